From an optimization exercise on the open Yosys and OpenROAD flow, aimed at small area and a short achievable clock period; shortcuts taken in it are not production practice. In this exercise RTL edits were held to simulation tests only and were not proved equivalent to the original. Runs are listed by start time; runs that overlapped did not see each other's results, and the first one shown may already differ from the original design. Some runs may be left out. An edit can pass the tests and still lose a function that they never use.

**run.sh**
```bash
#!/bin/bash
# synth_recipe.tcl (not shown) runs the flow's synth.tcl, then flattens the netlist and writes it again
# the make line also repeats each setting of config.mk as NAME=value (left out here)
make -C /OpenROAD-flow-scripts/flow DESIGN_CONFIG=/design/flow/config.mk WORK_HOME=/design/flow/orfs CLKGATE_MAP_FILE= SYNTH_SCRIPT=/design/flow/synth_recipe.tcl finish
```
**config.mk**
```make
export PLATFORM = sky130hd
export DESIGN_NAME = core_top
export DESIGN_NICKNAME = core_top
export VERILOG_FILES = /design/flow/design.v
export SDC_FILE = /design/flow/constraint.sdc
export NUM_CORES = 8
export LEC_CHECK = 0
export CAP_MARGIN = 20
export CORE_MARGIN = 2
export CORE_UTILIZATION = 40
export SLEW_MARGIN = 20
```
**constraint.sdc**
```tcl
create_clock -name core_clock -period 16.0 [get_ports {clk_i}]
set_input_delay 3.2000 -clock core_clock [delete_from_list [all_inputs] [get_ports {clk_i}]]
set_output_delay 3.2000 -clock core_clock [all_outputs]
set_load 0.01 [all_outputs]
```
**design.v**
```verilog
`timescale 1ns / 1ps 
module csr_file #(parameter HART_ID = 0, XLEN = 32 )
(
    input               clk_i,
    input               rst_i,
    input               stall_i,
    input [11: 0]       csr_raddr_i,
    output [XLEN-1 : 0] csr_data_o,
    input               csr_we_i,
    input  [11: 0]      csr_waddr_i,
    input  [XLEN-1 : 0] csr_wdata_i,
    input               fetch_valid_i,
    input               ext_irq_i,  
    input               tmr_irq_i,  
    input               sft_irq_i,  
    output              irq_taken_o,
    output [XLEN-1 : 0] pc_handler_o,
    input  [XLEN-1 : 0] nxt_unwb_PC_i,
    input  [XLEN-1 : 0] pc_i,       
    input               sys_jump_i,
    input  [ 1 : 0]     sys_jump_csr_addr_i,
    output              sys_jump_o,
    output [XLEN-1 : 0] sys_jump_csr_data_o,
    output [ 1 : 0]     privilege_level_o,
    input               xcpt_valid_i,
    input  [ 3 : 0]     xcpt_cause_i,
    input  [XLEN-1 : 0] xcpt_tval_i
);
reg  [XLEN-1 : 0] mstatus_r;
reg  [XLEN-1 : 0] mie_r;
reg  [XLEN-1 : 0] mip_r;
reg  [XLEN-1 : 0] mtvec_r;
reg  [XLEN-1 : 0] mscratch_r;
reg  [XLEN-1 : 0] mepc_r;
reg  [XLEN-1 : 0] mcause_r, mcause_d;
reg  [XLEN-1 : 0] mtval_r;   
reg  [XLEN-1 : 0] medeleg_r;   
reg  [XLEN-1 : 0] mideleg_r;   
reg  [63           : 0] mcycle_r;
reg  [63 : 0] minstret_r;
wire [XLEN-1 : 0] mvendorid = 0;   
wire [XLEN-1 : 0] marchid   = 0;
wire [XLEN-1 : 0] mimpid    = 0;
wire [XLEN-1 : 0] mhartid   = HART_ID;
wire [XLEN-1 : 0] sstatus;
wire [XLEN-1 : 0] sip;
wire [XLEN-1 : 0] sie;
reg  [XLEN-1 : 0] satp_r;
reg  [XLEN-1 : 0] stvec_r;
reg  [XLEN-1 : 0] sscratch_r;
reg  [XLEN-1 : 0] sepc_r;
reg  [XLEN-1 : 0] scause_r, scause_d;
reg  [XLEN-1 : 0] stval_r;   
reg  [63           : 0] cycle_r;
reg  [1            : 0] privilege_level_r;
wire [XLEN-1 : 0] mtvec_base;
wire [XLEN-1 : 0] stvec_base;
wire is_mret = (sys_jump_csr_addr_i == 2'b11);
wire is_sret = (sys_jump_csr_addr_i == 2'b01);
wire is_uret = (sys_jump_csr_addr_i == 2'b00);  
reg  [XLEN-1 : 0] csr_data;
reg          trap_to_M;
reg  [ 3: 0] interrupt_cause;
reg          irq_taken;
reg  [31: 0] pc_handler;
always @(posedge clk_i)
begin
    if (rst_i)
    begin
        mstatus_r <= {19'b0, 2'b11, 7'b0, 1'b1, 3'b0}; 
    end
    else if (irq_taken)
        if(trap_to_M)
        begin
            mstatus_r <= {mstatus_r[31:13], privilege_level_r, mstatus_r[10:8], mstatus_r[3], mstatus_r[6:4], 1'b0, mstatus_r[2:0]}; 
        end
        else
        begin
            mstatus_r <= {mstatus_r[31:9], privilege_level_r, mstatus_r[7:6], mstatus_r[1], mstatus_r[4:2], 1'b0, mstatus_r[0]}; 
        end
    else if (sys_jump_i)
    begin
        if(is_mret)
        begin
            mstatus_r <= {mstatus_r[31:8], 1'b1, mstatus_r[6:4], mstatus_r[7], mstatus_r[2:0]}; 
        end
        else if(is_sret)
        begin
            mstatus_r <= {mstatus_r[31:6], 1'b1,mstatus_r[4:2], mstatus_r[5],mstatus_r[0]}; 
        end
    end
    else if (csr_we_i)
    begin
        if(csr_waddr_i == 12'h300)
        begin
            mstatus_r <= csr_wdata_i;
        end
        else if(csr_waddr_i == 12'h100)
        begin
            mstatus_r <= {csr_wdata_i[31], mstatus_r[30:20], csr_wdata_i[19:18], mstatus_r[17], csr_wdata_i[16:13], mstatus_r[12:9], csr_wdata_i[8], mstatus_r[7:6], csr_wdata_i[5:4], mstatus_r[3:2], csr_wdata_i[1:0]};
        end
    end
end
always @(posedge clk_i)
begin
    if (rst_i)
    begin
        mie_r <= 32'b0;
    end
    else if (csr_we_i && csr_waddr_i == 12'h304)
    begin
        mie_r <= csr_wdata_i;
    end
end
always @(posedge clk_i)
begin
    if (rst_i)
    begin
        mip_r <= 32'b0;
    end
    else if (csr_we_i && csr_waddr_i == 12'h304)
    begin
        mip_r <= {22'b0, csr_wdata_i[9:8], 2'b0, csr_wdata_i[5:4], 2'b0, csr_wdata_i[1:0]};
    end
    else
    begin
        mip_r <= {20'b0, ext_irq_i, 3'b0, tmr_irq_i, 3'b0, sft_irq_i, 3'b0} & mie_r;
    end
end
assign mtvec_base = {mtvec_r[XLEN-1 : 2], 2'b00};
always @(posedge clk_i)
begin
    if (rst_i)
    begin
        mtvec_r <= 32'h0;  
    end
    else if (csr_we_i && csr_waddr_i == 12'h305)
    begin
        mtvec_r <= csr_wdata_i;
    end
end
always @(posedge clk_i)
begin
    if (rst_i)
    begin
        mscratch_r <= 32'b0;
    end
    else if (csr_we_i && csr_waddr_i == 12'h340)
    begin
        mscratch_r <= csr_wdata_i;
    end
end
always @(posedge clk_i)
begin
    if (rst_i)
    begin
        mepc_r <= 32'b0;
    end
    else if (irq_taken && trap_to_M)
    begin
        mepc_r <= nxt_unwb_PC_i;
    end
    else if (csr_we_i && csr_waddr_i == 12'h341)
    begin
        mepc_r <= csr_wdata_i;
    end
end
always @(posedge clk_i)
begin
    if (rst_i)
    begin
        mcause_r <= 32'b0;
    end
    else if (irq_taken)
    begin
        mcause_r <= mcause_d;
    end
    else if (csr_we_i && csr_waddr_i == 12'h342)
    begin
        mcause_r <= csr_wdata_i;
    end
end
always @(*)
begin
    mcause_d = mcause_r;
    if(irq_taken && trap_to_M)
    begin
        if(!xcpt_valid_i) mcause_d = {1'b1, 27'b0, interrupt_cause};
        else           mcause_d = {1'b0, 27'b0, xcpt_cause_i};     
    end
end
always @(posedge clk_i)
begin
    if (rst_i)
    begin
        mtval_r <= 32'b0;
    end
    else if(xcpt_valid_i && trap_to_M)
    begin
        if( (xcpt_cause_i >= 'd0  && xcpt_cause_i <= 'd1)  ||
            (xcpt_cause_i >= 'd4  && xcpt_cause_i <= 'd7)  ||
            (xcpt_cause_i >= 'd12 && xcpt_cause_i <= 'd13) ||
            (xcpt_cause_i == 'd15))
        begin
            mtval_r <= xcpt_tval_i;
        end
    end
    else if (csr_we_i && csr_waddr_i == 12'h343)
    begin
        mtval_r <= csr_wdata_i;
    end
end
always @(posedge clk_i)
begin
    if (rst_i)
    begin
        medeleg_r <= 32'b0;
    end
    else if (csr_we_i && csr_waddr_i == 12'h302)
    begin
        medeleg_r <= csr_wdata_i;
    end
end
always @(posedge clk_i)
begin
    if (rst_i)
    begin
        mideleg_r <= 32'b0;
    end
    else if (csr_we_i && csr_waddr_i == 12'h302)
    begin
        mideleg_r <= csr_wdata_i;
    end
end
always @(posedge clk_i)
begin
    if (rst_i)
    begin
        mcycle_r    <= 64'b0;
    end
    else if (csr_we_i &&
                (csr_waddr_i == 12'hB00 ||
                 csr_waddr_i == 12'hC00 ||
                 csr_waddr_i == 12'hC00 ||
                 csr_waddr_i == 12'hB80))
    begin
        case (csr_waddr_i)
            12'hB00 :
                mcycle_r[31 : 0] <= csr_wdata_i;
            12'hB80 :
                mcycle_r[63: 32] <= csr_wdata_i;
            12'hC00 :
                mcycle_r[31 : 0] <= csr_wdata_i;
            12'hC00 :
                mcycle_r[63: 32] <= csr_wdata_i;
        endcase
    end
    else
    begin
        mcycle_r <= mcycle_r + 1;
    end
end
always @(posedge clk_i)
begin
    if (rst_i) begin
        minstret_r <= 64'b0;
    end else if (csr_we_i &&
            (csr_waddr_i == 12'hC02 ||
             csr_waddr_i == 12'hC02 ||
             csr_waddr_i == 12'hB02 ||
             csr_waddr_i == 12'hB82)) begin
        case(csr_waddr_i)
            12'hC02:
                minstret_r <= {minstret_r[63:32], csr_wdata_i};
            12'hB02:
                minstret_r <= {minstret_r[63:32], csr_wdata_i};
            12'hB82:
                minstret_r <= {csr_waddr_i, minstret_r[31:0]};
            12'hC02:
                minstret_r <= {csr_waddr_i, minstret_r[31:0]};
        endcase
    end else if (stall_i) begin
        minstret_r <= minstret_r;
    end else begin
        minstret_r <= minstret_r + fetch_valid_i;
    end
end
assign sstatus = {mstatus_r[31], 11'b0, mstatus_r[19:18], 1'b0, mstatus_r[16:13], 4'b0, mstatus_r[ 8], 2'b0, mstatus_r[ 5: 4], 2'b0, mstatus_r[ 1: 0]};
assign sip = {20'b0, mip_r[9:8], 2'b0, mip_r[5:4], 2'b0, mip_r[1:0]};
assign sie = {20'b0, mie_r[9:8], 2'b0, mie_r[5:4], 2'b0, mie_r[1:0]};
always @(posedge clk_i)
begin
    if (rst_i)
    begin
        satp_r <= 32'b0;
    end
    else if (csr_we_i && csr_waddr_i == 12'h180)
    begin
        satp_r <= csr_wdata_i;
    end
end
assign stvec_base = {stvec_r[XLEN-1 : 2], 2'b00};
always @(posedge clk_i)
begin
    if (rst_i)
    begin
        stvec_r <= 32'h0;  
    end
    else if (csr_we_i && csr_waddr_i == 12'h105)
    begin
        stvec_r <= csr_wdata_i;
    end
end
always @(posedge clk_i)
begin
    if (rst_i)
    begin
        sscratch_r <= 32'b0;
    end
    else if (csr_we_i && csr_waddr_i == 12'h140)
    begin
        sscratch_r <= csr_wdata_i;
    end
end
always @(posedge clk_i)
begin
    if (rst_i)
    begin
        sepc_r <= 32'b0;
    end
    else if (irq_taken && !trap_to_M)
    begin
        sepc_r <= nxt_unwb_PC_i;
    end
    else if (csr_we_i && csr_waddr_i == 12'h141)
    begin
        sepc_r <= csr_wdata_i;
    end
end
always @(posedge clk_i)
begin
    if (rst_i)
    begin
        scause_r <= 32'b0;
    end
    else if (irq_taken)
    begin
        scause_r <= scause_d;
    end
    else if (csr_we_i && csr_waddr_i == 12'h142)
    begin
        scause_r <= csr_wdata_i;
    end
end
always @(*)
begin
    scause_d = scause_r;
    if(irq_taken && !trap_to_M)
    begin
        scause_d = {1'b0, 27'b0, xcpt_cause_i};
    end
end
always @(posedge clk_i)
begin
    if (rst_i)
    begin
        stval_r <= 32'b0;
    end
    else if(xcpt_valid_i && !trap_to_M)
    begin
        if( (xcpt_cause_i >= 'd0  && xcpt_cause_i <= 'd1)  ||
            (xcpt_cause_i >= 'd4  && xcpt_cause_i <= 'd7)  ||
            (xcpt_cause_i >= 'd12 && xcpt_cause_i <= 'd13) ||
            (xcpt_cause_i == 'd15))
        begin
            stval_r <= xcpt_tval_i;
        end
    end
    else if (csr_we_i && csr_waddr_i == 12'h143)
    begin
        stval_r <= csr_wdata_i;
    end
end
always @(posedge clk_i)
begin
    if (rst_i)
    begin
        cycle_r <= 64'b0;
    end
    else
    begin
        cycle_r <= cycle_r + 1;
    end
end
always @( * )
begin
    case (csr_raddr_i)
        12'h300:
            csr_data = mstatus_r;
        12'h304:
            csr_data = mie_r;
        12'h344:
            csr_data = mip_r;
        12'h305:
            csr_data = mtvec_r;
        12'h340:
            csr_data = mscratch_r;
        12'h341:
            csr_data = mepc_r;
        12'h342:
            csr_data = mcause_r;
        12'h343:       
            csr_data = mtval_r;
        12'hB00:
            csr_data = mcycle_r[31 : 0];
        12'hB80:
            csr_data = mcycle_r[63: 32];
        12'hB02:  csr_data = minstret_r[XLEN-1 :0];
        12'hB82: csr_data = minstret_r[63:32];
        12'hC02:  csr_data = minstret_r[XLEN-1 :0];
        12'hC02: csr_data = minstret_r[63:32];
        12'hF11:
            csr_data = mvendorid;
        12'hF12:
            csr_data = marchid;
        12'hF13:
            csr_data = mimpid;
        12'hF14:
            csr_data = mhartid;
        12'h302:
            csr_data = medeleg_r;
        12'h303:
            csr_data = mideleg_r;
        12'h100:
            csr_data = sstatus;
        12'h304:
            csr_data = sie;
        12'h144:
            csr_data = sip;
        12'h180:
            csr_data = satp_r;
        12'h105:
            csr_data = stvec_r;
        12'h140:
            csr_data = sscratch_r;
        12'h141:
            csr_data = sepc_r;
        12'h142:
            csr_data = scause_r;
        12'h143:
            csr_data = stval_r;
        12'hC00:                        
            csr_data = mcycle_r[31 : 0];   
        12'hC00:                       
            csr_data = mcycle_r[63: 32];   
        default :
            csr_data = 0;
    endcase
end
always@(*) begin
    irq_taken         = 0;
    interrupt_cause   = 0; 
    trap_to_M         = 1;
    if(!xcpt_valid_i)
    begin
        case(privilege_level_r)
            2'b11: if(mstatus_r[3])
                    begin
                        if(ext_irq_i & mie_r[11])     
                        begin
                            irq_taken       = 1;
                            trap_to_M       = 1;
                            interrupt_cause = 'd11;
                        end
                        else if(tmr_irq_i & mie_r[7])
                        begin
                            irq_taken      = 1;
                            trap_to_M      = 1;
                            interrupt_cause = 'd7;
                        end
                        else if(sft_irq_i & mie_r[3])
                        begin
                            irq_taken       = 1;
                            trap_to_M       = 1;
                            interrupt_cause = 'd3;
                        end
                        else
                        begin
                            irq_taken = 0;
                            trap_to_M = 1;
                        end
                    end
            2'b01: irq_taken = 0;
            2'b00: irq_taken = 0;
            default: irq_taken = 0;
        endcase
    end
    else
    begin
        irq_taken = 1;
        trap_to_M = (privilege_level_r == 2'b11)?1:~medeleg_r[xcpt_cause_i];
    end
end
always@(*)
begin
    if(trap_to_M)
    begin
        if(mtvec_r[1: 0] == 2'b00 || !mcause_d[31])
        begin
            pc_handler = mtvec_base;
        end
        else
        begin
            pc_handler = mtvec_base + (mcause_d[30: 0] << 2);
        end
    end
    else
    begin
        if(mtvec_r[1: 0] == 2'b00)
        begin
            pc_handler = stvec_base;
        end
        else
        begin
            pc_handler = stvec_base + (scause_d[30: 0] << 2);
        end
    end
end
always @(posedge clk_i)
begin
    if (rst_i)
    begin 
        privilege_level_r <= 2'b11; 
    end
    else
    begin
        if(is_mret)
        begin
            privilege_level_r <= mstatus_r[12:11];  
        end
        else if(is_sret)
        begin
            privilege_level_r <= {1'b0, mstatus_r[8]};  
        end
        else if(irq_taken)
        begin
            privilege_level_r <= (trap_to_M)?2'b11:2'b01;
        end
    end
end
assign csr_data_o = csr_data;
assign sys_jump_o = sys_jump_i;
assign sys_jump_csr_data_o = is_mret ? mepc_r :
                             is_sret ? sepc_r :
                             32'b0;
assign irq_taken_o  = irq_taken;
assign pc_handler_o = pc_handler;
assign privilege_level_o       = privilege_level_r;
endmodule
`timescale 1ns / 1ps
module alu #(parameter XLEN = 32)
(
    input  [XLEN-1 : 0] a_i,
    input  [XLEN-1 : 0] b_i,              
    input  [ 2 : 0]     operation_sel_i,
    input               shift_sel_i,      
    output [XLEN-1 : 0] alu_result_o
);
wire [XLEN-1 : 0] ones;
wire [XLEN-1 : 0] result_add, result_sll, result_slt, result_sltu;
wire [XLEN-1 : 0] result_xor, result_sr, result_or, result_and;
wire operation_add, operation_sll, operation_slt, operation_sltu;
wire operation_xor, operation_sr, operation_or, operation_and;
assign result_add = a_i + b_i;                                     
assign result_sll = a_i << b_i[4:0];                               
assign result_slt = ($signed(a_i) < $signed(b_i)) ? 1 : 0;         
assign result_sltu = (a_i < b_i) ? 1 : 0;                          
assign result_xor = a_i ^ b_i;                                     
assign result_sr = shift_sel_i? ($signed(a_i) >>> b_i[4:0]) : ($signed(a_i) >> b_i[4:0]);  
assign result_or = a_i | b_i;                                      
assign result_and = a_i & b_i;                                     
assign operation_add  = (operation_sel_i == 3'b000);
assign operation_sll  = (operation_sel_i == 3'b001);
assign operation_slt  = (operation_sel_i == 3'b010);
assign operation_sltu = (operation_sel_i == 3'b011);
assign operation_xor  = (operation_sel_i == 3'b100);
assign operation_sr   = (operation_sel_i == 3'b101);
assign operation_or   = (operation_sel_i == 3'b110);
assign operation_and  = (operation_sel_i == 3'b111);
assign alu_result_o =
       (    {XLEN{operation_add }} & result_add  )
       | (  {XLEN{operation_sll }} & result_sll  )
       | (  {XLEN{operation_slt }} & result_slt  )
       | (  {XLEN{operation_sltu}} & result_sltu )
       | (  {XLEN{operation_xor }} & result_xor  )
       | (  {XLEN{operation_sr  }} & result_sr   )
       | (  {XLEN{operation_or  }} & result_or   )
       | (  {XLEN{operation_and }} & result_and  );
endmodule  
`timescale 1ns / 1ps
module bcu#(parameter XLEN = 32)
(
    input  [XLEN-1 : 0] a_i,
    input  [XLEN-1 : 0] b_i,
    input  [ 2 : 0]     operation_sel_i,
    output              compare_result_o
);
wire signed [XLEN-1 : 0] signed_a = a_i;
wire signed [XLEN-1 : 0] signed_b = b_i;
wire result_beq  = (a_i == b_i) ? 1 : 0;
wire result_bne  = (a_i != b_i) ? 1 : 0;
wire result_blt  = (signed_a < signed_b) ? 1 : 0;
wire result_bge  = (signed_a >= signed_b) ? 1 : 0;
wire result_bltu = (a_i < b_i) ? 1 : 0;
wire result_bgeu = (a_i >= b_i) ? 1 : 0;
wire operation_beq = (operation_sel_i == 3'b000);
wire operation_bne = (operation_sel_i == 3'b001);
wire operation_blt = (operation_sel_i == 3'b100);
wire operation_bge = (operation_sel_i == 3'b101);
wire operation_bltu = (operation_sel_i == 3'b110);
wire operation_bgeu = (operation_sel_i == 3'b111);
assign compare_result_o =
       (operation_beq & result_beq )
       | (operation_bne & result_bne )
       | (operation_blt & result_blt )
       | (operation_bge & result_bge )
       | (operation_bltu & result_bltu)
       | (operation_bgeu & result_bgeu);
endmodule  
`timescale 1ns / 1ps 
module bpu #( parameter ENTRY_NUM = 32, parameter XLEN = 32 )
(
    input               clk_i,
    input               rst_i,
    input               stall_i,
    input  [XLEN-1 : 0] pc_i,
    input               is_jal_i,
    input               is_cond_branch_i,
    input  [XLEN-1 : 0] dec_pc_i,
    input               branch_taken_i,
    input               branch_misprediction_i,
    input  [XLEN-1 : 0] branch_target_addr_i,
    output              branch_hit_o,
    output              branch_decision_o,
    output [XLEN-1 : 0] branch_target_addr_o
);
localparam TBL_WIDTH = $clog2(ENTRY_NUM);
reg  [XLEN-1 : 0]      branch_pc_table[ENTRY_NUM-1 : 0];
wire                   we;
wire [XLEN-1 : 0]      predicted_pc;
wire [ENTRY_NUM-1 : 0] addr_hit_PCU;
wire [ENTRY_NUM-1 : 0] addr_hit_DEC;
reg  [TBL_WIDTH-1 : 0] read_addr;
reg  [TBL_WIDTH-1 : 0] write_addr;
reg  [TBL_WIDTH-1 : 0] update_addr;
reg  [1: 0]            branch_likelihood[ENTRY_NUM-1 : 0];
assign we = ~stall_i & (is_cond_branch_i | is_jal_i) & ~(|addr_hit_DEC);
genvar i;
generate
    for (i = 0; i < ENTRY_NUM; i = i + 1)
    begin
        assign addr_hit_PCU[i] = (branch_pc_table[i] == pc_i);
        assign addr_hit_DEC[i] = (branch_pc_table[i] == dec_pc_i);
    end
endgenerate
always @(posedge clk_i)
begin
    if (rst_i)
    begin
        write_addr <= 0;
    end
    else if (stall_i)
    begin
        write_addr <= write_addr;
    end
    else if (we)
    begin
        write_addr <= (write_addr == (ENTRY_NUM - 1)) ? 0 : write_addr + 1;
    end
end
always @(*)
begin
    case (addr_hit_PCU)
        32'h0000_0002: read_addr <= 1 ;
        32'h0000_0004: read_addr <= 2 ;
        32'h0000_0008: read_addr <= 3 ;
        32'h0000_0010: read_addr <= 4 ;
        32'h0000_0020: read_addr <= 5 ;
        32'h0000_0040: read_addr <= 6 ;
        32'h0000_0080: read_addr <= 7 ;
        32'h0000_0100: read_addr <= 8 ;
        32'h0000_0200: read_addr <= 9 ;
        32'h0000_0400: read_addr <= 10;
        32'h0000_0800: read_addr <= 11;
        32'h0000_1000: read_addr <= 12;
        32'h0000_2000: read_addr <= 13;
        32'h0000_4000: read_addr <= 14;
        32'h0000_8000: read_addr <= 15;
        32'h0001_0000: read_addr <= 16;
        32'h0002_0000: read_addr <= 17;
        32'h0004_0000: read_addr <= 18;
        32'h0008_0000: read_addr <= 19;
        32'h0010_0000: read_addr <= 20;
        32'h0020_0000: read_addr <= 21;
        32'h0040_0000: read_addr <= 22;
        32'h0080_0000: read_addr <= 23;
        32'h0100_0000: read_addr <= 24;
        32'h0200_0000: read_addr <= 25;
        32'h0400_0000: read_addr <= 26;
        32'h0800_0000: read_addr <= 27;
        32'h1000_0000: read_addr <= 28;
        32'h2000_0000: read_addr <= 29;
        32'h4000_0000: read_addr <= 30;
        32'h8000_0000: read_addr <= 31;
        default:       read_addr <= 0;   
    endcase
end
always @(*)
begin
    case (addr_hit_DEC)
        32'h0000_0002: update_addr <= 1 ;
        32'h0000_0004: update_addr <= 2 ;
        32'h0000_0008: update_addr <= 3 ;
        32'h0000_0010: update_addr <= 4 ;
        32'h0000_0020: update_addr <= 5 ;
        32'h0000_0040: update_addr <= 6 ;
        32'h0000_0080: update_addr <= 7 ;
        32'h0000_0100: update_addr <= 8 ;
        32'h0000_0200: update_addr <= 9 ;
        32'h0000_0400: update_addr <= 10;
        32'h0000_0800: update_addr <= 11;
        32'h0000_1000: update_addr <= 12;
        32'h0000_2000: update_addr <= 13;
        32'h0000_4000: update_addr <= 14;
        32'h0000_8000: update_addr <= 15;
        32'h0001_0000: update_addr <= 16;
        32'h0002_0000: update_addr <= 17;
        32'h0004_0000: update_addr <= 18;
        32'h0008_0000: update_addr <= 19;
        32'h0010_0000: update_addr <= 20;
        32'h0020_0000: update_addr <= 21;
        32'h0040_0000: update_addr <= 22;
        32'h0080_0000: update_addr <= 23;
        32'h0100_0000: update_addr <= 24;
        32'h0200_0000: update_addr <= 25;
        32'h0400_0000: update_addr <= 26;
        32'h0800_0000: update_addr <= 27;
        32'h1000_0000: update_addr <= 28;
        32'h2000_0000: update_addr <= 29;
        32'h4000_0000: update_addr <= 30;
        32'h8000_0000: update_addr <= 31;
        default:       update_addr <= 0;   
    endcase
end
integer idx;
always @(posedge clk_i)
begin
    if (rst_i)
    begin
        for (idx = 0; idx < ENTRY_NUM; idx = idx + 1)
            branch_pc_table[idx] <= 0;
    end
    else if (stall_i)
    begin
        for (idx = 0; idx < ENTRY_NUM; idx = idx + 1)
            branch_pc_table[idx] <= branch_pc_table[idx];
    end
    else if (we)
    begin
        branch_pc_table[write_addr] <= dec_pc_i;
    end
end
always @(posedge clk_i)
begin
    if (rst_i)
    begin
        for (idx = 0; idx < ENTRY_NUM; idx = idx + 1)
            branch_likelihood[idx] <= 2'b0;
    end
    else if (stall_i)
    begin
        for (idx = 0; idx < ENTRY_NUM; idx = idx + 1)
            branch_likelihood[idx] <= branch_likelihood[idx];
    end
    else
    begin
        if (we)
        begin
            branch_likelihood[write_addr] <= {branch_taken_i, branch_taken_i};
        end
        else if (branch_misprediction_i)
        begin
            case (branch_likelihood[update_addr])
                2'b00:   
                    if (branch_taken_i)
                        branch_likelihood[update_addr] <= 2'b01;
                    else
                        branch_likelihood[update_addr] <= 2'b00;
                2'b01:   
                    if (branch_taken_i)
                        branch_likelihood[update_addr] <= 2'b11;
                    else
                        branch_likelihood[update_addr] <= 2'b00;
                2'b10:   
                    if (branch_taken_i)
                        branch_likelihood[update_addr] <= 2'b11;
                    else
                        branch_likelihood[update_addr] <= 2'b00;
                2'b11:   
                    if (branch_taken_i)
                        branch_likelihood[update_addr] <= 2'b11;
                    else
                        branch_likelihood[update_addr] <= 2'b10;
            endcase
        end
    end
end
distri_ram #(.ENTRY_NUM(ENTRY_NUM), .XLEN(XLEN))
bpu_pc_history(
    .clk_i(clk_i),
    .we_i(we),
    .write_addr_i(write_addr),
    .read_addr_i(read_addr),
    .data_i(branch_target_addr_i),
    .data_o(predicted_pc)
);
assign branch_hit_o = ( | addr_hit_PCU) & ( | pc_i);
assign branch_target_addr_o = {32{( | addr_hit_PCU)}} & predicted_pc;
assign branch_decision_o = ( | branch_likelihood[read_addr][1]) | is_jal_i;
endmodule
`timescale 1ns / 1ps
module distri_ram
#(parameter ENTRY_NUM = 32,
  parameter XLEN = 32,
  parameter AWDTH = $clog2(ENTRY_NUM))
(
    input                clk_i,
    input                we_i,
    input  [AWDTH-1 : 0] read_addr_i,
    input  [AWDTH-1 : 0] write_addr_i,
    input  [XLEN-1 : 0]  data_i,
    output [XLEN-1 : 0]  data_o
);
reg [XLEN-1 : 0] RAM[ENTRY_NUM-1 : 0];
integer i;
assign data_o = RAM[read_addr_i];
always @(posedge clk_i)
begin
    if (we_i)
    begin
        RAM[write_addr_i] <= data_i;
    end
end
endmodule
`timescale 1ns / 1ps
module decode #(parameter XLEN = 32)
(
    input                   clk_i,
    input                   rst_i,
    input                   stall_i,
    input                   flush_i,
    input  [XLEN-1 : 0]     pc_i,
    input  [XLEN-1 : 0]     instruction_i,
    input                   branch_hit_i,
    input                   branch_decision_i,
    input  [XLEN-1 : 0]     csr_data_i,
    input  [ 1 : 0]         privilege_lvl_i,
    input  [XLEN-1 : 0]     rs1_data_i,
    input  [XLEN-1 : 0]     rs2_data_i,
    output [ 4 : 0]         rs1_addr_o,
    output [ 4 : 0]         rs2_addr_o,
    output                  illegal_instr_o,
    output reg [XLEN-1 : 0] imm_o,
    output reg [ 1 : 0]     inputA_sel_o,
    output reg [ 1 : 0]     inputB_sel_o,
    output reg [ 2 : 0]     operation_sel_o,
    output reg              alu_muldiv_sel_o,
    output reg              shift_sel_o,
    output reg              branch_hit_o,
    output reg              branch_decision_o,
    output reg              is_jalr_o,
    output reg              is_fencei_o,
    output reg [XLEN-1 : 0] pc_o,  
    output reg              is_branch_o,
    output reg              is_jal_o,
    output reg              is_csr_instr_o,
    output     [11 : 0]     csr_addr_o,
    output reg [ 4 : 0]     csr_imm_o,
    output reg              regfile_we_o,
    output reg [ 2 : 0]     regfile_input_sel_o,
    output reg              we_o,
    output reg              re_o,
    output reg [ 1 : 0]     dsize_sel_o,   
    output reg              signex_sel_o,  
    output reg              is_amo_o,
    output reg [ 4 : 0]     amo_type_o,
    output reg [ 4 : 0]     rd_addr_o,
    output reg [4 : 0]      rs1_addr2fwd_o,
    output reg [4 : 0]      rs2_addr2fwd_o,
    output reg [XLEN-1 : 0] rs1_data2fwd_o,
    output reg [XLEN-1 : 0] rs2_data2fwd_o,
    output reg [11 : 0]     csr_addr2fwd_o,
    output reg [XLEN-1 : 0] csr_data2fwd_o,
    output reg              sys_jump_o,
    output reg [ 1 : 0]     sys_jump_csr_addr_o,
    input                   fetch_valid_i,
    output reg              fetch_valid_o,
    input                   xcpt_valid_i,
    input  [ 3 : 0]         xcpt_cause_i,
    input  [XLEN-1 : 0]     xcpt_tval_i,
    output reg              xcpt_valid_o,
    output reg [ 3 : 0]     xcpt_cause_o,
    output reg [XLEN-1 : 0] xcpt_tval_o
);
wire [XLEN-1 : 0] imm;
wire [ 4 : 0]     rd_addr;
wire              we;
wire              re;
wire              regfile_we;
reg  [ 1 : 0]     inputA_sel;
reg  [ 1 : 0]     inputB_sel;
reg  [ 2 : 0]     regfile_input_sel;
wire [ 2 : 0]     operation_sel;
wire [ 1 : 0]     dsize_sel;
wire              signex_sel;      
wire              alu_muldiv_sel;  
wire              shift_sel;       
wire [ 4 : 0]     csr_imm;
wire [XLEN-1 : 0] rv32_instr = instruction_i;
wire [ 6 : 0]     opcode = rv32_instr[6: 0];
wire [ 4 : 0]     rv32_shamt = rv32_instr[24: 20];
wire [ 2 : 0]     rv32_funct3 = rv32_instr[14: 12];
wire [ 6 : 0]     rv32_funct7 = rv32_instr[XLEN-1 : 25];
wire [ 4 : 0]     amo_type = rv32_instr[XLEN-1 : 27];
wire [XLEN-1 : 0] immI, immS, immB, immU, immJ;
assign immI = { {21{rv32_instr[31]}}, rv32_instr[30: 25],
                 rv32_instr[24: 21], rv32_instr[20] };
assign immS = { {21{rv32_instr[31]}}, rv32_instr[30: 25], rv32_instr[11: 7] };
assign immB = { {20{rv32_instr[31]}}, rv32_instr[7],
                 rv32_instr[30: 25], rv32_instr[11: 8], 1'b0 };
assign immU = { rv32_instr[31: 12], 12'b0 };
assign immJ = { {12{rv32_instr[31]}}, rv32_instr[19: 12],
                rv32_instr[20], rv32_instr[30: 25], rv32_instr[24: 21], 1'b0 };
wire opcode_4_2_000 = (opcode[4: 2] == 3'b000);
wire opcode_4_2_001 = (opcode[4: 2] == 3'b001);
wire opcode_4_2_010 = (opcode[4: 2] == 3'b010);
wire opcode_4_2_011 = (opcode[4: 2] == 3'b011);
wire opcode_4_2_100 = (opcode[4: 2] == 3'b100);
wire opcode_4_2_101 = (opcode[4: 2] == 3'b101);
wire opcode_4_2_110 = (opcode[4: 2] == 3'b110);
wire opcode_4_2_111 = (opcode[4: 2] == 3'b111);
wire opcode_6_5_00 = (opcode[6: 5] == 2'b00);
wire opcode_6_5_01 = (opcode[6: 5] == 2'b01);
wire opcode_6_5_10 = (opcode[6: 5] == 2'b10);
wire opcode_6_5_11 = (opcode[6: 5] == 2'b11);
wire rv32_funct3_000 = (rv32_funct3 == 3'b000);
wire rv32_funct3_001 = (rv32_funct3 == 3'b001);
wire rv32_funct3_010 = (rv32_funct3 == 3'b010);
wire rv32_funct3_011 = (rv32_funct3 == 3'b011);
wire rv32_funct3_100 = (rv32_funct3 == 3'b100);
wire rv32_funct3_101 = (rv32_funct3 == 3'b101);
wire rv32_funct3_110 = (rv32_funct3 == 3'b110);
wire rv32_funct3_111 = (rv32_funct3 == 3'b111);
wire rv32_funct7_0000000 = (rv32_funct7 == 7'b0000000);
wire rv32_funct7_0100000 = (rv32_funct7 == 7'b0100000);
wire rv32_funct7_0000001 = (rv32_funct7 == 7'b0000001);
wire rv32_funct7_0000101 = (rv32_funct7 == 7'b0000101);
wire rv32_funct7_0001001 = (rv32_funct7 == 7'b0001001);
wire rv32_funct7_0001101 = (rv32_funct7 == 7'b0001101);
wire rv32_funct7_0010101 = (rv32_funct7 == 7'b0010101);
wire rv32_funct7_0100001 = (rv32_funct7 == 7'b0100001);
wire rv32_funct7_0010001 = (rv32_funct7 == 7'b0010001);
wire rv32_funct7_0101101 = (rv32_funct7 == 7'b0101101);
wire rv32_funct7_1111111 = (rv32_funct7 == 7'b1111111);
wire rv32_funct7_0000100 = (rv32_funct7 == 7'b0000100);
wire rv32_funct7_0001000 = (rv32_funct7 == 7'b0001000);
wire rv32_funct7_0001100 = (rv32_funct7 == 7'b0001100);
wire rv32_funct7_0101100 = (rv32_funct7 == 7'b0101100);
wire rv32_funct7_0010000 = (rv32_funct7 == 7'b0010000);
wire rv32_funct7_0010100 = (rv32_funct7 == 7'b0010100);
wire rv32_funct7_1100000 = (rv32_funct7 == 7'b1100000);
wire rv32_funct7_1110000 = (rv32_funct7 == 7'b1110000);
wire rv32_funct7_1010000 = (rv32_funct7 == 7'b1010000);
wire rv32_funct7_1101000 = (rv32_funct7 == 7'b1101000);
wire rv32_funct7_1111000 = (rv32_funct7 == 7'b1111000);
wire rv32_funct7_1010001 = (rv32_funct7 == 7'b1010001);
wire rv32_funct7_1110001 = (rv32_funct7 == 7'b1110001);
wire rv32_funct7_1100001 = (rv32_funct7 == 7'b1100001);
wire rv32_funct7_1101001 = (rv32_funct7 == 7'b1101001);
wire rv32_op = opcode_6_5_01 & opcode_4_2_100;       
wire rv32_op_imm = opcode_6_5_00 & opcode_4_2_100;   
wire rv32_jal = opcode_6_5_11 & opcode_4_2_011;      
wire rv32_jalr = opcode_6_5_11 & opcode_4_2_001;     
wire rv32_load = opcode_6_5_00 & opcode_4_2_000;     
wire rv32_store = opcode_6_5_01 & opcode_4_2_000;    
wire rv32_branch = opcode_6_5_11 & opcode_4_2_000;   
wire rv32_lui = opcode_6_5_01 & opcode_4_2_101;      
wire rv32_auipc = opcode_6_5_00 & opcode_4_2_101;    
wire rv32_miscmem = opcode_6_5_00 & opcode_4_2_011;  
wire rv32_system = opcode_6_5_11 & opcode_4_2_100;   
wire rv32_amo = opcode_6_5_01 & opcode_4_2_011;      
wire rv32m = rv32_op & rv32_funct7_0000001;   
wire rv32_imm_seli = rv32_op_imm | rv32_jalr | rv32_load;
wire rv32_imm_sels = rv32_store;
wire rv32_imm_selb = rv32_branch;
wire rv32_imm_selu = rv32_lui | rv32_auipc;
wire rv32_imm_selj = rv32_jal;
wire rv32_sub = rv32_op & rv32_funct3_000 & rv32_funct7_0100000;
wire rv32_beq = rv32_branch & rv32_funct3_000;
wire rv32_bne = rv32_branch & rv32_funct3_001;
wire rv32_blt = rv32_branch & rv32_funct3_100;
wire rv32_bgt = rv32_branch & rv32_funct3_101;
wire rv32_bltu = rv32_branch & rv32_funct3_110;
wire rv32_bgtu = rv32_branch & rv32_funct3_111;
wire rv32_fence  = rv32_miscmem & rv32_funct3_000;
wire rv32_fencei = rv32_miscmem & rv32_funct3_001;
wire rv32_csrrw = rv32_system & rv32_funct3_001;
wire rv32_csrrs = rv32_system & rv32_funct3_010;
wire rv32_csrrc = rv32_system & rv32_funct3_011;
wire rv32_csrrwi = rv32_system & rv32_funct3_101;
wire rv32_csrrsi = rv32_system & rv32_funct3_110;
wire rv32_csrrci = rv32_system & rv32_funct3_111;
wire rv32_csr = rv32_system & (~rv32_funct3_000);
wire rv32_sys_op = rv32_system & rv32_funct3_000;
wire rv32_ecall = rv32_sys_op & (rv32_instr[31: 20] == 12'b0000_0000_0000);
wire rv32_ebreak = rv32_sys_op & (rv32_instr[31: 20] == 12'b0000_0000_0001);
wire rv32_mret = rv32_sys_op & (rv32_instr[31: 20] == 12'b0011_0000_0010);
wire rv32_sret = rv32_sys_op & (rv32_instr[31: 20] == 12'b0001_0000_0010);
wire rv32_lb = rv32_load & rv32_funct3_000;
wire rv32_lh = rv32_load & rv32_funct3_001;
wire rv32_lw = rv32_load & rv32_funct3_010;
wire rv32_lbu = rv32_load & rv32_funct3_100;
wire rv32_lhu = rv32_load & rv32_funct3_101;
wire rv32_sb = rv32_store & rv32_funct3_000;
wire rv32_sh = rv32_store & rv32_funct3_001;
wire rv32_sw = rv32_store & rv32_funct3_010;
wire         xcpt_valid   = rv32_ecall;
wire [ 3: 0] xcpt_cause = (privilege_lvl_i == 2'b11)?'d11:
                         (privilege_lvl_i == 2'b01)?'d9 :'d8;
wire [31: 0] xcpt_tval  = 0;
assign imm =
       ({32{rv32_imm_seli}} & immI)
       | ({32{rv32_imm_sels}} & immS)
       | ({32{rv32_imm_selb}} & immB)
       | ({32{rv32_imm_selu}} & immU)
       | ({32{rv32_imm_selj}} & immJ)
       ;
assign regfile_we = rv32_lui | rv32_auipc | rv32_load | rv32_op_imm |
                    rv32_op | rv32_csr | rv32_amo | rv32_jal | rv32_jalr;
assign re = rv32_load | rv32_amo;  
assign we = rv32_store | rv32_fencei;
assign rd_addr = rv32_instr[11: 7];
assign rs1_addr_o = rv32_instr[19: 15];
assign rs2_addr_o = rv32_instr[24: 20];
assign dsize_sel = rv32_funct3[1: 0];              
assign signex_sel = rv32_funct3[2];                
assign alu_muldiv_sel = rv32m;                     
assign operation_sel = (rv32_lui | rv32_auipc) ?   
       3'b000 : rv32_funct3;                       
assign shift_sel = rv32_funct7_0100000;            
assign csr_addr_o = rv32_instr[31: 20];
assign csr_imm = rv32_instr[19: 15];
always @(*)
begin
    if (rv32_auipc | rv32_jal | rv32_branch)
        inputA_sel = 1;  
    else if (rv32_lui | rv32_store)
        inputA_sel = 0;  
    else
        inputA_sel = 2;  
end
always @(*)
begin
    if (rv32_sub)
        inputB_sel = 2;  
    else if (rv32_store | rv32_op | rv32_amo)
        inputB_sel = 1;  
    else
        inputB_sel = 0;  
end
always @(*)
begin
    if (rv32_lb | rv32_lbu)
        regfile_input_sel = 0;  
    else if (rv32_lh | rv32_lhu)
        regfile_input_sel = 1;  
    else if (rv32_lw | rv32_amo)
        regfile_input_sel = 2;  
    else if (rv32_jal | rv32_jalr)
        regfile_input_sel = 3;  
    else if (rv32_csr)
        regfile_input_sel = 5;  
    else
        regfile_input_sel = 4;  
end
assign illegal_instr_o =      
         rv32_fence
       | rv32_ebreak;
always @(posedge clk_i)
begin
    if (rst_i || (flush_i && !stall_i))  
    begin
        pc_o <= (flush_i)? pc_i : 0;
        fetch_valid_o <= 0;
        rs1_data2fwd_o <= 0;
        rs2_data2fwd_o <= 0;
        imm_o <= 0;
        inputA_sel_o <= 2;
        inputB_sel_o <= 0;
        operation_sel_o <= 0;
        signex_sel_o <= 0;
        dsize_sel_o <= 0;
        alu_muldiv_sel_o <= 0;
        shift_sel_o <= 0;
        is_branch_o <= 0;
        is_jal_o <= 0;
        is_jalr_o <= 0;
        regfile_we_o <= 1;
        regfile_input_sel_o <= 4;
        we_o <= 0;
        re_o <= 0;
        dsize_sel_o <= 0;
        rd_addr_o <= 0;
        rs1_addr2fwd_o <= 0;
        rs2_addr2fwd_o <= 0;
        is_csr_instr_o <= 0;
        csr_imm_o <= 0;
        branch_hit_o <= 0;
        branch_decision_o <= 0;
        is_fencei_o <= 0;
        amo_type_o <= 0;
        is_amo_o <= 0;
        sys_jump_o <= 0;
        sys_jump_csr_addr_o <= 0;
        xcpt_valid_o <= 0;
        xcpt_cause_o <= 0;
        xcpt_tval_o <= 0;
        csr_data2fwd_o <= 0;
        csr_addr2fwd_o <= 0;
    end
    else if (stall_i)
    begin
        pc_o <= pc_o;
        fetch_valid_o <= fetch_valid_o;
        rs1_data2fwd_o <= rs1_data2fwd_o;
        rs2_data2fwd_o <= rs2_data2fwd_o;
        imm_o <= imm_o;
        inputA_sel_o <= inputA_sel_o;
        inputB_sel_o <= inputB_sel_o;
        operation_sel_o <= operation_sel_o;
        signex_sel_o <= signex_sel_o;
        alu_muldiv_sel_o <= alu_muldiv_sel_o;
        shift_sel_o <= shift_sel_o;
        is_branch_o <= is_branch_o;
        is_jal_o <= is_jal_o;
        is_jalr_o <= is_jalr_o;
        regfile_we_o <= regfile_we_o;
        regfile_input_sel_o <= regfile_input_sel_o;
        we_o <= we_o;
        re_o <= re_o;
        dsize_sel_o <= dsize_sel_o;
        rd_addr_o <= rd_addr_o;
        rs1_addr2fwd_o <= rs1_addr2fwd_o;
        rs2_addr2fwd_o <= rs2_addr2fwd_o;
        is_csr_instr_o <= is_csr_instr_o;
        csr_imm_o <= csr_imm_o;
        branch_hit_o <= branch_hit_o;
        branch_decision_o <= branch_decision_o;
        is_fencei_o <= is_fencei_o;
        amo_type_o <= amo_type_o;
        is_amo_o <= is_amo_o;
        sys_jump_o <= sys_jump_o;
        sys_jump_csr_addr_o <= sys_jump_csr_addr_o;
        xcpt_valid_o <= xcpt_valid_o;
        xcpt_cause_o <= xcpt_cause_o;
        xcpt_tval_o <= xcpt_tval_o;
        csr_data2fwd_o <= csr_data2fwd_o;
        csr_addr2fwd_o <= csr_addr2fwd_o;
    end
    else if (xcpt_valid)
    begin
        pc_o <= pc_i;
        fetch_valid_o <= 1;
        rs1_data2fwd_o <= 0;
        rs2_data2fwd_o <= 0;
        imm_o <= 0;
        inputA_sel_o <= 2;
        inputB_sel_o <= 0;
        operation_sel_o <= 0;
        signex_sel_o <= 0;
        dsize_sel_o <= 0;
        alu_muldiv_sel_o <= 0;
        shift_sel_o <= 0;
        is_branch_o <= 0;
        is_jal_o <= 0;
        is_jalr_o <= 0;
        regfile_we_o <= 1;
        regfile_input_sel_o <= 4;
        we_o <= 0;
        re_o <= 0;
        dsize_sel_o <= 0;
        rd_addr_o <= 0;
        rs1_addr2fwd_o <= 0;
        rs2_addr2fwd_o <= 0;
        is_csr_instr_o <= 0;
        csr_imm_o <= 0;
        branch_hit_o <= 0;
        branch_decision_o <= 0;
        is_fencei_o <= 0;
        amo_type_o <= 0;
        is_amo_o <= 0;
        sys_jump_o <= 0;
        sys_jump_csr_addr_o <= 0;
        xcpt_valid_o <= xcpt_valid;
        xcpt_cause_o <= xcpt_cause;
        xcpt_tval_o <= xcpt_tval;
        csr_data2fwd_o <= 0;
        csr_addr2fwd_o <= 0;
    end
    else
    begin
        pc_o <= pc_i;
        fetch_valid_o <= fetch_valid_i;
        rs1_data2fwd_o <= rs1_data_i;
        rs2_data2fwd_o <= rs2_data_i;
        imm_o <= imm;
        inputA_sel_o <= inputA_sel;
        inputB_sel_o <= inputB_sel;
        operation_sel_o <= operation_sel;
        signex_sel_o <= signex_sel;
        alu_muldiv_sel_o <= alu_muldiv_sel;
        shift_sel_o <= shift_sel;
        is_branch_o <= rv32_branch;
        is_jal_o <= rv32_jal;
        is_jalr_o <= rv32_jalr;
        regfile_we_o <= regfile_we;
        regfile_input_sel_o <= regfile_input_sel;
        we_o <= we;
        re_o <= re;
        dsize_sel_o <= dsize_sel;
        rd_addr_o <= rd_addr;
        rs1_addr2fwd_o <= rs1_addr_o;
        rs2_addr2fwd_o <= rs2_addr_o;
        is_csr_instr_o <= rv32_csr;
        csr_imm_o <= csr_imm;
        branch_hit_o <= branch_hit_i;
        branch_decision_o <= branch_decision_i;
        is_fencei_o <= rv32_fencei;
        amo_type_o <= amo_type;
        is_amo_o <= rv32_amo;
        sys_jump_o <= rv32_mret | rv32_sret;
        sys_jump_csr_addr_o <= ({2{rv32_mret}} & 2'b11) | ({2{rv32_sret}} & 2'b01);
        xcpt_valid_o <= xcpt_valid_i;
        xcpt_cause_o <= xcpt_cause_i;
        xcpt_tval_o <= xcpt_tval_i;
        csr_data2fwd_o <= csr_data_i;
        csr_addr2fwd_o <= csr_addr_o;
    end
end
endmodule
`timescale 1ns / 1ps
module execute #( parameter XLEN = 32 )
(
    input                   clk_i,
    input                   rst_i,
    input                   stall_i,
    input                   flush_i,
    input  [XLEN-1 : 0]     imm_i,
    input  [ 1 : 0]         inputA_sel_i,
    input  [ 1 : 0]         inputB_sel_i,
    input  [ 2 : 0]         operation_sel_i,
    input                   alu_muldiv_sel_i,
    input                   shift_sel_i,
    input                   is_branch_i,
    input                   is_jal_i,
    input                   is_jalr_i,
    input                   branch_hit_i,
    input                   branch_decision_i,
    input                   regfile_we_i,
    input  [ 2 : 0]         regfile_input_sel_i,
    input                   we_i,
    input                   re_i,
    input  [ 1 : 0]         dsize_sel_i,
    input                   signex_sel_i,
    input  [ 4 : 0]         rd_addr_i,
    input                   is_fencei_i,
    input                   is_amo_i,
    input  [4 : 0]          amo_type_i,
    input  [ 4 : 0]         csr_imm_i,
    input                   csr_we_i,
    input  [11 : 0]         csr_we_addr_i,
    input  [XLEN-1 : 0]     rs1_data_i,
    input  [XLEN-1 : 0]     rs2_data_i,
    input  [XLEN-1 : 0]     csr_data_i,
    output [XLEN-1 : 0]     branch_restore_pc_o,     
    output [XLEN-1 : 0]     branch_target_addr_o,    
    output                  branch_taken_o,
    output                  branch_misprediction_o,
    output                  stall_from_exe_o,
    output reg              we_o,
    output reg              re_o,
    output reg              is_fencei_o,
    output reg              is_amo_o,
    output reg [ 4 : 0]     amo_type_o,
    output reg [XLEN-1 : 0] rs2_data_o,
    output reg [XLEN-1 : 0] addr_o,
    output reg [ 1 : 0]     dsize_sel_o,
    output reg [ 2 : 0]     regfile_input_sel_o,
    output reg              regfile_we_o,
    output reg [ 4 : 0]     rd_addr_o,
    output reg [XLEN-1 : 0] p_data_o,
    output reg              csr_we_o,
    output reg [11 : 0]     csr_we_addr_o,
    output reg [XLEN-1 : 0] csr_we_data_o,
    output reg              signex_sel_o,
    input  [XLEN-1 : 0]     pc_i,
    output reg [XLEN-1 : 0] pc_o,
    input                   sys_jump_i,
    input  [ 1 : 0]         sys_jump_csr_addr_i,
    output reg              sys_jump_o,
    output reg [ 1 : 0]     sys_jump_csr_addr_o,
    input                   fetch_valid_i,
    output reg              fetch_valid_o,
    input                   xcpt_valid_i,
    input  [ 3 : 0]         xcpt_cause_i,
    input  [XLEN-1 : 0]     xcpt_tval_i,
    output reg              xcpt_valid_o,
    output reg [ 3 : 0]     xcpt_cause_o,
    output reg [XLEN-1 : 0] xcpt_tval_o
);
reg  [XLEN-1 : 0] inputA, inputB;
wire [XLEN-1 : 0] alu_result;
wire [XLEN-1 : 0] muldiv_result;
wire              compare_result, stall_from_muldiv, muldiv_ready;
wire [XLEN-1 : 0] result;
wire [XLEN-1 : 0] mem_addr;
always @(*)
begin
    case (inputA_sel_i)
        3'd0: inputA = 0;
        3'd1: inputA = pc_i;
        3'd2: inputA = rs1_data_i;
        default: inputA = 0;
    endcase
end
always @(*)
begin
    case (inputB_sel_i)
        3'd0: inputB = imm_i;
        3'd1: inputB = rs2_data_i;
        3'd2: inputB = ~rs2_data_i + 1'b1;
        default: inputB = 0;
    endcase
end
wire [2: 0] alu_operation = (is_branch_i | is_jal_i | is_jalr_i)? 3'b000 : operation_sel_i;
wire [2: 0] muldiv_operation = operation_sel_i;
wire muldiv_req = alu_muldiv_sel_i & !muldiv_ready;
wire [2: 0] branch_operation = operation_sel_i;
alu ALU(
    .a_i(inputA),
    .b_i(inputB),
    .operation_sel_i(alu_operation),
    .shift_sel_i(shift_sel_i),
    .alu_result_o(alu_result)
);
muldiv MulDiv(
    .clk_i(clk_i),
    .rst_i(rst_i),
    .stall_i(stall_i),
    .a_i(inputA),
    .b_i(inputB),
    .req_i(muldiv_req),
    .operation_sel_i(muldiv_operation),
    .muldiv_result_o(muldiv_result),
    .ready_o(muldiv_ready)
);
bcu BCU(
    .a_i(rs1_data_i),
    .b_i(rs2_data_i),
    .operation_sel_i(branch_operation),
    .compare_result_o(compare_result)
);
assign mem_addr = rs1_data_i + imm_i;      
assign branch_target_addr_o = alu_result;  
assign branch_restore_pc_o = pc_i + 'd4;   
assign branch_taken_o = (is_branch_i & compare_result) | is_jal_i | is_jalr_i;
assign branch_misprediction_o = branch_hit_i &
                                    (branch_decision_i ^ branch_taken_o);
assign result = alu_muldiv_sel_i ? muldiv_result : alu_result;
assign stall_from_exe_o = alu_muldiv_sel_i & !muldiv_ready;
wire [XLEN-1 : 0] csr_inputA = csr_data_i;
wire [XLEN-1 : 0] csr_inputB = operation_sel_i[2] ? {27'b0, csr_imm_i} : rs1_data_i;
reg  [XLEN-1 : 0] csr_update_data;
always @(*)
begin
    case (operation_sel_i[1: 0])
        2'b01:
            csr_update_data = csr_inputB;
        2'b10:
            csr_update_data = csr_inputA | csr_inputB;
        2'b11:
            csr_update_data = csr_inputA & ~csr_inputB;
        default:
            csr_update_data = csr_inputA;
    endcase
end
always @(posedge clk_i)
begin
    if (rst_i || (flush_i && !stall_i))  
    begin
        we_o <= 0;
        re_o <= 0;
        rs2_data_o <= 0;
        addr_o <= 0;
        dsize_sel_o <= 0;
        signex_sel_o <= 0;
        regfile_input_sel_o <= 0;
        regfile_we_o <= 0;
        rd_addr_o <= 0;
        is_fencei_o <= 0;
        is_amo_o <= 0;
        amo_type_o <= 0;
        sys_jump_o <= 0;
        sys_jump_csr_addr_o <= 0;
        xcpt_valid_o <= 0;
        xcpt_cause_o <= 0;
        xcpt_tval_o <= 0;
        pc_o <= 0;
        fetch_valid_o <= 0;
        csr_we_o <= 0;
        csr_we_addr_o <= 0;
        csr_we_data_o <= 0;
    end
    else if (stall_i || stall_from_exe_o)
    begin
        we_o <= we_o;
        re_o <= re_o;
        rs2_data_o <= rs2_data_o;
        addr_o <= addr_o;
        dsize_sel_o <= dsize_sel_o;
        signex_sel_o <= signex_sel_o;
        regfile_input_sel_o <= regfile_input_sel_o;
        regfile_we_o <= regfile_we_o;
        rd_addr_o <= rd_addr_o;
        is_fencei_o <= is_fencei_o;
        is_amo_o <= is_amo_o;
        amo_type_o <= amo_type_o;
        sys_jump_o <= sys_jump_o;
        sys_jump_csr_addr_o <= sys_jump_csr_addr_o;
        xcpt_valid_o <= xcpt_valid_o;
        xcpt_cause_o <= xcpt_cause_o;
        xcpt_tval_o <= xcpt_tval_o;
        pc_o <= pc_o;
        fetch_valid_o <= fetch_valid_o;
        csr_we_o <= csr_we_o;
        csr_we_addr_o <= csr_we_addr_o;
        csr_we_data_o <= csr_we_data_o;
    end
    else
    begin
        we_o <= we_i ;
        re_o <= re_i;
        rs2_data_o <= rs2_data_i;
        addr_o  <= mem_addr;
        dsize_sel_o <= dsize_sel_i;
        signex_sel_o <= signex_sel_i;
        regfile_input_sel_o <= regfile_input_sel_i;
        regfile_we_o <= regfile_we_i;
        rd_addr_o <= rd_addr_i;
        is_fencei_o <= is_fencei_i;
        is_amo_o <= is_amo_i;
        amo_type_o <= amo_type_i;
        sys_jump_o <= sys_jump_i;
        sys_jump_csr_addr_o <= sys_jump_csr_addr_i;
        xcpt_valid_o <= xcpt_valid_i;
        xcpt_cause_o <= xcpt_cause_i;
        xcpt_tval_o <= xcpt_tval_i;
        pc_o <= pc_i;
        fetch_valid_o <= fetch_valid_i;
        csr_we_o <= csr_we_i;
        csr_we_addr_o <= csr_we_addr_i;
        csr_we_data_o <= csr_update_data;
    end
end
always @(posedge clk_i)
begin
    if (rst_i || (flush_i && !stall_i))  
    begin
        p_data_o <= 0;   
    end
    else if (stall_i || stall_from_exe_o)
    begin
        p_data_o <= p_data_o;
    end
    else
    begin
        case (regfile_input_sel_i)
            3'b011: p_data_o <= branch_restore_pc_o;
            3'b100: p_data_o <= result;
            3'b101: p_data_o <= csr_data_i;
            default: p_data_o <= 0;
        endcase
    end
end
endmodule
`timescale 1ns / 1ps
module fetch #( parameter XLEN = 32 )
(
    input                   clk_i,
    input                   rst_i,
    input                   stall_i,
    input                   flush_i,
    input  [XLEN-1 : 0]     instruction_i,
    input  [XLEN-1 : 0]     pc_i,
    input                   branch_hit_i,
    input                   branch_decision_i,
    output reg [XLEN-1 : 0] pc_o,
    output reg [XLEN-1 : 0] instruction_o,
    output reg              branch_hit_o,
    output reg              branch_decision_o,
    output reg              fetch_valid_o,  
    output reg              xcpt_valid_o,   
    output reg [ 3 : 0]     xcpt_cause_o,   
    output reg [XLEN-1 : 0] xcpt_tval_o     
);
reg stall_delay;
reg flush_delay;
reg [31: 0] instruction_delay;
always @(posedge clk_i)
begin
    stall_delay <= stall_i;
    flush_delay <= flush_i;
    instruction_delay <= stall_delay ? instruction_delay : instruction_i;
end
always @(*)
begin
    if (rst_i)
        instruction_o = 32'h00000013;
    else if (~fetch_valid_o)
        instruction_o = 32'h00000013;
    else if (stall_delay)
        instruction_o = instruction_delay;
    else if (flush_delay)
        instruction_o = 32'h00000013;
    else
        instruction_o = instruction_i;
end
always @(posedge clk_i)
begin
    if (rst_i)
    begin
        pc_o <= 32'h00000000;
        fetch_valid_o <= 0;
        branch_hit_o <= 0;
        branch_decision_o <= 0;
    end
    else if (stall_i)
    begin
        pc_o <= pc_o;
        fetch_valid_o <= fetch_valid_o;
        branch_hit_o <= branch_hit_o;
        branch_decision_o <= branch_decision_o;
    end
    else if (flush_i)
    begin
        pc_o <= pc_i;
        fetch_valid_o <= 0;
        branch_hit_o <= 0;
        branch_decision_o <= 0;
    end
    else
    begin
        pc_o <= pc_i;
        fetch_valid_o <= 1;  
        branch_hit_o <= branch_hit_i;
        branch_decision_o <= branch_decision_i;
    end
end
always @(posedge clk_i)
begin
    xcpt_valid_o <= 0;
    xcpt_cause_o <= 0;
    xcpt_tval_o <= 0;
end
endmodule
`timescale 1ns / 1ps
module forwarding_unit #( parameter XLEN = 32 )
(
    input  [4: 0]       rs1_addr_i,
    input  [4: 0]       rs2_addr_i,
    input  [11: 0]      csr_addr_i,
    input  [XLEN-1 : 0] rs1_data_i,
    input  [XLEN-1 : 0] rs2_data_i,
    input  [XLEN-1 : 0] csr_data_i,
    input  [4: 0]       exe_rd_addr_i,
    input               exe_regfile_we_i,
    input  [2: 0]       exe_regfile_input_sel_i,
    input  [XLEN-1 : 0] exe_p_data_i,
    input               exe_csr_we_i,
    input  [11: 0]      exe_csr_addr_i,
    input  [XLEN-1 : 0] exe_csr_data_i,
    input  [4: 0]       wbk_rd_addr_i,
    input               wbk_regfile_we_i,
    input  [XLEN-1 : 0] wbk_rd_data_i,
    input               wbk_csr_we_i,
    input  [11: 0]      wbk_csr_addr_i,
    input  [XLEN-1 : 0] wbk_csr_data_i,
    output [XLEN-1 : 0] rs1_o,
    output [XLEN-1 : 0] rs2_o,
    output [XLEN-1 : 0] csr_data_o
);
wire is_rs1_rd_EXE_MEM_same, is_rs2_rd_EXE_MEM_same, is_csr_addr_EXE_MEM_same;
wire is_rs1_rd_MEM_WB_same, is_rs2_rd_MEM_WB_same, is_csr_addr_MEM_WB_same;
wire is_rd_EXE_MEM_not_zero, is_rd_MEM_WB_not_zero;
wire rs1_EXE_MEM_fwd, rs2_EXE_MEM_fwd;
wire rs1_MEM_WB_fwd, rs2_MEM_WB_fwd;
wire [XLEN-1 : 0] correct_rs1_data, correct_rs2_data, correct_csr_data;
wire [XLEN-1 : 0] correct_fwd_src2, csr_EXE_MEM_fwd;
wire [XLEN-1 : 0] correct_fwd_src1, csr_MEM_WB_fwd;
assign is_rs1_rd_EXE_MEM_same = (rs1_addr_i == exe_rd_addr_i);
assign is_rs2_rd_EXE_MEM_same = (rs2_addr_i == exe_rd_addr_i);
assign is_csr_addr_EXE_MEM_same = (csr_addr_i == exe_csr_addr_i);
assign is_rs1_rd_MEM_WB_same = (rs1_addr_i == wbk_rd_addr_i);
assign is_rs2_rd_MEM_WB_same = (rs2_addr_i == wbk_rd_addr_i);
assign is_csr_addr_MEM_WB_same = (csr_addr_i == wbk_csr_addr_i);
assign is_rd_EXE_MEM_not_zero = ( | exe_rd_addr_i);
assign is_rd_MEM_WB_not_zero = ( | wbk_rd_addr_i);
assign rs1_EXE_MEM_fwd = exe_regfile_we_i & is_rs1_rd_EXE_MEM_same & is_rd_EXE_MEM_not_zero;
assign rs2_EXE_MEM_fwd = exe_regfile_we_i & is_rs2_rd_EXE_MEM_same & is_rd_EXE_MEM_not_zero;
assign csr_EXE_MEM_fwd = exe_csr_we_i & is_csr_addr_EXE_MEM_same;
assign rs1_MEM_WB_fwd = wbk_regfile_we_i & is_rs1_rd_MEM_WB_same & is_rd_MEM_WB_not_zero;
assign rs2_MEM_WB_fwd = wbk_regfile_we_i & is_rs2_rd_MEM_WB_same & is_rd_MEM_WB_not_zero;
assign csr_MEM_WB_fwd = wbk_csr_we_i & is_csr_addr_MEM_WB_same;
assign correct_fwd_src2 = wbk_rd_data_i;
assign correct_fwd_src1 = exe_p_data_i;     
assign correct_rs1_data =
       rs1_EXE_MEM_fwd ? correct_fwd_src1
       : rs1_MEM_WB_fwd ? correct_fwd_src2
       : rs1_data_i;
assign correct_rs2_data =
       rs2_EXE_MEM_fwd ? correct_fwd_src1
       : rs2_MEM_WB_fwd ? correct_fwd_src2
       : rs2_data_i;
assign correct_csr_data =
       csr_EXE_MEM_fwd ? exe_csr_data_i
       : csr_MEM_WB_fwd ? wbk_csr_data_i
       : csr_data_i;
assign rs1_o = correct_rs1_data;
assign rs2_o = correct_rs2_data;
assign csr_data_o = correct_csr_data;
endmodule    
`timescale 1ns / 1ps
module memory #( parameter XLEN = 32 )
(
    input  [XLEN-1 : 0]     mem_addr_i,
    input  [1 : 0]          dsize_sel_i,       
    input  [XLEN-1 : 0]     unaligned_data_i,  
    input                   we_i,
    input                   re_i,
    output reg [XLEN-1 : 0] data_o,            
    output reg [ 3 : 0]     byte_sel_o,
    output reg              mem_align_exception_o,
    input  [XLEN-1 : 0]     pc_i,
    output [XLEN-1 : 0]     pc_o,
    input                   sys_jump_i,
    input  [ 1 : 0]         sys_jump_csr_addr_i,
    output                  sys_jump_o,
    output [ 1 : 0]         sys_jump_csr_addr_o,
    input                   fetch_valid_i,
    output                  fetch_valid_o,
    input                   xcpt_valid_i,
    input  [ 3 : 0]         xcpt_cause_i,
    input  [XLEN-1 : 0]     xcpt_tval_i,
    output reg              xcpt_valid_o,
    output reg [ 3 : 0]     xcpt_cause_o,
    output reg [XLEN-1 : 0] xcpt_tval_o
);
assign sys_jump_o = sys_jump_i;
assign sys_jump_csr_addr_o = sys_jump_csr_addr_i;
assign pc_o = pc_i;
assign fetch_valid_o = fetch_valid_i;
always@(*)
begin
    if (mem_align_exception_o && (we_i || re_i))
    begin
        xcpt_valid_o   = 1'b1;
        xcpt_cause_o = (we_i)?'d6:'d4;
        xcpt_tval_o  = mem_addr_i;
    end
    else
    begin
        xcpt_valid_o   = xcpt_valid_i;
        xcpt_cause_o = xcpt_cause_i;
        xcpt_tval_o  = xcpt_tval_i;
    end
end
always @(*)
begin
    case (mem_addr_i[1:0])
        2'b00:
        begin
            case (dsize_sel_i)
                2'b00:
                begin    
                    data_o = {24'b0, unaligned_data_i[7: 0]};
                    byte_sel_o = 4'b0001;
                    mem_align_exception_o = 0;
                end
                2'b01:
                begin    
                    data_o = {16'b0, unaligned_data_i[15: 0]};
                    byte_sel_o = 4'b0011;
                    mem_align_exception_o = 0;
                end
                2'b10:
                begin    
                    data_o = unaligned_data_i;
                    byte_sel_o = 4'b1111;
                    mem_align_exception_o = 0;
                end
                default:
                begin
                    data_o = 0;
                    byte_sel_o = 4'b0000;
                    mem_align_exception_o = 1;
                end
            endcase
        end
        2'b01:
        begin
            case (dsize_sel_i)
                2'b00:
                begin    
                    data_o = {16'b0, unaligned_data_i[7: 0], 8'b0};
                    byte_sel_o = 4'b0010;
                    mem_align_exception_o = 0;
                end
                default:
                begin
                    data_o = 0;
                    byte_sel_o = 4'b0000;
                    mem_align_exception_o = 1;
                end
            endcase
        end
        2'b10:
        begin
            case (dsize_sel_i)
                2'b00:
                begin
                    data_o = {8'b0, unaligned_data_i[7: 0], 16'b0};
                    byte_sel_o = 4'b0100;
                    mem_align_exception_o = 0;
                end
                2'b01:
                begin
                    data_o = {unaligned_data_i[15: 0], 16'b0};
                    byte_sel_o = 4'b1100;
                    mem_align_exception_o = 0;
                end
                default:
                begin
                    data_o = 0;
                    byte_sel_o = 4'b0000;
                    mem_align_exception_o = 1;
                end
            endcase
        end
        2'b11:
        begin
            case (dsize_sel_i)
                2'b00:
                begin
                    data_o = {unaligned_data_i[7: 0], 24'b0};
                    byte_sel_o = 4'b1000;
                    mem_align_exception_o = 0;
                end
                default:
                begin
                    data_o = 0;
                    byte_sel_o = 4'b0000;
                    mem_align_exception_o = 1;
                end
            endcase
        end
        default:
        begin
            data_o = 0;
            byte_sel_o = 4'b0000;
            mem_align_exception_o = 0;
        end
    endcase
end
endmodule
`timescale 1ns / 1ps
module muldiv#(parameter XLEN = 32)
(
    input                   clk_i,
    input                   rst_i,
    input                   stall_i,
    input  [XLEN-1 : 0]     a_i,
    input  [XLEN-1 : 0]     b_i,
    input                   req_i,
    input  [ 2 : 0]         operation_sel_i,
    output reg [XLEN-1 : 0] muldiv_result_o,
    output reg              ready_o
);
function [XLEN-1 : 0] abs;
    input [XLEN-1 : 0] num;
    abs = num[XLEN-1] ? -num : num;
endfunction
wire operation_mul, operation_mulh, operation_mulhsu, operation_mulhu,
     operation_div, operation_divu, operation_rem, operation_remu;
assign operation_mul = (operation_sel_i == 3'b000);
assign operation_mulh = (operation_sel_i == 3'b001);
assign operation_mulhsu = (operation_sel_i == 3'b010);
assign operation_mulhu = (operation_sel_i == 3'b011);
assign operation_div = (operation_sel_i == 3'b100);
assign operation_divu = (operation_sel_i == 3'b101);
assign operation_rem = (operation_sel_i == 3'b110);
assign operation_remu = (operation_sel_i == 3'b111);
wire is_divider, is_a_zero, is_b_zero,
     is_a_neg, is_b_neg, signed_adjust, mul_overflow;
assign is_divider = operation_sel_i[2];
assign is_a_zero = (a_i == 32'b0);
assign is_b_zero = (b_i == 32'b0);
assign is_a_neg  = a_i[31] & (operation_mulh | operation_mulhsu | operation_div | operation_rem);
assign is_b_neg  = b_i[31] & (operation_mulh | operation_div | operation_rem);
assign signed_adjust = is_a_neg ^ is_b_neg;
assign mul_overflow   = (is_a_neg & (a_i[30: 0] == 31'b0));
wire [XLEN-1 : 0] op_a, op_b;
assign op_a = ( | is_a_neg)? abs(a_i) : a_i;
assign op_b = ( | is_b_neg)? abs(b_i) : b_i;
wire              is_calc_done;
reg  [XLEN-1 : 0] reg32;
reg  [XLEN*2 : 0] result;        
reg  [ 5 : 0]     cnt;
reg  [XLEN*2-1 : 0] fast_result, mul0, mul1;
reg  [ 1 : 0]       fast_mul_counter;
assign is_calc_done = !(operation_mul | operation_mulh | operation_mulhsu |
                        operation_mulhu)? ~|cnt : & fast_mul_counter;
wire [XLEN-1 : 0] mull, mulh, quotient, remainder;
assign mull = result[31 : 0];
assign mulh = result[63 : 32];
assign quotient = result[31 : 0];
assign remainder = result[64 : 33];
localparam S_IDLE        = 3'b000,
           S_CALC        = 3'b001,
           S_SIGN_ADJUST = 3'b010,
           S_DONE        = 3'b011,
           S_STALL       = 3'b100;
reg [2 : 0] S, S_nxt;
always @(posedge clk_i)
begin
    if (rst_i)
        S <= S_IDLE;
    else
        S <= S_nxt;
end
always @(*)
begin
    case (S)
        S_IDLE:
            S_nxt = (req_i)? (is_a_zero | is_b_zero)? S_DONE : S_CALC : S_IDLE;
        S_CALC:
            S_nxt = (is_calc_done)? S_SIGN_ADJUST : S_CALC;
        S_SIGN_ADJUST:
            S_nxt = S_DONE;
        S_DONE:
            S_nxt = (stall_i)? S_STALL : S_IDLE;
        S_STALL:
            S_nxt = (stall_i)? S_STALL : S_IDLE;
        default:
            S_nxt = S_IDLE;
    endcase
end
wire mul_add = result[0];
wire div_sub = (result[63: 32] >= reg32);
wire [32 : 0] adder_opa, adder_opb;
assign adder_opa = is_divider ? -reg32 : reg32;
assign adder_opb = result[63: 32];
wire [32 : 0] adder_tmp = adder_opa + adder_opb;
wire [64 : 0] result_tmp = {adder_tmp, result[31: 0]};
always @(posedge clk_i)
begin
    if (rst_i || ((S == S_IDLE) & req_i)) begin
        fast_result <= 32'b0;
        fast_mul_counter <= 2'b0; 
    end
    else begin
        mul0 <= op_a * op_b;
        mul1 <= mul0;
        fast_result <= mul1;
        fast_mul_counter <= (& fast_mul_counter)? fast_mul_counter : fast_mul_counter + 1;
    end
end
always @(posedge clk_i)
begin
    if ( (S == S_IDLE) & req_i)
    begin
        if (is_divider)
        begin                        
            if (is_b_zero)
            begin                    
                result[64: 33] <= a_i;
                result[32]  <= 1'b0;
                result[31: 0] <= {32{1'b1}};
            end
            else
            begin
                cnt <= 'd32;
                reg32 <= op_b;
                result <= {1'b0, 32'b0, op_a};   
            end
        end
        else
        begin                        
            if (is_a_zero | is_b_zero)
            begin
                result <= 65'b0;
            end
            else
            begin
                cnt <= 'd31;
                reg32 <= op_a;
                result <= {1'b0, 32'b0, op_b};   
            end
        end
    end
    else if (S == S_CALC)
    begin
        cnt <= cnt - 'd1;
        if (is_divider)
        begin
            result <= (div_sub)? {result_tmp[63 : 0], 1'b1} : {result[63 : 0], 1'b0};
        end
        else
        begin
            result <= (mul_add)? {1'b0, result_tmp[64 : 1]} : {1'b0, result[64 : 1]};
        end
    end
    else if (S == S_SIGN_ADJUST)
    begin
        if (is_divider)
        begin
            result[64: 33] <= (is_a_neg)? -remainder : remainder;
            result[31: 0] <= (signed_adjust)? -quotient : quotient;
        end
        else
        begin
            result <= (operation_mulh | operation_mulhu)? (signed_adjust)? -fast_result : fast_result
                    : (operation_mulhsu)? (is_a_neg)? -fast_result : fast_result : fast_result;
        end
    end
end
always @(posedge clk_i)
begin
    if (S == S_DONE || S == S_STALL)
        ready_o <= 1;
    else
        ready_o <= 0;
end
always @(posedge clk_i)
begin
    if (S == S_DONE)
        muldiv_result_o <= ( {32{operation_mul}} & mull)
                      | ( {32{operation_mulh | operation_mulhsu | operation_mulhu}} & mulh)
                      | ( {32{operation_div | operation_divu}} & quotient)
                      | ( {32{operation_rem | operation_remu}} & remainder)
                      ;
    else
        muldiv_result_o <= muldiv_result_o;
end
endmodule
`timescale 1ns / 1ps
module pipeline_control(
    input [4: 0] rs1_addr_i,
    input [4: 0] rs2_addr_i,
    input [4: 0] rd_addr_i,
    input        illegal_instr_i,
    input        is_load_instr_i,
    input        branch_hit_i,
    input        branch_taken_i,
    input        branch_misprediction_i,
    input        is_fencei_i,
    input        sys_jump_i,
    output       flush2fet_o,
    output       flush2dec_o,
    output       flush2exe_o,
    output       flush2wbk_o,
    output       stall_from_hazard_o
);
wire is_rs1_rd_same;
wire is_rs2_rd_same;
wire is_load_use;
wire branch_flush;
assign is_rs1_rd_same = (rs1_addr_i == rd_addr_i);
assign is_rs2_rd_same = (rs2_addr_i == rd_addr_i);
assign is_load_use = (is_rs1_rd_same | is_rs2_rd_same) & is_load_instr_i;
    assign branch_flush = (branch_taken_i & !branch_hit_i) |
                           branch_misprediction_i;
assign flush2fet_o = branch_flush | sys_jump_i | is_fencei_i;
assign flush2dec_o = branch_flush | is_load_use | illegal_instr_i | is_fencei_i;
assign flush2exe_o = is_fencei_i | sys_jump_i;
assign flush2wbk_o = sys_jump_i;
assign stall_from_hazard_o = is_load_use;
endmodule
`timescale 1ns / 1ps 
module program_counter #( parameter XLEN = 32 )
(
    input               clk_i,
    input               rst_i,
    input  [XLEN-1 : 0] init_pc_addr_i,
    input               irq_taken_i,
    input  [XLEN-1 : 0] PC_handler_i,
    input               stall_i,
    input               bpu_branch_hit_i,
    input               bpu_branch_decision_i,
    input  [XLEN-1 : 0] bpu_branch_target_addr_i,
    input               sys_jump_i,
    input  [XLEN-1 : 0] sys_jump_data_i,
    input               dec_branch_hit_i,
    input               dec_branch_decision_i,
    input  [XLEN-1 : 0] dec_pc_i,
    input               exe_branch_misprediction_i,
    input               exe_branch_taken_i,
    input  [XLEN-1 : 0] exe_branch_target_addr_i,
    input  [XLEN-1 : 0] exe_branch_restore_addr_i,   
    input               is_fencei_i,
    output [XLEN-1 : 0] pc_o
);
reg  [XLEN-1 : 0] pc_r;
wire              rv32 = 1;
wire [ 2 : 0]     pc_offset = rv32 ? 4 : 2;
wire [XLEN-1 : 0] pc_increment;
assign pc_increment = pc_r + pc_offset;
always @(posedge clk_i)
begin
    if (rst_i)
        pc_r <= init_pc_addr_i;
    else if (irq_taken_i)
        pc_r <= PC_handler_i;
    else if (stall_i)
        pc_r <= pc_r;
    else
    if (is_fencei_i)
        pc_r <= dec_pc_i;
    else
    if (exe_branch_taken_i & !dec_branch_hit_i)
        pc_r <= exe_branch_target_addr_i;
    else if (exe_branch_misprediction_i)
        pc_r <= dec_branch_decision_i ? exe_branch_restore_addr_i : exe_branch_target_addr_i;
    else if (sys_jump_i)
        pc_r <= sys_jump_data_i;
    else if (bpu_branch_hit_i & bpu_branch_decision_i)
        pc_r <= bpu_branch_target_addr_i;
    else
        pc_r <= pc_increment;
end
assign pc_o = pc_r;
endmodule    
`timescale 1ns / 1ps
module reg_file #(
    parameter NUM_REGS = 32,
    parameter XLEN = 32,
    parameter NRLEN = $clog2(NUM_REGS) )
(
    input                clk_i,
    input                rst_i,
    input  [NRLEN-1 : 0] rs1_addr_i,
    input  [NRLEN-1 : 0] rs2_addr_i,
    input                regfile_we_i,
    input  [NRLEN-1 : 0] rd_addr_i,
    input  [XLEN-1 : 0]  rd_data_i,
    output [XLEN-1 : 0]  rs1_data_o,
    output [XLEN-1 : 0]  rs2_data_o
);
wire we = regfile_we_i & ( | rd_addr_i);  
reg [XLEN-1 : 0] rf [0 : NUM_REGS-1];
assign rs1_data_o = (we & (rs1_addr_i == rd_addr_i)) ? rd_data_i : rf[rs1_addr_i];
assign rs2_data_o = (we & (rs2_addr_i == rd_addr_i)) ? rd_data_i : rf[rs2_addr_i];
integer i;
always @(posedge clk_i)
begin
    if (rst_i)
    begin
        rf[0 ] <= 32'b0;
        rf[1 ] <= 32'b0;  
        rf[2 ] <= 32'b0;  
        rf[3 ] <= 32'b0;  
        rf[4 ] <= 32'b0;  
        rf[5 ] <= 32'b0;  
        rf[6 ] <= 32'b0;  
        rf[7 ] <= 32'b0;  
        rf[8 ] <= 32'b0;  
        rf[9 ] <= 32'b0;  
        rf[10] <= 32'b0;  
        rf[11] <= 32'b0;  
        rf[12] <= 32'b0;  
        rf[13] <= 32'b0;  
        rf[14] <= 32'b0;  
        rf[15] <= 32'b0;  
        rf[16] <= 32'b0;  
        rf[17] <= 32'b0;  
        rf[18] <= 32'b0;  
        rf[19] <= 32'b0;  
        rf[20] <= 32'b0;  
        rf[21] <= 32'b0;  
        rf[22] <= 32'b0;  
        rf[23] <= 32'b0;  
        rf[24] <= 32'b0;  
        rf[25] <= 32'b0;  
        rf[26] <= 32'b0;  
        rf[27] <= 32'b0;  
        rf[28] <= 32'b0;  
        rf[29] <= 32'b0;  
        rf[30] <= 32'b0;  
        rf[31] <= 32'b0;  
    end
    else
    begin
        if (we)
        begin
            rf[rd_addr_i] <= rd_data_i;
        end
    end
end
endmodule
`timescale 1ns / 1ps
module writeback #( parameter XLEN = 32 )
(
    input               clk_i,
    input               rst_i,
    input               stall_i,
    input               flush_i,
    input               regfile_we_i,
    input  [ 4 : 0]     rd_addr_i,
    input  [ 2 : 0]     regfile_input_sel_i,
    input               signex_sel_i,
    input  [ 1 : 0]     addr_alignment_i,
    input  [XLEN-1 : 0] p_data_i,
    input               csr_we_i,
    input  [11: 0]      csr_we_addr_i,
    input  [XLEN-1 : 0] csr_we_data_i,
    input  [XLEN-1 : 0] m_data_i,
    output              rd_we_o,
    output [ 4 : 0]     rd_addr_o,
    output [XLEN-1 : 0] rd_data_o,
    input  [XLEN-1 : 0] pc_i,
    output [XLEN-1 : 0] pc_o,
    input               sys_jump_i,
    input  [ 1 : 0]     sys_jump_csr_addr_i,
    output              sys_jump_o,
    output [ 1 : 0]     sys_jump_csr_addr_o,
    input               fetch_valid_i,
    output              fetch_valid_o,
    output              csr_we_o,
    output [11 : 0]     csr_we_addr_o,
    output [XLEN-1 : 0] csr_we_data_o,
    input               xcpt_valid_i,
    input  [ 3 : 0]     xcpt_cause_i,
    input  [XLEN-1 : 0] xcpt_tval_i,
    output              xcpt_valid_o,
    output [ 3 : 0]     xcpt_cause_o,
    output [XLEN-1 : 0] xcpt_tval_o
);
reg [ 2 : 0]            regfile_input_sel_r;
reg                     regfile_we_r;
reg [ 4 : 0]            rd_addr_r;
reg                     signex_sel_r;
reg [ 1 : 0]            addr_alignment_r;
reg [XLEN-1 : 0]        p_data_r, data_r;
reg [XLEN-1 : 0]        aligned_data, rd_data;
reg                     xcpt_valid_r;
reg [ 3 : 0]            xcpt_cause_r;
reg [XLEN-1 : 0]        xcpt_tval_r;
reg                     sys_jump_r;
reg [ 1 : 0]            sys_jump_csr_addr_r;
reg [XLEN-1 : 0]        pc_r;
reg                     fetch_valid_r;
reg                     csr_we_r;
reg [XLEN-1 : 0]        csr_we_addr_r;
reg [XLEN-1 : 0]        csr_we_data_r;
always @(posedge clk_i)
begin
    if (rst_i || (flush_i && !stall_i))  
    begin
        regfile_we_r <= 0;
        rd_addr_r <= 0;
        regfile_input_sel_r <= 4;
        signex_sel_r <= 0;
        addr_alignment_r <= 0;
        p_data_r <= 0;
        csr_we_r <= 0;
        csr_we_addr_r <= 0;
        csr_we_data_r <= 0;
        sys_jump_r <= 0;
        sys_jump_csr_addr_r <= 0;
        xcpt_valid_r <= 0;
        xcpt_cause_r <= 0;
        xcpt_tval_r <= 0;
        pc_r <= 0;
        fetch_valid_r <= 0;
    end
    else if (stall_i)
    begin
        regfile_we_r <= regfile_we_r;
        rd_addr_r <= rd_addr_r;
        regfile_input_sel_r <= regfile_input_sel_r;
        signex_sel_r <= signex_sel_r;
        addr_alignment_r <= addr_alignment_r;
        p_data_r <= p_data_r;
        csr_we_r <= csr_we_r;
        csr_we_addr_r <= csr_we_addr_r;
        csr_we_data_r <= csr_we_data_r;
        sys_jump_r <= sys_jump_r;
        sys_jump_csr_addr_r <= sys_jump_csr_addr_r;
        xcpt_valid_r <= xcpt_valid_r;
        xcpt_cause_r <= xcpt_cause_r;
        xcpt_tval_r <= xcpt_tval_r;
        pc_r <= pc_r;
        fetch_valid_r <= fetch_valid_r;
    end
    else if (xcpt_valid_i)
    begin
        regfile_we_r <= 0;
        rd_addr_r <= 0;
        regfile_input_sel_r <= 4;
        signex_sel_r <= 0;
        addr_alignment_r <= 0;
        p_data_r <= 0;
        csr_we_r <= 0;
        csr_we_addr_r <= 0;
        csr_we_data_r <= 0;
        sys_jump_r <= 0;
        sys_jump_csr_addr_r <= 0;
        xcpt_valid_r <= xcpt_valid_i;
        xcpt_cause_r <= xcpt_cause_i;
        xcpt_tval_r <= xcpt_tval_i;
        pc_r <= pc_i;
        fetch_valid_r <= 1;
    end
    else
    begin
        regfile_we_r <= regfile_we_i;
        rd_addr_r <= rd_addr_i;
        regfile_input_sel_r <= regfile_input_sel_i;
        signex_sel_r <= signex_sel_i;
        addr_alignment_r <= addr_alignment_i;
        p_data_r <= p_data_i;
        csr_we_r <= csr_we_i;
        csr_we_addr_r <= csr_we_addr_i;
        csr_we_data_r <= csr_we_data_i;
        sys_jump_r <= sys_jump_i;
        sys_jump_csr_addr_r <= sys_jump_csr_addr_i;
        xcpt_valid_r <= xcpt_valid_i;
        xcpt_cause_r <= xcpt_cause_i;
        xcpt_tval_r <= xcpt_tval_i;
        pc_r <= pc_i;
        fetch_valid_r <= fetch_valid_i;
    end
end
always @(posedge clk_i)
begin
    if (rst_i)
        data_r <= 32'b0;
    else if (stall_i)
        data_r <= data_r;
    else if (xcpt_valid_i)
        data_r <= 32'b0;
    else
        data_r <= m_data_i;
end
always @(*)
begin
    case (addr_alignment_r)
        2'b00: aligned_data = data_r;
        2'b01: aligned_data = {data_r[ 7: 0], data_r[31: 8]};
        2'b10: aligned_data = {data_r[15: 0], data_r[31: 16]};
        2'b11: aligned_data = {data_r[23: 0], data_r[31: 24]};
        default: aligned_data = data_r;
    endcase
end
always @(*)
begin
    case (regfile_input_sel_r)
        3'b000: rd_data = signex_sel_r ?
                          {24'b0, aligned_data[7 : 0]} :
                          {{24{aligned_data[7]}}, aligned_data[7 : 0]};    
        3'b001: rd_data = signex_sel_r ?
                          {16'b0, aligned_data[15 : 0]} :
                          {{16{aligned_data[15]}}, aligned_data[15 : 0]};  
        3'b010: rd_data = aligned_data;                                    
        default: rd_data = p_data_r;                                       
    endcase
end
assign rd_we_o = regfile_we_r;
assign rd_addr_o = rd_addr_r;
assign rd_data_o = rd_data;
assign sys_jump_o = sys_jump_r;
assign sys_jump_csr_addr_o = sys_jump_csr_addr_r;
assign csr_we_o = csr_we_r;
assign csr_we_addr_o = csr_we_addr_r;
assign csr_we_data_o = csr_we_data_r;
assign xcpt_valid_o = xcpt_valid_r;
assign xcpt_cause_o = xcpt_cause_r;
assign xcpt_tval_o = xcpt_tval_r;
assign pc_o = pc_r;
assign fetch_valid_o = fetch_valid_r;
endmodule
`timescale 1ns / 1ps
module core_top #(
    parameter HART_ID       = 0,
    parameter XLEN          = 32,
    parameter BPU_ENTRY_NUM = 32
)
(
    input                 clk_i,
    input                 rst_i,
    input                 stall_i,
    input  [XLEN-1 : 0]   init_pc_addr_i,
    input  [XLEN-1 : 0]   code_i,
    input                 code_ready_i,
    output [XLEN-1 : 0]   code_addr_o,
    output                code_req_o,
    input  [XLEN-1 : 0]   data_i,
    input                 data_ready_i,
    output [XLEN-1 : 0]   data_o,
    output [XLEN-1 : 0]   data_addr_o,
    output                data_rw_o,       
    output [XLEN/8-1 : 0] data_byte_enable_o,
    output                data_req_o,
    output                data_is_amo_o,
    output [ 4: 0]        data_amo_type_o,
    output                cache_flush_o,
    input                 ext_irq_i,
    input                 tmr_irq_i,
    input                 sft_irq_i
);
wire [XLEN-1 : 0] fet_instr2dec, fet_pc2dec;
wire              fet_branch_hit, fet_branch_decision;
wire              fet_valid2dec;
wire              fet_xcpt_valid2dec;
wire [ 3 : 0]     fet_xcpt_cause2dec;
wire [XLEN-1 : 0] fet_xcpt_tval2dec;
wire [XLEN-1 : 0] dec_pc;
wire [ 4 : 0]     dec_rs1_addr, dec_rs2_addr, dec_rd_addr, dec_csr_imm;
wire              dec_we, dec_re;
wire              dec_is_branch, dec_is_jal, dec_is_jalr;
wire              dec_branch_hit, dec_branch_decision;
wire              dec_illegal_instr;
wire [ 4 : 0]     dec_rs1_addr2fwd, dec_rs2_addr2fwd;
wire [XLEN-1 : 0] dec_rs1_data2fwd, dec_rs2_data2fwd;
wire [11: 0]      dec_csr_addr2fwd;
wire [XLEN-1 : 0] dec_csr_data2fwd;
wire [11 : 0]     dec_csr_addr2csr;
wire              dec_is_csr_instr;
wire [XLEN-1 : 0] dec_imm2exe;
wire [ 1 : 0]     dec_inA_sel2exe, dec_inB_sel2exe, dec_dsize_sel2exe;
wire [ 2 : 0]     dec_regfile_sel2exe, dec_operation_sel2exe;
wire              dec_regfile_we2exe, dec_signex_sel2exe;
wire              dec_alu_muldiv_sel2exe, dec_shift_sel2exe;
wire              dec_is_fencei2exe;
wire              dec_is_amo2exe;
wire [ 4 : 0]     dec_amo_type2exe;
wire              dec_fetch_valid2exe;
wire              dec_sys_jump2exe;
wire [ 1 : 0]     dec_sys_jump_csr_addr2exe;
wire              dec_xcpt_valid2exe;
wire [ 3 : 0]     dec_xcpt_cause2exe;
wire [XLEN-1 : 0] dec_xcpt_tval2exe;
wire              exe_branch_taken;
wire [XLEN-1 : 0] exe_branch_restore_pc, exe_branch_target_addr;
wire              exe_we, exe_re;
wire              exe_regfile_we2wbk;
wire [ 1 : 0]     exe_dsize_sel2mem;
wire              exe_signex_sel2wbk;
wire [XLEN-1 : 0] exe_rs2_data2mem, exe_addr2mem, exe_p_data;
wire [ 4 : 0]     exe_rd_addr2wbk;
wire [ 2 : 0]     exe_regfile_input_sel2wbk;
wire              exe_branch_misprediction;
wire              exe_is_fencei;
wire              exe_is_amo2mem;
wire [ 4 : 0]     exe_amo_type2mem;
wire              exe_csr_we;
wire [11 : 0]     exe_csr_addr;
wire [31 : 0]     exe_csr_data;
wire              exe_fetch_valid2mem;
wire              exe_sys_jump2mem;
wire [ 1 : 0]     exe_sys_jump_csr_addr2mem;
wire              exe_xcpt_valid2mem;
wire [ 3 : 0]     exe_xcpt_cause2mem;
wire [XLEN-1 : 0] exe_xcpt_tval2mem;
wire [XLEN-1 : 0] exe_pc2mem;
wire [XLEN-1 : 0] mem_dataout;
wire [ 3 : 0]     mem_byte_sel;
wire              mem_align_exception;
wire              mem_fetch_valid2wbk;
wire              mem_sys_jump2wbk;
wire [ 1 : 0]     mem_sys_jump_csr_addr2wbk;
wire              mem_xcpt_valid2wbk;
wire [ 3 : 0]     mem_xcpt_cause2wbk;
wire [XLEN-1 : 0] mem_xcpt_tval2wbk;
wire [XLEN-1 : 0] mem_pc2wbk;
wire [XLEN-1 : 0] wbk_rd_data;
wire              wbk_rd_we;
wire [ 4 : 0]     wbk_rd_addr;
wire              wbk_csr_we;
wire [11 : 0]     wbk_csr_addr;
wire [XLEN-1 : 0] wbk_csr_data;
wire              wbk_fetch_valid2csr;
wire              wbk_sys_jump2csr;
wire [ 1 : 0]     wbk_sys_jump_csr_addr2csr;
wire              wbk_xcpt_valid2csr;
wire [ 3 : 0]     wbk_xcpt_cause2csr;
wire [XLEN-1 : 0] wbk_xcpt_tval2csr;
wire [XLEN-1 : 0] wbk_pc2csr;
wire plc_flush2fet, plc_flush2dec, plc_flush2exe, plc_flush2wbk;
wire [XLEN-1 : 0] pcu_pc;
wire [XLEN-1 : 0] fwd_rs1, fwd_rs2;
wire [XLEN-1 : 0] fwd_csr_data2exe;
wire [XLEN-1 : 0] rfu_rs1_data2dec, rfu_rs2_data2dec;
wire              csr_irq_taken;
reg               csr_irq_taken_r;
wire [XLEN-1 : 0] csr_pc_handler;
wire [XLEN-1 : 0] csr_data2dec;
wire              csr_sys_jump;
wire [XLEN-1 : 0] csr_sys_jump_data;
wire              bpu_branch_hit, bpu_branch_decision;
wire [XLEN-1 : 0] bpu_branch_target_addr;
wire              irq_taken;
reg  [XLEN-1 : 0] nxt_unwb_PC;
wire [ 1 : 0]     privilege_level;
assign code_addr_o = pcu_pc;
assign data_addr_o = exe_addr2mem;
assign data_rw_o = exe_we;
assign data_o = mem_dataout;
assign data_byte_enable_o = mem_byte_sel;
assign cache_flush_o = exe_is_fencei;
assign data_is_amo_o = exe_is_amo2mem;
assign data_amo_type_o = exe_amo_type2mem;
localparam i_NEXT = 0, i_WAIT = 1;
localparam d_IDLE = 0, d_WAIT = 1, d_STALL = 2;
reg iS, iS_nxt;
reg [1:0] dS, dS_nxt;
wire stall_from_hazard;  
wire stall_from_exe;     
wire stall_for_instr_fetch, stall_for_data_fetch;
wire stall_pipeline;
assign stall_for_instr_fetch = (!code_ready_i);
assign stall_for_data_fetch = (dS_nxt == d_WAIT) && (! exe_is_fencei);
assign stall_pipeline = stall_for_instr_fetch | stall_for_data_fetch | stall_from_exe;
assign irq_taken = csr_irq_taken | csr_irq_taken_r;
always @(posedge clk_i)
begin
    if (rst_i)
        csr_irq_taken_r <= 0;
    else if (stall_for_instr_fetch | stall_for_data_fetch | stall_from_exe)
        csr_irq_taken_r <= csr_irq_taken_r | csr_irq_taken;
    else
        csr_irq_taken_r <= 0;
end
always@(*) begin
    if (!wbk_xcpt_valid2csr) begin
        if (mem_fetch_valid2wbk)
            nxt_unwb_PC = mem_pc2wbk;
        else if (exe_fetch_valid2mem)
            nxt_unwb_PC = exe_pc2mem;
        else if (dec_fetch_valid2exe)
            nxt_unwb_PC = dec_pc;
        else if(fet_valid2dec)
            nxt_unwb_PC = fet_pc2dec;
        else
            nxt_unwb_PC = pcu_pc;
    end else begin
        nxt_unwb_PC = wbk_pc2csr;
    end
end
always @(posedge clk_i)
begin
    if (rst_i)
        iS <= i_NEXT;
    else
        iS <= iS_nxt;
end
always @(*)
begin
    case (iS)
        i_NEXT:  
            if (code_ready_i)
                iS_nxt = i_NEXT;
            else
                iS_nxt = i_WAIT;
        i_WAIT:
            if (code_ready_i)
                iS_nxt = i_NEXT;  
            else
                iS_nxt = i_WAIT;
    endcase
end
always @(posedge clk_i)
begin
    if (rst_i)
        dS <= d_IDLE;
    else
        dS <= dS_nxt;
end
always @(*)
begin
    case (dS)
        d_IDLE:
            if ((exe_re || exe_we) && !mem_align_exception)
                dS_nxt = d_WAIT;
            else
                dS_nxt = d_IDLE;
        d_WAIT:
            if (data_ready_i)
                if (stall_for_instr_fetch || stall_from_exe)
                    dS_nxt = d_STALL;
                else
                    dS_nxt = d_IDLE;
            else
                dS_nxt = d_WAIT;
        d_STALL:
            if (stall_for_instr_fetch || stall_from_exe)
                dS_nxt = d_STALL;
            else
                dS_nxt = d_IDLE;
        default:
            dS_nxt = d_IDLE;
    endcase
end
assign code_req_o = (iS == i_NEXT);
assign data_req_o = (dS == d_IDLE) && (exe_re || exe_we);
reg  [XLEN-1 : 0] data_read_reg;
wire [XLEN-1 : 0] data_read2wbk;
always @(posedge clk_i) begin
    if (rst_i)
        data_read_reg <= 0;
    else if (data_ready_i)
        data_read_reg <= data_i;
end
assign data_read2wbk = (dS == d_STALL) ? data_read_reg : data_i;
pipeline_control Pipeline_Control(
    .rs1_addr_i(dec_rs1_addr),
    .rs2_addr_i(dec_rs2_addr),
    .rd_addr_i(dec_rd_addr),
    .illegal_instr_i(dec_illegal_instr),
    .is_load_instr_i(dec_re),
    .branch_hit_i(dec_branch_hit),
    .branch_taken_i(exe_branch_taken),
    .branch_misprediction_i(exe_branch_misprediction),
    .is_fencei_i(exe_is_fencei),
    .sys_jump_i(csr_sys_jump),
    .flush2fet_o(plc_flush2fet),
    .flush2dec_o(plc_flush2dec),
    .flush2exe_o(plc_flush2exe),
    .flush2wbk_o(plc_flush2wbk),
    .stall_from_hazard_o(stall_from_hazard)
);
forwarding_unit Forwarding_Unit(
    .rs1_addr_i(dec_rs1_addr2fwd),
    .rs2_addr_i(dec_rs2_addr2fwd),
    .csr_addr_i(dec_csr_addr2fwd),
    .rs1_data_i(dec_rs1_data2fwd),
    .rs2_data_i(dec_rs2_data2fwd),
    .csr_data_i(dec_csr_data2fwd),
    .exe_regfile_we_i(exe_regfile_we2wbk),
    .exe_rd_addr_i(exe_rd_addr2wbk),
    .exe_regfile_input_sel_i(exe_regfile_input_sel2wbk),
    .exe_p_data_i(exe_p_data),
    .exe_csr_we_i(exe_csr_we),
    .exe_csr_addr_i(exe_csr_addr),
    .exe_csr_data_i(exe_csr_data),
    .wbk_regfile_we_i(wbk_rd_we),
    .wbk_rd_addr_i(wbk_rd_addr),
    .wbk_rd_data_i(wbk_rd_data),
    .wbk_csr_we_i(wbk_csr_we),
    .wbk_csr_addr_i(wbk_csr_addr),
    .wbk_csr_data_i(wbk_csr_data),
    .rs1_o(fwd_rs1),
    .rs2_o(fwd_rs2),
    .csr_data_o(fwd_csr_data2exe)
);
bpu #(.ENTRY_NUM(BPU_ENTRY_NUM), .XLEN(XLEN))
Branch_Prediction_Unit(
    .clk_i(clk_i),
    .rst_i(rst_i),
    .stall_i(stall_pipeline),
    .pc_i(pcu_pc),
    .is_jal_i(dec_is_jal),
    .is_cond_branch_i(dec_is_branch),
    .dec_pc_i(dec_pc),
    .branch_taken_i(exe_branch_taken),
    .branch_misprediction_i(exe_branch_misprediction),
    .branch_target_addr_i(exe_branch_target_addr),
    .branch_hit_o(bpu_branch_hit),
    .branch_decision_o(bpu_branch_decision),
    .branch_target_addr_o(bpu_branch_target_addr)
);
reg_file Register_File(
    .clk_i(clk_i),
    .rst_i(rst_i),
    .rs1_addr_i(dec_rs1_addr),
    .rs2_addr_i(dec_rs2_addr),
    .regfile_we_i(wbk_rd_we),
    .rd_addr_i(wbk_rd_addr),
    .rd_data_i(wbk_rd_data),
    .rs1_data_o(rfu_rs1_data2dec),
    .rs2_data_o(rfu_rs2_data2dec)
);
program_counter Program_Counter(
    .clk_i(clk_i),
    .rst_i(rst_i),
    .init_pc_addr_i(init_pc_addr_i),
    .irq_taken_i(csr_irq_taken),
    .PC_handler_i(csr_pc_handler),
    .stall_i(stall_pipeline || (stall_from_hazard && !irq_taken)),
    .bpu_branch_hit_i(bpu_branch_hit),
    .bpu_branch_decision_i(bpu_branch_decision),
    .bpu_branch_target_addr_i(bpu_branch_target_addr),
    .sys_jump_i(csr_sys_jump),
    .sys_jump_data_i(csr_sys_jump_data),
    .dec_branch_hit_i(dec_branch_hit),
    .dec_branch_decision_i(dec_branch_decision),
    .dec_pc_i(dec_pc),
    .exe_branch_misprediction_i(exe_branch_misprediction),
    .exe_branch_taken_i(exe_branch_taken),
    .exe_branch_target_addr_i(exe_branch_target_addr),
    .exe_branch_restore_addr_i(exe_branch_restore_pc),
    .is_fencei_i(exe_is_fencei),
    .pc_o(pcu_pc)
);
fetch Fetch(
    .clk_i(clk_i),
    .rst_i(rst_i),
    .stall_i(stall_pipeline || (stall_from_hazard && !irq_taken)),
    .flush_i(plc_flush2fet || csr_irq_taken),
    .branch_hit_i(bpu_branch_hit),
    .branch_decision_i(bpu_branch_decision),
    .instruction_i(code_i),
    .pc_i(pcu_pc),
    .pc_o(fet_pc2dec),
    .instruction_o(fet_instr2dec),
    .branch_hit_o(fet_branch_hit),
    .branch_decision_o(fet_branch_decision),
    .fetch_valid_o(fet_valid2dec),    
    .xcpt_valid_o(fet_xcpt_valid2dec),  
    .xcpt_cause_o(fet_xcpt_cause2dec),  
    .xcpt_tval_o(fet_xcpt_tval2dec)     
);
decode Decode(
    .clk_i(clk_i),
    .rst_i(rst_i),
    .stall_i(stall_pipeline),
    .flush_i(plc_flush2dec || csr_irq_taken),
    .instruction_i(fet_instr2dec),
    .branch_hit_i(fet_branch_hit),
    .branch_decision_i(fet_branch_decision),
    .csr_data_i(csr_data2dec),
    .privilege_lvl_i(privilege_level),
    .rs1_data_i(rfu_rs1_data2dec),
    .rs2_data_i(rfu_rs2_data2dec),
    .rs1_addr_o(dec_rs1_addr),
    .rs2_addr_o(dec_rs2_addr),
    .illegal_instr_o(dec_illegal_instr),
    .imm_o(dec_imm2exe),
    .inputA_sel_o(dec_inA_sel2exe),
    .inputB_sel_o(dec_inB_sel2exe),
    .operation_sel_o(dec_operation_sel2exe),
    .alu_muldiv_sel_o(dec_alu_muldiv_sel2exe),
    .shift_sel_o(dec_shift_sel2exe),
    .branch_hit_o(dec_branch_hit),  
    .branch_decision_o(dec_branch_decision),
    .is_jalr_o(dec_is_jalr),
    .is_fencei_o(dec_is_fencei2exe),
    .is_branch_o(dec_is_branch),
    .is_jal_o(dec_is_jal),
    .is_csr_instr_o(dec_is_csr_instr),
    .csr_addr_o(dec_csr_addr2csr),
    .csr_imm_o(dec_csr_imm),   
    .regfile_we_o(dec_regfile_we2exe),
    .regfile_input_sel_o(dec_regfile_sel2exe),
    .we_o(dec_we),
    .re_o(dec_re),    
    .dsize_sel_o(dec_dsize_sel2exe),
    .signex_sel_o(dec_signex_sel2exe),
    .is_amo_o(dec_is_amo2exe),
    .amo_type_o(dec_amo_type2exe),
    .rd_addr_o(dec_rd_addr),
    .rs1_addr2fwd_o(dec_rs1_addr2fwd),
    .rs2_addr2fwd_o(dec_rs2_addr2fwd),
    .rs1_data2fwd_o(dec_rs1_data2fwd),
    .rs2_data2fwd_o(dec_rs2_data2fwd),
    .csr_addr2fwd_o(dec_csr_addr2fwd),  
    .csr_data2fwd_o(dec_csr_data2fwd),
    .pc_i(fet_pc2dec),
    .pc_o(dec_pc),
    .sys_jump_o(dec_sys_jump2exe),
    .sys_jump_csr_addr_o(dec_sys_jump_csr_addr2exe),
    .fetch_valid_i(fet_valid2dec),
    .fetch_valid_o(dec_fetch_valid2exe),
    .xcpt_valid_i(fet_xcpt_valid2dec),
    .xcpt_cause_i(fet_xcpt_cause2dec),
    .xcpt_tval_i(fet_xcpt_tval2dec),
    .xcpt_valid_o(dec_xcpt_valid2exe),
    .xcpt_cause_o(dec_xcpt_cause2exe),
    .xcpt_tval_o(dec_xcpt_tval2exe)
);
execute Execute(
    .clk_i(clk_i),
    .rst_i(rst_i),
    .stall_i(stall_for_instr_fetch | stall_for_data_fetch),
    .flush_i(plc_flush2exe || irq_taken),
    .imm_i(dec_imm2exe),
    .inputA_sel_i(dec_inA_sel2exe),
    .inputB_sel_i(dec_inB_sel2exe),
    .operation_sel_i(dec_operation_sel2exe),
    .alu_muldiv_sel_i(dec_alu_muldiv_sel2exe),
    .shift_sel_i(dec_shift_sel2exe),
    .is_branch_i(dec_is_branch),
    .is_jal_i(dec_is_jal),
    .is_jalr_i(dec_is_jalr),
    .is_fencei_i(dec_is_fencei2exe),
    .branch_hit_i(dec_branch_hit),
    .branch_decision_i(dec_branch_decision),
    .regfile_we_i(dec_regfile_we2exe),
    .regfile_input_sel_i(dec_regfile_sel2exe),
    .we_i(dec_we),
    .re_i(dec_re),
    .dsize_sel_i(dec_dsize_sel2exe),
    .signex_sel_i(dec_signex_sel2exe),
    .rd_addr_i(dec_rd_addr),
    .is_amo_i(dec_is_amo2exe),
    .amo_type_i(dec_amo_type2exe),
    .csr_imm_i(dec_csr_imm),
    .csr_we_i(dec_is_csr_instr),
    .csr_we_addr_i(dec_csr_addr2fwd),
    .rs1_data_i(fwd_rs1),
    .rs2_data_i(fwd_rs2),
    .csr_data_i(fwd_csr_data2exe),
    .branch_taken_o(exe_branch_taken),
    .branch_misprediction_o(exe_branch_misprediction),
    .branch_target_addr_o(exe_branch_target_addr),      
    .branch_restore_pc_o(exe_branch_restore_pc),        
    .stall_from_exe_o(stall_from_exe),
    .we_o(exe_we),
    .re_o(exe_re),
    .is_fencei_o(exe_is_fencei),
    .is_amo_o(exe_is_amo2mem),
    .amo_type_o(exe_amo_type2mem),
    .rs2_data_o(exe_rs2_data2mem),
    .addr_o(exe_addr2mem),
    .dsize_sel_o(exe_dsize_sel2mem),
    .regfile_we_o(exe_regfile_we2wbk),
    .regfile_input_sel_o(exe_regfile_input_sel2wbk),
    .rd_addr_o(exe_rd_addr2wbk),
    .p_data_o(exe_p_data),
    .csr_we_o(exe_csr_we),
    .csr_we_addr_o(exe_csr_addr),
    .csr_we_data_o(exe_csr_data),
    .signex_sel_o(exe_signex_sel2wbk),
    .pc_i(dec_pc),
    .pc_o(exe_pc2mem),
    .sys_jump_i(dec_sys_jump2exe),
    .sys_jump_csr_addr_i(dec_sys_jump_csr_addr2exe),
    .sys_jump_o(exe_sys_jump2mem),
    .sys_jump_csr_addr_o(exe_sys_jump_csr_addr2mem),
    .fetch_valid_i(dec_fetch_valid2exe),
    .fetch_valid_o(exe_fetch_valid2mem),
    .xcpt_valid_i(dec_xcpt_valid2exe),
    .xcpt_cause_i(dec_xcpt_cause2exe),
    .xcpt_tval_i(dec_xcpt_tval2exe),
    .xcpt_valid_o(exe_xcpt_valid2mem),
    .xcpt_cause_o(exe_xcpt_cause2mem),
    .xcpt_tval_o(exe_xcpt_tval2mem)
);
memory Memory(
    .mem_addr_i(exe_addr2mem),
    .unaligned_data_i(exe_rs2_data2mem),       
    .dsize_sel_i(exe_dsize_sel2mem),
    .we_i(exe_we),
    .re_i(exe_re),
    .data_o(mem_dataout),                      
    .byte_sel_o(mem_byte_sel),
    .mem_align_exception_o(mem_align_exception),
    .pc_i(exe_pc2mem),
    .pc_o(mem_pc2wbk),
    .sys_jump_i(exe_sys_jump2mem),
    .sys_jump_csr_addr_i(exe_sys_jump_csr_addr2mem),
    .sys_jump_o(mem_sys_jump2wbk),
    .sys_jump_csr_addr_o(mem_sys_jump_csr_addr2wbk),
    .fetch_valid_i(exe_fetch_valid2mem),
    .fetch_valid_o(mem_fetch_valid2wbk),
    .xcpt_valid_i(exe_xcpt_valid2mem),
    .xcpt_cause_i(exe_xcpt_cause2mem),
    .xcpt_tval_i(exe_xcpt_tval2mem),
    .xcpt_valid_o(mem_xcpt_valid2wbk),
    .xcpt_cause_o(mem_xcpt_cause2wbk),
    .xcpt_tval_o(mem_xcpt_tval2wbk)
);
writeback Writeback(
    .clk_i(clk_i),
    .rst_i(rst_i),
    .stall_i(stall_pipeline),
    .flush_i(plc_flush2wbk || irq_taken),
    .regfile_we_i(exe_regfile_we2wbk),
    .rd_addr_i(exe_rd_addr2wbk),
    .regfile_input_sel_i(exe_regfile_input_sel2wbk),
    .signex_sel_i(exe_signex_sel2wbk),
    .addr_alignment_i(exe_addr2mem[1: 0]),
    .p_data_i(exe_p_data),
    .csr_we_i(exe_csr_we),
    .csr_we_addr_i(exe_csr_addr),
    .csr_we_data_i(exe_csr_data),
    .m_data_i(data_read2wbk),
    .rd_we_o(wbk_rd_we),
    .rd_addr_o(wbk_rd_addr),
    .rd_data_o(wbk_rd_data),
    .pc_i(mem_pc2wbk),
    .pc_o(wbk_pc2csr),
    .sys_jump_i(mem_sys_jump2wbk),
    .sys_jump_csr_addr_i(mem_sys_jump_csr_addr2wbk),
    .sys_jump_o(wbk_sys_jump2csr),
    .sys_jump_csr_addr_o(wbk_sys_jump_csr_addr2csr),
    .fetch_valid_i(mem_fetch_valid2wbk),
    .fetch_valid_o(wbk_fetch_valid2csr),
    .csr_we_o(wbk_csr_we),
    .csr_we_addr_o(wbk_csr_addr),
    .csr_we_data_o(wbk_csr_data),
    .xcpt_valid_i(mem_xcpt_valid2wbk),
    .xcpt_cause_i(mem_xcpt_cause2wbk),
    .xcpt_tval_i(mem_xcpt_tval2wbk),
    .xcpt_valid_o(wbk_xcpt_valid2csr),
    .xcpt_cause_o(wbk_xcpt_cause2csr),
    .xcpt_tval_o(wbk_xcpt_tval2csr)
);
csr_file #( .HART_ID(HART_ID) )
CSR(
    .clk_i(clk_i),
    .rst_i(rst_i),
    .stall_i(stall_pipeline),
    .csr_raddr_i(dec_csr_addr2csr),
    .csr_data_o(csr_data2dec),
    .csr_we_i(wbk_csr_we),
    .csr_waddr_i(wbk_csr_addr),
    .csr_wdata_i(wbk_csr_data),
    .fetch_valid_i(wbk_fetch_valid2csr),
    .ext_irq_i(ext_irq_i),
    .tmr_irq_i(tmr_irq_i),
    .sft_irq_i(sft_irq_i),
    .irq_taken_o(csr_irq_taken),
    .pc_handler_o(csr_pc_handler),
    .nxt_unwb_PC_i(nxt_unwb_PC),
    .pc_i(wbk_pc2csr),
    .sys_jump_i(wbk_sys_jump2csr),
    .sys_jump_csr_addr_i(wbk_sys_jump_csr_addr2csr),
    .sys_jump_csr_data_o(csr_sys_jump_data),
    .sys_jump_o(csr_sys_jump),
    .privilege_level_o(privilege_level),
    .xcpt_valid_i(wbk_xcpt_valid2csr),
    .xcpt_cause_i(wbk_xcpt_cause2csr),
    .xcpt_tval_i(wbk_xcpt_tval2csr)
);
endmodule
```
==> results of run 1 <==
-- placed cells by master (no fill, tap or decap), types with 120 or more instances in the layout --
cell type,instances
nor2b_1,197
xor2_1,1749
a311oi_1,250
mux2_2,182
clkbuf_1,145
nor4_1,499
and3_1,299
buf_4,1084
inv_1,1221
a22oi_1,290
mux2i_1,816
nor2_1,2837
o221ai_1,133
clkdlybuf4s50_1,208
dfxtp_1,1285
nor3_1,514
o211ai_1,196
ha_1,575
o21ai_0,829
xnor2_1,867
clkbuf_16,579
a21o_1,120
o22ai_1,391
edfxtp_1,3492
a221oi_1,135
nand2_1,3736
nand3_1,872
a22o_1,124
and2_1,994
fa_1,901
a31oi_1,311
a21oi_1,1569
nand4_1,384
a211oi_1,690
-- per-layer routing --
metal  share of wire  global-route usage
met1            0.37               0.451
met2            0.42               0.527
met3            0.12              0.0895
met4           0.094               0.265
met5         0.00026                   0
-- per-stage QoR --
stage | utilization | hold slack, ps | instances | setup WS [ps]
after floorplan | - | 400 | 30600 | 2100
after global placement | 0.423 | 401 | 39200 | 567
after detailed placement | 0.423 | 405 | 39200 | 748
after CTS | 0.448 | 411 | 40300 | 610
after global routing | 0.448 | 420 | 40300 | 4.39
final | 0.448 | 385 | 40300 | 393
-- final timing paths --
check | end | slack (ps) | cells past startpoint
min | Writeback.csr_we_data_r[16] | 390 | 2
min reg2reg | Writeback.csr_we_data_r[16] | 390 | 2
max reg2reg | Execute.MulDiv.mul0[61] | 390 | 48
max | Execute.MulDiv.mul0[61] | 390 | 48
-- critical path: cells and delay by family, from the launching register on --
family / cells / cell delay, ps
xor+xnor: 2 / 800
buf+inv: 9 / 2030
compound gates: 15 / 3150
simple gates: 11 / 3570
mux: 2 / 830
fa+ha+maj: 9 / 4520
flops: 1 / 350
-- final cells by class --
class / count / area, um2 / area share
multi-input combinational: 22000 / 151000 / 0.459
sequential: 4798 / 131000 / 0.398
clock buffer: 763 / 15500 / 0.0472
tap: 9827 / 12300 / 0.0374
timing repair buffer: 1362 / 11600 / 0.0352
inverter: 1246 / 4690 / 0.0142
clock inverter: 258 / 2760 / 0.00840
antenna: 49 / 123 / 0.000373
-- logic make-up after synthesis --
group                      after synthesis  synth area share
AOI/OAI and AO/OA                     5805             0.130
xor gates and xnor gates              2696            0.0803
adders and majority gates             1477            0.0858
buffers and inverters                 3827            0.0498
DFF                                   4798             0.445
muxes                                 1052            0.0383
other                                    1         0.0000127
and+or+nand+nor                      11000             0.171
-- what timing repair did --
item	CTS	global route
setup endpoints to repair	0	3
gates resized for setup	0	5
buffers inserted	0	3
==> flow_summary.yaml, run 1 <==
sta:
  worst_pin_slew_ps: 1350
  hold_viol_final: 0
  maxSlewHeadroom: 0.0979
  grt_setup_unrepaired: "false"
  fin_skew_ps: 117
  min_period_ps: 15610
  max_freq_mhz: 64.1
  fin_setup_tns_ps: 0
  final-setup-viol-count: 0
  timing.final.crit_share: 0.975
  final_max_slew_viol_count: 0
run_status:
  outcome: "complete, no violations"
die:
  coreArea_um2: 734000
  die_y_um: 862
  start_util: 0.401
  die_w_um: 862
  num_rows: 315
  io_pins: 214
  design.die.area_um2: 742000
worst_setup_path:
  arrival_ps: 16470
  path_class: "flop to flop"
  cp_max_fo: 34
  cp_slowest_stage_delay_ps: 730
  startpoint_type: "flop"
  critPathLaunch: "Writeback.addr_alignment_r[0]"
  reg2reg_from: "Writeback.addr_alignment_r[0]"
  slowest_stage: "xnor2_2"
  end_kind: "flop"
  required_ps: 16860
final_layout:
  final_area_um2: 329000
  drive_gt1_frac: 0.0900
  reg.largest.list: "Branch_Prediction_Unit.bpu_pc_history.RAM x1024, Branch_Prediction_Unit.branch_pc_table x1024, Register_File.rf x1024"
  fin_nets: 31600
  syn_to_final_growth_pct: 11.9
  fillers: 69500
run:
  cap_violations: 0
drt:
  initialDrtViolationCount: 37800
  dr.pass1.iters: 11
  drc: 0
  vias_per_cell: 6.33
  finalWirelength_um: 1370000
  ant_nets: 0
  wl_per_cell_um: 34.0
  num_vias: 255000
global_route:
  antenna_found_initial: 106
  grt_pass1_wl_um: 1890000
  overflow: 0
  grt_pass1_vias: 243000
  grt_max_degree: 179
  grt_util_all_layers: 0.356
logic_synthesis:
  netlist_area_um2: 294000
  yosysMostFrequentCell: "nand2_1"
  synthArstFlopShare: 0
  synthDistinctLibCells: 107
  avgSynthCellArea_um2: 9.61
  yosysWarningCount: 12
  synthTopCellsByCount: "3790 x nand2_1, 3492 x edfxtp_1, 2932 x nor2_1"
  synth_top_area_share: 0.356
  synth_cells: 30600
  synth_top_area_cell: "edfxtp_1"
  ys_seq_elements: 4798
  synth_edf_count: 3492
  ys_seq_area_frac: 0.445
  ys.flop_type: "edfxtp_1"
  synthTopCellsByArea: "edfxtp_1 36%, dfxtp_1 8.9%, fa_1 6.1%, xor2_1 5.2%, nand2_1 4.8%"
placement:
  placed_cell_area_um2: 310000
  dp_hpwl_um: 907000
  finalWeightedCongestion: 1.04
  io_buffers: 210
clock_tree:
  clock_latency_ps: 1210
  clk_pin_slew_ps: 60
  clock-root-buffer: "clkbuf_16"
  cts_sinks: 4798
  ctsLongestPathBuffers: 4
  cts_max_level: 6
  cts_tree: "built"
  numCtsBuffers: 561
  cts_hold_buffers: 0
min_path:
  hold_class: "flop to flop"
  min_from: "Execute.csr_we_data_o[16]"
Power of run 1 is not shown: the default activity estimate is doubtful for this run.
==> inputs of run 2 (changes only) <==
--- a/design.v
+++ b/design.v
@@ -628,5 +628,5 @@
        | (operation_bgeu & result_bgeu);
 endmodule  
-`timescale 1ns / 1ps 
+`timescale 1ns / 1ps
 module bpu #( parameter ENTRY_NUM = 32, parameter XLEN = 32 )
 (
@@ -635,7 +635,11 @@
     input               stall_i,
     input  [XLEN-1 : 0] pc_i,
+    input  [XLEN-1 : 0] fet_pc_i,
+    input               fet_stall_i,
+    input               dec_flush_i,
     input               is_jal_i,
     input               is_cond_branch_i,
     input  [XLEN-1 : 0] dec_pc_i,
+    input               dec_imm_sign_i,
     input               branch_taken_i,
     input               branch_misprediction_i,
@@ -646,186 +650,111 @@
 );
 localparam TBL_WIDTH = $clog2(ENTRY_NUM);
-reg  [XLEN-1 : 0]      branch_pc_table[ENTRY_NUM-1 : 0];
-wire                   we;
-wire [XLEN-1 : 0]      predicted_pc;
-wire [ENTRY_NUM-1 : 0] addr_hit_PCU;
-wire [ENTRY_NUM-1 : 0] addr_hit_DEC;
-reg  [TBL_WIDTH-1 : 0] read_addr;
+reg  [XLEN-1 : 0]      tag[ENTRY_NUM-1 : 0];
+reg  [ENTRY_NUM-1 : 0] valid;
+reg  [21 : 0]          target[ENTRY_NUM-1 : 0];
+reg  [1 : 0]           likelihood[ENTRY_NUM-1 : 0];
 reg  [TBL_WIDTH-1 : 0] write_addr;
-reg  [TBL_WIDTH-1 : 0] update_addr;
-reg  [1: 0]            branch_likelihood[ENTRY_NUM-1 : 0];
-assign we = ~stall_i & (is_cond_branch_i | is_jal_i) & ~(|addr_hit_DEC);
+reg  [ENTRY_NUM-1 : 0] fet_hit;    
+reg  [ENTRY_NUM-1 : 0] dec_hit;    
+wire pc_zero     = ~|pc_i;
+wire fet_pc_zero = ~|fet_pc_i;
+wire dec_eq_pc   = (dec_pc_i == pc_i);
+wire dec_eq_fet  = (dec_pc_i == fet_pc_i);
+wire we = ~stall_i & (is_cond_branch_i | is_jal_i) & ~(|dec_hit);
+wire [ENTRY_NUM-1 : 0] pc_hit;      
+wire [ENTRY_NUM-1 : 0] pc_vhit;     
+wire [ENTRY_NUM-1 : 0] wsel;
 genvar i;
 generate
     for (i = 0; i < ENTRY_NUM; i = i + 1)
-    begin
-        assign addr_hit_PCU[i] = (branch_pc_table[i] == pc_i);
-        assign addr_hit_DEC[i] = (branch_pc_table[i] == dec_pc_i);
+    begin : g_entry
+        wire eq = (tag[i] == pc_i);
+        assign pc_vhit[i] = valid[i] & eq;
+        assign pc_hit[i]  = valid[i] ? eq : pc_zero;
+        assign wsel[i]    = we & (write_addr == i);
     end
 endgenerate
+wire [ENTRY_NUM-1 : 0] fet_hit_held = (fet_hit & ~wsel) | (wsel & {ENTRY_NUM{dec_eq_fet}});
+wire [ENTRY_NUM-1 : 0] fet_hit_new  = (pc_hit  & ~wsel) | (wsel & {ENTRY_NUM{dec_eq_pc}});
 always @(posedge clk_i)
 begin
     if (rst_i)
-    begin
-        write_addr <= 0;
-    end
-    else if (stall_i)
-    begin
-        write_addr <= write_addr;
-    end
-    else if (we)
-    begin
-        write_addr <= (write_addr == (ENTRY_NUM - 1)) ? 0 : write_addr + 1;
-    end
-end
-always @(*)
-begin
-    case (addr_hit_PCU)
-        32'h0000_0002: read_addr <= 1 ;
-        32'h0000_0004: read_addr <= 2 ;
-        32'h0000_0008: read_addr <= 3 ;
-        32'h0000_0010: read_addr <= 4 ;
-        32'h0000_0020: read_addr <= 5 ;
-        32'h0000_0040: read_addr <= 6 ;
-        32'h0000_0080: read_addr <= 7 ;
-        32'h0000_0100: read_addr <= 8 ;
-        32'h0000_0200: read_addr <= 9 ;
-        32'h0000_0400: read_addr <= 10;
-        32'h0000_0800: read_addr <= 11;
-        32'h0000_1000: read_addr <= 12;
-        32'h0000_2000: read_addr <= 13;
-        32'h0000_4000: read_addr <= 14;
-        32'h0000_8000: read_addr <= 15;
-        32'h0001_0000: read_addr <= 16;
-        32'h0002_0000: read_addr <= 17;
-        32'h0004_0000: read_addr <= 18;
-        32'h0008_0000: read_addr <= 19;
-        32'h0010_0000: read_addr <= 20;
-        32'h0020_0000: read_addr <= 21;
-        32'h0040_0000: read_addr <= 22;
-        32'h0080_0000: read_addr <= 23;
-        32'h0100_0000: read_addr <= 24;
-        32'h0200_0000: read_addr <= 25;
-        32'h0400_0000: read_addr <= 26;
-        32'h0800_0000: read_addr <= 27;
-        32'h1000_0000: read_addr <= 28;
-        32'h2000_0000: read_addr <= 29;
-        32'h4000_0000: read_addr <= 30;
-        32'h8000_0000: read_addr <= 31;
-        default:       read_addr <= 0;   
-    endcase
+        fet_hit <= {ENTRY_NUM{1'b1}};
+    else if (fet_stall_i)
+        fet_hit <= fet_hit_held;
+    else
+        fet_hit <= fet_hit_new;
 end
-always @(*)
+always @(posedge clk_i)
 begin
-    case (addr_hit_DEC)
-        32'h0000_0002: update_addr <= 1 ;
-        32'h0000_0004: update_addr <= 2 ;
-        32'h0000_0008: update_addr <= 3 ;
-        32'h0000_0010: update_addr <= 4 ;
-        32'h0000_0020: update_addr <= 5 ;
-        32'h0000_0040: update_addr <= 6 ;
-        32'h0000_0080: update_addr <= 7 ;
-        32'h0000_0100: update_addr <= 8 ;
-        32'h0000_0200: update_addr <= 9 ;
-        32'h0000_0400: update_addr <= 10;
-        32'h0000_0800: update_addr <= 11;
-        32'h0000_1000: update_addr <= 12;
-        32'h0000_2000: update_addr <= 13;
-        32'h0000_4000: update_addr <= 14;
-        32'h0000_8000: update_addr <= 15;
-        32'h0001_0000: update_addr <= 16;
-        32'h0002_0000: update_addr <= 17;
-        32'h0004_0000: update_addr <= 18;
-        32'h0008_0000: update_addr <= 19;
-        32'h0010_0000: update_addr <= 20;
-        32'h0020_0000: update_addr <= 21;
-        32'h0040_0000: update_addr <= 22;
-        32'h0080_0000: update_addr <= 23;
-        32'h0100_0000: update_addr <= 24;
-        32'h0200_0000: update_addr <= 25;
-        32'h0400_0000: update_addr <= 26;
-        32'h0800_0000: update_addr <= 27;
-        32'h1000_0000: update_addr <= 28;
-        32'h2000_0000: update_addr <= 29;
-        32'h4000_0000: update_addr <= 30;
-        32'h8000_0000: update_addr <= 31;
-        default:       update_addr <= 0;   
-    endcase
+    if (rst_i)
+        dec_hit <= {ENTRY_NUM{~dec_flush_i | fet_pc_zero}};
+    else if (dec_flush_i && !stall_i)
+        dec_hit <= fet_hit_held;
+    else if (stall_i)
+        dec_hit <= dec_hit;
+    else
+        dec_hit <= fet_hit_held;
 end
-integer idx;
 always @(posedge clk_i)
 begin
     if (rst_i)
-    begin
-        for (idx = 0; idx < ENTRY_NUM; idx = idx + 1)
-            branch_pc_table[idx] <= 0;
-    end
-    else if (stall_i)
-    begin
-        for (idx = 0; idx < ENTRY_NUM; idx = idx + 1)
-            branch_pc_table[idx] <= branch_pc_table[idx];
-    end
+        write_addr <= 0;
     else if (we)
-    begin
-        branch_pc_table[write_addr] <= dec_pc_i;
-    end
+        write_addr <= write_addr + 1;
 end
+wire [21 : 0] target_entry = {dec_imm_sign_i,
+                              branch_target_addr_i[21] ^ dec_pc_i[21] ^ dec_imm_sign_i,
+                              branch_target_addr_i[20 : 1]};
+wire no_dec_hit = ~|dec_hit;
+wire upd = ~stall_i & ~we & branch_misprediction_i;
+integer idx;
 always @(posedge clk_i)
 begin
     if (rst_i)
-    begin
-        for (idx = 0; idx < ENTRY_NUM; idx = idx + 1)
-            branch_likelihood[idx] <= 2'b0;
-    end
-    else if (stall_i)
-    begin
-        for (idx = 0; idx < ENTRY_NUM; idx = idx + 1)
-            branch_likelihood[idx] <= branch_likelihood[idx];
-    end
+        valid <= 0;
     else
-    begin
-        if (we)
-        begin
-            branch_likelihood[write_addr] <= {branch_taken_i, branch_taken_i};
-        end
-        else if (branch_misprediction_i)
+        valid <= valid | wsel;
+end
+always @(posedge clk_i)
+begin
+    for (idx = 0; idx < ENTRY_NUM; idx = idx + 1)
+        if (wsel[idx])
         begin
-            case (branch_likelihood[update_addr])
-                2'b00:   
-                    if (branch_taken_i)
-                        branch_likelihood[update_addr] <= 2'b01;
-                    else
-                        branch_likelihood[update_addr] <= 2'b00;
-                2'b01:   
-                    if (branch_taken_i)
-                        branch_likelihood[update_addr] <= 2'b11;
-                    else
-                        branch_likelihood[update_addr] <= 2'b00;
-                2'b10:   
-                    if (branch_taken_i)
-                        branch_likelihood[update_addr] <= 2'b11;
-                    else
-                        branch_likelihood[update_addr] <= 2'b00;
-                2'b11:   
-                    if (branch_taken_i)
-                        branch_likelihood[update_addr] <= 2'b11;
-                    else
-                        branch_likelihood[update_addr] <= 2'b10;
-            endcase
+            tag[idx] <= dec_pc_i;
+            target[idx] <= target_entry;
         end
+end
+always @(posedge clk_i)
+begin
+    for (idx = 0; idx < ENTRY_NUM; idx = idx + 1)
+    begin
+        if (rst_i)
+            likelihood[idx] <= 2'b0;
+        else if (wsel[idx])
+            likelihood[idx] <= {branch_taken_i, branch_taken_i};
+        else if (upd & (dec_hit[idx] | ((idx == 0) & no_dec_hit)))
+            likelihood[idx] <= branch_taken_i ? {|likelihood[idx], 1'b1}
+                                              : {&likelihood[idx], 1'b0};
     end
 end
-distri_ram #(.ENTRY_NUM(ENTRY_NUM), .XLEN(XLEN))
-bpu_pc_history(
-    .clk_i(clk_i),
-    .we_i(we),
-    .write_addr_i(write_addr),
-    .read_addr_i(read_addr),
-    .data_i(branch_target_addr_i),
-    .data_o(predicted_pc)
-);
-assign branch_hit_o = ( | addr_hit_PCU) & ( | pc_i);
-assign branch_target_addr_o = {32{( | addr_hit_PCU)}} & predicted_pc;
-assign branch_decision_o = ( | branch_likelihood[read_addr][1]) | is_jal_i;
+reg [21 : 0] rd_target;
+reg          rd_taken;
+always @(*)
+begin
+    rd_target = 0;
+    rd_taken = 0;
+    for (idx = 0; idx < ENTRY_NUM; idx = idx + 1)
+    begin
+        rd_target = rd_target | ({22{pc_vhit[idx]}} & target[idx]);
+        rd_taken  = rd_taken  | (pc_vhit[idx] & likelihood[idx][1]);
+    end
+end
+wire [10 : 0] pc_hi     = pc_i[31 : 21];
+wire [10 : 0] target_hi = (rd_target[20] == rd_target[21]) ? pc_hi :
+                          rd_target[20] ? pc_hi + 11'd1 : pc_hi - 11'd1;
+assign branch_hit_o = (| pc_vhit) & ~pc_zero;
+assign branch_target_addr_o = {target_hi, rd_target[19 : 0], pc_i[0]};
+assign branch_decision_o = rd_taken | is_jal_i;
 endmodule
 `timescale 1ns / 1ps
@@ -1806,43 +1735,24 @@
     output reg              ready_o
 );
-function [XLEN-1 : 0] abs;
-    input [XLEN-1 : 0] num;
-    abs = num[XLEN-1] ? -num : num;
-endfunction
-wire operation_mul, operation_mulh, operation_mulhsu, operation_mulhu,
-     operation_div, operation_divu, operation_rem, operation_remu;
-assign operation_mul = (operation_sel_i == 3'b000);
-assign operation_mulh = (operation_sel_i == 3'b001);
-assign operation_mulhsu = (operation_sel_i == 3'b010);
-assign operation_mulhu = (operation_sel_i == 3'b011);
-assign operation_div = (operation_sel_i == 3'b100);
-assign operation_divu = (operation_sel_i == 3'b101);
-assign operation_rem = (operation_sel_i == 3'b110);
-assign operation_remu = (operation_sel_i == 3'b111);
-wire is_divider, is_a_zero, is_b_zero,
-     is_a_neg, is_b_neg, signed_adjust, mul_overflow;
-assign is_divider = operation_sel_i[2];
-assign is_a_zero = (a_i == 32'b0);
-assign is_b_zero = (b_i == 32'b0);
-assign is_a_neg  = a_i[31] & (operation_mulh | operation_mulhsu | operation_div | operation_rem);
-assign is_b_neg  = b_i[31] & (operation_mulh | operation_div | operation_rem);
-assign signed_adjust = is_a_neg ^ is_b_neg;
-assign mul_overflow   = (is_a_neg & (a_i[30: 0] == 31'b0));
-wire [XLEN-1 : 0] op_a, op_b;
-assign op_a = ( | is_a_neg)? abs(a_i) : a_i;
-assign op_b = ( | is_b_neg)? abs(b_i) : b_i;
-wire              is_calc_done;
+wire operation_mul    = (operation_sel_i == 3'b000);
+wire operation_mulh   = (operation_sel_i == 3'b001);
+wire operation_mulhsu = (operation_sel_i == 3'b010);
+wire operation_mulhu  = (operation_sel_i == 3'b011);
+wire operation_div    = (operation_sel_i == 3'b100);
+wire operation_rem    = (operation_sel_i == 3'b110);
+wire is_divider = operation_sel_i[2];
+wire is_a_zero  = (a_i == 32'b0);
+wire is_b_zero  = (b_i == 32'b0);
+wire is_a_neg   = a_i[31] & (operation_mulh | operation_mulhsu | operation_div | operation_rem);
+wire is_b_neg   = b_i[31] & (operation_mulh | operation_div | operation_rem);
+wire signed_adjust = is_a_neg ^ is_b_neg;
+wire [XLEN-1 : 0] op_a = is_a_neg ? -a_i : a_i;
+wire [XLEN-1 : 0] op_b = is_b_neg ? -b_i : b_i;
 reg  [XLEN-1 : 0] reg32;
 reg  [XLEN*2 : 0] result;        
 reg  [ 5 : 0]     cnt;
-reg  [XLEN*2-1 : 0] fast_result, mul0, mul1;
-reg  [ 1 : 0]       fast_mul_counter;
-assign is_calc_done = !(operation_mul | operation_mulh | operation_mulhsu |
-                        operation_mulhu)? ~|cnt : & fast_mul_counter;
-wire [XLEN-1 : 0] mull, mulh, quotient, remainder;
-assign mull = result[31 : 0];
-assign mulh = result[63 : 32];
-assign quotient = result[31 : 0];
-assign remainder = result[64 : 33];
+reg  [ 1 : 0]     fast_mul_counter;
+reg               neg_r;
+wire is_calc_done = is_divider ? ~|cnt : &fast_mul_counter;
 localparam S_IDLE        = 3'b000,
            S_CALC        = 3'b001,
@@ -1875,81 +1785,48 @@
     endcase
 end
-wire mul_add = result[0];
-wire div_sub = (result[63: 32] >= reg32);
-wire [32 : 0] adder_opa, adder_opb;
-assign adder_opa = is_divider ? -reg32 : reg32;
-assign adder_opb = result[63: 32];
-wire [32 : 0] adder_tmp = adder_opa + adder_opb;
-wire [64 : 0] result_tmp = {adder_tmp, result[31: 0]};
-always @(posedge clk_i)
-begin
-    if (rst_i || ((S == S_IDLE) & req_i)) begin
-        fast_result <= 32'b0;
-        fast_mul_counter <= 2'b0; 
-    end
-    else begin
-        mul0 <= op_a * op_b;
-        mul1 <= mul0;
-        fast_result <= mul1;
+wire start = (S == S_IDLE) & req_i;
+always @(posedge clk_i)
+begin
+    if (rst_i || start)
+        fast_mul_counter <= 2'b0;
+    else
         fast_mul_counter <= (& fast_mul_counter)? fast_mul_counter : fast_mul_counter + 1;
-    end
 end
+wire [32 : 0] div_diff = {1'b0, result[63: 32]} - {1'b0, reg32};
+wire          div_sub  = ~div_diff[32];
+wire [42 : 0] mul_acc = result[64: 33] + reg32 * result[10: 0];
+wire mul_load = (S == S_CALC) & ~is_divider & (fast_mul_counter == 2'b01);
+wire mul_step = ~is_divider & (((S == S_CALC) & fast_mul_counter[1]) | (S == S_SIGN_ADJUST));
 always @(posedge clk_i)
 begin
-    if ( (S == S_IDLE) & req_i)
-    begin
-        if (is_divider)
-        begin                        
-            if (is_b_zero)
-            begin                    
-                result[64: 33] <= a_i;
-                result[32]  <= 1'b0;
-                result[31: 0] <= {32{1'b1}};
-            end
-            else
-            begin
-                cnt <= 'd32;
-                reg32 <= op_b;
-                result <= {1'b0, 32'b0, op_a};   
-            end
-        end
+    if (start)
+    begin
+        cnt <= 'd32;
+        reg32 <= op_b;
+        neg_r <= 1'b0;
+        if (is_b_zero)
+            result <= is_divider ? {a_i, 1'b0, {32{1'b1}}} : 65'b0;
         else
-        begin                        
-            if (is_a_zero | is_b_zero)
-            begin
-                result <= 65'b0;
-            end
-            else
-            begin
-                cnt <= 'd31;
-                reg32 <= op_a;
-                result <= {1'b0, 32'b0, op_b};   
-            end
-        end
+            result <= {33'b0, op_a};
+    end
+    else if (mul_load)
+    begin
+        reg32 <= op_b;
+        result <= {33'b0, op_a};
+    end
+    else if (mul_step)
+    begin
+        result <= {mul_acc, result[32: 11]};
+        if (S == S_SIGN_ADJUST)
+            neg_r <= (operation_mulhsu) ? is_a_neg : signed_adjust & ~operation_mul;
     end
     else if (S == S_CALC)
     begin
         cnt <= cnt - 'd1;
-        if (is_divider)
-        begin
-            result <= (div_sub)? {result_tmp[63 : 0], 1'b1} : {result[63 : 0], 1'b0};
-        end
-        else
-        begin
-            result <= (mul_add)? {1'b0, result_tmp[64 : 1]} : {1'b0, result[64 : 1]};
-        end
+        result <= (div_sub)? {div_diff[31 : 0], result[31 : 0], 1'b1} : {result[63 : 0], 1'b0};
     end
     else if (S == S_SIGN_ADJUST)
     begin
-        if (is_divider)
-        begin
-            result[64: 33] <= (is_a_neg)? -remainder : remainder;
-            result[31: 0] <= (signed_adjust)? -quotient : quotient;
-        end
-        else
-        begin
-            result <= (operation_mulh | operation_mulhu)? (signed_adjust)? -fast_result : fast_result
-                    : (operation_mulhsu)? (is_a_neg)? -fast_result : fast_result : fast_result;
-        end
+        neg_r <= (operation_rem | operation_sel_i == 3'b111) ? is_a_neg : signed_adjust;
     end
 end
@@ -1961,14 +1838,12 @@
         ready_o <= 0;
 end
+wire [XLEN-1 : 0] sel_result =
+       (operation_sel_i[2:1] == 2'b11) ? result[64: 33] :
+       (operation_sel_i[2] | operation_mul) ? result[31: 0] : result[63: 32];
+wire neg_cin = neg_r & (operation_sel_i[2] | (result[31: 0] == 32'b0));
 always @(posedge clk_i)
 begin
     if (S == S_DONE)
-        muldiv_result_o <= ( {32{operation_mul}} & mull)
-                      | ( {32{operation_mulh | operation_mulhsu | operation_mulhu}} & mulh)
-                      | ( {32{operation_div | operation_divu}} & quotient)
-                      | ( {32{operation_rem | operation_remu}} & remainder)
-                      ;
-    else
-        muldiv_result_o <= muldiv_result_o;
+        muldiv_result_o <= (sel_result ^ {XLEN{neg_r}}) + neg_cin;
 end
 endmodule
@@ -2077,53 +1952,32 @@
 );
 wire we = regfile_we_i & ( | rd_addr_i);  
-reg [XLEN-1 : 0] rf [0 : NUM_REGS-1];
-assign rs1_data_o = (we & (rs1_addr_i == rd_addr_i)) ? rd_data_i : rf[rs1_addr_i];
-assign rs2_data_o = (we & (rs2_addr_i == rd_addr_i)) ? rd_data_i : rf[rs2_addr_i];
+reg [XLEN-1 : 0]     rf [1 : NUM_REGS-1];
+reg [NUM_REGS-1 : 1] valid;
 integer i;
 always @(posedge clk_i)
 begin
     if (rst_i)
+        valid <= 0;
+    else if (we)
+        valid[rd_addr_i] <= 1'b1;
+end
+always @(posedge clk_i)
+begin
+    if (we)
+        rf[rd_addr_i] <= rd_data_i;
+end
+reg [XLEN-1 : 0] rs1_rf, rs2_rf;
+always @(*)
+begin
+    rs1_rf = 0;
+    rs2_rf = 0;
+    for (i = 1; i < NUM_REGS; i = i + 1)
     begin
-        rf[0 ] <= 32'b0;
-        rf[1 ] <= 32'b0;  
-        rf[2 ] <= 32'b0;  
-        rf[3 ] <= 32'b0;  
-        rf[4 ] <= 32'b0;  
-        rf[5 ] <= 32'b0;  
-        rf[6 ] <= 32'b0;  
-        rf[7 ] <= 32'b0;  
-        rf[8 ] <= 32'b0;  
-        rf[9 ] <= 32'b0;  
-        rf[10] <= 32'b0;  
-        rf[11] <= 32'b0;  
-        rf[12] <= 32'b0;  
-        rf[13] <= 32'b0;  
-        rf[14] <= 32'b0;  
-        rf[15] <= 32'b0;  
-        rf[16] <= 32'b0;  
-        rf[17] <= 32'b0;  
-        rf[18] <= 32'b0;  
-        rf[19] <= 32'b0;  
-        rf[20] <= 32'b0;  
-        rf[21] <= 32'b0;  
-        rf[22] <= 32'b0;  
-        rf[23] <= 32'b0;  
-        rf[24] <= 32'b0;  
-        rf[25] <= 32'b0;  
-        rf[26] <= 32'b0;  
-        rf[27] <= 32'b0;  
-        rf[28] <= 32'b0;  
-        rf[29] <= 32'b0;  
-        rf[30] <= 32'b0;  
-        rf[31] <= 32'b0;  
-    end
-    else
-    begin
-        if (we)
-        begin
-            rf[rd_addr_i] <= rd_data_i;
-        end
+        rs1_rf = rs1_rf | ({XLEN{valid[i] & (rs1_addr_i == i)}} & rf[i]);
+        rs2_rf = rs2_rf | ({XLEN{valid[i] & (rs2_addr_i == i)}} & rf[i]);
     end
 end
+assign rs1_data_o = (we & (rs1_addr_i == rd_addr_i)) ? rd_data_i : rs1_rf;
+assign rs2_data_o = (we & (rs2_addr_i == rd_addr_i)) ? rd_data_i : rs2_rf;
 endmodule
 `timescale 1ns / 1ps
@@ -2165,10 +2019,7 @@
     output [XLEN-1 : 0] xcpt_tval_o
 );
-reg [ 2 : 0]            regfile_input_sel_r;
 reg                     regfile_we_r;
 reg [ 4 : 0]            rd_addr_r;
-reg                     signex_sel_r;
-reg [ 1 : 0]            addr_alignment_r;
-reg [XLEN-1 : 0]        p_data_r, data_r;
+reg [XLEN-1 : 0]        rd_data_r;
 reg [XLEN-1 : 0]        aligned_data, rd_data;
 reg                     xcpt_valid_r;
@@ -2180,6 +2031,29 @@
 reg                     fetch_valid_r;
 reg                     csr_we_r;
-reg [XLEN-1 : 0]        csr_we_addr_r;
+reg [11 : 0]            csr_we_addr_r;
 reg [XLEN-1 : 0]        csr_we_data_r;
+always @(*)
+begin
+    case (addr_alignment_i)
+        2'b00: aligned_data = m_data_i;
+        2'b01: aligned_data = {m_data_i[ 7: 0], m_data_i[31: 8]};
+        2'b10: aligned_data = {m_data_i[15: 0], m_data_i[31: 16]};
+        2'b11: aligned_data = {m_data_i[23: 0], m_data_i[31: 24]};
+        default: aligned_data = m_data_i;
+    endcase
+end
+always @(*)
+begin
+    case (regfile_input_sel_i)
+        3'b000: rd_data = signex_sel_i ?
+                          {24'b0, aligned_data[7 : 0]} :
+                          {{24{aligned_data[7]}}, aligned_data[7 : 0]};    
+        3'b001: rd_data = signex_sel_i ?
+                          {16'b0, aligned_data[15 : 0]} :
+                          {{16{aligned_data[15]}}, aligned_data[15 : 0]};  
+        3'b010: rd_data = aligned_data;                                    
+        default: rd_data = p_data_i;                                       
+    endcase
+end
 always @(posedge clk_i)
 begin
@@ -2188,8 +2062,5 @@
         regfile_we_r <= 0;
         rd_addr_r <= 0;
-        regfile_input_sel_r <= 4;
-        signex_sel_r <= 0;
-        addr_alignment_r <= 0;
-        p_data_r <= 0;
+        rd_data_r <= 0;
         csr_we_r <= 0;
         csr_we_addr_r <= 0;
@@ -2207,8 +2078,5 @@
         regfile_we_r <= regfile_we_r;
         rd_addr_r <= rd_addr_r;
-        regfile_input_sel_r <= regfile_input_sel_r;
-        signex_sel_r <= signex_sel_r;
-        addr_alignment_r <= addr_alignment_r;
-        p_data_r <= p_data_r;
+        rd_data_r <= rd_data_r;
         csr_we_r <= csr_we_r;
         csr_we_addr_r <= csr_we_addr_r;
@@ -2226,8 +2094,5 @@
         regfile_we_r <= 0;
         rd_addr_r <= 0;
-        regfile_input_sel_r <= 4;
-        signex_sel_r <= 0;
-        addr_alignment_r <= 0;
-        p_data_r <= 0;
+        rd_data_r <= 0;
         csr_we_r <= 0;
         csr_we_addr_r <= 0;
@@ -2245,8 +2110,5 @@
         regfile_we_r <= regfile_we_i;
         rd_addr_r <= rd_addr_i;
-        regfile_input_sel_r <= regfile_input_sel_i;
-        signex_sel_r <= signex_sel_i;
-        addr_alignment_r <= addr_alignment_i;
-        p_data_r <= p_data_i;
+        rd_data_r <= rd_data;
         csr_we_r <= csr_we_i;
         csr_we_addr_r <= csr_we_addr_i;
@@ -2261,41 +2123,7 @@
     end
 end
-always @(posedge clk_i)
-begin
-    if (rst_i)
-        data_r <= 32'b0;
-    else if (stall_i)
-        data_r <= data_r;
-    else if (xcpt_valid_i)
-        data_r <= 32'b0;
-    else
-        data_r <= m_data_i;
-end
-always @(*)
-begin
-    case (addr_alignment_r)
-        2'b00: aligned_data = data_r;
-        2'b01: aligned_data = {data_r[ 7: 0], data_r[31: 8]};
-        2'b10: aligned_data = {data_r[15: 0], data_r[31: 16]};
-        2'b11: aligned_data = {data_r[23: 0], data_r[31: 24]};
-        default: aligned_data = data_r;
-    endcase
-end
-always @(*)
-begin
-    case (regfile_input_sel_r)
-        3'b000: rd_data = signex_sel_r ?
-                          {24'b0, aligned_data[7 : 0]} :
-                          {{24{aligned_data[7]}}, aligned_data[7 : 0]};    
-        3'b001: rd_data = signex_sel_r ?
-                          {16'b0, aligned_data[15 : 0]} :
-                          {{16{aligned_data[15]}}, aligned_data[15 : 0]};  
-        3'b010: rd_data = aligned_data;                                    
-        default: rd_data = p_data_r;                                       
-    endcase
-end
 assign rd_we_o = regfile_we_r;
 assign rd_addr_o = rd_addr_r;
-assign rd_data_o = rd_data;
+assign rd_data_o = rd_data_r;
 assign sys_jump_o = sys_jump_r;
 assign sys_jump_csr_addr_o = sys_jump_csr_addr_r;
@@ -2589,4 +2417,8 @@
     .stall_i(stall_pipeline),
     .pc_i(pcu_pc),
+    .fet_pc_i(fet_pc2dec),
+    .fet_stall_i(stall_pipeline || (stall_from_hazard && !irq_taken)),
+    .dec_flush_i(plc_flush2dec || csr_irq_taken),
+    .dec_imm_sign_i(dec_imm2exe[XLEN-1]),
     .is_jal_i(dec_is_jal),
     .is_cond_branch_i(dec_is_branch),
==> flow_summary.yaml, run 2 <==
run_status:
  outcome: "complete, no violations"
run:
  cap_violations: 0
placement:
  placed_cell_area_um2: 233000
  dp_hpwl_um: 686000
  finalWeightedCongestion: 1.03
  io_buffers: 210
drt:
  finalWirelength_um: 1060000
  wl_per_cell_um: 37.4
  vias_per_cell: 6.72
  wl_met2_um: 446000
  highest_layer: "met5"
  dr.pass1.iters: 10
  initialDrtViolationCount: 33000
  wl_met1_um: 380000
  ant_nets: 0
  wl_met3_um: 134000
  drc: 0
  num_vias: 190000
logic_synthesis:
  synthTopCellsByArea: "edfxtp_1 40%, dfxtp_1 12%, xnor2_1 4.3%, nand2_1 3.8%, a22oi_1 3.2%"
  avgSynthCellArea_um2: 10.6
  ys_seq_area_frac: 0.528
  netlist_area_um2: 221000
  synthDistinctLibCells: 104
  yosysWarningCount: 14
  synth_top_area_cell: "edfxtp_1"
  ys_seq_elements: 4344
  yosysMostFrequentCell: "edfxtp_1"
  ys.flop_type: "edfxtp_1"
  synth_top_area_share: 0.404
  synth_edf_count: 2975
  synthArstFlopShare: 0
  synth_cells: 20900
  synthTopCellsByCount: "2975 x edfxtp_1, 2223 x nand2_1, 1441 x nor2_1"
worst_setup_path:
  r2r_slack_ps: 5540
  arrival_ps: 11340
  cpMostUsedCell: "ha_1"
  required_ps: 16880
  end_kind: "flop"
  cp_max_fo: 15
  startpoint_type: "flop"
  slowest_stage: "a221oi_1"
  reg2regPathDepth: 29
  path_class: "flop to flop"
  cp_slowest_stage_delay_ps: 920
clock_tree:
  cts_sinks: 4344
  clock-root-buffer: "clkbuf_16"
  clk_pin_slew_ps: 60
  ctsLongestPathBuffers: 4
  cts_hold_buffers: 0
  postCtsSetupBuffers: 0
  numCtsBuffers: 443
  cts_resized: 0
  cts_max_level: 5
  clock_latency_ps: 1170
  cts_tree: "built"
sta:
  worst_pin_slew_ps: 1390
  final-setup-viol-count: 0
  final_max_slew_viol_count: 0
  fin_setup_tns_ps: 0
  hold_viol_final: 0
  fin_skew_ps: 110
  timing.final.crit_share: 0.654
  max_freq_mhz: 95.6
  maxSlewHeadroom: 0.0735
  grt_setup_unrepaired: "false"
  min_period_ps: 10460
final_layout:
  seqCellArea_um2: 117000
  final_area_um2: 248000
  fin_nets: 21400
  largest_register_ff_count: 1024
  multi_input_area_um2: 97100
  fillers: 51300
  drive_gt1_frac: 0.0888
  syn_to_final_growth_pct: 12.4
  top_register: "Branch_Prediction_Unit.tag"
  reg.largest.list: "Branch_Prediction_Unit.tag x1024, Register_File.rf x992, Branch_Prediction_Unit.target x704"
  mostFrequentLayoutCell: "edfxtp_1"
  final_cell_mix: "2975 x edfxtp_1, 2215 x nand2_1, 1359 x nor2_1"
global_route:
  grt_max_degree: 205
  grt_pass1_wl_um: 1440000
  antenna_found_initial: 70
  grt_pass1_vias: 176000
  overflow: 0
  grt_util_all_layers: 0.364
die:
  coreArea_um2: 549000
  start_util: 0.402
  die_y_um: 747
  io_pins: 214
  design.die.area_um2: 558000
  num_rows: 272
  die_w_um: 747
min_path:
  holdPathStages: 2
  hold_class: "flop to flop"
==> run 2: cell count changes in the layout (fill, tap and decap cells not counted), moves of 517 or more <==
cell,change
xor2_1,-1299
nand2_1,-1521
a22oi_1,+649
fa_1,-594
edfxtp_1,-517
inv_1,-649
and2_1,-777
nor2_1,-1478
==> run 2: cell families after synthesis <==
group | synth area share
buffers and inverters | 0.0384
xor gates and xnor gates | 0.0607
adders and majority gates | 0.0495
and+or+nand+nor | 0.129
DFF | 0.528
AOI/OAI and AO/OA | 0.169
muxes | 0.0250
==> run 2: path summary, 6_finish.rpt <==
path / startpoint / endpoint
worst min-delay path: Decode.signex_sel_o / Decode.signex_sel_o
worst min register to register: Decode.signex_sel_o / Decode.signex_sel_o
worst max-delay path: Writeback.rd_addr_r[0] / Program_Counter.pc_r[31]
worst max register to register: Writeback.rd_addr_r[0] / Program_Counter.pc_r[31]
==> run 2: cell type report <==
type	instances	area share
inverters	583	0.00884
repair buffers	965	0.0321
well taps	7261	0.0366
diodes	49	0.000494
clock inverters	243	0.0114
multi-input cells	14300	0.391
clock buffers	595	0.0495
flip-flops and latches	4344	0.470
==> run 2: critical path: cells and delay by family (launching register included) <==
kind                     cells  cell delay (ps)
AO/OA/AOI/OAI               12             4800
XOR/XNOR                     2              260
adder cells (fa/ha/maj)      3             1400
buffers and inverters        3              750
flip-flops                   1              310
AND/OR/NAND/NOR              9             2650
==> run 2: metrics by stage <==
step / std cells / hold slack, ps / utilization / worst slack [ps]
after global placement: 27400 / 432 / 0.424 / 6120
after floorplan: 20900 / 419 / - / 7880
after detailed placement: 27400 / 444 / 0.424 / 6070
after CTS: 28300 / 455 / 0.452 / 6070
after global routing: 28300 / 469 / 0.452 / 5470
final: 28300 / 453 / 0.452 / 5540
==> run 2: layer usage <==
metal  vias to the layer above  track usage
met4                        36        0.271
met3                      4028       0.0958
met2                     15000        0.537
met5                         -     0.000595
li1                      77300            -
met1                     94100        0.459
Power of run 2 is not shown: the default activity estimate is doubtful for this run.
==> inputs of run 3 (changes only) <==
==> flow/run.sh (new file) <==
#!/bin/bash
# Standard ORFS layout (standard.sh, standard synthesis unchanged) with
# repair_timing asked to leave a larger setup margin.
set -o pipefail
bash standard.sh SETUP_SLACK_MARGIN=9 finish > standard_finish.log 2>&1
==> standard.sh (new file) <==
#!/bin/bash
# synth_recipe.tcl (not shown) runs the flow's synth.tcl, then flattens the netlist and writes it again
# the make line also repeats each setting of config.mk as NAME=value (left out here)
make -C /OpenROAD-flow-scripts/flow DESIGN_CONFIG=/design/flow/config.mk WORK_HOME=/design/flow/orfs CLKGATE_MAP_FILE= SYNTH_SCRIPT=/design/flow/synth_recipe.tcl "${@:-finish}"
removed: run.sh
==> flow_summary.yaml, run 3 <==
sta:
  grt_setup_unrepaired: "true"
  worst_pin_slew_ps: 1310
  fin_setup_tns_ps: 0
  max_freq_mhz: 140
  maxSlewHeadroom: 0.120
  fin_skew_ps: 69.1
  min_period_ps: 7130
  hold_viol_final: 0
  final_max_slew_viol_count: 0
  final-setup-viol-count: 0
  timing.final.crit_share: 0.446
logic_synthesis:
  synthTopCellsByArea: "edfxtp_1 40%, dfxtp_1 12%, xnor2_1 4.3%, nand2_1 3.8%, a22oi_1 3.2%"
  yosysMostFrequentCell: "edfxtp_1"
  synth_top_area_share: 0.404
  avgSynthCellArea_um2: 10.6
  synth_edf_count: 2975
  synthArstFlopShare: 0
  ys_seq_area_frac: 0.528
  synthDistinctLibCells: 104
  synthTopCellsByCount: "2975 x edfxtp_1, 2223 x nand2_1, 1441 x nor2_1"
  ys_seq_elements: 4344
  ys.flop_type: "edfxtp_1"
  synth_top_area_cell: "edfxtp_1"
  synth_cells: 20900
  netlist_area_um2: 221000
  yosysWarningCount: 14
die:
  num_rows: 272
  io_pins: 214
  die_w_um: 747
  design.die.area_um2: 558000
  die_y_um: 747
  coreArea_um2: 549000
  start_util: 0.402
placement:
  io_buffers: 210
  dp_hpwl_um: 666000
  finalWeightedCongestion: 1.04
clock_tree:
  cts_max_level: 5
  numCtsBuffers: 446
  cts_hold_buffers: 0
  clock-root-buffer: "clkbuf_16"
  ctsLongestPathBuffers: 4
  clock_latency_ps: 1130
  cts_sinks: 4344
  cts_tree: "built"
  clk_pin_slew_ps: 70
final_layout:
  reg.largest.list: "Branch_Prediction_Unit.tag x1024, Register_File.rf x992, Branch_Prediction_Unit.target x704"
  seqCellArea_um2: 117000
  syn_to_final_growth_pct: 13.8
  multi_input_area_um2: 98600
  drive_gt1_frac: 0.103
  fin_nets: 21600
  top_register: "Branch_Prediction_Unit.tag"
  fillers: 50900
  final_cell_mix: "2975 x edfxtp_1, 2212 x nand2_1, 1354 x nor2_1"
  largest_register_ff_count: 1024
  mostFrequentLayoutCell: "edfxtp_1"
global_route:
  grt_max_degree: 116
  grt_pass1_wl_um: 1420000
  overflow: 0
  grt_pass1_vias: 176000
  antenna_found_initial: 64
  grt_util_all_layers: 0.358
run:
  cap_violations: 0
worst_setup_path:
  arrival_ps: 7930
  end_kind: "flop"
  slowest_stage: "or4b_4"
  path_cells: "inv_8, ha_4, nor4b_4, or4b_4, buf_12, or4_4, a221oi_4, a31o_4, a311oi_1, or3_4, inv_1, ha_4, or3_1, o221a_2, o221ai_1, a31oi_1, o211ai_1, a221oi_1, xnor2_1, o21ai_1, a221oi_2, o21ai_0"
  cp_max_fo: 10
  cpMostUsedCell: "ha_4"
  cp_slowest_stage_delay_ps: 520
  required_ps: 16800
  path_class: "flop to flop"
  startpoint_type: "flop"
drt:
  vias_per_cell: 6.74
  ant_nets: 0
  initialDrtViolationCount: 34700
  finalWirelength_um: 1050000
  num_vias: 192000
  drc: 0
  dr.pass1.iters: 12
  wl_per_cell_um: 36.9
run_status:
  outcome: "complete, no violations"
min_path:
  hold_class: "flop to flop"
==> run 3: cell counts after synthesis <==
No cell type changed its count.
==> run 3: critical path: cells and delay by family (launching register included) <==
kind	cells	cell delay (ps)
AOI/OAI and AO/OA	11	3100
and+or+nand+nor	5	2030
adders and majority gates	2	460
buffers and inverters	3	450
DFF	1	400
xor gates and xnor gates	1	390
==> run 3: cell type report <==
cell class                 count  area share
timing repair inverter         2   0.0000597
multi-input combinational  14300       0.392
timing repair buffer        1089      0.0378
clock inverter               230     0.00892
clock buffer                 614      0.0507
inverter                     583     0.00891
antenna                       40    0.000398
sequential                  4344       0.465
tap                         7261      0.0361
==> run 3: through the flow <==
step / cell area (um2) / hold WS, ps / std cells / utilization / worst slack, ps
6_report: 251000 / 453 / 28500 / 0.458 / 8870
5_1_grt: 251000 / 468 / 28400 / 0.457 / 8870
4_1_cts: 250000 / 453 / 28300 / 0.455 / 8990
3_5_place_dp: 233000 / 443 / 27400 / 0.424 / 6230
3_3_place_gp: 233000 / 436 / 27400 / 0.423 / 6310
2_1_floorplan: 221000 / 419 / 20900 / - / 8020
==> run 3: kinds of logic after synthesis <==
group	count (synthesis)	share of synthesized area
muxes	542	0.0250
DFF	4344	0.528
adders and majority gates	689	0.0495
xor gates and xnor gates	1532	0.0607
AOI/OAI and AO/OA	5431	0.169
and+or+nand+nor	6101	0.129
buffers and inverters	2221	0.0384
==> run 3: metal layers <==
metal,GRT usage,share of wire,up-vias
li1,-,-,77600
met1,0.455,0.36,94100
met2,0.523,0.41,15900
met3,0.107,0.14,4135
met5,0.000595,0.00032,-
met4,0.250,0.089,46
==> run 3: repair_timing <==
action                                   CTS  global route
gates resized for setup                  292           147
cloned                                    13             8
pin swaps                                 43            71
setup buffers                             72            87
endpoints found under the setup margin  1102           471
==> run 3: worst paths after layout <==
kind | start | end | slack, ps | depth (start not counted)
setup reg to reg | Writeback.rd_addr_r[0] | Program_Counter.pc_r[0] | 8870 | 22
hold reg to reg | Decode.sys_jump_csr_addr_o[0] | Execute.sys_jump_csr_addr_o[0] | 450 | 2
setup / recovery | Writeback.rd_addr_r[0] | Program_Counter.pc_r[0] | 8870 | 22
hold / removal | Decode.sys_jump_csr_addr_o[0] | Execute.sys_jump_csr_addr_o[0] | 450 | 2
Power of run 3 is not shown: the default activity estimate is doubtful for this run.
==> inputs of run 4 (changes only) <==
--- a/design.v
+++ b/design.v
@@ -563,38 +563,33 @@
     input  [XLEN-1 : 0] a_i,
     input  [XLEN-1 : 0] b_i,              
+    input               sub_i,            
     input  [ 2 : 0]     operation_sel_i,
     input               shift_sel_i,      
     output [XLEN-1 : 0] alu_result_o
 );
-wire [XLEN-1 : 0] ones;
-wire [XLEN-1 : 0] result_add, result_sll, result_slt, result_sltu;
-wire [XLEN-1 : 0] result_xor, result_sr, result_or, result_and;
-wire operation_add, operation_sll, operation_slt, operation_sltu;
-wire operation_xor, operation_sr, operation_or, operation_and;
-assign result_add = a_i + b_i;                                     
-assign result_sll = a_i << b_i[4:0];                               
-assign result_slt = ($signed(a_i) < $signed(b_i)) ? 1 : 0;         
-assign result_sltu = (a_i < b_i) ? 1 : 0;                          
-assign result_xor = a_i ^ b_i;                                     
-assign result_sr = shift_sel_i? ($signed(a_i) >>> b_i[4:0]) : ($signed(a_i) >> b_i[4:0]);  
-assign result_or = a_i | b_i;                                      
-assign result_and = a_i & b_i;                                     
-assign operation_add  = (operation_sel_i == 3'b000);
-assign operation_sll  = (operation_sel_i == 3'b001);
-assign operation_slt  = (operation_sel_i == 3'b010);
-assign operation_sltu = (operation_sel_i == 3'b011);
-assign operation_xor  = (operation_sel_i == 3'b100);
-assign operation_sr   = (operation_sel_i == 3'b101);
-assign operation_or   = (operation_sel_i == 3'b110);
-assign operation_and  = (operation_sel_i == 3'b111);
+wire operation_add  = (operation_sel_i == 3'b000);
+wire operation_sll  = (operation_sel_i == 3'b001);
+wire operation_slt  = (operation_sel_i == 3'b010);
+wire operation_sltu = (operation_sel_i == 3'b011);
+wire operation_xor  = (operation_sel_i == 3'b100);
+wire operation_sr   = (operation_sel_i == 3'b101);
+wire operation_or   = (operation_sel_i == 3'b110);
+wire operation_and  = (operation_sel_i == 3'b111);
+wire              sub_mode = sub_i | operation_slt | operation_sltu;
+wire [XLEN : 0]   sum = {1'b0, a_i} + {1'b0, b_i ^ {XLEN{sub_mode}}} + sub_mode;
+wire              ltu = ~sum[XLEN];
+wire              lt  = (a_i[XLEN-1] ^ b_i[XLEN-1]) ? a_i[XLEN-1] : ltu;
+wire [XLEN-1 : 0] result_add = sum[XLEN-1 : 0];
+wire [XLEN-1 : 0] result_sll = a_i << b_i[4:0];
+wire [XLEN-1 : 0] result_sr  = shift_sel_i? ($signed(a_i) >>> b_i[4:0]) : ($signed(a_i) >> b_i[4:0]);
 assign alu_result_o =
        (    {XLEN{operation_add }} & result_add  )
        | (  {XLEN{operation_sll }} & result_sll  )
-       | (  {XLEN{operation_slt }} & result_slt  )
-       | (  {XLEN{operation_sltu}} & result_sltu )
-       | (  {XLEN{operation_xor }} & result_xor  )
+       | (  {{(XLEN-1){1'b0}}, operation_slt  & lt } )
+       | (  {{(XLEN-1){1'b0}}, operation_sltu & ltu} )
+       | (  {XLEN{operation_xor }} & (a_i ^ b_i) )
        | (  {XLEN{operation_sr  }} & result_sr   )
-       | (  {XLEN{operation_or  }} & result_or   )
-       | (  {XLEN{operation_and }} & result_and  );
+       | (  {XLEN{operation_or  }} & (a_i | b_i) )
+       | (  {XLEN{operation_and }} & (a_i & b_i) );
 endmodule  
 `timescale 1ns / 1ps
@@ -606,25 +601,22 @@
     output              compare_result_o
 );
-wire signed [XLEN-1 : 0] signed_a = a_i;
-wire signed [XLEN-1 : 0] signed_b = b_i;
-wire result_beq  = (a_i == b_i) ? 1 : 0;
-wire result_bne  = (a_i != b_i) ? 1 : 0;
-wire result_blt  = (signed_a < signed_b) ? 1 : 0;
-wire result_bge  = (signed_a >= signed_b) ? 1 : 0;
-wire result_bltu = (a_i < b_i) ? 1 : 0;
-wire result_bgeu = (a_i >= b_i) ? 1 : 0;
-wire operation_beq = (operation_sel_i == 3'b000);
-wire operation_bne = (operation_sel_i == 3'b001);
-wire operation_blt = (operation_sel_i == 3'b100);
-wire operation_bge = (operation_sel_i == 3'b101);
-wire operation_bltu = (operation_sel_i == 3'b110);
-wire operation_bgeu = (operation_sel_i == 3'b111);
-assign compare_result_o =
-       (operation_beq & result_beq )
-       | (operation_bne & result_bne )
-       | (operation_blt & result_blt )
-       | (operation_bge & result_bge )
-       | (operation_bltu & result_bltu)
-       | (operation_bgeu & result_bgeu);
+wire [XLEN : 0] diff = {1'b0, a_i} - {1'b0, b_i};
+wire eq  = (a_i == b_i);
+wire ltu = diff[XLEN];
+wire lt  = (a_i[XLEN-1] ^ b_i[XLEN-1]) ? a_i[XLEN-1] : ltu;
+reg r;
+always @(*)
+begin
+    case (operation_sel_i)
+        3'b000:  r = eq;
+        3'b001:  r = ~eq;
+        3'b100:  r = lt;
+        3'b101:  r = ~lt;
+        3'b110:  r = ltu;
+        3'b111:  r = ~ltu;
+        default: r = 1'b0;
+    endcase
+end
+assign compare_result_o = r;
 endmodule  
 `timescale 1ns / 1ps
@@ -1278,5 +1270,5 @@
         3'd0: inputB = imm_i;
         3'd1: inputB = rs2_data_i;
-        3'd2: inputB = ~rs2_data_i + 1'b1;
+        3'd2: inputB = rs2_data_i;       
         default: inputB = 0;
     endcase
@@ -1289,4 +1281,5 @@
     .a_i(inputA),
     .b_i(inputB),
+    .sub_i(inputB_sel_i == 2'd2),
     .operation_sel_i(alu_operation),
     .shift_sel_i(shift_sel_i),
@@ -1311,5 +1304,6 @@
 );
 assign mem_addr = rs1_data_i + imm_i;      
-assign branch_target_addr_o = alu_result;  
+wire [XLEN-1 : 0] pc_imm = pc_i + imm_i;
+assign branch_target_addr_o = is_jalr_i ? mem_addr : pc_imm;
 assign branch_restore_pc_o = pc_i + 'd4;   
 assign branch_taken_o = (is_branch_i & compare_result) | is_jal_i | is_jalr_i;
==> flow/run.sh (replaced) <==
#!/bin/bash
# Standard ORFS layout (standard.sh, standard synthesis unchanged) with
# repair_timing asked to leave a larger setup margin.
set -o pipefail
bash standard.sh SETUP_SLACK_MARGIN=11 TNS_END_PERCENT=5 finish > standard_finish.log 2>&1
==> flow_summary.yaml, run 4 <==
min_path:
  hold_class: "flop to flop"
global_route:
  grt_max_degree: 189
  grt_pass1_wl_um: 1470000
  grt_util_all_layers: 0.371
  grt_pass1_vias: 179000
  antenna_found_initial: 111
  overflow: 0
final_layout:
  syn_to_final_growth_pct: 17.5
  fillers: 50200
  drive_gt1_frac: 0.144
  final_cell_mix: "2975 x edfxtp_1, 2273 x nand2_1, 1332 x dfxtp_1"
  fin_nets: 22000
  mostFrequentLayoutCell: "edfxtp_1"
  largest_register_ff_count: 1024
  top_register: "Branch_Prediction_Unit.tag"
  reg.largest.list: "Branch_Prediction_Unit.tag x1024, Register_File.rf x992, Branch_Prediction_Unit.target x704"
clock_tree:
  cts_tree: "built"
  ctsLongestPathBuffers: 4
  numCtsBuffers: 459
  clock_latency_ps: 1140
  cts_max_level: 5
  clk_pin_slew_ps: 60
  cts_sinks: 4344
  clock-root-buffer: "clkbuf_16"
drt:
  drc: 0
  num_vias: 196000
  initialDrtViolationCount: 35300
  ant_nets: 0
  vias_per_cell: 6.77
  wl_per_cell_um: 38.1
  finalWirelength_um: 1100000
  dr.pass1.iters: 8
worst_setup_path:
  path_class: "input pin to flop"
  cp_slowest_stage_delay_ps: 390
  startpoint_type: "input pin"
  arrival_ps: 7700
  cp_max_fo: 5
  end_kind: "flop"
  path_cells: "buf_12, nand2_4, and3_4, nor3_4, or2_4, nor2_4, a31oi_4, ha_4, fa_2, a211oi_4, o21ai_2, a31oi_4, o21ai_4, a22o_4, a221o_1, o31a_1, a311oi_4, buf_4, xor2_4, a311oi_4, a21oi_2, o21ai_1"
  slowest_stage: "fa_2"
  required_ps: 16830
logic_synthesis:
  avgSynthCellArea_um2: 10.7
  synth_top_area_share: 0.402
  synthTopCellsByArea: "edfxtp_1 40%, dfxtp_1 12%, xnor2_1 3.9%, nand2_1 3.9%, a21oi_1 3.2%"
  synthArstFlopShare: 0
  yosysWarningCount: 15
  netlist_area_um2: 222000
  synthTopCellsByCount: "2975 x edfxtp_1, 2314 x nand2_1, 1399 x a21oi_1"
  synth_edf_count: 2975
  ys_seq_area_frac: 0.525
  synthDistinctLibCells: 122
  ys_seq_elements: 4344
  synth_cells: 20800
  yosysMostFrequentCell: "edfxtp_1"
  ys.flop_type: "edfxtp_1"
  synth_top_area_cell: "edfxtp_1"
sta:
  timing.final.crit_share: 0.429
  min_period_ps: 6870
  hold_viol_final: 0
  grt_setup_unrepaired: "true"
  worst_pin_slew_ps: 1700
  final_max_slew_viol_count: 6
  final-setup-viol-count: 0
  fin_setup_tns_ps: 0
  fin_skew_ps: 136
  worst_slack_ps: 9130
  max_freq_mhz: 146
  maxSlewHeadroom: -0.141
die:
  design.die.area_um2: 562000
  die_w_um: 749
  io_pins: 214
  num_rows: 273
  die_y_um: 749
  coreArea_um2: 553000
  start_util: 0.402
placement:
  dp_worst_setup_slack_ps: 6190
  dp_hpwl_um: 682000
  io_buffers: 210
  finalWeightedCongestion: 1.05
run_status:
  outcome: "failed layout checks"
  so_faults: "capacitance limit, slew limit"
run:
  cap_violations: 2
==> run 4: changes by cell type in the layout (fill, tap and decap cells not counted), moves of 85 or more <==
| cell | before | now |
|---|---|---|
| buf_4 | 776 | 892 |
| buf_6 | 49 | 164 |
| nand3_1 | 492 | 396 |
| nor2_1 | 1354 | 1205 |
| o21ai_0 | 712 | 470 |
| o21ai_1 | 27 | 112 |
| o21ai_2 | 10 | 97 |
| xnor2_1 | 1078 | 987 |
| xor2_1 | 450 | 583 |
==> run 4: final timing paths <==
check,end,depth (start not counted),startpoint,slack [ps]
worst max-delay path,Program_Counter.pc_r[28],22,ext_irq_i,9130
worst min-delay path,Decode.sys_jump_csr_addr_o[0],2,Decode.sys_jump_csr_addr_o[0],450
worst max register to register,Program_Counter.pc_r[28],24,Writeback.xcpt_cause_r[0],9210
worst min register to register,Decode.sys_jump_csr_addr_o[0],2,Decode.sys_jump_csr_addr_o[0],450
==> run 4: cell families after synthesis <==
group / count (synthesis) / share of synthesized area
muxes: 610 / 0.0280
xor gates and xnor gates: 1597 / 0.0630
DFF: 4344 / 0.525
adders and majority gates: 723 / 0.0511
and+or+nand+nor: 5882 / 0.122
AOI/OAI and AO/OA: 5438 / 0.169
buffers and inverters: 2235 / 0.0408
==> run 4: cell type report <==
class	instances	area, um2	share of cell area
Multi-Input combinational cell	14300	103000	0.393
Clock buffer	607	12700	0.0487
Timing Repair Buffer	1463	14700	0.0562
Inverter	632	2470	0.00946
Tap cell	7287	9120	0.0349
Antenna cell	68	170	0.000652
Sequential cell	4344	117000	0.447
Clock inverter	247	2490	0.00953
Timing Repair inverter	2	20.0	0.0000767
==> run 4: timing repair <==
| action | CTS | global route |
|---|---|---|
| setup endpoints to repair | 3855 | 3286 |
| buffers inserted | 296 | 227 |
| hold buffers | 0 | 0 |
| pin swaps | 204 | 247 |
| resized for setup | 794 | 892 |
| gates cloned | 46 | 25 |
==> run 4: per-stage QoR <==
| stage | std cells | utilization | cell area [um2] | hold WS (ps) |
|---|---|---|---|---|
| final | 28900 | 0.472 | 261000 | 449 |
| after detailed placement | 27400 | 0.422 | 234000 | 436 |
| after floorplan | 20800 | - | 223000 | 415 |
| after global placement | 27400 | 0.422 | 234000 | 434 |
| after CTS | 28600 | 0.462 | 255000 | 446 |
| after global routing | 28900 | 0.472 | 261000 | 471 |
==> run 4: worst max-delay path, delay by kind of cell <==
family                   cells  cell delay, ps
XOR/XNOR                     1             220
buffers and inverters        2             320
AO/OA/AOI/OAI               12            2600
adder cells (fa/ha/maj)      2             600
AND/OR/NAND/NOR              5             750
==> run 4: metal layers <==
| layer | share of wire | GRT usage | vias to the layer above |
|---|---|---|---|
| li1 | - | - | 78300 |
| met1 | 0.35 | 0.461 | 96200 |
| met2 | 0.41 | 0.539 | 16800 |
| met3 | 0.15 | 0.136 | 4535 |
| met4 | 0.088 | 0.251 | 56 |
| met5 | 0.00040 | 0.000595 | - |
Power of run 4 is not shown: the default activity estimate is doubtful for this run.
==> inputs of run 5 (changes only) <==
--- a/design.v
+++ b/design.v
@@ -792,4 +792,5 @@
     output [ 4 : 0]         rs2_addr_o,
     output                  illegal_instr_o,
+    output                  xcpt_valid_dec_o,
     output reg [XLEN-1 : 0] imm_o,
     output reg [ 1 : 0]     inputA_sel_o,
@@ -957,4 +958,5 @@
 wire rv32_sw = rv32_store & rv32_funct3_010;
 wire         xcpt_valid   = rv32_ecall;
+assign xcpt_valid_dec_o = xcpt_valid;
 wire [ 3: 0] xcpt_cause = (privilege_lvl_i == 2'b11)?'d11:
                          (privilege_lvl_i == 2'b01)?'d9 :'d8;
@@ -1510,4 +1512,18 @@
 module forwarding_unit #( parameter XLEN = 32 )
 (
+    input               clk_i,
+    input               rst_i,
+    input               dec_stall_i,       
+    input               dec_flush_i,
+    input               dec_xcpt_i,        
+    input  [4: 0]       dec_rs1_nxt_i,     
+    input  [4: 0]       dec_rs2_nxt_i,
+    input               dec_regfile_we_i,  
+    input  [4: 0]       dec_rd_addr_i,
+    input               exe_stall_i,       
+    input               exe_sfe_i,         
+    input               exe_flush_i,
+    input               wbk_flush_i,
+    input               mem_xcpt_i,        
     input  [4: 0]       rs1_addr_i,
     input  [4: 0]       rs2_addr_i,
@@ -1549,9 +1565,27 @@
 assign is_rd_EXE_MEM_not_zero = ( | exe_rd_addr_i);
 assign is_rd_MEM_WB_not_zero = ( | wbk_rd_addr_i);
-assign rs1_EXE_MEM_fwd = exe_regfile_we_i & is_rs1_rd_EXE_MEM_same & is_rd_EXE_MEM_not_zero;
-assign rs2_EXE_MEM_fwd = exe_regfile_we_i & is_rs2_rd_EXE_MEM_same & is_rd_EXE_MEM_not_zero;
+wire       dec_clr = rst_i | (dec_flush_i & ~dec_stall_i);
+wire [4:0] rs1_n = dec_clr ? 5'd0 : dec_stall_i ? rs1_addr_i : dec_xcpt_i ? 5'd0 : dec_rs1_nxt_i;
+wire [4:0] rs2_n = dec_clr ? 5'd0 : dec_stall_i ? rs2_addr_i : dec_xcpt_i ? 5'd0 : dec_rs2_nxt_i;
+wire       exe_clr = rst_i | (exe_flush_i & ~exe_stall_i);
+wire       exe_hold = exe_stall_i | exe_sfe_i;
+wire [4:0] exe_rd_n = exe_clr ? 5'd0 : exe_hold ? exe_rd_addr_i : dec_rd_addr_i;
+wire       exe_we_n = exe_clr ? 1'b0 : exe_hold ? exe_regfile_we_i : dec_regfile_we_i;
+wire       wbk_clr = rst_i | (wbk_flush_i & ~dec_stall_i);
+wire [4:0] wbk_rd_n = wbk_clr ? 5'd0 : dec_stall_i ? wbk_rd_addr_i : mem_xcpt_i ? 5'd0 : exe_rd_addr_i;
+wire       wbk_we_n = wbk_clr ? 1'b0 : dec_stall_i ? wbk_regfile_we_i : mem_xcpt_i ? 1'b0 : exe_regfile_we_i;
+reg rs1_EXE_MEM_fwd_r, rs2_EXE_MEM_fwd_r, rs1_MEM_WB_fwd_r, rs2_MEM_WB_fwd_r;
+always @(posedge clk_i)
+begin
+    rs1_EXE_MEM_fwd_r <= exe_we_n & (rs1_n == exe_rd_n) & (|exe_rd_n);
+    rs2_EXE_MEM_fwd_r <= exe_we_n & (rs2_n == exe_rd_n) & (|exe_rd_n);
+    rs1_MEM_WB_fwd_r  <= wbk_we_n & (rs1_n == wbk_rd_n) & (|wbk_rd_n);
+    rs2_MEM_WB_fwd_r  <= wbk_we_n & (rs2_n == wbk_rd_n) & (|wbk_rd_n);
+end
+assign rs1_EXE_MEM_fwd = rs1_EXE_MEM_fwd_r;
+assign rs2_EXE_MEM_fwd = rs2_EXE_MEM_fwd_r;
+assign rs1_MEM_WB_fwd  = rs1_MEM_WB_fwd_r;
+assign rs2_MEM_WB_fwd  = rs2_MEM_WB_fwd_r;
 assign csr_EXE_MEM_fwd = exe_csr_we_i & is_csr_addr_EXE_MEM_same;
-assign rs1_MEM_WB_fwd = wbk_regfile_we_i & is_rs1_rd_MEM_WB_same & is_rd_MEM_WB_not_zero;
-assign rs2_MEM_WB_fwd = wbk_regfile_we_i & is_rs2_rd_MEM_WB_same & is_rd_MEM_WB_not_zero;
 assign csr_MEM_WB_fwd = wbk_csr_we_i & is_csr_addr_MEM_WB_same;
 assign correct_fwd_src2 = wbk_rd_data_i;
@@ -1748,4 +1782,6 @@
 reg  [ 1 : 0]     fast_mul_counter;
 reg               neg_r;
+reg  [XLEN-1 : 0] mul_hc;          
+reg               mul_ci;          
 wire is_calc_done = is_divider ? ~|cnt : &fast_mul_counter;
 localparam S_IDLE        = 3'b000,
@@ -1789,5 +1825,34 @@
 wire [32 : 0] div_diff = {1'b0, result[63: 32]} - {1'b0, reg32};
 wire          div_sub  = ~div_diff[32];
-wire [42 : 0] mul_acc = result[64: 33] + reg32 * result[10: 0];
+function [85 : 0] csa;     
+    input [42 : 0] x, y, z;
+    begin
+        csa[42 : 0]  = x ^ y ^ z;
+        csa[85 : 43] = {(x[41 : 0] & y[41 : 0]) | (x[41 : 0] & z[41 : 0]) | (y[41 : 0] & z[41 : 0]), 1'b0};
+    end
+endfunction
+wire [42 : 0] pp [0 : 10];
+genvar gi;
+generate
+    for (gi = 0; gi < 11; gi = gi + 1)
+    begin : g_pp
+        assign pp[gi] = {11'b0, reg32 & {XLEN{result[gi]}}} << gi;
+    end
+endgenerate
+wire [85 : 0] l1a = csa(pp[0], pp[1], pp[2]);
+wire [85 : 0] l1b = csa(pp[3], pp[4], pp[5]);
+wire [85 : 0] l1c = csa(pp[6], pp[7], pp[8]);
+wire [85 : 0] l1d = csa(pp[9], pp[10], {11'b0, result[64: 33]});
+wire [42 : 0] hc  = {11'b0, mul_hc};
+wire [85 : 0] l2a = csa(l1a[42:0], l1a[85:43], l1b[42:0]);
+wire [85 : 0] l2b = csa(l1b[85:43], l1c[42:0], l1c[85:43]);
+wire [85 : 0] l2c = csa(l1d[42:0], l1d[85:43], hc);
+wire [85 : 0] l3a = csa(l2a[42:0], l2a[85:43], l2b[42:0]);
+wire [85 : 0] l3b = csa(l2b[85:43], l2c[42:0], l2c[85:43]);
+wire [85 : 0] l4a = csa(l3a[42:0], l3a[85:43], l3b[42:0]);
+wire [85 : 0] l5a = csa(l4a[42:0], {l4a[85:44], mul_ci}, l3b[85:43]);
+wire [42 : 0] ms  = l5a[42:0];
+wire [42 : 0] mc  = l5a[85:43];
+wire [11 : 0] mlo = {1'b0, ms[10:0]} + {1'b0, mc[10:0]};
 wire mul_load = (S == S_CALC) & ~is_divider & (fast_mul_counter == 2'b01);
 wire mul_step = ~is_divider & (((S == S_CALC) & fast_mul_counter[1]) | (S == S_SIGN_ADJUST));
@@ -1799,4 +1864,6 @@
         reg32 <= op_b;
         neg_r <= 1'b0;
+        mul_hc <= 0;
+        mul_ci <= 1'b0;
         if (is_b_zero)
             result <= is_divider ? {a_i, 1'b0, {32{1'b1}}} : 65'b0;
@@ -1807,9 +1874,13 @@
     begin
         reg32 <= op_b;
+        mul_hc <= 0;
+        mul_ci <= 1'b0;
         result <= {33'b0, op_a};
     end
     else if (mul_step)
     begin
-        result <= {mul_acc, result[32: 11]};
+        result <= {ms[42: 11], mlo[10: 0], result[32: 11]};
+        mul_hc <= mc[42: 11];
+        mul_ci <= mlo[11];
         if (S == S_SIGN_ADJUST)
             neg_r <= (operation_mulhsu) ? is_a_neg : signed_adjust & ~operation_mul;
@@ -1832,7 +1903,8 @@
         ready_o <= 0;
 end
+wire [XLEN-1 : 0] res_hi = result[64: 33] + mul_hc + mul_ci;
 wire [XLEN-1 : 0] sel_result =
-       (operation_sel_i[2:1] == 2'b11) ? result[64: 33] :
-       (operation_sel_i[2] | operation_mul) ? result[31: 0] : result[63: 32];
+       (operation_sel_i[2:1] == 2'b11) ? res_hi :
+       (operation_sel_i[2] | operation_mul) ? result[31: 0] : {res_hi[30: 0], result[32]};
 wire neg_cin = neg_r & (operation_sel_i[2] | (result[31: 0] == 32'b0));
 always @(posedge clk_i)
@@ -2172,4 +2244,5 @@
 wire              dec_branch_hit, dec_branch_decision;
 wire              dec_illegal_instr;
+wire              dec_xcpt_valid;
 wire [ 4 : 0]     dec_rs1_addr2fwd, dec_rs2_addr2fwd;
 wire [XLEN-1 : 0] dec_rs1_data2fwd, dec_rs2_data2fwd;
@@ -2382,4 +2455,18 @@
 );
 forwarding_unit Forwarding_Unit(
+    .clk_i(clk_i),
+    .rst_i(rst_i),
+    .dec_stall_i(stall_pipeline),
+    .dec_flush_i(plc_flush2dec || csr_irq_taken),
+    .dec_xcpt_i(dec_xcpt_valid),
+    .dec_rs1_nxt_i(dec_rs1_addr),
+    .dec_rs2_nxt_i(dec_rs2_addr),
+    .dec_regfile_we_i(dec_regfile_we2exe),
+    .dec_rd_addr_i(dec_rd_addr),
+    .exe_stall_i(stall_for_instr_fetch | stall_for_data_fetch),
+    .exe_sfe_i(stall_from_exe),
+    .exe_flush_i(plc_flush2exe || irq_taken),
+    .wbk_flush_i(plc_flush2wbk || irq_taken),
+    .mem_xcpt_i(mem_xcpt_valid2wbk),
     .rs1_addr_i(dec_rs1_addr2fwd),
     .rs2_addr_i(dec_rs2_addr2fwd),
@@ -2491,4 +2578,5 @@
     .rs2_addr_o(dec_rs2_addr),
     .illegal_instr_o(dec_illegal_instr),
+    .xcpt_valid_dec_o(dec_xcpt_valid),
     .imm_o(dec_imm2exe),
     .inputA_sel_o(dec_inA_sel2exe),
==> flow/run.sh (replaced) <==
#!/bin/bash
# Standard ORFS layout (standard.sh, with the standard synthesis
# unchanged), with repair_timing asked to leave a larger setup margin
# (fixing the worst 5% of endpoints) and smaller clock-tree buffers.
set -o pipefail
bash standard.sh SETUP_SLACK_MARGIN=10 TNS_END_PERCENT=5 CTS_BUF_LIST=sky130_fd_sc_hd__clkbuf_8 finish > standard_finish.log 2>&1
==> flow_summary.yaml, run 5 <==
run_status:
  outcome: "complete, no violations"
placement:
  dp_hpwl_um: 685000
  finalWeightedCongestion: 1.04
  io_buffers: 210
logic_synthesis:
  synthArstFlopShare: 0
  yosysWarningCount: 16
  ys_seq_area_frac: 0.523
  synth_edf_count: 2975
  synth_top_area_share: 0.397
  ys.flop_type: "edfxtp_1"
  avgSynthCellArea_um2: 10.6
  netlist_area_um2: 225000
  synthDistinctLibCells: 112
  synth_cells: 21200
  ys_seq_elements: 4391
  yosysMostFrequentCell: "edfxtp_1"
  synthTopCellsByArea: "edfxtp_1 40%, dfxtp_1 13%, xnor2_1 3.5%, nand2_1 3.4%, a22oi_1 3.4%"
  synth_top_area_cell: "edfxtp_1"
  synthTopCellsByCount: "2975 x edfxtp_1, 2021 x nand2_1, 1464 x nor2_1"
die:
  die_w_um: 754
  num_rows: 275
  io_pins: 214
  coreArea_um2: 561000
  design.die.area_um2: 569000
  die_y_um: 754
  start_util: 0.401
worst_setup_path:
  startpoint_type: "flop"
  arrival_ps: 3110
  path_class: "flop to output pin"
  slowest_stage: "clkdlybuf4s50_1"
  cp_slowest_stage_delay_ps: 570
  required_ps: 12800
  cp_max_fo: 8
  end_kind: "output pin"
  path_cells: "inv_2, ha_2, and2_4, a22o_1, clkdlybuf4s50_1"
final_layout:
  syn_to_final_growth_pct: 13.8
  mostFrequentLayoutCell: "edfxtp_1"
  final_cell_mix: "2975 x edfxtp_1, 1999 x nand2_1, 1407 x a21oi_1"
  drive_gt1_frac: 0.115
  largest_register_ff_count: 1024
  fin_nets: 22300
  top_register: "Branch_Prediction_Unit.tag"
  reg.largest.list: "Branch_Prediction_Unit.tag x1024, Register_File.rf x992, Branch_Prediction_Unit.target x704"
global_route:
  top_usage_layer: "met2"
  overflow: 0
  grt_max_degree: 197
  use_met1: 0.467
  grt_util_all_layers: 0.368
  use_met2: 0.521
  globalRouteMet3Util: 0.134
  grt_pass1_vias: 181000
  grt_pass1_wl_um: 1480000
  antenna_found_initial: 144
clock_tree:
  numCtsBuffers: 735
  clock-root-buffer: "clkbuf_8"
  clock_latency_ps: 1450
  cts_max_level: 6
  cts_sinks: 4391
  ctsLongestPathBuffers: 4
  clk_pin_slew_ps: 70
  cts_tree: "built"
sta:
  fin_setup_tns_ps: 0
  worst_pin_slew_ps: 1310
  maxSlewHeadroom: 0.128
  final_max_slew_viol_count: 0
  timing.final.crit_share: 0.394
  hold_viol_final: 0
  grt_setup_unrepaired: "true"
  min_period_ps: 6310
  fin_skew_ps: 169
  max_freq_mhz: 158
  final-setup-viol-count: 0
drt:
  num_vias: 197000
  dr.pass1.iters: 13
  wl_per_cell_um: 37.4
  drc: 0
  initialDrtViolationCount: 34500
  ant_nets: 0
  vias_per_cell: 6.67
  finalWirelength_um: 1110000
run:
  cap_violations: 0
min_path:
  hold_class: "flop to flop"
==> run 5: changes by cell type after synthesis, sizes merged, moves of 57 or more <==
cell and delta:
nand2 -294, and2 +194, nor2 +120, inv +94
xnor2 -94, a22oi +81, xor2 +70, clkbuf +65
nor3 +62, buf -57
==> run 5: final timing paths <==
check | cells past startpoint | slack [ps] | startpoint | to
worst max register to register | 18 | 9800 | Forwarding_Unit.rs1_MEM_WB_fwd_r | Program_Counter.pc_r[20]
worst max-delay path | 5 | 9690 | Execute.dsize_sel_o[0] | data_o[24]
worst min register to register | 2 | 430 | Decode.dsize_sel_o[1] | Execute.dsize_sel_o[1]
worst min-delay path | 2 | 430 | Decode.dsize_sel_o[1] | Execute.dsize_sel_o[1]
==> run 5: kinds of logic (layout without fill, tap and decap cells) <==
family,count (synthesis),in the layout,synth area share
fa+ha+maj,772,772,0.0545
xor+xnor,1573,1573,0.0612
compound gates,5582,5582,0.170
simple gates,5962,5971,0.125
buf+inv,2342,3159,0.0407
flops,4391,4391,0.523
other cells,0,73,0
mux,577,577,0.0261
==> run 5: per-stage QoR <==
stage	worst slack (ps)	instances	utilization	cell area (um2)	hold slack, ps
after floorplan	9230	21200	-	226000	431
after global placement	6710	28000	0.423	237000	437
after detailed placement	6710	28000	0.423	237000	445
after CTS	9650	29400	0.452	254000	422
after global routing	9700	29500	0.457	256000	468
final	9690	29600	0.457	256000	434
==> run 5: final cells by class <==
type	count	area, um2
Fill cell	52500	305000
Sequential cell	4391	118000
Multi-Input combinational cell	14500	101000
Clock buffer	808	11100
Timing Repair Buffer	1087	10700
Tap cell	7479	9360
Clock inverter	532	3000
Inverter	731	2800
Antenna cell	73	183
Timing Repair inverter	1	5.00
==> run 5: layer usage <==
| metal | share of wire | vias to the layer above |
|---|---|---|
| li1 | - | 79200 |
| met1 | 0.36 | 96800 |
| met2 | 0.40 | 16900 |
| met3 | 0.15 | 4333 |
| met4 | 0.089 | 78 |
| met5 | 0.00057 | - |
==> run 5: critical path, delay by kind of cell, from the launching register on <==
family,cells,cell delay [ps]
AO/OA/AOI/OAI,1,230
adder cells (fa/ha/maj),1,240
buffers and inverters,2,670
flip-flops,1,380
AND/OR/NAND/NOR,1,230
==> run 5: timing repair <==
action                                  4_1_cts  5_1_grt
gates cloned                                 15       21
endpoints found under the setup margin      839      879
setup buffers                                61       84
pin swaps                                    61       68
resized for setup                           468      244
hold buffers                                  0        0
Power of run 5 is not shown: the default activity estimate is doubtful for this run.
==> inputs of run 6 (changes only) <==
==> flow/run.sh (replaced) <==
#!/bin/bash
# Standard ORFS layout (standard.sh, with the standard synthesis
# unchanged), with repair_timing asked to leave a larger setup margin
# (fixing the worst 5% of endpoints, without gate cloning) and larger
# clock-tree sink clusters.
set -o pipefail
bash standard.sh SETUP_SLACK_MARGIN=10 TNS_END_PERCENT=5 SKIP_GATE_CLONING=1 \
    CTS_CLUSTER_SIZE=24 CTS_CLUSTER_DIAMETER=80 finish > standard_finish.log 2>&1
==> flow_summary.yaml, run 6 <==
run_status:
  outcome: "complete, no violations"
drt:
  vias_per_cell: 6.75
  wl_per_cell_um: 38.2
  ant_nets: 0
  dr.pass1.iters: 13
  num_vias: 193000
  initialDrtViolationCount: 34900
  finalWirelength_um: 1090000
  drc: 0
worst_setup_path:
  end_kind: "flop"
  r2r_end: "Program_Counter.pc_r[20]"
  critPathLaunch: "tmr_irq_i"
  reg2regPathDepth: 18
  required_ps: 16780
  cp_max_fo: 4
  path_class: "input pin to flop"
  reg2reg_from: "Forwarding_Unit.rs1_MEM_WB_fwd_r"
  r2r_slack_ps: 9670
  arrival_ps: 7200
  startpoint_type: "input pin"
final_layout:
  top_register: "Branch_Prediction_Unit.tag"
  largest_register_ff_count: 1024
  final_cell_mix: "2975 x edfxtp_1, 1996 x nand2_1, 1404 x a21oi_1"
  fin_nets: 21800
  mostFrequentLayoutCell: "edfxtp_1"
  reg.largest.list: "Branch_Prediction_Unit.tag x1024, Register_File.rf x992, Branch_Prediction_Unit.target x704"
  syn_to_final_growth_pct: 11.6
  drive_gt1_frac: 0.0947
  fillers: 52400
die:
  num_rows: 275
  io_pins: 214
  die_w_um: 754
  design.die.area_um2: 569000
  die_y_um: 754
  coreArea_um2: 561000
  start_util: 0.401
clock_tree:
  cts_tree: "built"
  clk_pin_slew_ps: 110
  ctsLongestPathBuffers: 4
  cts_sinks: 4391
  cts_hold_buffers: 0
  numCtsBuffers: 265
  clock_latency_ps: 1090
  cts_max_level: 5
  clock-root-buffer: "clkbuf_16"
logic_synthesis:
  synth_top_area_cell: "edfxtp_1"
  yosysWarningCount: 16
  synth_edf_count: 2975
  ys_seq_area_frac: 0.523
  ys.flop_type: "edfxtp_1"
  synthArstFlopShare: 0
  synth_top_area_share: 0.397
  synthTopCellsByCount: "2975 x edfxtp_1, 2021 x nand2_1, 1464 x nor2_1"
  synth_cells: 21200
  yosysMostFrequentCell: "edfxtp_1"
  avgSynthCellArea_um2: 10.6
  synthTopCellsByArea: "edfxtp_1 40%, dfxtp_1 13%, xnor2_1 3.5%, nand2_1 3.4%, a22oi_1 3.4%"
  synthDistinctLibCells: 112
  ys_seq_elements: 4391
  netlist_area_um2: 225000
sta:
  worst_pin_slew_ps: 1280
  min_period_ps: 6420
  hold_viol_final: 0
  fin_skew_ps: 146
  final-setup-viol-count: 0
  maxSlewHeadroom: 0.141
  final_max_slew_viol_count: 0
  max_freq_mhz: 156
  fin_setup_tns_ps: 0
  timing.final.crit_share: 0.401
  grt_setup_unrepaired: "true"
global_route:
  overflow: 0
  antenna_found_initial: 129
  grt_pass1_wl_um: 1470000
  grt_pass1_vias: 177000
  grt_util_all_layers: 0.365
  grt_max_degree: 197
run:
  cap_violations: 0
min_path:
  hold_class: "flop to flop"
  holdPathStages: 2
  hold_path_end: "Execute.dsize_sel_o[1]"
  min_from: "Decode.dsize_sel_o[1]"
placement:
  dp_hpwl_um: 685000
  io_buffers: 210
  finalWeightedCongestion: 1.04
run 6: cell counts after synthesis:
Identical to the previous run, type by type.
run 6: how the worst max path moves through the flow:
stage,endpoint,slack [ps],cells after the start
floorplan,Program_Counter.pc_r[30],9230,21
global placement,Program_Counter.pc_r[30],6710,20
detailed placement,Program_Counter.pc_r[30],6710,20
CTS,data_o[5],9740,6
global route,Program_Counter.pc_r[30],9520,21
finish,Program_Counter.pc_r[30],9580,21
run 6: layout make-up:
cell class,count,area [um2],area share
sequential,4391,118000,0.469
multi-input combinational,14500,101000,0.404
timing repair buffer,1106,11100,0.0441
tap,7479,9360,0.0372
clock buffer,324,7070,0.0281
inverter,731,2790,0.0111
clock inverter,119,1590,0.00631
antenna,59,148,0.000588
run 6: metrics by stage:
stage                     instances  cell area, um2  utilization  hold slack (ps)  worst slack (ps)
after floorplan               21200          226000            -              431              9230
after global placement        28000          237000        0.423              437              6710
after detailed placement      28000          237000        0.423              445              6710
after CTS                     28500          249000        0.444              436              9740
after global routing          28600          251000        0.448              474              9520
final                         28700          251000        0.448              419              9580
run 6: kinds of logic after synthesis:
family / count (synthesis) / synth area share
AO/OA/AOI/OAI: 5582 / 0.170
XOR/XNOR: 1573 / 0.0612
adder cells (fa/ha/maj): 772 / 0.0545
buffers and inverters: 2342 / 0.0407
flip-flops: 4391 / 0.523
multiplexers: 577 / 0.0261
AND/OR/NAND/NOR: 5962 / 0.125
run 6: routing by layer:
layer,track usage,share of wire,wire [um],vias to the layer above
met5,0,0.00048,526,-
met4,0.243,0.087,95200,68
met3,0.123,0.15,163000,4036
met2,0.523,0.41,444000,16100
met1,0.468,0.36,391000,95400
li1,-,-,-,77900
run 6: timing repair:
item	in CTS	in global routing
pin swaps	78	82
endpoints found under the setup margin	1530	1282
setup buffers	87	109
resized for setup	532	230
run 6: worst max-delay path, stage by stage:
cell and delay [ps]:
buf_6 110, nand2_4 70, nand3_4 70, and2_4 160, or2_4 260, nor2_4 130
a31oi_4 60, ha_4 300, a21o_1 120, a21o_1 170, nand2_2 100, a211o_1 370
and3b_2 240, o311a_4 340, o211ai_1 170, buf_4 200, nand2_4 80, a311oi_4 400
a21oi_2 120, o31ai_4 360, o22ai_2 140
Power of run 6 is not shown: the default activity estimate is doubtful for this run.
==> inputs of run 7 (changes only) <==
--- a/design.v
+++ b/design.v
@@ -502,28 +502,37 @@
     end
 end
+wire        vec_mode = (mtvec_r[1: 0] != 2'b00);
+wire [25 : 0] m_hi_inc = mtvec_r[31: 6] + 26'd1;
+wire [25 : 0] s_hi_inc = stvec_r[31: 6] + 26'd1;
+wire [ 6 : 0] m_ext_lo = {1'b0, mtvec_r[5: 2], 2'b00} + 7'd44;
+wire [ 6 : 0] m_tmr_lo = {1'b0, mtvec_r[5: 2], 2'b00} + 7'd28;
+wire [ 6 : 0] m_sft_lo = {1'b0, mtvec_r[5: 2], 2'b00} + 7'd12;
+wire [ 6 : 0] s_x_lo   = {1'b0, stvec_r[5: 2], 2'b00} + {1'b0, xcpt_cause_i, 2'b00};
+wire [XLEN-1 : 0] m_ext_tgt  = {m_ext_lo[6] ? m_hi_inc : mtvec_r[31: 6], m_ext_lo[5: 0]};
+wire [XLEN-1 : 0] m_tmr_tgt  = {m_tmr_lo[6] ? m_hi_inc : mtvec_r[31: 6], m_tmr_lo[5: 0]};
+wire [XLEN-1 : 0] m_sft_tgt  = {m_sft_lo[6] ? m_hi_inc : mtvec_r[31: 6], m_sft_lo[5: 0]};
+wire [XLEN-1 : 0] s_xcpt_tgt = {s_x_lo[6] ? s_hi_inc : stvec_r[31: 6], s_x_lo[5: 0]};
 always@(*)
 begin
-    if(trap_to_M)
+    if (xcpt_valid_i)
     begin
-        if(mtvec_r[1: 0] == 2'b00 || !mcause_d[31])
-        begin
+        if (trap_to_M)
             pc_handler = mtvec_base;
-        end
+        else if (vec_mode)
+            pc_handler = s_xcpt_tgt;
         else
-        begin
-            pc_handler = mtvec_base + (mcause_d[30: 0] << 2);
-        end
+            pc_handler = stvec_base;
     end
-    else
+    else if (vec_mode)
     begin
-        if(mtvec_r[1: 0] == 2'b00)
-        begin
-            pc_handler = stvec_base;
-        end
+        if (ext_irq_i & mie_r[11])
+            pc_handler = m_ext_tgt;
+        else if (tmr_irq_i & mie_r[7])
+            pc_handler = m_tmr_tgt;
         else
-        begin
-            pc_handler = stvec_base + (scause_d[30: 0] << 2);
-        end
+            pc_handler = m_sft_tgt;
     end
+    else
+        pc_handler = mtvec_base;
 end
 always @(posedge clk_i)
@@ -808,5 +817,5 @@
     output reg              is_csr_instr_o,
     output     [11 : 0]     csr_addr_o,
-    output reg [ 4 : 0]     csr_imm_o,
+    output     [ 4 : 0]     csr_imm_o,
     output reg              regfile_we_o,
     output reg [ 2 : 0]     regfile_input_sel_o,
@@ -984,4 +993,5 @@
 assign csr_addr_o = rv32_instr[31: 20];
 assign csr_imm = rv32_instr[19: 15];
+assign csr_imm_o = rs1_addr2fwd_o;
 always @(*)
 begin
@@ -1048,5 +1058,4 @@
         rs2_addr2fwd_o <= 0;
         is_csr_instr_o <= 0;
-        csr_imm_o <= 0;
         branch_hit_o <= 0;
         branch_decision_o <= 0;
@@ -1087,5 +1096,4 @@
         rs2_addr2fwd_o <= rs2_addr2fwd_o;
         is_csr_instr_o <= is_csr_instr_o;
-        csr_imm_o <= csr_imm_o;
         branch_hit_o <= branch_hit_o;
         branch_decision_o <= branch_decision_o;
@@ -1127,5 +1135,4 @@
         rs2_addr2fwd_o <= 0;
         is_csr_instr_o <= 0;
-        csr_imm_o <= 0;
         branch_hit_o <= 0;
         branch_decision_o <= 0;
@@ -1166,5 +1173,4 @@
         rs2_addr2fwd_o <= rs2_addr_o;
         is_csr_instr_o <= rv32_csr;
-        csr_imm_o <= csr_imm;
         branch_hit_o <= branch_hit_i;
         branch_decision_o <= branch_decision_i;
@@ -1226,7 +1232,8 @@
     output reg              is_amo_o,
     output reg [ 4 : 0]     amo_type_o,
-    output reg [XLEN-1 : 0] rs2_data_o,
+    output reg [XLEN-1 : 0] st_data_o,
+    output reg [ 3 : 0]     byte_sel_o,
+    output reg              misalign_o,
     output reg [XLEN-1 : 0] addr_o,
-    output reg [ 1 : 0]     dsize_sel_o,
     output reg [ 2 : 0]     regfile_input_sel_o,
     output reg              regfile_we_o,
@@ -1330,4 +1337,36 @@
     endcase
 end
+function [36 : 0] store_align;     
+    input [1 : 0]  a;
+    input [1 : 0]  dsize;
+    input [31 : 0] d;
+    begin
+        case (a)
+            2'b00:
+                case (dsize)
+                    2'b00:   store_align = {1'b0, 4'b0001, 24'b0, d[7: 0]};
+                    2'b01:   store_align = {1'b0, 4'b0011, 16'b0, d[15: 0]};
+                    2'b10:   store_align = {1'b0, 4'b1111, d};
+                    default: store_align = {1'b1, 4'b0000, 32'b0};
+                endcase
+            2'b01:
+                case (dsize)
+                    2'b00:   store_align = {1'b0, 4'b0010, 16'b0, d[7: 0], 8'b0};
+                    default: store_align = {1'b1, 4'b0000, 32'b0};
+                endcase
+            2'b10:
+                case (dsize)
+                    2'b00:   store_align = {1'b0, 4'b0100, 8'b0, d[7: 0], 16'b0};
+                    2'b01:   store_align = {1'b0, 4'b1100, d[15: 0], 16'b0};
+                    default: store_align = {1'b1, 4'b0000, 32'b0};
+                endcase
+            default:
+                case (dsize)
+                    2'b00:   store_align = {1'b0, 4'b1000, d[7: 0], 24'b0};
+                    default: store_align = {1'b1, 4'b0000, 32'b0};
+                endcase
+        endcase
+    end
+endfunction
 always @(posedge clk_i)
 begin
@@ -1336,7 +1375,8 @@
         we_o <= 0;
         re_o <= 0;
-        rs2_data_o <= 0;
+        st_data_o <= 0;
+        byte_sel_o <= 4'b0001;
+        misalign_o <= 0;
         addr_o <= 0;
-        dsize_sel_o <= 0;
         signex_sel_o <= 0;
         regfile_input_sel_o <= 0;
@@ -1361,7 +1401,8 @@
         we_o <= we_o;
         re_o <= re_o;
-        rs2_data_o <= rs2_data_o;
+        st_data_o <= st_data_o;
+        byte_sel_o <= byte_sel_o;
+        misalign_o <= misalign_o;
         addr_o <= addr_o;
-        dsize_sel_o <= dsize_sel_o;
         signex_sel_o <= signex_sel_o;
         regfile_input_sel_o <= regfile_input_sel_o;
@@ -1386,7 +1427,6 @@
         we_o <= we_i ;
         re_o <= re_i;
-        rs2_data_o <= rs2_data_i;
+        {misalign_o, byte_sel_o, st_data_o} <= store_align(mem_addr[1: 0], dsize_sel_i, rs2_data_i);
         addr_o  <= mem_addr;
-        dsize_sel_o <= dsize_sel_i;
         signex_sel_o <= signex_sel_i;
         regfile_input_sel_o <= regfile_input_sel_i;
@@ -1436,4 +1476,6 @@
     input                   stall_i,
     input                   flush_i,
+    input  [ 4 : 0]         dec_rd_i,
+    output                  rs_match_o,     
     input  [XLEN-1 : 0]     instruction_i,
     input  [XLEN-1 : 0]     pc_i,
@@ -1471,4 +1513,10 @@
         instruction_o = instruction_i;
 end
+wire match_nop   = (dec_rd_i == 5'd0);
+wire match_delay = (instruction_delay[19: 15] == dec_rd_i) | (instruction_delay[24: 20] == dec_rd_i);
+wire match_code  = (instruction_i[19: 15] == dec_rd_i) | (instruction_i[24: 20] == dec_rd_i);
+assign rs_match_o = (rst_i | ~fetch_valid_o) ? match_nop :
+                    stall_delay ? match_delay :
+                    flush_delay ? match_nop : match_code;
 always @(posedge clk_i)
 begin
@@ -1611,11 +1659,12 @@
 (
     input  [XLEN-1 : 0]     mem_addr_i,
-    input  [1 : 0]          dsize_sel_i,       
-    input  [XLEN-1 : 0]     unaligned_data_i,  
+    input  [XLEN-1 : 0]     st_data_i,
+    input  [ 3 : 0]         byte_sel_i,
+    input                   misalign_i,
     input                   we_i,
     input                   re_i,
-    output reg [XLEN-1 : 0] data_o,            
-    output reg [ 3 : 0]     byte_sel_o,
-    output reg              mem_align_exception_o,
+    output [XLEN-1 : 0]     data_o,            
+    output [ 3 : 0]         byte_sel_o,
+    output                  mem_align_exception_o,
     input  [XLEN-1 : 0]     pc_i,
     output [XLEN-1 : 0]     pc_o,
@@ -1637,4 +1686,7 @@
 assign pc_o = pc_i;
 assign fetch_valid_o = fetch_valid_i;
+assign data_o = st_data_i;
+assign byte_sel_o = byte_sel_i;
+assign mem_align_exception_o = misalign_i;
 always@(*)
 begin
@@ -1652,101 +1704,4 @@
     end
 end
-always @(*)
-begin
-    case (mem_addr_i[1:0])
-        2'b00:
-        begin
-            case (dsize_sel_i)
-                2'b00:
-                begin    
-                    data_o = {24'b0, unaligned_data_i[7: 0]};
-                    byte_sel_o = 4'b0001;
-                    mem_align_exception_o = 0;
-                end
-                2'b01:
-                begin    
-                    data_o = {16'b0, unaligned_data_i[15: 0]};
-                    byte_sel_o = 4'b0011;
-                    mem_align_exception_o = 0;
-                end
-                2'b10:
-                begin    
-                    data_o = unaligned_data_i;
-                    byte_sel_o = 4'b1111;
-                    mem_align_exception_o = 0;
-                end
-                default:
-                begin
-                    data_o = 0;
-                    byte_sel_o = 4'b0000;
-                    mem_align_exception_o = 1;
-                end
-            endcase
-        end
-        2'b01:
-        begin
-            case (dsize_sel_i)
-                2'b00:
-                begin    
-                    data_o = {16'b0, unaligned_data_i[7: 0], 8'b0};
-                    byte_sel_o = 4'b0010;
-                    mem_align_exception_o = 0;
-                end
-                default:
-                begin
-                    data_o = 0;
-                    byte_sel_o = 4'b0000;
-                    mem_align_exception_o = 1;
-                end
-            endcase
-        end
-        2'b10:
-        begin
-            case (dsize_sel_i)
-                2'b00:
-                begin
-                    data_o = {8'b0, unaligned_data_i[7: 0], 16'b0};
-                    byte_sel_o = 4'b0100;
-                    mem_align_exception_o = 0;
-                end
-                2'b01:
-                begin
-                    data_o = {unaligned_data_i[15: 0], 16'b0};
-                    byte_sel_o = 4'b1100;
-                    mem_align_exception_o = 0;
-                end
-                default:
-                begin
-                    data_o = 0;
-                    byte_sel_o = 4'b0000;
-                    mem_align_exception_o = 1;
-                end
-            endcase
-        end
-        2'b11:
-        begin
-            case (dsize_sel_i)
-                2'b00:
-                begin
-                    data_o = {unaligned_data_i[7: 0], 24'b0};
-                    byte_sel_o = 4'b1000;
-                    mem_align_exception_o = 0;
-                end
-                default:
-                begin
-                    data_o = 0;
-                    byte_sel_o = 4'b0000;
-                    mem_align_exception_o = 1;
-                end
-            endcase
-        end
-        default:
-        begin
-            data_o = 0;
-            byte_sel_o = 4'b0000;
-            mem_align_exception_o = 0;
-        end
-    endcase
-end
 endmodule
 `timescale 1ns / 1ps
@@ -1760,5 +1715,5 @@
     input                   req_i,
     input  [ 2 : 0]         operation_sel_i,
-    output reg [XLEN-1 : 0] muldiv_result_o,
+    output [XLEN-1 : 0]     muldiv_result_o,
     output reg              ready_o
 );
@@ -1766,5 +1721,4 @@
 wire operation_mulh   = (operation_sel_i == 3'b001);
 wire operation_mulhsu = (operation_sel_i == 3'b010);
-wire operation_mulhu  = (operation_sel_i == 3'b011);
 wire operation_div    = (operation_sel_i == 3'b100);
 wire operation_rem    = (operation_sel_i == 3'b110);
@@ -1781,7 +1735,8 @@
 reg  [ 5 : 0]     cnt;
 reg  [ 1 : 0]     fast_mul_counter;
-reg               neg_r;
-reg  [XLEN-1 : 0] mul_hc;          
-reg               mul_ci;          
+reg               neg_r;         
+reg  [XLEN-1 : 0] mul_hc;        
+reg               mul_ci;        
+reg  [ 2 : 0]     op_r;          
 wire is_calc_done = is_divider ? ~|cnt : &fast_mul_counter;
 localparam S_IDLE        = 3'b000,
@@ -1825,36 +1780,33 @@
 wire [32 : 0] div_diff = {1'b0, result[63: 32]} - {1'b0, reg32};
 wire          div_sub  = ~div_diff[32];
-function [85 : 0] csa;     
-    input [42 : 0] x, y, z;
+function [79 : 0] csa;     
+    input [39 : 0] x, y, z;
     begin
-        csa[42 : 0]  = x ^ y ^ z;
-        csa[85 : 43] = {(x[41 : 0] & y[41 : 0]) | (x[41 : 0] & z[41 : 0]) | (y[41 : 0] & z[41 : 0]), 1'b0};
+        csa[39 : 0]  = x ^ y ^ z;
+        csa[79 : 40] = {(x[38 : 0] & y[38 : 0]) | (x[38 : 0] & z[38 : 0]) | (y[38 : 0] & z[38 : 0]), 1'b0};
     end
 endfunction
-wire [42 : 0] pp [0 : 10];
+wire [39 : 0] pp [0 : 7];
 genvar gi;
 generate
-    for (gi = 0; gi < 11; gi = gi + 1)
+    for (gi = 0; gi < 8; gi = gi + 1)
     begin : g_pp
-        assign pp[gi] = {11'b0, reg32 & {XLEN{result[gi]}}} << gi;
+        assign pp[gi] = {8'b0, reg32 & {XLEN{result[gi]}}} << gi;
     end
 endgenerate
-wire [85 : 0] l1a = csa(pp[0], pp[1], pp[2]);
-wire [85 : 0] l1b = csa(pp[3], pp[4], pp[5]);
-wire [85 : 0] l1c = csa(pp[6], pp[7], pp[8]);
-wire [85 : 0] l1d = csa(pp[9], pp[10], {11'b0, result[64: 33]});
-wire [42 : 0] hc  = {11'b0, mul_hc};
-wire [85 : 0] l2a = csa(l1a[42:0], l1a[85:43], l1b[42:0]);
-wire [85 : 0] l2b = csa(l1b[85:43], l1c[42:0], l1c[85:43]);
-wire [85 : 0] l2c = csa(l1d[42:0], l1d[85:43], hc);
-wire [85 : 0] l3a = csa(l2a[42:0], l2a[85:43], l2b[42:0]);
-wire [85 : 0] l3b = csa(l2b[85:43], l2c[42:0], l2c[85:43]);
-wire [85 : 0] l4a = csa(l3a[42:0], l3a[85:43], l3b[42:0]);
-wire [85 : 0] l5a = csa(l4a[42:0], {l4a[85:44], mul_ci}, l3b[85:43]);
-wire [42 : 0] ms  = l5a[42:0];
-wire [42 : 0] mc  = l5a[85:43];
-wire [11 : 0] mlo = {1'b0, ms[10:0]} + {1'b0, mc[10:0]};
+wire [79 : 0] l1a = csa(pp[0], pp[1], pp[2]);
+wire [79 : 0] l1b = csa(pp[3], pp[4], pp[5]);
+wire [79 : 0] l1c = csa(pp[6], pp[7], {8'b0, result[63: 32]});
+wire [79 : 0] l2a = csa(l1a[39:0], l1a[79:40], l1b[39:0]);
+wire [79 : 0] l2b = csa(l1b[79:40], l1c[39:0], l1c[79:40]);
+wire [79 : 0] l3a = csa(l2a[39:0], l2a[79:40], l2b[39:0]);
+wire [79 : 0] l4a = csa(l3a[39:0], {l3a[79:41], mul_ci}, l2b[79:40]);
+wire [79 : 0] l5a = csa(l4a[39:0], l4a[79:40], {8'b0, mul_hc});
+wire [39 : 0] ms  = l5a[39:0];
+wire [39 : 0] mc  = l5a[79:40];
+wire [ 8 : 0] mlo = {1'b0, ms[7:0]} + {1'b0, mc[7:0]};
 wire mul_load = (S == S_CALC) & ~is_divider & (fast_mul_counter == 2'b01);
-wire mul_step = ~is_divider & (((S == S_CALC) & fast_mul_counter[1]) | (S == S_SIGN_ADJUST));
+wire mul_step = ~is_divider & (((S == S_CALC) & fast_mul_counter[1]) |
+                               (S == S_SIGN_ADJUST) | (S == S_DONE));
 always @(posedge clk_i)
 begin
@@ -1880,7 +1832,7 @@
     else if (mul_step)
     begin
-        result <= {ms[42: 11], mlo[10: 0], result[32: 11]};
-        mul_hc <= mc[42: 11];
-        mul_ci <= mlo[11];
+        result[63: 0] <= {ms[39: 8], mlo[7: 0], result[31: 8]};
+        mul_hc <= mc[39: 8];
+        mul_ci <= mlo[8];
         if (S == S_SIGN_ADJUST)
             neg_r <= (operation_mulhsu) ? is_a_neg : signed_adjust & ~operation_mul;
@@ -1903,14 +1855,15 @@
         ready_o <= 0;
 end
-wire [XLEN-1 : 0] res_hi = result[64: 33] + mul_hc + mul_ci;
-wire [XLEN-1 : 0] sel_result =
-       (operation_sel_i[2:1] == 2'b11) ? res_hi :
-       (operation_sel_i[2] | operation_mul) ? result[31: 0] : {res_hi[30: 0], result[32]};
-wire neg_cin = neg_r & (operation_sel_i[2] | (result[31: 0] == 32'b0));
 always @(posedge clk_i)
 begin
     if (S == S_DONE)
-        muldiv_result_o <= (sel_result ^ {XLEN{neg_r}}) + neg_cin;
+        op_r <= operation_sel_i;
 end
+wire [XLEN-1 : 0] prod_hi = result[63: 32] + mul_hc + mul_ci;
+wire [XLEN-1 : 0] sel_result =
+       (op_r[2:1] == 2'b11) ? result[64: 33] :
+       (op_r[2] | (op_r[1:0] == 2'b00)) ? result[31: 0] : prod_hi;
+wire neg_cin = neg_r & (op_r[2] | (result[31: 0] == 32'b0));
+assign muldiv_result_o = (sel_result ^ {XLEN{neg_r}}) + neg_cin;
 endmodule
 `timescale 1ns / 1ps
@@ -1918,4 +1871,5 @@
     input [4: 0] rs1_addr_i,
     input [4: 0] rs2_addr_i,
+    input        rs_match_i,    
     input [4: 0] rd_addr_i,
     input        illegal_instr_i,
@@ -1938,5 +1892,5 @@
 assign is_rs1_rd_same = (rs1_addr_i == rd_addr_i);
 assign is_rs2_rd_same = (rs2_addr_i == rd_addr_i);
-assign is_load_use = (is_rs1_rd_same | is_rs2_rd_same) & is_load_instr_i;
+assign is_load_use = rs_match_i & is_load_instr_i;
     assign branch_flush = (branch_taken_i & !branch_hit_i) |
                            branch_misprediction_i;
@@ -2235,4 +2189,5 @@
 wire              fet_branch_hit, fet_branch_decision;
 wire              fet_valid2dec;
+wire              fet_rs_match;
 wire              fet_xcpt_valid2dec;
 wire [ 3 : 0]     fet_xcpt_cause2dec;
@@ -2269,7 +2224,8 @@
 wire              exe_we, exe_re;
 wire              exe_regfile_we2wbk;
-wire [ 1 : 0]     exe_dsize_sel2mem;
+wire [ 3 : 0]     exe_byte_sel2mem;
+wire              exe_misalign2mem;
 wire              exe_signex_sel2wbk;
-wire [XLEN-1 : 0] exe_rs2_data2mem, exe_addr2mem, exe_p_data;
+wire [XLEN-1 : 0] exe_st_data2mem, exe_addr2mem, exe_p_data;
 wire [ 4 : 0]     exe_rd_addr2wbk;
 wire [ 2 : 0]     exe_regfile_input_sel2wbk;
@@ -2440,4 +2396,5 @@
     .rs1_addr_i(dec_rs1_addr),
     .rs2_addr_i(dec_rs2_addr),
+    .rs_match_i(fet_rs_match),
     .rd_addr_i(dec_rd_addr),
     .illegal_instr_i(dec_illegal_instr),
@@ -2550,4 +2507,6 @@
     .stall_i(stall_pipeline || (stall_from_hazard && !irq_taken)),
     .flush_i(plc_flush2fet || csr_irq_taken),
+    .dec_rd_i(dec_rd_addr),
+    .rs_match_o(fet_rs_match),
     .branch_hit_i(bpu_branch_hit),
     .branch_decision_i(bpu_branch_decision),
@@ -2664,7 +2623,8 @@
     .is_amo_o(exe_is_amo2mem),
     .amo_type_o(exe_amo_type2mem),
-    .rs2_data_o(exe_rs2_data2mem),
+    .st_data_o(exe_st_data2mem),
+    .byte_sel_o(exe_byte_sel2mem),
+    .misalign_o(exe_misalign2mem),
     .addr_o(exe_addr2mem),
-    .dsize_sel_o(exe_dsize_sel2mem),
     .regfile_we_o(exe_regfile_we2wbk),
     .regfile_input_sel_o(exe_regfile_input_sel2wbk),
@@ -2692,6 +2652,7 @@
 memory Memory(
     .mem_addr_i(exe_addr2mem),
-    .unaligned_data_i(exe_rs2_data2mem),       
-    .dsize_sel_i(exe_dsize_sel2mem),
+    .st_data_i(exe_st_data2mem),               
+    .byte_sel_i(exe_byte_sel2mem),
+    .misalign_i(exe_misalign2mem),
     .we_i(exe_we),
     .re_i(exe_re),
==> flow/run.sh (replaced) <==
#!/bin/bash
# Standard ORFS layout (standard.sh, with the standard synthesis
# unchanged), with repair_timing asked to leave a larger setup margin
# (fixing the worst 5% of endpoints, without gate cloning), larger clock-tree
# sink clusters without dummy loads, denser placement, and buf_4 port buffers.
set -o pipefail
bash standard.sh SETUP_SLACK_MARGIN=11 TNS_END_PERCENT=5 SKIP_GATE_CLONING=1 PLACE_DENSITY=0.7 \
    "CTS_ARGS=-sink_clustering_enable -repair_clock_nets -sink_clustering_size 24 -sink_clustering_max_diameter 80 -dont_use_dummy_load" \
    "BUFFER_PORTS_ARGS=-buffer_cell sky130_fd_sc_hd__buf_4" \
    finish > standard_finish.log 2>&1
==> flow_summary.yaml, run 7 <==
final_layout:
  reg.largest.list: "Branch_Prediction_Unit.tag x1024, Register_File.rf x992, Branch_Prediction_Unit.target x704"
  syn_to_final_growth_pct: 14.5
  mostFrequentLayoutCell: "edfxtp_1"
  fin_nets: 21600
  drive_gt1_frac: 0.138
  final_cell_mix: "2946 x edfxtp_1, 1980 x nand2_1, 1368 x a21oi_1"
  largest_register_ff_count: 1024
  top_register: "Branch_Prediction_Unit.tag"
logic_synthesis:
  synthArstFlopShare: 0
  synth_cells: 20700
  synthTopCellsByArea: "edfxtp_1 40%, dfxtp_1 13%, xnor2_1 5.0%, nand2_1 3.4%, a21oi_1 3.4%"
  ys_seq_area_frac: 0.530
  synthTopCellsByCount: "2946 x edfxtp_1, 2003 x nand2_1, 1505 x nor2_1"
  yosysMostFrequentCell: "edfxtp_1"
  avgSynthCellArea_um2: 10.6
  yosysWarningCount: 16
  synth_top_area_cell: "edfxtp_1"
  synthDistinctLibCells: 115
  ys.flop_type: "edfxtp_1"
  synth_top_area_share: 0.402
  ys_seq_elements: 4360
  synth_edf_count: 2946
  netlist_area_um2: 220000
worst_setup_path:
  cp_slowest_stage_delay_ps: 620
  r2r_slack_ps: 10580
  reg2reg_from: "Writeback.xcpt_cause_r[0]"
  cp_num_buf_inv: 5
  path_cells: "buf_16, nand2b_4, buf_4, buf_4, buf_12, nor2_4, nand2_1, nor2_2, and3_4, buf_12, a222oi_1, a21oi_2, a21oi_1, nor2_1"
  cp_max_fo: 17
  slowest_stage: "and3_4"
  end_kind: "flop"
  critPathTopFamily: "simple AND/OR/NAND/NOR gates"
  arrival_ps: 6580
  startpoint_type: "input pin"
  cp.depth: 14
  reg2regPathDepth: 11
  r2r_end: "CSR.mepc_r[15]"
  required_ps: 16960
  critPathLaunch: "rst_i"
  path_class: "input pin to flop"
global_route:
  grt_max_degree: 200
  overflow: 0
  grt_util_all_layers: 0.374
  grt_pass1_wl_um: 1470000
  grt_pass1_vias: 178000
  antenna_found_initial: 117
clock_tree:
  clk_pin_slew_ps: 110
  clock_latency_ps: 1100
  cts_sinks: 4360
  cts_max_level: 4
  clock-root-buffer: "clkbuf_16"
  numCtsBuffers: 245
  cts_tree: "built"
  ctsLongestPathBuffers: 4
sta:
  final-setup-viol-count: 0
  worst_pin_slew_ps: 1280
  max_freq_mhz: 178
  hold_viol_final: 0
  fin_skew_ps: 271
  maxSlewHeadroom: 0.138
  min_period_ps: 5620
  grt_setup_unrepaired: "true"
  timing.final.crit_share: 0.351
  fin_setup_tns_ps: 0
  final_max_slew_viol_count: 0
drt:
  wl_per_cell_um: 39.1
  vias_per_cell: 7.03
  num_vias: 199000
  dr.pass1.iters: 13
  initialDrtViolationCount: 40200
  drc: 0
  ant_nets: 0
  finalWirelength_um: 1110000
die:
  design.die.area_um2: 557000
  start_util: 0.402
  coreArea_um2: 549000
  io_pins: 214
  die_y_um: 746
  num_rows: 272
  die_w_um: 746
min_path:
  holdPathStages: 2
  min_from: "Branch_Prediction_Unit.likelihood[12][0]"
  hold_class: "flop to flop"
  hold_path_end: "Branch_Prediction_Unit.likelihood[12][1]"
run_status:
  outcome: "complete, no violations"
placement:
  finalWeightedCongestion: 1.03
  dp_hpwl_um: 661000
  io_buffers: 210
run:
  cap_violations: 0
-- run 7: changes by cell type after synthesis, sizes merged, moves of 73 or more --
| cell | before | now |
|---|---|---|
| a221oi | 376 | 491 |
| inv | 721 | 631 |
| fa | 347 | 251 |
| xor2 | 664 | 329 |
| xnor2 | 909 | 1264 |
| and2 | 392 | 247 |
| ha | 425 | 352 |
| o21ai | 752 | 633 |
| nand4 | 463 | 537 |
| nand3 | 387 | 497 |
-- run 7: layer usage --
metal / global-route usage / up-vias / routed length [um]
met5: 0.00463 / - / 719
met4: 0.278 / 80 / 113000
met3: 0.157 / 5628 / 184000
met2: 0.523 / 19600 / 438000
met1: 0.458 / 96400 / 371000
li1: - / 77300 / -
-- run 7: final cells by class --
class	instances	area, um2
antenna	107	268
fill	49700	296000
timing repair buffer	1554	17300
inverter	637	2440
tap	7261	9080
sequential	4360	117000
clock buffer	245	6130
multi-input combinational	14100	100000
-- run 7: what timing repair did --
action                                 in CTS  in global routing
setup buffers                             463                236
hold buffers                                0                  0
gates resized for setup                  1005                514
setup endpoints to repair                3135               2122
pin swaps                                 183                155
endpoints found under the hold margin       0                  0
-- run 7: worst max path at each step --
stage / to
floorplan: Branch_Prediction_Unit.dec_hit[0]
global placement: Forwarding_Unit.rs2_EXE_MEM_fwd_r
detailed placement: Forwarding_Unit.rs2_EXE_MEM_fwd_r
CTS: code_addr_o[25]
global route: Decode.csr_data2fwd_o[7]
finish: Decode.rs1_data2fwd_o[11]
-- run 7: cell families after synthesis --
family / Yosys count / share of synthesized area
compound gates: 5316 / 0.166
xor+xnor: 1593 / 0.0633
fa+ha+maj: 605 / 0.0429
buf+inv: 2249 / 0.0399
flops: 4360 / 0.530
mux: 683 / 0.0319
simple gates: 5936 / 0.126
-- run 7: metrics by stage --
step,area (um2),instances,setup WS [ps],hold slack [ps],util
6_report,252000,28300,10380,373,0.460
4_1_cts,247000,28000,10670,366,0.450
3_3_place_gp,231000,27200,7350,437,0.421
5_1_grt,252000,28200,10470,405,0.459
3_5_place_dp,231000,27200,7370,443,0.421
2_1_floorplan,221000,20700,9630,406,-
-- run 7: tightest hold or removal path: cells and delay by family (launching register included) --
family,cells,cell delay [ps]
simple gates,2,140
flops,1,320
Power of run 7 is not shown: the default activity estimate is doubtful for this run.
==> inputs of run 8 (changes only) <==
--- a/flow/run.sh
+++ b/flow/run.sh
@@ -5,5 +5,5 @@
 # sink clusters without dummy loads, denser placement, and buf_4 port buffers.
 set -o pipefail
-bash standard.sh SETUP_SLACK_MARGIN=11 TNS_END_PERCENT=5 SKIP_GATE_CLONING=1 PLACE_DENSITY=0.7 \
+bash standard.sh SETUP_SLACK_MARGIN=11.5 TNS_END_PERCENT=5 SKIP_GATE_CLONING=1 PLACE_DENSITY=0.7 \
     "CTS_ARGS=-sink_clustering_enable -repair_clock_nets -sink_clustering_size 24 -sink_clustering_max_diameter 80 -dont_use_dummy_load" \
     "BUFFER_PORTS_ARGS=-buffer_cell sky130_fd_sc_hd__buf_4" \
==> flow_summary.yaml, run 8 <==
run_status:
  outcome: "complete, no violations"
sta:
  grt_setup_unrepaired: "true"
  timing.final.crit_share: 0.352
  fin_skew_ps: 268
  max_freq_mhz: 178
  hold_viol_final: 0
  final_max_slew_viol_count: 0
  maxSlewHeadroom: 0.135
  min_period_ps: 5630
  fin_setup_tns_ps: 0
  worst_pin_slew_ps: 1290
  final-setup-viol-count: 0
min_path:
  hold_class: "flop to flop"
  holdPathStages: 2
  min_from: "Branch_Prediction_Unit.likelihood[12][0]"
drt:
  initialDrtViolationCount: 40200
  ant_nets: 0
  dr.pass1.iters: 17
  finalWirelength_um: 1120000
  vias_per_cell: 7.03
  drc: 0
  num_vias: 201000
  wl_per_cell_um: 39.3
logic_synthesis:
  synthTopCellsByArea: "edfxtp_1 40%, dfxtp_1 13%, xnor2_1 5.0%, nand2_1 3.4%, a21oi_1 3.4%"
  synth_cells: 20700
  synth_top_area_share: 0.402
  ys_seq_elements: 4360
  yosysMostFrequentCell: "edfxtp_1"
  synth_top_area_cell: "edfxtp_1"
  synth_edf_count: 2946
  synthTopCellsByCount: "2946 x edfxtp_1, 2003 x nand2_1, 1505 x nor2_1"
  synthDistinctLibCells: 115
  avgSynthCellArea_um2: 10.6
  netlist_area_um2: 220000
  yosysWarningCount: 16
  ys.flop_type: "edfxtp_1"
  ys_seq_area_frac: 0.530
  synthArstFlopShare: 0
final_layout:
  drive_gt1_frac: 0.159
  reg.largest.list: "Branch_Prediction_Unit.tag x1024, Register_File.rf x992, Branch_Prediction_Unit.target x704"
  largest_register_ff_count: 1024
  fin_nets: 21900
  mostFrequentLayoutCell: "edfxtp_1"
  top_register: "Branch_Prediction_Unit.tag"
  final_cell_mix: "2946 x edfxtp_1, 1973 x nand2_1, 1364 x dfxtp_1"
  syn_to_final_growth_pct: 16.7
worst_setup_path:
  startpoint_type: "input pin"
  critPathLaunch: "rst_i"
  path_cells: "buf_16, nand2b_4, buf_12, a21oi_4, buf_6, buf_6, and3_4, nand2_4, or4_4, nor2_4, buf_12, a222oi_1, nand4_1, o21ai_2, a21oi_2"
  cp_slowest_stage_delay_ps: 890
  r2r_slack_ps: 10490
  end_kind: "flop"
  reg2regPathDepth: 20
  reg2reg_from: "Forwarding_Unit.rs1_MEM_WB_fwd_r"
  arrival_ps: 6490
  slowest_stage: "a222oi_1"
  required_ps: 16860
  cp_max_fo: 33
  path_class: "input pin to flop"
placement:
  finalWeightedCongestion: 1.03
  io_buffers: 210
  dp_hpwl_um: 661000
global_route:
  grt_max_degree: 200
  overflow: 0
  antenna_found_initial: 109
  grt_pass1_vias: 178000
  grt_util_all_layers: 0.374
  grt_pass1_wl_um: 1470000
die:
  die_y_um: 746
  die_w_um: 746
  start_util: 0.402
  coreArea_um2: 549000
  num_rows: 272
  io_pins: 214
  design.die.area_um2: 557000
clock_tree:
  clock_latency_ps: 1100
  cts_sinks: 4360
  clk_pin_slew_ps: 110
  numCtsBuffers: 245
  cts_max_level: 4
  cts_hold_buffers: 0
  clock-root-buffer: "clkbuf_16"
  cts_tree: "built"
  ctsLongestPathBuffers: 4
run:
  cap_violations: 0
run 8: cell counts after synthesis:
No cell type changed its count.
run 8: kinds of logic after synthesis:
group                    count (synthesis)  synth area share
AND/OR/NAND/NOR                       5936             0.126
AO/OA/AOI/OAI                         5316             0.166
flip-flops                            4360             0.530
buffers and inverters                 2249            0.0399
XOR/XNOR                              1593            0.0633
multiplexers                           683            0.0319
adder cells (fa/ha/maj)                605            0.0429
run 8: layer usage:
layer | part of all wire | up-vias | global-route usage
met5 | 0.0014 | - | 0.00574
met4 | 0.10 | 97 | 0.277
met3 | 0.17 | 5649 | 0.157
met2 | 0.39 | 19800 | 0.524
met1 | 0.33 | 97400 | 0.457
li1 | - | 77900 | -
run 8: path summary, 6_finish.rpt:
check | endpoint
setup / recovery | Decode.csr_data2fwd_o[18]
hold / removal | Branch_Prediction_Unit.likelihood[12][1]
setup reg to reg | Program_Counter.pc_r[10]
hold reg to reg | Branch_Prediction_Unit.likelihood[12][1]
run 8: through the flow:
step,hold WS [ps],worst slack (ps),util,area [um2],cells
floorplan,406,9630,-,221000,20700
global placement,437,7350,0.421,231000,27200
detailed placement,443,7370,0.421,231000,27200
CTS,366,10670,0.451,248000,28000
global route,394,10480,0.468,257000,28500
finish,364,10370,0.468,257000,28600
run 8: final cells by class:
type / instances / area, um2
fill: 49200 / 292000
sequential: 4360 / 117000
multi-input combinational: 14100 / 102000
timing repair buffer: 1826 / 20300
tap: 7261 / 9080
clock buffer: 245 / 6130
inverter: 637 / 2460
antenna: 126 / 315
run 8: critical path, delay by kind of cell:
| family | cells | cell delay [ps] |
|---|---|---|
| buf+inv | 5 | 740 |
| compound gates | 4 | 1350 |
| simple gates | 6 | 1100 |
run 8: what timing repair did:
| item | CTS | global route |
|---|---|---|
| gates resized for setup | 1060 | 896 |
| setup endpoints to repair | 3821 | 3563 |
| pin swaps | 209 | 308 |
| setup buffers | 489 | 483 |
Power of run 8 is not shown: the default activity estimate is doubtful for this run.
==> inputs of run 9 (changes only) <==
--- a/design.v
+++ b/design.v
@@ -1478,4 +1478,6 @@
     input  [ 4 : 0]         dec_rd_i,
     output                  rs_match_o,     
+    output [XLEN-1 : 0]     instr_raw_o,
+    output                  nop_o,
     input  [XLEN-1 : 0]     instruction_i,
     input  [XLEN-1 : 0]     pc_i,
@@ -1513,4 +1515,6 @@
         instruction_o = instruction_i;
 end
+assign instr_raw_o = stall_delay ? instruction_delay : instruction_i;
+assign nop_o = rst_i | ~fetch_valid_o | (~stall_delay & flush_delay);
 wire match_nop   = (dec_rd_i == 5'd0);
 wire match_delay = (instruction_delay[19: 15] == dec_rd_i) | (instruction_delay[24: 20] == dec_rd_i);
@@ -2190,4 +2194,6 @@
 wire              fet_valid2dec;
 wire              fet_rs_match;
+wire [XLEN-1 : 0] fet_instr_raw;    
+wire              fet_nop;
 wire              fet_xcpt_valid2dec;
 wire [ 3 : 0]     fet_xcpt_cause2dec;
@@ -2472,6 +2478,6 @@
     .clk_i(clk_i),
     .rst_i(rst_i),
-    .rs1_addr_i(dec_rs1_addr),
-    .rs2_addr_i(dec_rs2_addr),
+    .rs1_addr_i(fet_instr_raw[19: 15]),
+    .rs2_addr_i(fet_instr_raw[24: 20]),
     .regfile_we_i(wbk_rd_we),
     .rd_addr_i(wbk_rd_addr),
@@ -2509,4 +2515,6 @@
     .dec_rd_i(dec_rd_addr),
     .rs_match_o(fet_rs_match),
+    .instr_raw_o(fet_instr_raw),
+    .nop_o(fet_nop),
     .branch_hit_i(bpu_branch_hit),
     .branch_decision_i(bpu_branch_decision),
@@ -2530,8 +2538,8 @@
     .branch_hit_i(fet_branch_hit),
     .branch_decision_i(fet_branch_decision),
-    .csr_data_i(csr_data2dec),
+    .csr_data_i(fet_nop ? {XLEN{1'b0}} : csr_data2dec),
     .privilege_lvl_i(privilege_level),
-    .rs1_data_i(rfu_rs1_data2dec),
-    .rs2_data_i(rfu_rs2_data2dec),
+    .rs1_data_i(fet_nop ? {XLEN{1'b0}} : rfu_rs1_data2dec),
+    .rs2_data_i(fet_nop ? {XLEN{1'b0}} : rfu_rs2_data2dec),
     .rs1_addr_o(dec_rs1_addr),
     .rs2_addr_o(dec_rs2_addr),
@@ -2716,5 +2724,5 @@
     .rst_i(rst_i),
     .stall_i(stall_pipeline),
-    .csr_raddr_i(dec_csr_addr2csr),
+    .csr_raddr_i(fet_instr_raw[31: 20]),
     .csr_data_o(csr_data2dec),
     .csr_we_i(wbk_csr_we),
--- a/flow/run.sh
+++ b/flow/run.sh
@@ -5,5 +5,5 @@
 # sink clusters without dummy loads, denser placement, and buf_4 port buffers.
 set -o pipefail
-bash standard.sh SETUP_SLACK_MARGIN=11.5 TNS_END_PERCENT=5 SKIP_GATE_CLONING=1 PLACE_DENSITY=0.7 \
+bash standard.sh SETUP_SLACK_MARGIN=11 TNS_END_PERCENT=5 SKIP_GATE_CLONING=1 PLACE_DENSITY=0.7 \
     "CTS_ARGS=-sink_clustering_enable -repair_clock_nets -sink_clustering_size 24 -sink_clustering_max_diameter 80 -dont_use_dummy_load" \
     "BUFFER_PORTS_ARGS=-buffer_cell sky130_fd_sc_hd__buf_4" \
==> flow_summary.yaml, run 9 <==
logic_synthesis:
  ys_seq_elements: 4360
  yosysMostFrequentCell: "edfxtp_1"
  yosysWarningCount: 16
  ys_seq_area_frac: 0.529
  yosys.area_share.adder: 0.0428
  synthDistinctLibCells: 122
  synth_top_area_share: 0.399
  synthXorXnorAreaFrac: 0.0633
  synth-simple-area-share: 0.123
  synth_top_area_cell: "edfxtp_1"
  synthArstFlopShare: 0
  ys.flop_type: "edfxtp_1"
  netlist_area_um2: 220000
  synth_compound_area_frac: 0.168
  avgSynthCellArea_um2: 10.7
  synth_top_family_by_area: "compound AO/OA/AOI/OAI gates"
  synthTopCellsByArea: "edfxtp_1 40%, dfxtp_1 13%, xnor2_1 4.9%, nand2_1 3.2%, a22oi_1 3.0%"
  synth_cells: 20600
  synth_edf_count: 2929
  synthMuxAreaShare: 0.0330
  synthTopCellsByCount: "2929 x edfxtp_1, 1890 x nand2_1, 1582 x nor2_1"
final_layout:
  largest_register_ff_count: 1024
  final_cell_mix: "2929 x edfxtp_1, 1863 x nand2_1, 1462 x nor2_1"
  reg.largest.list: "Branch_Prediction_Unit.tag x1024, Register_File.rf x992, Branch_Prediction_Unit.target x704"
  mostFrequentLayoutCell: "edfxtp_1"
  final_cell_count_no_fill: 28100
  fillers: 49900
  fin_nets: 21500
  syn_to_final_growth_pct: 13.8
  top_register: "Branch_Prediction_Unit.tag"
  drive_gt1_frac: 0.134
placement:
  dp.cells: 27100
  finalWeightedCongestion: 1.05
  io_buffers: 210
  dp_hpwl_um: 645000
min_path:
  holdPathStages: 2
  hold_class: "flop to flop"
clock_tree:
  clock_latency_ps: 1080
  numCtsBuffers: 262
  cts_max_level: 5
  cts_hold_buffers: 0
  ctsLongestPathBuffers: 4
  cts_sinks: 4360
  clk_pin_slew_ps: 100
  cts_tree: "built"
  clock-root-buffer: "clkbuf_16"
sta:
  final-setup-viol-count: 0
  max_freq_mhz: 171
  worst_pin_slew_ps: 1360
  timing.final.crit_share: 0.365
  whs_ps: 440
  grt_setup_unrepaired: "true"
  hold_viol_final: 0
  min_period_ps: 5830
  fin_skew_ps: 165
  maxSlewHeadroom: 0.0858
  fin_setup_tns_ps: 0
  final_max_slew_viol_count: 0
worst_setup_path:
  end_kind: "flop"
  cp_slowest_stage_delay_ps: 1080
  critPathTopFamily: "simple AND/OR/NAND/NOR gates"
  cp_max_fo: 9
  required_ps: 16820
  reg2regPathDepth: 11
  path_cells: "nand3_1, nor2_1, nand2_1, nor3_1, nand2_1, xor2_1, o221ai_2, nor4_4, o211ai_1, a211oi_1, a2111oi_0"
  path_class: "flop to flop"
  cpMostUsedCell: "nand2_1"
  startpoint_type: "flop"
  arrival_ps: 6650
  r2r_slack_ps: 10170
  cp.depth: 11
  cp_num_buf_inv: 0
  slowest_stage: "edfxtp_1"
die:
  coreArea_um2: 549000
  design.die.area_um2: 557000
  start_util: 0.402
  die_w_um: 746
  io_pins: 214
  num_rows: 272
  die_y_um: 746
global_route:
  grt_pass1_wl_um: 1430000
  grt_max_degree: 150
  grt_util_all_layers: 0.362
  overflow: 0
  grt_pass1_vias: 177000
  antenna_found_initial: 92
drt:
  drc: 0
  num_vias: 196000
  dr.pass1.iters: 13
  finalWirelength_um: 1070000
  wl_per_cell_um: 38.3
  vias_per_cell: 6.97
  ant_nets: 0
  initialDrtViolationCount: 38200
run_status:
  outcome: "complete, no violations"
run:
  cap_violations: 0
[run 9: cell count changes after synthesis, sizes merged, moves of 74 or more]
| cell | delta |
|---|---|
| clkbuf | -101 |
| nor2 | +78 |
| a221oi | +74 |
| nand2 | -112 |
| a22o | +88 |
| a21oi | -143 |
[run 9: worst register-to-register path, delay by kind of cell, from the launching register on]
| family | cells | cell delay (ps) |
|---|---|---|
| AO/OA/AOI/OAI | 4 | 1670 |
| XOR/XNOR | 1 | 840 |
| flip-flops | 1 | 1080 |
| AND/OR/NAND/NOR | 6 | 2040 |
[run 9: cell type report]
cell class,instances,area [um2],share of cell area
Sequential cell,4360,117000,0.465
Tap cell,7261,9080,0.0362
Antenna cell,63,158,0.000629
Timing Repair Buffer,1498,16100,0.0642
Multi-Input combinational cell,14000,99600,0.397
Clock buffer,262,6560,0.0261
Inverter,672,2630,0.0105
[run 9: logic make-up (layout without fill, tap and decap cells)]
| family | count (synthesis) | count (layout) |
|---|---|---|
| AND/OR/NAND/NOR | 5781 | 5781 |
| adder cells (fa/ha/maj) | 604 | 604 |
| other | 0 | 63 |
| AO/OA/AOI/OAI | 5286 | 5286 |
| buffers and inverters | 2243 | 2432 |
| multiplexers | 705 | 705 |
| flip-flops | 4360 | 4360 |
| XOR/XNOR | 1593 | 1593 |
[run 9: final timing paths]
| check | end | from |
|---|---|---|
| max | Execute.p_data_o[17] | Decode.pc_o[5] |
| min | Writeback.csr_we_data_r[29] | Execute.csr_we_data_o[29] |
| max reg2reg | Execute.p_data_o[17] | Decode.pc_o[5] |
| min reg2reg | Writeback.csr_we_data_r[29] | Execute.csr_we_data_o[29] |
[run 9: stage by stage]
| step | util | worst slack, ps | instance area, um2 |
|---|---|---|---|
| 6_report | 0.457 | 10170 | 251000 |
| 4_1_cts | 0.448 | 10420 | 246000 |
| 3_5_place_dp | 0.421 | 7280 | 231000 |
| 5_1_grt | 0.457 | 10280 | 251000 |
| 3_3_place_gp | 0.421 | 7220 | 231000 |
| 2_1_floorplan | - | 9990 | 221000 |
[run 9: metal layers]
layer	track usage	vias to the layer above	part of all wire
li1	-	76800	-
met1	0.461	95000	0.34
met2	0.495	18900	0.39
met3	0.155	4758	0.18
met4	0.243	80	0.090
met5	0.00171	-	0.00086
[run 9: what timing repair did]
action / in CTS / in global routing
gates cloned: 0 / 0
resized for setup: 990 / 479
pin swaps: 119 / 137
setup endpoints to repair: 2925 / 1058
setup buffers: 324 / 303
Power of run 9 is not shown: the default activity estimate is doubtful for this run.
==> inputs of run 10 (changes only) <==
==> flow/run.sh (replaced) <==
#!/bin/bash
# Standard ORFS layout (standard.sh, with the standard synthesis
# unchanged), with repair_timing asked to leave a larger setup margin
# (fixing the worst 5% of endpoints, without gate cloning), larger clock-tree
# sink clusters without dummy loads, and buf_4 port buffers.
set -o pipefail
bash standard.sh SETUP_SLACK_MARGIN=11 TNS_END_PERCENT=5 SKIP_GATE_CLONING=1 \
    "CTS_ARGS=-sink_clustering_enable -repair_clock_nets -sink_clustering_size 24 -sink_clustering_max_diameter 80 -dont_use_dummy_load" \
    "BUFFER_PORTS_ARGS=-buffer_cell sky130_fd_sc_hd__buf_4" \
    finish > standard_finish.log 2>&1
==> flow_summary.yaml, run 10 <==
run_status:
  outcome: "complete, no violations"
global_route:
  grt_pass1_vias: 174000
  grt_pass1_wl_um: 1480000
  overflow: 0
  antenna_found_initial: 98
  grt_util_all_layers: 0.378
  grt_max_degree: 117
final_layout:
  syn_to_final_growth_pct: 14.6
  final_cell_count_no_fill: 28100
  largest_register_ff_count: 1024
  drive_gt1_frac: 0.138
  final_area_um2: 252000
  mostFrequentLayoutCell: "edfxtp_1"
  final_util: 0.460
  reg.largest.list: "Branch_Prediction_Unit.tag x1024, Register_File.rf x992, Branch_Prediction_Unit.target x704"
  fin_nets: 21500
  final_cell_mix: "2929 x edfxtp_1, 1856 x nand2_1, 1452 x nor2_1"
  top_register: "Branch_Prediction_Unit.tag"
logic_synthesis:
  synthMuxAreaShare: 0.0330
  netlist_area_um2: 220000
  synth-simple-area-share: 0.123
  avgSynthCellArea_um2: 10.7
  yosys.area_share.adder: 0.0428
  synthXorXnorAreaFrac: 0.0633
  synth_top_area_share: 0.399
  synthArstFlopShare: 0
  synth_top_family_by_area: "compound AO/OA/AOI/OAI gates"
  synthTopCellsByArea: "edfxtp_1 40%, dfxtp_1 13%, xnor2_1 4.9%, nand2_1 3.2%, a22oi_1 3.0%"
  ys.flop_type: "edfxtp_1"
  synthDistinctLibCells: 122
  ys_seq_elements: 4360
  synth_edf_count: 2929
  synth_compound_area_frac: 0.168
  ys_seq_area_frac: 0.529
  yosysMostFrequentCell: "edfxtp_1"
  synth_top_area_cell: "edfxtp_1"
  synth_cells: 20600
  synthTopCellsByCount: "2929 x edfxtp_1, 1890 x nand2_1, 1582 x nor2_1"
  yosysWarningCount: 16
clock_tree:
  cts_tree: "built"
  cts_sinks: 4360
  cts_hold_buffers: 0
  cts_max_level: 5
  clock_latency_ps: 1070
  clk_pin_slew_ps: 100
  numCtsBuffers: 265
  ctsLongestPathBuffers: 4
  clock-root-buffer: "clkbuf_16"
sta:
  final-setup-viol-count: 0
  final_max_slew_viol_count: 0
  timing.final.crit_share: 0.357
  fin_skew_ps: 163
  max_freq_mhz: 175
  maxSlewHeadroom: 0.123
  worst_pin_slew_ps: 1290
  fin_setup_tns_ps: 0
  min_period_ps: 5710
  grt_setup_unrepaired: "true"
  hold_viol_final: 0
die:
  start_util: 0.402
  coreArea_um2: 549000
  io_pins: 214
  design.die.area_um2: 557000
  num_rows: 272
  die_y_um: 746
  die_w_um: 746
placement:
  dp.cells: 27100
  placed_cell_area_um2: 231000
  dp_hpwl_um: 660000
  finalWeightedCongestion: 1.02
  io_buffers: 210
drt:
  drc: 0
  vias_per_cell: 6.97
  initialDrtViolationCount: 38400
  dr.pass1.iters: 11
  wl_per_cell_um: 39.8
  num_vias: 196000
  finalWirelength_um: 1120000
  ant_nets: 0
run:
  cap_violations: 0
min_path:
  hold_path_end: "Writeback.pc_r[11]"
  min_from: "Execute.pc_o[11]"
  hold_class: "flop to flop"
  holdPathStages: 2
worst_setup_path:
  cp_slowest_stage_delay_ps: 710
  cp_max_fo: 2
  reg2reg_from: "Program_Counter.pc_r[5]"
  cp_num_buf_inv: 2
  r2r_end: "Program_Counter.pc_r[30]"
  end_kind: "output pin"
  required_ps: 12800
  arrival_ps: 2510
  path_cells: "nor2_4, buf_8, nor3_4, buf_6"
  reg2regPathDepth: 26
  critPathTopFamily: "simple AND/OR/NAND/NOR gates"
  r2r_slack_ps: 10370
  slowest_stage: "nor3_4"
  startpoint_type: "flop"
  path_class: "flop to output pin"
[run 10: worst register-to-register path, cell delays in order (launching register included)]
cell and delay [ps]:
edfxtp_1 510, buf_12 240, buf_16 200, buf_6 180
inv_1 70, o21ai_0 440, nor4_2 150, and3_1 290
a221oi_2 310, nand4_1 110, buf_4 200, nor2_4 210
buf_4 160, buf_6 90, ha_4 180, a21o_1 180
a21oi_2 160, o21bai_1 100, a21oi_2 160, o21bai_1 100
a21oi_2 160, o21bai_1 80, a21oi_1 150, xnor2_1 130
o211ai_1 350, a21oi_2 100, o31a_1 290
[run 10: final cells by class]
type	count	area [um2]
flip-flops and latches	4360	117000
repair buffers	1545	17000
clock buffers	265	6630
fillers	50600	296000
well taps	7261	9080
diodes	75	188
multi-input cells	14000	100000
inverters	672	2640
[run 10: cells by family after synthesis]
group | after synthesis
fa+ha+maj | 604
compound gates | 5286
mux | 705
buf+inv | 2243
simple gates | 5781
flops | 4360
xor+xnor | 1593
[run 10: worst max-delay path by stage]
stage	startpoint	end	slack, ps	depth (start not counted)
floorplan	data_ready_i	Decode.rs2_addr2fwd_o[4]	9990	12
global placement	rst_i	Decode.csr_data2fwd_o[14]	7890	13
detailed placement	rst_i	Decode.csr_data2fwd_o[14]	7890	13
CTS	Execute.re_o	data_req_o	10420	4
global route	Execute.we_o	data_req_o	10330	4
finish	Execute.re_o	data_req_o	10290	4
[run 10: what timing repair did]
action	4_1_cts	5_1_grt
pin swaps	158	137
gates resized for setup	900	507
setup buffers	426	268
endpoints found under the setup margin	2782	1193
[run 10: per-layer routing]
metal | routed length (um) | GRT usage | vias up
met4 | 89500 | 0.221 | 72
met1 | 408000 | 0.504 | 97300
met5 | 1220 | 0.00720 | -
met3 | 180000 | 0.137 | 4042
li1 | - | - | 77000
met2 | 441000 | 0.523 | 17700
[run 10: metrics by stage]
step	setup WS [ps]	hold slack [ps]
global route	10330	437
floorplan	9990	406
detailed placement	7890	443
finish	10290	419
CTS	10420	425
global placement	7890	437
Power of run 10 is not shown: the default activity estimate is doubtful for this run.
==> inputs of run 11 (changes only) <==
==> flow/run.sh (replaced) <==
#!/bin/bash
# Standard ORFS layout (standard.sh, with the standard synthesis
# unchanged), with repair_timing asked to leave a larger setup margin
# (fixing the worst 15% of endpoints, without gate cloning), larger clock-tree
# sink clusters without dummy loads, denser placement, and buf_4 port buffers.
set -o pipefail
bash standard.sh SETUP_SLACK_MARGIN=11 TNS_END_PERCENT=15 SKIP_GATE_CLONING=1 PLACE_DENSITY=0.7 \
    "CTS_ARGS=-sink_clustering_enable -repair_clock_nets -sink_clustering_size 24 -sink_clustering_max_diameter 80 -dont_use_dummy_load" \
    "BUFFER_PORTS_ARGS=-buffer_cell sky130_fd_sc_hd__buf_4" \
    finish > standard_finish.log 2>&1
==> flow_summary.yaml, run 11 <==
final_layout:
  fin_nets: 21600
  top_register: "Branch_Prediction_Unit.tag"
  largest_register_ff_count: 1024
  reg.largest.list: "Branch_Prediction_Unit.tag x1024, Register_File.rf x992, Branch_Prediction_Unit.target x704"
  syn_to_final_growth_pct: 14.9
  final_cell_mix: "2929 x edfxtp_1, 1859 x nand2_1, 1451 x nor2_1"
  mostFrequentLayoutCell: "edfxtp_1"
  drive_gt1_frac: 0.144
placement:
  dp_hpwl_um: 645000
  finalWeightedCongestion: 1.05
  io_buffers: 210
  dp_worst_setup_slack_ps: 7280
global_route:
  grt_max_degree: 150
  antenna_found_initial: 115
  overflow: 0
  grt_pass1_wl_um: 1450000
  grt_util_all_layers: 0.368
  grt_pass1_vias: 179000
logic_synthesis:
  ys_seq_area_frac: 0.529
  synthTopCellsByCount: "2929 x edfxtp_1, 1890 x nand2_1, 1582 x nor2_1"
  synthDistinctLibCells: 122
  avgSynthCellArea_um2: 10.7
  synth_edf_count: 2929
  synthTopCellsByArea: "edfxtp_1 40%, dfxtp_1 13%, xnor2_1 4.9%, nand2_1 3.2%, a22oi_1 3.0%"
  ys.flop_type: "edfxtp_1"
  yosysWarningCount: 16
  synth_top_area_cell: "edfxtp_1"
  ys_seq_elements: 4360
  synth_cells: 20600
  yosysMostFrequentCell: "edfxtp_1"
  netlist_area_um2: 220000
  synthArstFlopShare: 0
  synth_top_area_share: 0.399
drt:
  dr.pass1.iters: 13
  ant_nets: 0
  finalWirelength_um: 1090000
  wl_per_cell_um: 38.6
  vias_per_cell: 7.00
  initialDrtViolationCount: 40200
  num_vias: 198000
  drc: 0
clock_tree:
  cts_hold_buffers: 0
  clock-root-buffer: "clkbuf_16"
  numCtsBuffers: 262
  clk_pin_slew_ps: 100
  cts_max_level: 5
  ctsLongestPathBuffers: 4
  clock_latency_ps: 1080
  cts_sinks: 4360
  cts_tree: "built"
die:
  num_rows: 272
  start_util: 0.402
  io_pins: 214
  design.die.area_um2: 557000
  die_w_um: 746
  die_y_um: 746
  coreArea_um2: 549000
run_status:
  so_faults: "capacitance limit, slew limit"
  outcome: "failed layout checks"
min_path:
  min_from: "Execute.csr_we_data_o[29]"
  hold_path_end: "Writeback.csr_we_data_r[29]"
  holdPathStages: 2
  hold_class: "flop to flop"
worst_setup_path:
  r2r_end: "Program_Counter.pc_r[31]"
  reg2regPathDepth: 26
  r2r_slack_ps: 10410
  cpMostUsedCell: "a21oi_2"
  path_class: "flop to flop"
  reg2reg_from: "Program_Counter.pc_r[21]"
  end_kind: "flop"
  arrival_ps: 6320
  required_ps: 16730
  cp_max_fo: 9
  cp_slowest_stage_delay_ps: 450
  slowest_stage: "edfxtp_1"
  startpoint_type: "flop"
sta:
  final_max_slew_viol_count: 3
  min_period_ps: 5590
  fin_skew_ps: 182
  final-setup-viol-count: 0
  worst_pin_slew_ps: 1560
  maxSlewHeadroom: -0.0491
  fin_setup_tns_ps: 0
  timing.final.crit_share: 0.349
  hold_viol_final: 0
  max_freq_mhz: 179
  grt_setup_unrepaired: "true"
  worst_slack_ps: 10410
run:
  cap_violations: 1
[run 11: cell counts after synthesis]
No cell type changed its count.
[run 11: cell type report]
type / instances / area [um2]
diodes: 58 / 145
multi-input cells: 14000 / 100000
inverters: 672 / 2630
fillers: 49600 / 295000
well taps: 7261 / 9080
clock buffers: 262 / 6560
flip-flops and latches: 4360 / 117000
repair buffers: 1632 / 18000
[run 11: through the flow]
step | util | instance area, um2 | cells | hold slack (ps)
after floorplan | - | 221000 | 20600 | 406
after global placement | 0.421 | 231000 | 27100 | 437
after detailed placement | 0.421 | 231000 | 27100 | 443
after CTS | 0.454 | 249000 | 27900 | 431
after global routing | 0.461 | 253000 | 28200 | 467
final | 0.462 | 253000 | 28200 | 447
[run 11: kinds of logic after synthesis]
family | Yosys count | share of synthesized area
fa+ha+maj | 604 | 0.0428
buf+inv | 2243 | 0.0407
flops | 4360 | 0.529
compound gates | 5286 | 0.168
mux | 705 | 0.0330
xor+xnor | 1593 | 0.0633
simple gates | 5781 | 0.123
[run 11: what timing repair did]
action / in CTS / in global routing
buffers inserted: 510 / 252
endpoints found under the hold margin: 0 / 0
pin swaps: 216 / 173
gates resized for setup: 1332 / 360
setup endpoints to repair: 2925 / 860
[run 11: critical path, delay by kind of cell, from the launching register on]
family	cells	cell delay [ps]
simple gates	6	1100
compound gates	11	2090
buf+inv	6	1090
xor+xnor	2	300
flops	1	450
fa+ha+maj	1	250
[run 11: worst max path at each step]
stage / start / to / slack (ps) / depth (start not counted)
floorplan: data_ready_i / Decode.rs2_addr2fwd_o[4] / 9990 / 12
finish: Program_Counter.pc_r[21] / Program_Counter.pc_r[31] / 10410 / 26
CTS: Execute.re_o / data_req_o / 10420 / 4
detailed placement: rst_i / Forwarding_Unit.rs1_EXE_MEM_fwd_r / 7280 / 11
global route: Execute.re_o / data_req_o / 10370 / 4
global placement: rst_i / Forwarding_Unit.rs1_EXE_MEM_fwd_r / 7220 / 11
[run 11: layer usage]
layer | global-route usage | wire [um] | share of wire
met3 | 0.167 | 197000 | 0.18
met5 | 0.00506 | 1110 | 0.0010
met1 | 0.461 | 368000 | 0.34
met4 | 0.248 | 99000 | 0.091
met2 | 0.503 | 423000 | 0.39
Power of run 11 is not shown: the default activity estimate is doubtful for this run.
==> inputs of run 12 (changes only) <==
--- a/design.v
+++ b/design.v
@@ -1478,6 +1478,4 @@
     input  [ 4 : 0]         dec_rd_i,
     output                  rs_match_o,     
-    output [XLEN-1 : 0]     instr_raw_o,
-    output                  nop_o,
     input  [XLEN-1 : 0]     instruction_i,
     input  [XLEN-1 : 0]     pc_i,
@@ -1515,6 +1513,4 @@
         instruction_o = instruction_i;
 end
-assign instr_raw_o = stall_delay ? instruction_delay : instruction_i;
-assign nop_o = rst_i | ~fetch_valid_o | (~stall_delay & flush_delay);
 wire match_nop   = (dec_rd_i == 5'd0);
 wire match_delay = (instruction_delay[19: 15] == dec_rd_i) | (instruction_delay[24: 20] == dec_rd_i);
@@ -2194,6 +2190,4 @@
 wire              fet_valid2dec;
 wire              fet_rs_match;
-wire [XLEN-1 : 0] fet_instr_raw;    
-wire              fet_nop;
 wire              fet_xcpt_valid2dec;
 wire [ 3 : 0]     fet_xcpt_cause2dec;
@@ -2478,6 +2472,6 @@
     .clk_i(clk_i),
     .rst_i(rst_i),
-    .rs1_addr_i(fet_instr_raw[19: 15]),
-    .rs2_addr_i(fet_instr_raw[24: 20]),
+    .rs1_addr_i(dec_rs1_addr),
+    .rs2_addr_i(dec_rs2_addr),
     .regfile_we_i(wbk_rd_we),
     .rd_addr_i(wbk_rd_addr),
@@ -2515,6 +2509,4 @@
     .dec_rd_i(dec_rd_addr),
     .rs_match_o(fet_rs_match),
-    .instr_raw_o(fet_instr_raw),
-    .nop_o(fet_nop),
     .branch_hit_i(bpu_branch_hit),
     .branch_decision_i(bpu_branch_decision),
@@ -2538,8 +2530,8 @@
     .branch_hit_i(fet_branch_hit),
     .branch_decision_i(fet_branch_decision),
-    .csr_data_i(fet_nop ? {XLEN{1'b0}} : csr_data2dec),
+    .csr_data_i(csr_data2dec),
     .privilege_lvl_i(privilege_level),
-    .rs1_data_i(fet_nop ? {XLEN{1'b0}} : rfu_rs1_data2dec),
-    .rs2_data_i(fet_nop ? {XLEN{1'b0}} : rfu_rs2_data2dec),
+    .rs1_data_i(rfu_rs1_data2dec),
+    .rs2_data_i(rfu_rs2_data2dec),
     .rs1_addr_o(dec_rs1_addr),
     .rs2_addr_o(dec_rs2_addr),
@@ -2724,5 +2716,5 @@
     .rst_i(rst_i),
     .stall_i(stall_pipeline),
-    .csr_raddr_i(fet_instr_raw[31: 20]),
+    .csr_raddr_i(dec_csr_addr2csr),
     .csr_data_o(csr_data2dec),
     .csr_we_i(wbk_csr_we),
==> flow/run.sh (replaced) <==
#!/bin/bash
# Standard ORFS layout (standard.sh, with the standard synthesis
# unchanged), with repair_timing asked to leave a larger setup margin
# (fixing the worst 5% of endpoints, without gate cloning), larger clock-tree
# sink clusters without dummy loads, denser placement, and buf_4 port buffers.
set -o pipefail
bash standard.sh SETUP_SLACK_MARGIN=10.7 TNS_END_PERCENT=5 SKIP_GATE_CLONING=1 PLACE_DENSITY=0.7 \
    "CTS_ARGS=-sink_clustering_enable -repair_clock_nets -sink_clustering_size 24 -sink_clustering_max_diameter 80 -dont_use_dummy_load" \
    "BUFFER_PORTS_ARGS=-buffer_cell sky130_fd_sc_hd__buf_4" \
    finish > standard_finish.log 2>&1
==> flow_summary.yaml, run 12 <==
run_status:
  outcome: "complete, no violations"
drt:
  drc: 0
  wl_per_cell_um: 38.8
  initialDrtViolationCount: 39500
  num_vias: 196000
  wl_met1_um: 367000
  wl_met3_um: 180000
  highest_layer: "met5"
  ant_nets: 0
  finalWirelength_um: 1090000
  dr.pass1.iters: 15
  wl_met2_um: 431000
  vias_per_cell: 6.98
worst_setup_path:
  cpMostUsedCell: "nor2_1"
  r2r_end: "Program_Counter.pc_r[5]"
  critPathTopFamily: "simple AND/OR/NAND/NOR gates"
  cp.depth: 16
  critPathLaunch: "rst_i"
  startpoint_type: "input pin"
  r2r_slack_ps: 10350
  endpoint: "Decode.rs2_data2fwd_o[13]"
  end_kind: "flop"
  arrival_ps: 6650
  reg2regPathDepth: 19
  required_ps: 16980
  cp_num_buf_inv: 4
  cp_max_fo: 28
  slowest_stage: "a21oi_2"
  reg2reg_from: "Program_Counter.pc_r[25]"
  path_cells: "buf_16, nand2b_4, buf_12, buf_4, a21oi_4, nand2_1, nor2_1, and3_2, buf_8, a22o_1, a221oi_1, nand4_1, nor3_1, a21oi_2, a21oi_1, nor2_1"
  cp_slowest_stage_delay_ps: 510
  path_class: "input pin to flop"
sta:
  fin_skew_ps: 274
  final_max_slew_viol_count: 0
  final-setup-viol-count: 0
  worst_pin_slew_ps: 1390
  min_period_ps: 5670
  fin_setup_tns_ps: 0
  hold_viol_final: 0
  grt_setup_unrepaired: "true"
  maxSlewHeadroom: 0.0732
  max_freq_mhz: 176
  timing.final.crit_share: 0.354
logic_synthesis:
  synth_top_area_share: 0.402
  synth_top_family_by_area: "compound AO/OA/AOI/OAI gates"
  synth_compound_area_frac: 0.166
  netlist_area_um2: 220000
  synthDistinctLibCells: 115
  ys_seq_area_frac: 0.530
  yosysWarningCount: 16
  synth_top_area_cell: "edfxtp_1"
  ys.flop_type: "edfxtp_1"
  synthXorXnorAreaFrac: 0.0633
  synth_edf_count: 2946
  yosysMostFrequentCell: "edfxtp_1"
  synth_cells: 20700
  synthTopCellsByCount: "2946 x edfxtp_1, 2003 x nand2_1, 1505 x nor2_1"
  synthMuxAreaShare: 0.0319
  avgSynthCellArea_um2: 10.6
  synthTopCellsByArea: "edfxtp_1 40%, dfxtp_1 13%, xnor2_1 5.0%, nand2_1 3.4%, a21oi_1 3.4%"
  ys_seq_elements: 4360
  synth-simple-area-share: 0.126
  yosys.area_share.adder: 0.0429
  synthArstFlopShare: 0
clock_tree:
  ctsLongestPathBuffers: 4
  cts_sinks: 4360
  clock-root-buffer: "clkbuf_16"
  clock_latency_ps: 1090
  cts_hold_buffers: 0
  numCtsBuffers: 245
  cts_max_level: 4
  clk_pin_slew_ps: 100
  cts_tree: "built"
placement:
  dp.cells: 27200
  dp_hpwl_um: 661000
  finalWeightedCongestion: 1.03
  placed_cell_area_um2: 231000
  io_buffers: 210
global_route:
  antenna_found_initial: 117
  grt_max_degree: 200
  grt_pass1_wl_um: 1450000
  overflow: 0
  grt_pass1_vias: 176000
  grt_util_all_layers: 0.367
final_layout:
  top_register: "Branch_Prediction_Unit.tag"
  syn_to_final_growth_pct: 12.6
  reg.largest.list: "Branch_Prediction_Unit.tag x1024, Register_File.rf x992, Branch_Prediction_Unit.target x704"
  final_util: 0.452
  largest_register_ff_count: 1024
  fillers: 50200
  final_cell_mix: "2946 x edfxtp_1, 1982 x nand2_1, 1418 x a21oi_1"
  drive_gt1_frac: 0.120
  mostFrequentLayoutCell: "edfxtp_1"
  fin_nets: 21500
  final_area_um2: 248000
  final_cell_count_no_fill: 28100
die:
  die_y_um: 746
  coreArea_um2: 549000
  die_w_um: 746
  start_util: 0.402
  design.die.area_um2: 557000
  num_rows: 272
  io_pins: 214
min_path:
  hold_class: "flop to flop"
run:
  cap_violations: 0
[run 12: cell types whose count changed after synthesis, sizes merged, moves of 39 or more]
cell / delta
a21oi: +143
a221oi: -74
a22o: -88
a22oi: +43
buf: -60
clkbuf: +101
mux2i: -39
nand2: +112
nor2: -78
o21ai: +40
[run 12: final cells by class]
class	instances	area, um2	share of cell area
flip-flops and latches	4360	117000	0.471
multi-input cells	14100	98700	0.398
repair buffers	1375	14500	0.0587
well taps	7261	9080	0.0366
clock buffers	245	6130	0.0247
inverters	637	2440	0.00983
diodes	74	185	0.000747
[run 12: worst min-delay path: cells and delay by family, from the launching register on]
| kind | cells | cell delay, ps |
|---|---|---|
| flip-flops | 1 | 320 |
| AND/OR/NAND/NOR | 2 | 150 |
[run 12: logic make-up after synthesis]
group / count (synthesis)
compound gates: 5316
xor+xnor: 1593
fa+ha+maj: 605
buf+inv: 2249
flops: 4360
mux: 683
simple gates: 5936
[run 12: worst min path at each step]
stage                                                         from                                       end  slack [ps]  cells after the start
after global placement                            CSR.scause_r[20]                          CSR.scause_r[20]         440                      2
after detailed placement                          CSR.scause_r[10]                          CSR.scause_r[10]         440                      2
after floorplan                          Decode.operation_sel_o[2]                    Execute.MulDiv.op_r[2]         410                      0
after CTS                 Branch_Prediction_Unit.likelihood[12][0]  Branch_Prediction_Unit.likelihood[12][1]         370                      2
final                     Branch_Prediction_Unit.likelihood[12][0]  Branch_Prediction_Unit.likelihood[12][1]         370                      2
after global routing      Branch_Prediction_Unit.likelihood[12][0]  Branch_Prediction_Unit.likelihood[12][1]         390                      2
[run 12: through the flow]
| stage | hold WS [ps] | setup slack (ps) |
|---|---|---|
| final | 367 | 10330 |
| after global routing | 392 | 10460 |
| after CTS | 366 | 10520 |
| after detailed placement | 443 | 7370 |
| after global placement | 437 | 7350 |
| after floorplan | 406 | 9630 |
[run 12: timing repair]
action                                  in CTS  in global routing
gates resized for setup                    734                301
endpoints found under the setup margin    2552                930
pin swaps                                  123                106
buffers inserted                           273                246
[run 12: routing by layer]
metal / vias up / GRT usage
li1: 76800 / -
met4: 113 / 0.267
met1: 95000 / 0.455
met5: - / 0.00326
met3: 5281 / 0.144
met2: 18900 / 0.518
Power of run 12 is not shown: the default activity estimate is doubtful for this run.
==> inputs of run 13 (changes only) <==
--- a/flow/run.sh
+++ b/flow/run.sh
@@ -5,5 +5,5 @@
 # sink clusters without dummy loads, denser placement, and buf_4 port buffers.
 set -o pipefail
-bash standard.sh SETUP_SLACK_MARGIN=10.7 TNS_END_PERCENT=5 SKIP_GATE_CLONING=1 PLACE_DENSITY=0.7 \
+bash standard.sh SETUP_SLACK_MARGIN=11 TNS_END_PERCENT=5 SKIP_GATE_CLONING=1 PLACE_DENSITY=0.75 \
     "CTS_ARGS=-sink_clustering_enable -repair_clock_nets -sink_clustering_size 24 -sink_clustering_max_diameter 80 -dont_use_dummy_load" \
     "BUFFER_PORTS_ARGS=-buffer_cell sky130_fd_sc_hd__buf_4" \
==> flow_summary.yaml, run 13 <==
run_status:
  outcome: "complete, no violations"
logic_synthesis:
  ys_seq_area_frac: 0.530
  synth_compound_area_frac: 0.166
  synthTopCellsByArea: "edfxtp_1 40%, dfxtp_1 13%, xnor2_1 5.0%, nand2_1 3.4%, a21oi_1 3.4%"
  netlist_area_um2: 220000
  synth_top_area_cell: "edfxtp_1"
  synth_top_area_share: 0.402
  synth_edf_count: 2946
  yosysWarningCount: 16
  synthXorXnorAreaFrac: 0.0633
  yosys.area_share.adder: 0.0429
  ys_seq_elements: 4360
  synthTopCellsByCount: "2946 x edfxtp_1, 2003 x nand2_1, 1505 x nor2_1"
  synthDistinctLibCells: 115
  synth_top_family_by_area: "compound AO/OA/AOI/OAI gates"
  synthArstFlopShare: 0
  synthMuxAreaShare: 0.0319
  ys.flop_type: "edfxtp_1"
  synth-simple-area-share: 0.126
  avgSynthCellArea_um2: 10.6
  synth_cells: 20700
  yosysMostFrequentCell: "edfxtp_1"
min_path:
  hold_path_end: "Writeback.csr_we_data_r[6]"
  min_from: "Execute.csr_we_data_o[6]"
  hold_class: "flop to flop"
  holdPathStages: 2
drt:
  ant_nets: 0
  dr.pass1.iters: 11
  wl_per_cell_um: 37.9
  finalWirelength_um: 1070000
  initialDrtViolationCount: 39700
  vias_per_cell: 7.02
  num_vias: 199000
  drc: 0
worst_setup_path:
  slowest_stage: "a21oi_2"
  reg2regPathDepth: 23
  path_cells: "buf_16, nor2b_4, buf_12, buf_4, o21ai_4, a21oi_2, and2_1, and3_2, buf_8, a22o_1, a221oi_1, nand4_1, nor3_1, a21oi_2, a21oi_1, nor2_4"
  arrival_ps: 6820
  r2r_slack_ps: 10390
  cpMostUsedCell: "a21oi_2"
  startpoint_type: "input pin"
  reg2reg_from: "Program_Counter.pc_r[9]"
  cp_slowest_stage_delay_ps: 530
  cp_max_fo: 31
  end_kind: "flop"
  r2r_end: "Program_Counter.pc_r[30]"
  required_ps: 17060
  path_class: "input pin to flop"
clock_tree:
  ctsLongestPathBuffers: 4
  clock_latency_ps: 1110
  cts_tree: "built"
  cts_sinks: 4360
  clk_pin_slew_ps: 100
  numCtsBuffers: 238
  clock-root-buffer: "clkbuf_16"
  cts_max_level: 4
sta:
  max_freq_mhz: 174
  whs_ps: 436
  fin_skew_ps: 225
  final_max_slew_viol_count: 0
  maxSlewHeadroom: 0.0692
  hold_viol_final: 0
  min_period_ps: 5760
  worst_pin_slew_ps: 1400
  fin_setup_tns_ps: 0
  timing.final.crit_share: 0.360
  final-setup-viol-count: 0
  grt_setup_unrepaired: "true"
run:
  cap_violations: 0
die:
  start_util: 0.402
  num_rows: 272
  design.die.area_um2: 557000
  die_w_um: 746
  die_y_um: 746
  io_pins: 214
  coreArea_um2: 549000
placement:
  dp_hpwl_um: 645000
  finalWeightedCongestion: 1.06
  placed_cell_area_um2: 231000
  io_buffers: 210
  dp.cells: 27300
final_layout:
  reg.largest.list: "Branch_Prediction_Unit.tag x1024, Register_File.rf x992, Branch_Prediction_Unit.target x704"
  final_area_um2: 252000
  final_cell_mix: "2946 x edfxtp_1, 1974 x nand2_1, 1374 x dfxtp_1"
  fillers: 49300
  final_cell_count_no_fill: 28300
  mostFrequentLayoutCell: "edfxtp_1"
  largest_register_ff_count: 1024
  top_register: "Branch_Prediction_Unit.tag"
  drive_gt1_frac: 0.139
  fin_nets: 21700
  syn_to_final_growth_pct: 14.3
global_route:
  grt_pass1_vias: 181000
  grt_util_all_layers: 0.364
  grt_pass1_wl_um: 1440000
  grt_max_degree: 201
  antenna_found_initial: 118
  overflow: 0
## run 13: changes by cell type in the layout (fill, tap and decap cells not counted), moves of 27 or more
| cell | before | now |
|---|---|---|
| a21oi_1 | 1418 | 1328 |
| a21oi_2 | 47 | 130 |
| buf_12 | 201 | 246 |
| buf_4 | 1004 | 1108 |
| buf_6 | 73 | 100 |
| buf_8 | 33 | 61 |
| diode_2 | 74 | 114 |
| nor2_1 | 1392 | 1358 |
## run 13: cells by family after synthesis
logic type | after synthesis
simple gates | 5936
compound gates | 5316
flops | 4360
buf+inv | 2249
xor+xnor | 1593
mux | 683
fa+ha+maj | 605
## run 13: through the flow
stage	util	setup WS, ps
after floorplan	-	9630
after global placement	0.421	7400
final	0.459	10240
after detailed placement	0.421	7280
after CTS	0.451	10570
after global routing	0.459	10370
## run 13: worst max-delay path by stage
| stage | startpoint | endpoint | slack [ps] | cells after the start |
|---|---|---|---|---|
| after floorplan | data_ready_i | Branch_Prediction_Unit.dec_hit[0] | 9630 | 11 |
| after global placement | rst_i | Decode.rs2_data2fwd_o[0] | 7400 | 13 |
| after detailed placement | rst_i | Decode.rs2_data2fwd_o[4] | 7280 | 13 |
| after CTS | Execute.re_o | data_req_o | 10570 | 3 |
| after global routing | rst_i | Decode.csr_data2fwd_o[16] | 10370 | 16 |
| final | rst_i | Decode.rs2_data2fwd_o[0] | 10240 | 16 |
## run 13: cell type report
| type | instances | area, um2 | area share |
|---|---|---|---|
| Inverter | 637 | 2430 | 0.00967 |
| Timing Repair Buffer | 1591 | 17200 | 0.0683 |
| Antenna cell | 114 | 285 | 0.00113 |
| Multi-Input combinational cell | 14100 | 100000 | 0.397 |
| Sequential cell | 4360 | 117000 | 0.464 |
| Tap cell | 7261 | 9080 | 0.0361 |
| Clock buffer | 238 | 5960 | 0.0237 |
## run 13: worst max-delay path: cells and delay by family
family	cells	cell delay, ps
AND/OR/NAND/NOR	6	1120
buffers and inverters	4	850
AO/OA/AOI/OAI	6	1500
## run 13: routing by layer
metal  up-vias  share of wire  GRT usage
li1      77400              -          -
met1     95600           0.33      0.435
met2     19800           0.39      0.505
met3      5972           0.17      0.163
met4        90           0.10      0.283
met5         -         0.0017     0.0165
## run 13: timing repair
| action | CTS | global route |
|---|---|---|
| setup endpoints to repair | 3241 | 2206 |
| resized for setup | 1151 | 435 |
| buffers inserted | 506 | 219 |
| hold buffers | 0 | 0 |
| pin swaps | 234 | 135 |
| cloned | 0 | 0 |
Power of run 13 is not shown: the default activity estimate is doubtful for this run.

-- static timing again, ports no longer ideal --
How much do the figures lean on ideal ports? The routed layouts below were timed once more, with nothing changed but the port constraints. Step 1 (the two cells are an assumption about what drives the block):
set clk [get_ports {clk_i}]
set_driving_cell -lib_cell sky130_fd_sc_hd__clkbuf_16 $clk
set_driving_cell -lib_cell sky130_fd_sc_hd__buf_2 [delete_from_list [all_inputs] $clk]
Step 2, shift: input delay + t, output delay - t, t = (earliest + latest rising clock arrival at the registers) / 2. This alone moves slack from input paths to output paths. Slacks: no drivers / after step 1 / after step 2; pairs: no drivers / after step 1.
run	t, ns	slack for setup (ns)	hold WS [ns]	latest minus earliest clock arrival (ns)	worst register clock-pin slew, ns	worst data-port slew with drivers (ns)
run 1	1.300	0.393 / 0.393 / 0.393	0.385 / 0.385 / 0.385	0.121 / 0.121	0.07 / 0.07	0.08
run 2	1.210	5.540 / 5.539 / 5.539	0.453 / 0.453 / 0.453	0.117 / 0.117	0.08 / 0.08	0.13
run 3	1.227	8.870 / 8.870 / 7.771	0.453 / 0.453 / 0.453	0.073 / 0.074	0.07 / 0.07	0.11
run 4	1.222	9.130 / 9.211 / 7.992	0.449 / 0.449 / 0.449	0.137 / 0.136	0.08 / 0.08	0.60
run 5	1.490	9.690 / 9.561 / 8.233	0.434 / 0.434 / 0.434	0.178 / 0.177	0.08 / 0.08	0.45
run 6	1.137	9.585 / 9.408 / 8.271	0.419 / 0.419 / 0.419	0.166 / 0.165	0.11 / 0.11	0.46
run 7	1.120	10.380 / 10.451 / 9.331	0.373 / 0.373 / 0.373	0.326 / 0.326	0.11 / 0.11	0.12
run 8	1.120	10.374 / 10.415 / 9.296	0.364 / 0.364 / 0.364	0.330 / 0.330	0.11 / 0.11	0.12
run 9	1.127	10.166 / 10.166 / 9.336	0.440 / 0.440 / 0.440	0.170 / 0.170	0.11 / 0.11	0.18
run 10	1.114	10.291 / 10.154 / 9.423	0.419 / 0.419 / 0.419	0.182 / 0.183	0.11 / 0.11	0.12
run 11	1.130	10.415 / 10.291 / 9.428	0.447 / 0.447 / 0.447	0.182 / 0.183	0.11 / 0.11	0.18
run 12	1.105	10.330 / 10.305 / 9.291	0.367 / 0.367 / 0.367	0.331 / 0.331	0.12 / 0.12	0.13
run 13	1.157	10.244 / 10.323 / 9.165	0.436 / 0.436 / 0.436	0.258 / 0.257	0.11 / 0.11	0.17
In run 7, run 8 and run 12 the clock reaches the registers at very different times; t lies between them, and the last value is a rough guide only. The setup slack of run 5, which loses most, moves by -0.129 ns with the drivers and by -1.457 ns with both steps.
